Context: an optimization exercise on an open-source flow, tuned for small area, a short achievable clock period and few clock cycles per item. The choices shown serve that exercise and are no tape-out recipe. Only simulation tests tie the RTL to the original design; equivalence was not proved. The runs stand in the order in which they began. Some may have run side by side, so a run need not build on the results above it, and the first need not be the original design. Not every run is shown, and edits may drop behaviour that the tests do not exercise. Power is estimated from default activity; no workload was simulated.

===== design/flow/config.mk =====
export PLATFORM = sky130hd
export DESIGN_NAME = tnn_conv
export DESIGN_NICKNAME = tnn_conv
export VERILOG_FILES = /design/flow/design.v
export SDC_FILE = /design/flow/constraint.sdc
export NUM_CORES = 4
export LEC_CHECK = 0
export CAP_MARGIN = 20
export CORE_MARGIN = 2
export CORE_UTILIZATION = 40
export SLEW_MARGIN = 20

===== design/flow/constraint.sdc =====
create_clock -name core_clock -period 8.5 [get_ports {clk}]
set_input_delay 1.7000 -clock core_clock [delete_from_list [all_inputs] [get_ports {clk}]]
set_output_delay 1.7000 -clock core_clock [all_outputs]
set_load 0.01 [all_outputs]

===== design/flow/design.v =====
module select_unit(clk,rst_n,select_in,kernel,select_out);
parameter FEATURE_WIDTH = 32; 
parameter KERNEL_WIDTH = 2;
input   clk;
input   rst_n;
input   signed [FEATURE_WIDTH-1:0]                          select_in;
input   signed [KERNEL_WIDTH - 1 : 0]                       kernel;
output  reg signed [FEATURE_WIDTH-1:0]                      select_out;
always @(posedge clk or negedge rst_n)
    begin
        if(!rst_n)
            select_out <= 0;
        else
            begin
            if(kernel == 1)
                select_out <= select_in;
            else if(kernel == -1)
                select_out <= -select_in;
            else 
                select_out <= 0;
            end
    end
endmodule
module add_unit(clk,rst_n,adder_a,adder_b,adder_out);    
    parameter data_in_width = 32;
input clk;
input rst_n;
input [data_in_width-1:0] adder_a;
input [data_in_width-1:0] adder_b;
output [data_in_width-1:0]adder_out;
reg [data_in_width:0]sum;
always@(posedge clk or negedge rst_n)
begin
    if(!rst_n)
        sum <= 0;
    else
        sum <= adder_a + adder_b;
end
assign adder_out = sum[data_in_width - 1:0];
endmodule
module mult_scaler(clk,rst_n,in1,in2,out);
parameter FEATURE_WIDTH = 32;
parameter SCALER_WIDTH = 32;
input                                                   clk;
input                                                   rst_n;
input  signed [ FEATURE_WIDTH - 1 : 0 ]                 in1;
input  signed [ SCALER_WIDTH - 1 : 0 ]                  in2;
output signed[ FEATURE_WIDTH - 1 : 0 ]                  out;
reg    signed [ FEATURE_WIDTH + SCALER_WIDTH  - 1 :0]   temp_out;
always@(posedge clk or negedge rst_n)
    if(!rst_n)
        temp_out<= 0;
    else
        temp_out <= in1 * in2;
assign out = temp_out>>>16;
endmodule
module CLP( 
    clk,
    rst_n,
    feature_in,
    weight_in,
    weight_scaler,
    bias_in,
    feature_out
    );
parameter Tn = 2;
parameter Tm = 1;
parameter KERNEL_SIZE = 5;
parameter KERNEL_WIDTH = 2;
parameter SCALER_WIDTH = 32;
parameter FEATURE_WIDTH = 32;
parameter FEATURE_SIZE = 28;
parameter ADDER_TREE_CELL=63;
parameter ADDER_TREE_CELL2 = 3;
parameter BIAS_WIDTH = 32;
input clk;
input rst_n;
input        [ Tn * KERNEL_SIZE * KERNEL_SIZE * FEATURE_WIDTH - 1 : 0 ]                  feature_in;
input        [ Tn * Tm * KERNEL_SIZE * KERNEL_SIZE * KERNEL_WIDTH - 1 : 0 ]              weight_in;
input        [ SCALER_WIDTH - 1 : 0 ]                                                    weight_scaler;
input        [ Tm * BIAS_WIDTH - 1 : 0 ]                                                 bias_in;
output       [ Tm * FEATURE_WIDTH - 1 : 0 ]                                              feature_out;
wire        [ FEATURE_WIDTH - 1 : 0 ]                                                   feature_in_wire[Tn * KERNEL_SIZE * KERNEL_SIZE - 1:0];
wire        [ KERNEL_WIDTH - 1 : 0 ]                                                    weight_in_wire[Tn * Tm * KERNEL_SIZE * KERNEL_SIZE - 1 : 0];
wire        [ FEATURE_WIDTH - 1 : 0 ]                                                   select_out_wire[Tn * Tm * KERNEL_SIZE * KERNEL_SIZE - 1 : 0];
wire signed [ FEATURE_WIDTH - 1 :0 ]                                                    adder_tree_wire[Tn * Tm * ADDER_TREE_CELL - 1 : 0];
wire signed [ FEATURE_WIDTH - 1 : 0 ]                                                   scaler_out[Tm - 1 : 0];
wire signed [ FEATURE_WIDTH - 1 : 0 ]                                                   adder_tree_wire2[Tm * ADDER_TREE_CELL2 - 1 : 0];
wire signed [ FEATURE_WIDTH - 1 : 0 ]                                                   bias_out[Tm - 1 : 0];
genvar i;
genvar j;
genvar k;
genvar x;
genvar y;
genvar z;
generate
    for(i = 0 ; i < Tn ; i = i + 1) begin:feature_in_wire_i
        for(j = 0 ; j < KERNEL_SIZE ; j = j + 1) begin:feature_in_wire_j
            for(k = 0 ; k < KERNEL_SIZE; k = k + 1) begin:feature_in_wire_k
                assign feature_in_wire[i * KERNEL_SIZE * KERNEL_SIZE + j * KERNEL_SIZE + k] 
                        = feature_in[i * KERNEL_SIZE * KERNEL_SIZE * FEATURE_WIDTH + j * KERNEL_SIZE * FEATURE_WIDTH + k * FEATURE_WIDTH  + FEATURE_WIDTH - 1 :
                                     i * KERNEL_SIZE * KERNEL_SIZE * FEATURE_WIDTH + j * KERNEL_SIZE * FEATURE_WIDTH + k * FEATURE_WIDTH  ];
            end
        end
    end
endgenerate
generate
    for(i = 0 ; i < Tm;i = i + 1) begin:weight_in_wire_i
        for(j = 0 ; j < Tn; j = j + 1) begin:weight_in_wire_j
            for(k = 0 ; k < KERNEL_SIZE ; k = k + 1) begin:weight_in_wire_k
                for(x = 0 ; x < KERNEL_SIZE ; x = x+ 1) begin:weight_in_wire_x
                    assign weight_in_wire[i * Tn * KERNEL_SIZE * KERNEL_SIZE + j * KERNEL_SIZE * KERNEL_SIZE + k * KERNEL_SIZE + x]
                            = weight_in[i * Tn * KERNEL_SIZE * KERNEL_SIZE * KERNEL_WIDTH + j * KERNEL_SIZE * KERNEL_SIZE * KERNEL_WIDTH + k * KERNEL_SIZE * KERNEL_WIDTH + x * KERNEL_WIDTH + KERNEL_WIDTH - 1 :
                                        i * Tn * KERNEL_SIZE * KERNEL_SIZE * KERNEL_WIDTH + j * KERNEL_SIZE * KERNEL_SIZE * KERNEL_WIDTH + k * KERNEL_SIZE * KERNEL_WIDTH + x * KERNEL_WIDTH];
                end
            end
        end
    end
endgenerate
generate 
    for(x = 0; x < Tm;x = x + 1) begin:select_m
        for(k = 0; k < Tn; k = k + 1) begin:select_n
            for(i = 0; i < KERNEL_SIZE; i = i + 1) begin:select_r
               for(j = 0; j < KERNEL_SIZE; j = j + 1) begin:select_c
                   select_unit my_select_unit(
                                        .clk(clk),
                                        .rst_n(rst_n),
                                        .select_in(feature_in_wire[k * KERNEL_SIZE * KERNEL_SIZE + i * KERNEL_SIZE + j]),
                                        .kernel(weight_in_wire[x * Tn *KERNEL_SIZE *KERNEL_SIZE + k * KERNEL_SIZE * KERNEL_SIZE + i * KERNEL_SIZE + j]),                                
                                        .select_out(select_out_wire[x * Tn * KERNEL_SIZE * KERNEL_SIZE + k * KERNEL_SIZE * KERNEL_SIZE + i * KERNEL_SIZE + j])
                                        );
                end
            end
        end
    end
endgenerate 
generate
    for(x = 0; x < Tm;x = x + 1) begin:adder_tree_wire_m
        for(k = 0; k < Tn; k = k + 1) begin:adder_tree_wire_n
            for(z = (ADDER_TREE_CELL - 1)/2 + KERNEL_SIZE * KERNEL_SIZE ; z < ADDER_TREE_CELL;z = z + 1) begin:adder_tree_wire_z
                assign adder_tree_wire[x * Tn * ADDER_TREE_CELL + k *ADDER_TREE_CELL + z] = 0;
            end
            for (i = 0; i < KERNEL_SIZE; i = i + 1) begin:adder_tree_i
                for(j = 0;j < KERNEL_SIZE;j = j + 1) begin:adder_tree_j
                   assign adder_tree_wire[x * Tn * ADDER_TREE_CELL + k * ADDER_TREE_CELL + i * KERNEL_SIZE + j + (ADDER_TREE_CELL - 1)/2 ]
                              =select_out_wire[x * Tn * KERNEL_SIZE * KERNEL_SIZE + k * KERNEL_SIZE * KERNEL_SIZE   + i * KERNEL_SIZE + j];
                end
            end
        end
    end
endgenerate
generate 
    for(x = 0; x < Tm;x = x + 1) begin:add_m
        for(k = 0; k < Tn; k = k + 1) begin:add_n
            for(i =ADDER_TREE_CELL - 1; i >= 1;i = i - 2) begin:add_i
                      add_unit my_adder_tree(
                        .clk(clk),
                        .rst_n(rst_n),
                        .adder_a(adder_tree_wire[x * Tn * ADDER_TREE_CELL  + k * ADDER_TREE_CELL  + (i - 1)]),
                        .adder_b(adder_tree_wire[x * Tn * ADDER_TREE_CELL  + k * ADDER_TREE_CELL  + i]),
                        .adder_out(adder_tree_wire[x * Tn * ADDER_TREE_CELL + k * ADDER_TREE_CELL  + (i/2) -1])
                      );
            end
        end
    end
endgenerate
generate
    for(i = 0 ; i < Tm ; i = i + 1) begin:adder_tree_wire2_i
        for(j = 0 ; j < Tn ; j = j + 1) begin:adder_tree_wire2_j
            assign adder_tree_wire2[ i * ADDER_TREE_CELL2 + j + ( ADDER_TREE_CELL2 - 1 ) / 2 ] = adder_tree_wire[i * Tn * ADDER_TREE_CELL + j * ADDER_TREE_CELL];
        end
    end
endgenerate
generate
    for(i = 0 ; i < Tm ; i = i + 1) begin:add_2_i
        for(j = ADDER_TREE_CELL2 - 1 ; j >= 1;j = j - 2) begin:add2_j
             add_unit my_adder_tree2(
                               .clk(clk),
                               .rst_n(rst_n),
                               .adder_a(adder_tree_wire2[ i * ADDER_TREE_CELL2  + (j - 1)]),
                               .adder_b(adder_tree_wire2[ i * ADDER_TREE_CELL2 + j]),
                               .adder_out(adder_tree_wire2[ i * ADDER_TREE_CELL2  + ( j / 2 ) - 1])
                             );
        end
    end
endgenerate
generate 
    for(i = 0; i < Tm;i = i + 1) begin:mult_i
            mult_scaler my_mult_scaler(
                                        .clk(clk),
                                        .rst_n(rst_n),
                                        .in1(adder_tree_wire2[i * ADDER_TREE_CELL2]),
                                        .in2(weight_scaler),
                                        .out(scaler_out[i])
                                        );
    end
endgenerate
generate
    for(i = 0; i < Tm;i = i + 1) begin:add_bias_i
            add_unit bias_add(
                                .clk(clk),
                                .rst_n(rst_n),
                                .adder_a(scaler_out[i]),
                                .adder_b(bias_in[i * BIAS_WIDTH + BIAS_WIDTH - 1 : i * BIAS_WIDTH]),
                                .adder_out(bias_out[i])
                            );
    end
endgenerate
generate
    for(i = 0 ; i < Tm ; i = i + 1) begin:feature_out_i
        assign feature_out[i * FEATURE_WIDTH + FEATURE_WIDTH - 1 : i * FEATURE_WIDTH] = bias_out[i];
    end
endgenerate
endmodule
module tnn_conv(
    input               clk,
    input               rst_n,
    input               in_valid,
    output              in_ready,
    input  [1599:0]     feature_in,      
    input  [99:0]       weight_in,       
    input  [31:0]       scaler_in,
    input  [31:0]       bias_in,         
    output              out_valid,
    output [31:0]       feature_out      
    );
localparam LATENCY = 9;
reg [LATENCY - 1 : 0] valid_pipe;
always@(posedge clk or negedge rst_n)
    if(!rst_n)
        valid_pipe <= 0;
    else
        valid_pipe <= {valid_pipe[LATENCY - 2 : 0], in_valid};
assign in_ready  = 1'b1;
assign out_valid = valid_pipe[LATENCY - 1];
CLP #(
        .Tn(2),
        .Tm(1),
        .ADDER_TREE_CELL2(3)
    ) CLP0(
        .clk(clk),
        .rst_n(rst_n),
        .feature_in(feature_in),
        .weight_in(weight_in),
        .weight_scaler(scaler_in),
        .bias_in(bias_in),
        .feature_out(feature_out)
    );
endmodule

===== design/flow/run.sh =====
#!/bin/bash
# synth_recipe.tcl (not shown) runs the flow's synth.tcl, then flattens the netlist and writes it again
# the make line also repeats each setting of config.mk as NAME=value (left out here)
make -C /OpenROAD-flow-scripts/flow DESIGN_CONFIG=/design/flow/config.mk WORK_HOME=/design/flow/orfs CLKGATE_MAP_FILE= SYNTH_SCRIPT=/design/flow/synth_recipe.tcl finish

==> results.toml, run 1 <==
[critical_path]
path_max_fanout = 10
cp_slowest_cell = "fa_1"
cp.arrival_ns = 9.13
r2r_slack_ns = 0.56
required_ns = 9.34
critical_path_class = "in2reg"
worst_setup_path_end_kind = "flop"
start_kind = "input port"
reg2reg_from = "CLP0.add_2_i[0].add2_j[2].my_adder_tree2.sum[19]"
cp_slowest_stage_delay_ns = 0.59
cp_common_cell = "fa_1"
reg2reg_to = "CLP0.mult_i[0].my_mult_scaler.temp_out[47]"
ff2ff_path_depth = 27

[drt]
firstDrtPassIters = 8
via_per_inst = 5.27
wirelength_mm = 776
post-route-drc-count = 0
wl_per_cell_um = 23.7
drt.antenna.violating_nets = 0
vias = 172116
first_iter_violations = 11772

[logic_synthesis]
postSynthCellCount = 22570
synth-compound-area-share_pct = 13.3
async_reset_ff_share_pct = 100
yosys_warnings = 5
synthMuxAreaShare_pct = 0.231
yosysTopAreaCellShare_pct = 38.0
synth_edf_count = 0
syn_nets = 26988
synth.distinct_cells = 80
synth_top_family_by_area = "adder cells"
synthSimpleGateAreaFrac_pct = 16.1
syn-cell-area_um2 = 226000
synthXorXnorAreaFrac_pct = 11.5
seq_area_frac_synth_pct = 38.0
yosysTopAreaCell = "dfrtp_1"
synth_ff_type = "dfrtp_1"
synth_seq_cells = 3433
synth_commonest_cells = "3,433 x dfrtp_1, 2,594 x xnor2_1, 2,010 x and2_1, 1,763 x ha_1, 1,614 x nand2_1"
synth_fa_ha_area_share_pct = 17.6
yosys-top-cells-area = "dfrtp_1 38%, xnor2_1 10%, ha_1 9.8%"
synth.most_common_cell = "dfrtp_1"
syn_avg_cell_area_um2 = 10.0

[hold_path]
holdPathStages = 0
hold_class = "reg2reg"

[cts]
cts_tree = "built"
h-tree-depth = 5
cts-root-buf = "clkbuf_16"
clkTransAtPathRegs_ns = 0.06
cts_sinks = 3433
clk_latency_ns = 1.02
numCtsBuffers = 388
clk_path_buf_depth = 4

[timing]
finalCritPeriodShare_pct = 97.5
hold_slack_ns = 0.315
maxClockFrequency_mhz = 121
worstMarginPinSlew_ns = 1.39
drv_slew = 0
final-setup-viol-count = 0
finClkSkew_ns = 0.0886
final_hold_viol_count = 0
period_needed_ns = 8.29
rsz0062_at_grt = "false"
max_slew_margin_pct = 6.96

[die]
pin_count = 1801
start_util_pct = 40.1
die_h_um = 755
die_w_um = 755
core_area_um2 = 564000
rows = 276
die_area_um2 = 571000

[global_route]
grt.overflow.total = 0
grt_pass1_vias = 171570
grt_pass1_wl_mm = 1120
antenna_found_initial = 322
grt_max_degree = 178
grtUsageTotal_pct = 26.5

[final_layout]
nFillCells = 52164
syn_to_final_growth_pct = 19.3
seqCellArea_um2 = 85900
layout.nets = 29049
multiInputGateArea_um2 = 133000
drive_above_1_share_pct = 4.83

[placement]
gp_congestion = 0.995
hpwl_mm = 648
portBuffers = 1799

[job]
cap_violations = 0

[status]
outcome = "finished clean"
## worst max path at each step
stage                              from  depth (start not counted)                                          to  slack, ns
after CTS                  scaler_in[8]                         27  CLP0.mult_i[0].my_mult_scaler.temp_out[47]       0.03
after floorplan           scaler_in[19]                         28  CLP0.mult_i[0].my_mult_scaler.temp_out[47]     0.0003
after detailed placement   scaler_in[8]                         27  CLP0.mult_i[0].my_mult_scaler.temp_out[47]      -1.04
after global routing      scaler_in[15]                         28  CLP0.mult_i[0].my_mult_scaler.temp_out[47]      0.005
final                     scaler_in[14]                         29  CLP0.mult_i[0].my_mult_scaler.temp_out[47]       0.21
after global placement     scaler_in[8]                         27  CLP0.mult_i[0].my_mult_scaler.temp_out[47]      -1.02
## logic make-up after synthesis
logic type               Yosys count
flip-flops                      3433
other                              1
AND/OR/NAND/NOR                 6897
adder cells (fa/ha/maj)         2651
multiplexers                      52
buffers and inverters           1881
XOR/XNOR                        2974
AO/OA/AOI/OAI                   4681
## routing by layer
metal,routed length (µm),part of all wire [%],vias up,GRT usage (%)
li1,-,-,81476,-
met1,307000,40,84102,31.7
met2,373000,48,4785,44.7
met3,42200,5.4,1637,4.40
met4,52500,6.8,116,15.8
met5,774,0.10,-,0
## worst max-delay path, delay by kind of cell
family,cells,cell delay (ns)
AOI/OAI and AO/OA,7,1.65
xor gates and xnor gates,1,0.14
adders and majority gates,9,3.96
buffers and inverters,8,1.13
and+or+nand+nor,4,0.54
## cells in the final DEF (no fill, tap or decap), types with 92 or more instances in the layout
cell and count:
or3_1 348, dfrtp_1 3422, nand2_1 1612, a21o_1 499, nand3_1 230, nor3_1 297, ha_1 1759, inv_1 1397
o21ai_0 1174, clkdlybuf4s50_1 1766, diode_2 214, or4_1 241, nor2_1 993, nand2b_1 400, o31ai_1 471, xor2_1 380
nor4_1 92, o21bai_1 110, fa_1 879, a21oi_1 1169, o21a_1 335, clkbuf_16 401, nor2b_1 324, xnor2_1 2592
or2_2 92, and2_1 2007, a211oi_1 106, buf_4 288, o41ai_1 213
## stage by stage
| step | setup WS [ns] | area [µm²] | utilization, % | setup TNS, ns | std cells |
|---|---|---|---|---|---|
| after floorplan | 0.000276 | 226000 | - | 0 | 22570 |
| after global placement | -1.02 | 255000 | 45.2 | -17.68 | 31730 |
| after detailed placement | -1.04 | 255000 | 45.2 | -18.40 | 31730 |
| after CTS | 0.0268 | 269000 | 47.6 | 0 | 32439 |
| after global routing | 0.00525 | 269000 | 47.8 | 0 | 32623 |
| final | 0.208 | 269000 | 47.8 | 0 | 32670 |
## timing repair
action / in CTS / in global routing
pin swaps: 1 / 34
setup endpoints to repair: 1 / 12
gates cloned: 0 / 7
setup buffers: 0 / 8
gates resized for setup: 0 / 62
hold buffers: 0 / 0
## layout make-up
cell class / instances / area share [%]
flip-flops and latches: 3433 / 31.9
clock buffers: 519 / 4.10
clock inverters: 190 / 1.05
diodes: 214 / 0.199
inverters: 1397 / 1.95
well taps: 7506 / 3.49
repair buffers: 2155 / 7.94
multi-input cells: 17256 / 49.4
Testbench counts, summed over its fixed seeds: cycles 6,688, items 6,400.
Power of run 1 is left out: the tool's default activity adds up to more than one toggle a clock period on the data nets, which glitch-free logic cannot reach.
--- run 2: outline of the changes from run 1 ---
design/flow/design.v: 249 -> 5606 lines; modules unchanged: 0
  select_unit: edited, 23 -> 9 lines
  CLP: edited, 158 -> 5567 lines, shown in part
  tnn_conv: edited, 35 -> 30 lines
  removed: add_unit, mult_scaler
==> module select_unit as of run 2 <==
module select_unit(
    input  [31:0] select_in,
    input  [1:0]  kernel,
    output [31:0] select_out,
    output        neg_one
    );
assign select_out = {32{kernel[0]}} & (select_in ^ {32{kernel[1]}});
assign neg_one    = kernel[0] & kernel[1];
endmodule
==> module CLP, changes in run 2, first 38 of 5723 lines <==
@@ -1,158 +1,5567 @@
-module CLP( 
-    clk,
-    rst_n,
-    feature_in,
-    weight_in,
-    weight_scaler,
-    bias_in,
-    feature_out
+module CLP(
+    input             clk,
+    input  [1599:0]   feature_in,
+    input  [99:0]     weight_in,
+    input  [31:0]     weight_scaler,
+    input  [31:0]     bias_in,
+    output [31:0]     feature_out
     );
-parameter Tn = 2;
-parameter Tm = 1;
-parameter KERNEL_SIZE = 5;
-parameter KERNEL_WIDTH = 2;
-parameter SCALER_WIDTH = 32;
-parameter FEATURE_WIDTH = 32;
-parameter FEATURE_SIZE = 28;
-parameter ADDER_TREE_CELL=63;
-parameter ADDER_TREE_CELL2 = 3;
-parameter BIAS_WIDTH = 32;
-input clk;
-input rst_n;
-input        [ Tn * KERNEL_SIZE * KERNEL_SIZE * FEATURE_WIDTH - 1 : 0 ]                  feature_in;
-input        [ Tn * Tm * KERNEL_SIZE * KERNEL_SIZE * KERNEL_WIDTH - 1 : 0 ]              weight_in;
-input        [ SCALER_WIDTH - 1 : 0 ]                                                    weight_scaler;
-input        [ Tm * BIAS_WIDTH - 1 : 0 ]                                                 bias_in;
-output       [ Tm * FEATURE_WIDTH - 1 : 0 ]                                              feature_out;
-wire        [ FEATURE_WIDTH - 1 : 0 ]                                                   feature_in_wire[Tn * KERNEL_SIZE * KERNEL_SIZE - 1:0];
-wire        [ KERNEL_WIDTH - 1 : 0 ]                                                    weight_in_wire[Tn * Tm * KERNEL_SIZE * KERNEL_SIZE - 1 : 0];
-wire        [ FEATURE_WIDTH - 1 : 0 ]                                                   select_out_wire[Tn * Tm * KERNEL_SIZE * KERNEL_SIZE - 1 : 0];
-wire signed [ FEATURE_WIDTH - 1 :0 ]                                                    adder_tree_wire[Tn * Tm * ADDER_TREE_CELL - 1 : 0];
==> module tnn_conv as of run 2 <==
module tnn_conv(
    input               clk,
    input               rst_n,
    input               in_valid,
    output              in_ready,
    input  [1599:0]     feature_in,      
    input  [99:0]       weight_in,       
    input  [31:0]       scaler_in,
    input  [31:0]       bias_in,
    output              out_valid,
    output [31:0]       feature_out
    );
localparam LATENCY = 5;
reg [LATENCY - 1 : 0] valid_pipe;
always@(posedge clk or negedge rst_n)
    if(!rst_n)
        valid_pipe <= 0;
    else
        valid_pipe <= {valid_pipe[LATENCY - 2 : 0], in_valid};
assign in_ready  = 1'b1;
assign out_valid = valid_pipe[LATENCY - 1];
CLP CLP0(
        .clk(clk),
        .feature_in(feature_in),
        .weight_in(weight_in),
        .weight_scaler(scaler_in),
        .bias_in(bias_in),
        .feature_out(feature_out)
    );
endmodule
==> results.toml, run 2 <==
[status]
outcome = "finished clean"

[critical_path]
start_kind = "input port"
worst_setup_path_end_kind = "flop"
r2r_slack_ns = 3.55
critical_path_class = "in2reg"
ff2ff_path_depth = 15
path_max_fanout = 21
required_ns = 9.14
cp.arrival_ns = 5.71
reg2reg_from = "CLP0.m4_26_2"
reg2reg_to = "CLP0.res_q[23]"

[timing]
setup-tns-final_ns = 0
rsz0062_at_grt = "false"
hold_slack_ns = 0.352
finalCritPeriodShare_pct = 59.5
period_needed_ns = 5.06
finClkSkew_ns = 0.0412
maxClockFrequency_mhz = 198
final_hold_viol_count = 0
final-setup-viol-count = 0
max_slew_margin_pct = 12.2
drv_slew = 0
worstMarginPinSlew_ns = 1.32

[drt]
wirelength_mm = 656
wl_per_cell_um = 44.5
first_iter_violations = 11276
post-route-drc-count = 0
firstDrtPassIters = 14
vias = 82281
drt.antenna.violating_nets = 0
via_per_inst = 5.58

[placement]
hpwl_mm = 562
gp_congestion = 1.14
portBuffers = 1799

[die]
rows = 182
die_area_um2 = 252000
start_util_pct = 40.3
die_h_um = 502
core_area_um2 = 246000
pin_count = 1801
die_w_um = 502

[final_layout]
layout_common_cells = "1,921 x xor2_1, 1,899 x fa_1, 1,728 x clkdlybuf4s50_1"
utilization_pct = 50.4
layout_commonest_cell = "xor2_1"
multiInputGateArea_um2 = 74800
top_regs = "CLP0.acc_q x32, CLP0.res_q x32"
seqCellArea_um2 = 16700
drive_above_1_share_pct = 4.13
syn_to_final_growth_pct = 25.0
nFillCells = 22879
layout.nets = 15015

[hold_path]
worstHoldEndpoint = "valid_pipe[4]"
holdPathStages = 0
min_from = "valid_pipe[3]"
hold_class = "reg2reg"

[cts]
clkTransAtPathRegs_ns = 0.06
hold_buffers = 0
cts_sinks = 828
numCtsBuffers = 100
clk_path_buf_depth = 3
ctsResizeCount = 0
h-tree-depth = 3
cts-root-buf = "clkbuf_16"
cts_setup_buffers = 0
cts_tree = "built"
clk_latency_ns = 0.78

[logic_synthesis]
syn_nets = 13554
seq_area_frac_synth_pct = 16.7
async_reset_ff_share_pct = 0.604
synth_commonest_cells = "1,932 x xor2_1, 1,899 x fa_1, 1,553 x inv_1, 1,414 x and2_1, 823 x dfxtp_1"
synth_ff_type = "dfxtp_1"
syn_avg_cell_area_um2 = 10.2
synth.most_common_cell = "xor2_1"
yosysTopAreaCellShare_pct = 38.3
synth.distinct_cells = 65
yosysTopAreaCell = "fa_1"
synth_edf_count = 0
syn-cell-area_um2 = 99400
yosys-top-cells-area = "fa_1 38%, xor2_1 17%, dfxtp_1 17%"
yosys_warnings = 2
synth_seq_cells = 828
postSynthCellCount = 9750

[global_route]
grt_max_degree = 35
antenna_found_initial = 216
grt.overflow.total = 0
grt_pass1_wl_mm = 834
grt_pass1_vias = 85096
grtUsageTotal_pct = 51.2

[job]
cap_violations = 0
-- run 2: cell count changes in the layout (fill, tap and decap cells not counted), moves of 1020 or more --
cell,change
a21oi_1,-1116
fa_1,+1020
xnor2_1,-2282
dfrtp_1,-3417
ha_1,-1621
xor2_1,+1541
nand2_1,-1308
o21ai_0,-1120
-- run 2: cell families after synthesis --
| group | after synthesis | synth area share [%] |
|---|---|---|
| XOR/XNOR | 2246 | 19.8 |
| flip-flops | 828 | 16.7 |
| multiplexers | 1 | 0.0113 |
| adder cells (fa/ha/maj) | 2037 | 40.0 |
| AO/OA/AOI/OAI | 640 | 4.62 |
| other | 1 | 0.00377 |
| AND/OR/NAND/NOR | 1851 | 10.8 |
| buffers and inverters | 2146 | 8.11 |
-- run 2: layer usage --
layer	vias to the layer above	share of wire, %	GRT usage [%]
li1	31687	-	-
met3	1613	13	23.1
met1	42581	35	59.2
met4	82	9.5	39.4
met5	-	0.10	0
met2	6318	42	73.7
-- run 2: worst max-delay path by stage --
stage,start,to,slack [ns],cells after the start
4_1_cts,CLP0.m4_26_2,CLP0.res_q[23],3.60,15
3_5_place_dp,weight_in[36],CLP0.a1_21_13,2.85,6
5_1_grt,CLP0.m4_26_2,CLP0.res_q[23],3.41,15
6_report,weight_in[36],CLP0.a1_21_13,3.44,6
2_1_floorplan,weight_in[25],CLP0.a1_1_9,3.95,8
3_3_place_gp,weight_in[4],CLP0.a1_23_13,2.27,5
-- run 2: per-stage QoR --
stage               area, µm²  setup slack [ns]  cells
CTS                    124000              3.60  14607
floorplan               99400              3.95   9750
detailed placement     120000              2.85  14421
global placement       120000              2.27  14419
finish                 124000              3.44  14744
global route           124000              3.41  14682
-- run 2: final cells by class --
class	count	area share (%)
Sequential cell	828	13.4
Tap cell	3312	3.34
Antenna cell	137	0.276
Inverter	1555	4.70
Timing Repair Buffer	1950	15.2
Multi-Input combinational cell	6776	60.3
Clock buffer	136	2.29
Clock inverter	50	0.565
-- run 2: critical path: stages --
cell             delay [ns]
clkdlybuf4s50_1        1.13
buf_4                  0.45
and2_1                 0.21
fa_1                   0.65
fa_1                   1.00
fa_1                   0.51
Testbench counts for the RTL of run 2, summed over its fixed seeds: cycles 6,560, items 6,400.
Power of run 2 is not shown: the default activity estimate is doubtful for this run.
==> run 3: too many edits to list; what changed since run 2 <==
design/flow/design.v: 5606 -> 6100 lines; modules unchanged: 0
  select_unit: edited, 9 -> 13 lines
  add_unit: new, 10 lines
  CLP: edited, 5567 -> 6047 lines, shown in part
  tnn_conv: edited, 30 -> 30 lines
==> module select_unit as of run 3 <==
module select_unit(
    input  [31:0] select_in,
    input         pos,
    input         neg,
    output [31:0] select_n
    );
genvar i;
generate
    for (i = 0; i < 32; i = i + 1) begin : bit_i
        assign select_n[i] = ~(select_in[i] ? pos : neg);
    end
endgenerate
endmodule
==> module add_unit as of run 3 <==
module add_unit(
    input  a,
    input  b,
    input  c,
    output s,
    output co
    );
assign s  = a ^ b ^ c;
assign co = (a & b) | (a & c) | (b & c);
endmodule
==> module CLP, changes in run 3, first 28 of 10517 lines <==
@@ -6,121 +6,175 @@
     input  [31:0]     bias_in,
     output [31:0]     feature_out
     );
-wire [49:0] q;
+wire [49:0] qn;
 wire [31:0] r0;
-select_unit su0(.select_in(feature_in[31:0]), .kernel(weight_in[1:0]), .select_out(r0), .neg_one(q[0]));
+select_unit su0(.select_in(feature_in[31:0]), .pos(weight_in[0] & ~weight_in[1]), .neg(weight_in[0] & weight_in[1]), .select_n(r0));
+assign qn[0] = ~(weight_in[0] & weight_in[1]);
 wire [31:0] r1;
-select_unit su1(.select_in(feature_in[63:32]), .kernel(weight_in[3:2]), .select_out(r1), .neg_one(q[1]));
+select_unit su1(.select_in(feature_in[63:32]), .pos(weight_in[2] & ~weight_in[3]), .neg(weight_in[2] & weight_in[3]), .select_n(r1));
+assign qn[1] = ~(weight_in[2] & weight_in[3]);
 wire [31:0] r2;
-select_unit su2(.select_in(feature_in[95:64]), .kernel(weight_in[5:4]), .select_out(r2), .neg_one(q[2]));
+select_unit su2(.select_in(feature_in[95:64]), .pos(weight_in[4] & ~weight_in[5]), .neg(weight_in[4] & weight_in[5]), .select_n(r2));
+assign qn[2] = ~(weight_in[4] & weight_in[5]);
 wire [31:0] r3;
-select_unit su3(.select_in(feature_in[127:96]), .kernel(weight_in[7:6]), .select_out(r3), .neg_one(q[3]));
+select_unit su3(.select_in(feature_in[127:96]), .pos(weight_in[6] & ~weight_in[7]), .neg(weight_in[6] & weight_in[7]), .select_n(r3));
+assign qn[3] = ~(weight_in[6] & weight_in[7]);
 wire [31:0] r4;
-select_unit su4(.select_in(feature_in[159:128]), .kernel(weight_in[9:8]), .select_out(r4), .neg_one(q[4]));
+select_unit su4(.select_in(feature_in[159:128]), .pos(weight_in[8] & ~weight_in[9]), .neg(weight_in[8] & weight_in[9]), .select_n(r4));
+assign qn[4] = ~(weight_in[8] & weight_in[9]);
 wire [31:0] r5;
-select_unit su5(.select_in(feature_in[191:160]), .kernel(weight_in[11:10]), .select_out(r5), .neg_one(q[5]));
==> module tnn_conv, changes in run 3 <==
@@ -10,7 +10,7 @@
     output              out_valid,
     output [31:0]       feature_out
     );
-localparam LATENCY = 5;
+localparam LATENCY = 6;
 reg [LATENCY - 1 : 0] valid_pipe;
 always@(posedge clk or negedge rst_n)
     if(!rst_n)
--- a/design/flow/config.mk
+++ b/design/flow/config.mk
@@ -5,7 +5,11 @@
 export SDC_FILE = /design/flow/constraint.sdc
 export NUM_CORES = 4
 export LEC_CHECK = 0
+export ABC_CLOCK_PERIOD_IN_PS = 3300
 export CAP_MARGIN = 20
 export CORE_MARGIN = 2
 export CORE_UTILIZATION = 40
+export SETUP_SLACK_MARGIN = 5
 export SLEW_MARGIN = 20
+export SYNTH_HIERARCHICAL = 1
+export SYNTH_MINIMUM_KEEP_SIZE = 0
==> results.toml, run 3 <==
[logic_synthesis]
synthXorXnorAreaFrac_pct = 6.03
syn-cell-area_um2 = 93500
syn_avg_cell_area_um2 = 13.3
synth_top_family_by_area = "adder cells"
synth_fa_ha_area_share_pct = 43.0
synth_seq_cells = 1011
synthMuxAreaShare_pct = 17.2
seq_area_frac_synth_pct = 21.7
synth_commonest_cells = "1,906 x fa_1, 1,602 x mux2i_1, 1,005 x dfxtp_1, 570 x xnor2_1, 441 x a22oi_1"
synth.distinct_cells = 67
synth.most_common_cell = "fa_1"
yosysTopAreaCellShare_pct = 40.8
async_reset_ff_share_pct = 0.593
synth-compound-area-share_pct = 5.04
yosys_warnings = 8
yosysTopAreaCell = "fa_1"
synth_ff_type = "dfxtp_1"
synth_edf_count = 0
syn_nets = 10864
synthSimpleGateAreaFrac_pct = 1.61
yosys-top-cells-area = "fa_1 41%, dfxtp_1 22%, mux2i_1 17%"
postSynthCellCount = 7029

[die]
die_w_um = 487
rows = 177
die_h_um = 487
start_util_pct = 40.2

[status]
outcome = "stopped before the end"
haltStage = "I/O pin placement"
error = "[ERROR PPL-0024] Number of IO pins (1801) exceeds maximum number of available positions (1764). Increase the die perimeter from 1949.44um to 2449.36um."
-- run 3: cell count changes after synthesis, moves of 202 or more --
cell | before | now
inv_1 | 1553 | 209
nand2_1 | 304 | 102
clkbuf_1 | 502 | 201
xnor2_1 | 314 | 570
mux2i_1 | 0 | 1602
buf_6 | 0 | 300
xor2_1 | 1932 | 73
and2_1 | 1414 | 6
-- run 3: cells by family after synthesis --
logic type                 count (synthesis)
xor gates and xnor gates                 643
AOI/OAI and AO/OA                        652
DFF                                     1011
buffers and inverters                    762
muxes                                   1602
and+or+nand+nor                          290
other                                      1
adders and majority gates               2068
-- run 3: modules after synthesis, one instance, submodules excluded --
module       flops+latches  times used  cells  area [µm²]
CLP                   1005           1   3218       35800
add_unit                 0        1903      1        20.0
select_unit              0          50     38         388
tnn_conv                 6           1      8         161
Testbench counts for the RTL of run 3, summed over its fixed seeds: cycles 6,592, items 6,400.
==> inputs of run 4 (changes only) <==
==> design/flow/flow/run.sh (new file) <==
#!/bin/bash
# The standard layout, with the port buffers made from the smallest buffer
# cell (buf_1) instead of the delay-buffer cell buffer_ports picks by default.
# Synthesis is the standard one (standard.sh synth runs as part of finish).
set -euo pipefail
export BUFFER_PORTS_ARGS="-buffer_cell sky130_fd_sc_hd__buf_1"
bash standard.sh > standard_flow.log 2>&1
==> design/flow/standard.sh (new file) <==
#!/bin/bash
# synth_recipe.tcl (not shown) runs the flow's synth.tcl, then flattens the netlist and writes it again
# the make line also repeats each setting of config.mk as NAME=value (left out here)
make -C /OpenROAD-flow-scripts/flow DESIGN_CONFIG=/design/flow/config.mk WORK_HOME=/design/flow/orfs CLKGATE_MAP_FILE= SYNTH_SCRIPT=/design/flow/synth_recipe.tcl "${@:-finish}"
removed: design/flow/run.sh
==> results.toml, run 4 <==
[logic_synthesis]
async_reset_ff_share_pct = 0.593
synth_edf_count = 0
seq_area_frac_synth_pct = 21.7
yosys-top-cells-area = "fa_1 41%, dfxtp_1 22%, mux2i_1 17%"
synth_ff_type = "dfxtp_1"
syn_nets = 10864
synth.distinct_cells = 67
yosys_warnings = 8
syn-cell-area_um2 = 93500
synth_commonest_cells = "1,906 x fa_1, 1,602 x mux2i_1, 1,005 x dfxtp_1, 570 x xnor2_1, 441 x a22oi_1"
yosysTopAreaCellShare_pct = 40.8
synth.most_common_cell = "fa_1"
postSynthCellCount = 7029
yosysTopAreaCell = "fa_1"
synth_seq_cells = 1011
syn_avg_cell_area_um2 = 13.3

[die]
start_util_pct = 40.2
die_h_um = 487
rows = 177
die_w_um = 487

[status]
haltStage = "I/O pin placement"
error = "[ERROR PPL-0024] Number of IO pins (1801) exceeds maximum number of available positions (1764). Increase the die perimeter from 1949.44um to 2449.36um."
outcome = "stopped before the end"
==> run 4: cell counts after synthesis <==
Identical to the previous run, type by type.
==> run 4: cell families after synthesis <==
family | share of synthesized area, %
AOI/OAI and AO/OA | 5.04
xor gates and xnor gates | 6.03
adders and majority gates | 43.0
buffers and inverters | 5.48
DFF | 21.7
muxes | 17.2
other | 0.00401
and+or+nand+nor | 1.61
==> run 4: per-module statistics from Yosys, one instance, submodules excluded <==
module / cells inside / area, µm²
CLP: 3218 / 35800
select_unit: 38 / 388
tnn_conv: 8 / 161
add_unit: 1 / 20.0
==> inputs of run 5 (changes only) <==
==> design/flow/run.sh (new file) <==
#!/bin/bash
# synth_recipe.tcl (not shown) runs the flow's synth.tcl, then flattens the netlist and writes it again
# the make line also repeats each setting of config.mk as NAME=value (left out here)
make -C /OpenROAD-flow-scripts/flow DESIGN_CONFIG=/design/flow/config.mk WORK_HOME=/design/flow/orfs CLKGATE_MAP_FILE= SYNTH_SCRIPT=/design/flow/synth_recipe.tcl finish
--- a/design/flow/config.mk
+++ b/design/flow/config.mk
@@ -7,8 +7,8 @@
 export LEC_CHECK = 0
 export ABC_CLOCK_PERIOD_IN_PS = 3300
 export CAP_MARGIN = 20
-export CORE_MARGIN = 2
-export CORE_UTILIZATION = 40
+export CORE_AREA = 4 4 506 506
+export DIE_AREA = 0 0 510 510
 export SETUP_SLACK_MARGIN = 5
 export SLEW_MARGIN = 20
 export SYNTH_HIERARCHICAL = 1
removed: design/flow/flow/run.sh
removed: design/flow/standard.sh
==> results.toml, run 5 <==
[logic_synthesis]
synth_commonest_cells = "1,906 x fa_1, 1,602 x mux2i_1, 1,005 x dfxtp_1, 570 x xnor2_1, 441 x a22oi_1"
synth.distinct_cells = 67
yosysTopAreaCellShare_pct = 40.8
async_reset_ff_share_pct = 0.593
syn_avg_cell_area_um2 = 13.3
synth.most_common_cell = "fa_1"
postSynthCellCount = 7029
synth_edf_count = 0
yosys_warnings = 8
synth_ff_type = "dfxtp_1"
syn-cell-area_um2 = 93500
syn_nets = 10864
yosysTopAreaCell = "fa_1"
synth_seq_cells = 1011
yosys-top-cells-area = "fa_1 41%, dfxtp_1 22%, mux2i_1 17%"
seq_area_frac_synth_pct = 21.7

[placement]
place_area_um2 = 116000
dpl.cell_count = 11783
hpwl_mm = 541
gp_congestion = 1.09
portBuffers = 1799
dpl_worst_slack_ns = 2.79

[power]
p_per_area_nw_per_um2 = 419
ir_worst_vdd_v = 0.000494
p_leak_nw = 50.4

[final_layout]
layout_common_cells = "1,615 x clkdlybuf4s50_1, 1,060 x fa_1, 944 x dfxtp_1"
final_cells = 12844
final_area_um2 = 139000
nFillCells = 20593
layout.nets = 13052
top_regs = "CLP0.acc_q x32, CLP0.res_q x32"
syn_to_final_growth_pct = 48.9
drive_above_1_share_pct = 32.0
layout_commonest_cell = "clkdlybuf4s50_1"

[die]
start_util_pct = 37.2
die_h_um = 510
rows = 184
die_area_um2 = 260000
die_w_um = 510
pin_count = 1801
core_area_um2 = 251000

[timing]
worstMarginPinSlew_ns = 1.32
fin_ws_ns = 4.73
max_slew_margin_pct = 12.2
final-setup-viol-count = 0
finalCritPeriodShare_pct = 44.3
rsz0062_at_grt = "true"
setup-tns-final_ns = 0
finClkSkew_ns = 0.0529
period_needed_ns = 3.77
maxClockFrequency_mhz = 265
drv_slew = 0
final_hold_viol_count = 0

[drt]
vias = 82897
wirelength_mm = 796
firstDrtPassIters = 9
first_iter_violations = 11919
post-route-drc-count = 0
drt.antenna.violating_nets = 0
wl_per_cell_um = 62.0
via_per_inst = 6.45

[global_route]
grt_pass1_vias = 84483
grt_max_degree = 35
grt.overflow.total = 0
antenna_found_initial = 189
grt_pass1_wl_mm = 962
grtUsageTotal_pct = 59.2

[critical_path]
path_max_fanout = 5
start_kind = "input port"
critical_path_class = "in2reg"
cp.arrival_ns = 4.47
required_ns = 9.20
startpoint = "weight_in[56]"
reg2reg_from = "CLP0.a1_2_9"
worst_setup_path_end_kind = "flop"

[cts]
cts_tree = "built"
clkTransAtPathRegs_ns = 0.06
h-tree-depth = 3
hold_buffers = 0
cts_sinks = 1011
numCtsBuffers = 118
clk_path_buf_depth = 3
clk_latency_ns = 0.83
cts-root-buf = "clkbuf_16"

[status]
outcome = "finished clean"

[hold_path]
hold_class = "reg2reg"
min_from = "CLP0.a2_0_0"

[job]
cap_violations = 0
run 5: final timing paths:
kind / endpoint / slack (ns) / depth (start not counted)
setup / recovery: CLP0.a1_28_14 / 4.73 / 8
hold reg to reg: CLP0.acc_q[0] / 0.36 / 1
hold / removal: CLP0.acc_q[0] / 0.36 / 1
max in group asynchronous: valid_pipe[2] / 7.20 / 1
setup reg to reg: CLP0.a2_4_1 / 4.96 / 5
min in group asynchronous: valid_pipe[1] / 1.10 / 1
run 5: per-module statistics from Yosys, one instance, submodules excluded:
module	cells	area, µm²	times used	flops+latches
tnn_conv	8	161	1	6
select_unit	38	388	50	0
CLP	3218	35800	1	1005
add_unit	1	20.0	1903	0
run 5: logic make-up after synthesis:
group           share of synthesized area (%)
buf+inv                                  5.48
xor+xnor                                 6.03
flops                                    21.7
other cells                           0.00401
mux                                      17.2
simple gates                             1.61
fa+ha+maj                                43.0
compound gates                           5.04
run 5: cell type report:
| cell class | count | area (µm²) | share of cell area [%] |
|---|---|---|---|
| diodes | 181 | 453 | 0.326 |
| flip-flops and latches | 1011 | 20400 | 14.6 |
| multi-input cells | 5257 | 76600 | 55.1 |
| repair buffers | 2611 | 31800 | 22.9 |
| clock inverters | 66 | 961 | 0.691 |
| clock buffers | 152 | 3300 | 2.37 |
| inverters | 209 | 1290 | 0.926 |
| repair inverters | 9 | 91.3 | 0.0657 |
| well taps | 3348 | 4190 | 3.01 |
run 5: stage by stage:
stage               util, %  hold WS [ns]  power [mW]
floorplan                 -         0.329        31.8
global route           55.3         0.360        60.6
finish                 55.4         0.357        58.2
CTS                    54.1         0.358        56.0
detailed placement     46.3         0.342        48.6
global placement       46.3         0.336        48.4
run 5: what timing repair did:
action / 4_1_cts / 5_1_grt
buffers inserted: 405 / 85
cloned: 154 / 18
pin swaps: 392 / 290
endpoints found under the setup margin: 544 / 202
gates resized for setup: 1823 / 396
run 5: metal layers:
| metal | part of all wire, % | up-vias | track usage, % |
|---|---|---|---|
| li1 | - | 28238 | - |
| met1 | 31 | 42955 | 60.2 |
| met2 | 39 | 8503 | 80.5 |
| met3 | 16 | 3111 | 37.2 |
| met4 | 13 | 90 | 59.7 |
| met5 | 0.24 | - | 2.98 |
run 5: worst max-delay path, stage by stage:
cell and delay, ns:
buf_8 0.08, nor2b_4 0.14, buf_12 0.17, buf_16 0.20, mux2i_4 0.10, fa_2 0.83, fa_2 0.68, fa_2 0.54
run 5: power by group:
part / total [mW] / leakage (nW) / internal [mW] / switching (mW)
Combinational: 41.8 / 39.8 / 17.9 / 24.0
Clock: 5.86 / 2.08 / 3.33 / 2.53
Sequential: 10.6 / 8.52 / 7.97 / 2.59
==> inputs of run 6 (changes only) <==
==> design/flow/flow/run.sh (new file) <==
#!/bin/bash
# The standard layout, with the port buffers made from the smallest buffer
# cell (buf_1) instead of the delay-buffer cell buffer_ports picks by default.
# Synthesis is the standard one (standard.sh synth runs as part of finish).
set -euo pipefail
export BUFFER_PORTS_ARGS="-buffer_cell sky130_fd_sc_hd__buf_1"
bash standard.sh > standard_flow.log 2>&1
==> design/flow/standard.sh (new file) <==
#!/bin/bash
# synth_recipe.tcl (not shown) runs the flow's synth.tcl, then flattens the netlist and writes it again
# the make line also repeats each setting of config.mk as NAME=value (left out here)
make -C /OpenROAD-flow-scripts/flow DESIGN_CONFIG=/design/flow/config.mk WORK_HOME=/design/flow/orfs CLKGATE_MAP_FILE= SYNTH_SCRIPT=/design/flow/synth_recipe.tcl "${@:-finish}"
removed: design/flow/run.sh
==> results.toml, run 6 <==
[status]
outcome = "finished clean"

[critical_path]
r2r_slack_ns = 5.03
required_ns = 9.27
path_buf_inv = 2
critical-path-top-delay-family = "adder cells"
worst_setup_path_end_kind = "flop"
critical_path_class = "in2reg"
reg2reg_to = "CLP0.res_q[18]"
crit_chain = "buf_1 -> nor2b_4 -> buf_12 -> mux2i_1 -> fa_2 -> fa_2 -> fa_2"
cp_slowest_stage_delay_ns = 0.62
start_kind = "input port"
cp_slowest_cell = "fa_2"
reg2reg_from = "CLP0.m5_0_0"
path_max_fanout = 32
ff2ff_path_depth = 9
cp.arrival_ns = 4.58
cp_common_cell = "fa_2"

[global_route]
grt_pass1_vias = 79206
grtUsageTotal_pct = 51.2
antenna_found_initial = 156
grt_max_degree = 35
grt.overflow.total = 0
grt_pass1_wl_mm = 842

[power]
report.power.total_mw = 55.9
p_per_area_nw_per_um2 = 469
internal-power_mw = 27.9
p_seq_share_pct = 19.1
p_switching_mw = 28.0
p_leak_nw = 42.7
clkPwrFrac_pct = 10.1
ir_worst_vdd_v = 0.000403
pwr-share-comb_pct = 70.8
switching_share_pct = 50.1

[logic_synthesis]
synth_commonest_cells = "1,906 x fa_1, 1,602 x mux2i_1, 1,005 x dfxtp_1, 570 x xnor2_1, 441 x a22oi_1"
syn-cell-area_um2 = 93500
yosysTopAreaCell = "fa_1"
syn_nets = 10864
yosys-top-cells-area = "fa_1 41%, dfxtp_1 22%, mux2i_1 17%"
synth_seq_cells = 1011
synth.distinct_cells = 67
yosysTopAreaCellShare_pct = 40.8
postSynthCellCount = 7029
synth.most_common_cell = "fa_1"
syn_avg_cell_area_um2 = 13.3
async_reset_ff_share_pct = 0.593
synth_ff_type = "dfxtp_1"
seq_area_frac_synth_pct = 21.7
synth_edf_count = 0
yosys_warnings = 8

[cts]
numCtsBuffers = 121
hold_buffers = 0
cts_tree = "built"
h-tree-depth = 3
clk_latency_ns = 0.85
cts_sinks = 1011
clk_path_buf_depth = 3
cts-root-buf = "clkbuf_16"
clkTransAtPathRegs_ns = 0.06

[die]
die_w_um = 510
core_area_um2 = 251000
die_h_um = 510
die_area_um2 = 260000
start_util_pct = 37.2
rows = 184
pin_count = 1801

[timing]
drv_slew = 0
final-setup-viol-count = 0
finalCritPeriodShare_pct = 44.7
finClkSkew_ns = 0.0538
worstMarginPinSlew_ns = 1.33
period_needed_ns = 3.80
setup-tns-final_ns = 0
rsz0062_at_grt = "true"
final_hold_viol_count = 0
maxClockFrequency_mhz = 263
max_slew_margin_pct = 11.1

[drt]
wirelength_mm = 719
via_per_inst = 6.33
drt.antenna.violating_nets = 0
wl_per_cell_um = 57.6
first_iter_violations = 11807
firstDrtPassIters = 7
post-route-drc-count = 0
vias = 78921

[final_layout]
drive_above_1_share_pct = 26.0
layout_common_cells = "1,731 x buf_1, 1,114 x fa_1, 1,077 x mux2i_1"
top_regs = "CLP0.acc_q x32, CLP0.res_q x32"
layout.nets = 12752
syn_to_final_growth_pct = 27.5
layout_commonest_cell = "buf_1"

[job]
cap_violations = 0

[placement]
gp_congestion = 1.08
hpwl_mm = 524
portBuffers = 1799

[hold_path]
worstHoldEndpoint = "CLP0.acc_q[1]"
holdPathStages = 1
hold_class = "reg2reg"
min_from = "CLP0.a2_1_0"
run 6: modules after synthesis, one instance, submodules excluded:
| module | times used | cells | flip-flops and latches |
|---|---|---|---|
| CLP | 1 | 3218 | 1005 |
| select_unit | 50 | 38 | 0 |
| add_unit | 1903 | 1 | 0 |
| tnn_conv | 1 | 8 | 6 |
run 6: kinds of logic (layout without fill, tap and decap cells):
kind of cell / Yosys count / after routing / share of synthesized area, %
adder cells (fa/ha/maj): 2068 / 2068 / 43.0
multiplexers: 1602 / 1602 / 17.2
flip-flops: 1011 / 1011 / 21.7
buffers and inverters: 762 / 2751 / 5.48
AO/OA/AOI/OAI: 652 / 652 / 5.04
XOR/XNOR: 643 / 643 / 6.03
AND/OR/NAND/NOR: 290 / 292 / 1.61
other: 1 / 107 / 0.00401
run 6: power by group through the flow:
| stage | registers (mW) | clock network, mW | logic, mW |
|---|---|---|---|
| 2_1_floorplan | 8.97 | 0 | 22.8 |
| 3_3_place_gp | 10.6 | 0 | 36.9 |
| 3_5_place_dp | 10.6 | 0 | 37.2 |
| 4_1_cts | 10.5 | 5.66 | 37.9 |
| 5_1_grt | 10.7 | 5.84 | 42.3 |
| 6_report | 10.7 | 5.67 | 39.5 |
run 6: timing repair:
| action | CTS | global route |
|---|---|---|
| gates cloned | 42 | 42 |
| pin swaps | 86 | 168 |
| resized for setup | 671 | 374 |
| endpoints found under the setup margin | 516 | 175 |
| buffers inserted | 140 | 150 |
run 6: worst max-delay path by stage:
stage | start | end | slack, ns | cells after the start
after floorplan | weight_in[82] | CLP0.a1_10_16 | 4.84 | 6
after global placement | weight_in[34] | CLP0.a1_31_13 | 2.89 | 8
after detailed placement | weight_in[86] | CLP0.a1_1_14 | 3.06 | 7
after CTS | weight_in[55] | CLP0.a1_27_16 | 4.91 | 8
after global routing | weight_in[7] | CLP0.a1_4_13 | 4.87 | 7
final | weight_in[7] | CLP0.a1_4_13 | 4.70 | 7
run 6: worst reg2reg max path: stages (launching register included):
cell and delay (ns):
dfxtp_1 0.32, fa_1 0.49, fa_1 0.44, a21oi_1 0.25, o22a_1 0.27, a21oi_1 0.15, o41ai_2 0.57, o21ba_2 0.24
o21ai_0 0.14, xnor2_2 0.47
run 6: through the flow:
step	hold WS (ns)	std cells	utilization [%]	area, µm²	setup WS, ns
after CTS	0.353	12176	45.7	115000	4.91
after floorplan	0.329	7029	-	97200	4.84
final	0.357	12474	47.4	119000	4.70
after global routing	0.362	12410	47.4	119000	4.87
after detailed placement	0.336	11768	41.8	105000	3.06
after global placement	0.339	11768	41.8	105000	2.89
run 6: area by class of cell:
cell class,instances,area (µm²)
Clock inverter,59,703
Timing Repair inverter,2,20.0
Sequential cell,1011,20400
Clock buffer,167,3500
Timing Repair Buffer,2314,15300
Antenna cell,106,265
Fill cell,22641,132000
Tap cell,3348,4190
Inverter,209,1200
Multi-Input combinational cell,5258,73600
run 6: metal layers:
metal	share of wire [%]	up-vias	global-route usage, %
li1	-	27484	-
met1	33	41391	57.6
met2	40	7670	72.9
met3	15	2312	26.3
met4	11	64	40.3
met5	0.089	-	0.603
==> run 7: too many edits to list; what changed since run 6 <==
design/flow/design.v: 6100 -> 6522 lines; modules unchanged: 3
  CLP: edited, 6047 -> 6469 lines, shown in part
==> module CLP, changes in run 7, first 125 of 5645 lines <==
@@ -190,6 +190,14 @@
 reg a1_1_12;
 reg a1_1_13;
 reg a1_1_14;
+reg a1_1_15;
+reg a1_1_16;
+reg a1_1_17;
+reg a1_1_18;
+reg a1_1_19;
+reg a1_1_20;
+reg a1_1_21;
+reg a1_1_22;
 reg a1_2_0;
 reg a1_2_1;
 reg a1_2_2;
@@ -210,6 +218,14 @@
 reg a1_2_17;
 reg a1_2_18;
 reg a1_2_19;
+reg a1_2_20;
+reg a1_2_21;
+reg a1_2_22;
+reg a1_2_23;
+reg a1_2_24;
+reg a1_2_25;
+reg a1_2_26;
+reg a1_2_27;
 reg a1_3_0;
 reg a1_3_1;
 reg a1_3_2;
@@ -229,6 +245,12 @@
 reg a1_3_16;
 reg a1_3_17;
 reg a1_3_18;
+reg a1_3_19;
+reg a1_3_20;
+reg a1_3_21;
+reg a1_3_22;
+reg a1_3_23;
+reg a1_3_24;
 reg a1_4_0;
 reg a1_4_1;
 reg a1_4_2;
@@ -246,6 +268,12 @@
 reg a1_4_14;
 reg a1_4_15;
 reg a1_4_16;
+reg a1_4_17;
+reg a1_4_18;
+reg a1_4_19;
+reg a1_4_20;
+reg a1_4_21;
+reg a1_4_22;
 reg a1_5_0;
 reg a1_5_1;
 reg a1_5_2;
@@ -263,6 +291,12 @@
 reg a1_5_14;
 reg a1_5_15;
 reg a1_5_16;
+reg a1_5_17;
+reg a1_5_18;
+reg a1_5_19;
+reg a1_5_20;
+reg a1_5_21;
+reg a1_5_22;
 reg a1_6_0;
 reg a1_6_1;
 reg a1_6_2;
@@ -280,6 +314,12 @@
 reg a1_6_14;
 reg a1_6_15;
 reg a1_6_16;
+reg a1_6_17;
+reg a1_6_18;
+reg a1_6_19;
+reg a1_6_20;
+reg a1_6_21;
+reg a1_6_22;
 reg a1_7_0;
 reg a1_7_1;
 reg a1_7_2;
@@ -297,6 +337,12 @@
 reg a1_7_14;
 reg a1_7_15;
 reg a1_7_16;
+reg a1_7_17;
+reg a1_7_18;
+reg a1_7_19;
+reg a1_7_20;
+reg a1_7_21;
+reg a1_7_22;
 reg a1_8_0;
 reg a1_8_1;
 reg a1_8_2;
@@ -314,6 +360,12 @@
 reg a1_8_14;
 reg a1_8_15;
 reg a1_8_16;
+reg a1_8_17;
+reg a1_8_18;
+reg a1_8_19;
+reg a1_8_20;
+reg a1_8_21;
+reg a1_8_22;
 reg a1_9_0;
 reg a1_9_1;
 reg a1_9_2;
@@ -331,6 +383,12 @@
 reg a1_9_14;
 reg a1_9_15;
 reg a1_9_16;
+reg a1_9_17;
+reg a1_9_18;
+reg a1_9_19;
+reg a1_9_20;
+reg a1_9_21;
+reg a1_9_22;
 reg a1_10_0;
 reg a1_10_1;
 reg a1_10_2;
@@ -348,6 +406,12 @@
 reg a1_10_14;
 reg a1_10_15;
 reg a1_10_16;
==> design/flow/flow/run.sh (replaced) <==
#!/bin/bash
set -euo pipefail
export BUFFER_PORTS_ARGS="-buffer_cell sky130_fd_sc_hd__buf_1"
export SETUP_SLACK_MARGIN=5.3
bash standard.sh > standard_flow.log 2>&1
==> design/flow/config.mk (replaced) <==
export PLATFORM = sky130hd
export DESIGN_NAME = tnn_conv
export DESIGN_NICKNAME = tnn_conv
export VERILOG_FILES = /design/flow/design.v
export SDC_FILE = /design/flow/constraint.sdc
export NUM_CORES = 4
export LEC_CHECK = 0
export ABC_CLOCK_PERIOD_IN_PS = 3500
export CAP_MARGIN = 20
export CORE_AREA = 4 4 506 506
export DIE_AREA = 0 0 510 510
export SLEW_MARGIN = 20
export SYNTH_HIERARCHICAL = 1
export SYNTH_MINIMUM_KEEP_SIZE = 0
==> results.toml, run 7 <==
[status]
outcome = "finished clean"

[final_layout]
utilization_pct = 46.5
layout_common_cells = "1,785 x fa_1, 1,766 x buf_1, 1,341 x mux2i_1"
final_cells = 12529
layout.nets = 12757
drive_above_1_share_pct = 14.6
syn_to_final_growth_pct = 19.8
nFillCells = 23144
layout_commonest_cell = "fa_1"
top_regs = "CLP0.acc_q x32, CLP0.res_q x32"

[global_route]
grt.overflow.total = 0
grt_pass1_vias = 78791
grt_max_degree = 35
antenna_found_initial = 192
grtUsageTotal_pct = 48.5
grt_pass1_wl_mm = 807

[logic_synthesis]
yosysTopAreaCellShare_pct = 39.1
syn_nets = 11037
syn_avg_cell_area_um2 = 13.5
async_reset_ff_share_pct = 0.490
synth_seq_cells = 1225
seq_area_frac_synth_pct = 25.2
yosys_warnings = 8
synth_ff_type = "dfxtp_1"
postSynthCellCount = 7205
yosysTopAreaCell = "fa_1"
yosys-top-cells-area = "fa_1 39%, dfxtp_1 25%, mux2i_1 16%"
synth_commonest_cells = "1,906 x fa_1, 1,600 x mux2i_1, 1,219 x dfxtp_1, 579 x xnor2_1, 440 x a22oi_1"
synth.most_common_cell = "fa_1"
syn-cell-area_um2 = 97500
synth_edf_count = 0
synth.distinct_cells = 65

[critical_path]
critical_path_class = "reg2reg"
reg2reg_from = "CLP0.a2_4_2"
cp_slowest_stage_delay_ns = 0.45
r2r_slack_ns = 4.98
start_kind = "flop"
cp_slowest_cell = "fa_2"
worst_setup_path_end_kind = "flop"
cp.arrival_ns = 4.28
required_ns = 9.26
crit_chain = "fa_2 -> ha_4 -> fa_2 -> ha_4 -> nor2b_4 -> o21ai_4 -> a21oi_4 -> o211ai_1 -> buf_4 -> buf_4 -> buf_8 -> o221ai_4 -> a21oi_2 -> o21bai_1 -> xnor2_1"
ff2ff_path_depth = 15
path_max_fanout = 3
reg2reg_to = "CLP0.acc_q[31]"

[hold_path]
min_from = "CLP0.a2_1_0"
holdPathStages = 1
hold_class = "reg2reg"
worstHoldEndpoint = "CLP0.acc_q[1]"

[timing]
final_hold_viol_count = 0
drv_slew = 0
worstMarginPinSlew_ns = 1.22
finalCritPeriodShare_pct = 41.4
rsz0062_at_grt = "true"
period_needed_ns = 3.52
max_slew_margin_pct = 18.9
setup-tns-final_ns = 0
fin_ws_ns = 4.98
final-setup-viol-count = 0
finClkSkew_ns = 0.0484
maxClockFrequency_mhz = 284

[power]
p_per_area_nw_per_um2 = 505
switching_share_pct = 48.4
ir_worst_vdd_v = 0.000541
clkPwrFrac_pct = 11.7
p_switching_mw = 28.6
pwr-share-comb_pct = 67.2
p_seq_share_pct = 21.1
p_leak_nw = 43.2
internal-power_mw = 30.5

[placement]
dpl_worst_slack_ns = 3.08
gp_congestion = 1.10
portBuffers = 1799
hpwl_mm = 528
dpl.cell_count = 11939

[cts]
clk_latency_ns = 0.86
cts-root-buf = "clkbuf_16"
clkTransAtPathRegs_ns = 0.06
h-tree-depth = 4
cts_tree = "built"
hold_buffers = 0
numCtsBuffers = 147
cts_sinks = 1225
clk_path_buf_depth = 3

[die]
die_h_um = 510
rows = 184
pin_count = 1801
die_w_um = 510
die_area_um2 = 260000
start_util_pct = 38.8
core_area_um2 = 251000

[drt]
drt.antenna.violating_nets = 0
wl_per_cell_um = 52.9
vias = 75736
first_iter_violations = 9878
wirelength_mm = 663
via_per_inst = 6.04
post-route-drc-count = 0
firstDrtPassIters = 6

[job]
cap_violations = 0
## run 7: changes by cell type after synthesis, sizes merged, moves of 6 or more
| cell | delta |
|---|---|
| o21ai | +6 |
| a21oi | +9 |
| dfxtp | +214 |
| a21o | -8 |
| xnor2 | +9 |
| inv | -6 |
| nor2 | -11 |
## run 7: final cells by class
class	instances	area [µm²]	share of cell area, %
multi-input cells	5231	70400	60.2
flip-flops and latches	1225	24800	21.2
repair buffers	2115	11000	9.38
well taps	3348	4190	3.59
clock buffers	191	4120	3.52
inverters	203	1040	0.888
clock inverters	79	1030	0.886
diodes	135	338	0.289
repair inverters	2	20.0	0.0171
## run 7: routing by layer
metal	global-route usage [%]	share of wire (%)
met1	56.9	35
met2	68.6	41
met3	23.2	14
met4	36.0	10
met5	0	0.10
## run 7: timing repair
item	CTS	global route
buffers inserted	80	77
setup endpoints to repair	766	245
pin swaps	62	45
cloned	9	19
resized for setup	457	199
## run 7: logic make-up (layout without fill, tap and decap cells)
kind of cell               after synthesis  in the layout  synth area share [%]
xor gates and xnor gates               651            651                  5.85
buffers and inverters                  753           2590                  5.24
DFF                                   1225           1225                  25.2
AOI/OAI and AO/OA                      638            638                  4.67
adders and majority gates             2065           2065                  41.2
muxes                                 1600           1600                  16.4
other                                    1            136               0.00385
and+or+nand+nor                        272            276                  1.45
## run 7: power groups by stage
stage / Combinational, mW / Clock [mW] / Sequential (mW)
3_5_place_dp: 35.8 / 0 / 12.3
6_report: 39.7 / 6.89 / 12.5
2_1_floorplan: 23.2 / 0 / 9.96
3_3_place_gp: 35.4 / 0 / 12.3
5_1_grt: 42.8 / 7.11 / 12.4
4_1_cts: 38.4 / 6.88 / 12.2
## run 7: worst max-delay path by stage
stage                  start             end  slack, ns
2_1_floorplan  weight_in[57]     CLP0.a1_0_8       5.17
3_3_place_gp   weight_in[79]   CLP0.a1_31_16       3.05
3_5_place_dp   weight_in[79]   CLP0.a1_31_16       3.08
4_1_cts          CLP0.a2_4_2  CLP0.acc_q[28]       4.93
5_1_grt          CLP0.a2_5_2  CLP0.acc_q[28]       4.86
6_report         CLP0.a2_4_2  CLP0.acc_q[31]       4.98
## run 7: per-module statistics from Yosys (local to each module, per instance)
module / copies in the design / area, µm²
select_unit: 50 / 388
CLP: 1 / 39800
add_unit: 1903 / 20.0
tnn_conv: 1 / 161
## run 7: critical path: cells and delay by family (launching register included)
kind	cells	cell delay [ns]
xor gates and xnor gates	1	0.13
buffers and inverters	3	0.44
adders and majority gates	4	1.44
and+or+nand+nor	1	0.19
DFF	1	0.32
AOI/OAI and AO/OA	6	0.89
## run 7: per-stage QoR
step           power, mW  hold slack (ns)  cell area, µm²
3_3_place_gp        47.7            0.334          107000
3_5_place_dp        48.1            0.337          107000
5_1_grt             62.4            0.351          117000
2_1_floorplan       33.2            0.329           98900
4_1_cts             57.5            0.349          115000
6_report            59.0            0.349          117000
Testbench counts for the RTL of run 7, summed over its fixed seeds: cycles 6,592, items 6,400.
## Run 8: large edit since run 7, in outline
design/flow/design.v: 6522 -> 6952 lines; modules unchanged: 2
  select_unit: edited, 13 -> 13 lines
  weight_decode: new, 8 lines
  CLP: edited, 6469 -> 6891 lines, shown in part
==> module select_unit as of run 8 <==
module select_unit #(parameter W = 8) (
    input  [W-1:0] select_in,
    input          pos,
    input          neg,
    output [W-1:0] select_n
    );
genvar i;
generate
    for (i = 0; i < W; i = i + 1) begin : bit_i
        assign select_n[i] = ~(select_in[i] ? pos : neg);
    end
endgenerate
endmodule
==> module weight_decode as of run 8 <==
module weight_decode(
    input  [1:0] kernel,
    output       pos,
    output       neg
    );
assign pos = kernel[0] & ~kernel[1];
assign neg = kernel[0] &  kernel[1];
endmodule
==> module CLP, changes in run 8, first 30 of 4961 lines <==
@@ -8,154 +8,704 @@
     );
 wire [49:0] qn;
 wire [31:0] r0;
-select_unit su0(.select_in(feature_in[31:0]), .pos(weight_in[0] & ~weight_in[1]), .neg(weight_in[0] & weight_in[1]), .select_n(r0));
+wire p0_0, n0_0;
+weight_decode wd0_0(.kernel(weight_in[1:0]), .pos(p0_0), .neg(n0_0));
+select_unit #(.W(8)) su0_0(.select_in(feature_in[7:0]), .pos(p0_0), .neg(n0_0), .select_n(r0[7:0]));
+wire p0_1, n0_1;
+weight_decode wd0_1(.kernel(weight_in[1:0]), .pos(p0_1), .neg(n0_1));
+select_unit #(.W(8)) su0_1(.select_in(feature_in[15:8]), .pos(p0_1), .neg(n0_1), .select_n(r0[15:8]));
+wire p0_2, n0_2;
+weight_decode wd0_2(.kernel(weight_in[1:0]), .pos(p0_2), .neg(n0_2));
+select_unit #(.W(8)) su0_2(.select_in(feature_in[23:16]), .pos(p0_2), .neg(n0_2), .select_n(r0[23:16]));
+wire p0_3, n0_3;
+weight_decode wd0_3(.kernel(weight_in[1:0]), .pos(p0_3), .neg(n0_3));
+select_unit #(.W(8)) su0_3(.select_in(feature_in[31:24]), .pos(p0_3), .neg(n0_3), .select_n(r0[31:24]));
 assign qn[0] = ~(weight_in[0] & weight_in[1]);
 wire [31:0] r1;
-select_unit su1(.select_in(feature_in[63:32]), .pos(weight_in[2] & ~weight_in[3]), .neg(weight_in[2] & weight_in[3]), .select_n(r1));
+wire p1_0, n1_0;
+weight_decode wd1_0(.kernel(weight_in[3:2]), .pos(p1_0), .neg(n1_0));
+select_unit #(.W(8)) su1_0(.select_in(feature_in[39:32]), .pos(p1_0), .neg(n1_0), .select_n(r1[7:0]));
+wire p1_1, n1_1;
+weight_decode wd1_1(.kernel(weight_in[3:2]), .pos(p1_1), .neg(n1_1));
+select_unit #(.W(8)) su1_1(.select_in(feature_in[47:40]), .pos(p1_1), .neg(n1_1), .select_n(r1[15:8]));
+wire p1_2, n1_2;
+weight_decode wd1_2(.kernel(weight_in[3:2]), .pos(p1_2), .neg(n1_2));
+select_unit #(.W(8)) su1_2(.select_in(feature_in[55:48]), .pos(p1_2), .neg(n1_2), .select_n(r1[23:16]));
+wire p1_3, n1_3;
==> results.toml, run 8 <==
[status]
outcome = "finished clean"

[cts]
clk_latency_ns = 0.84
clkTransAtPathRegs_ns = 0.06
cts-root-buf = "clkbuf_16"
cts_sinks = 1161
cts_tree = "built"
h-tree-depth = 4
numCtsBuffers = 141
clk_path_buf_depth = 3
hold_buffers = 0

[hold_path]
hold_class = "reg2reg"

[logic_synthesis]
synthSimpleGateAreaFrac_pct = 4.48
synth-compound-area-share_pct = 4.84
synth_commonest_cells = "1,906 x fa_1, 1,600 x mux2i_1, 1,155 x dfxtp_1, 572 x xnor2_1, 442 x a22oi_1"
synthMuxAreaShare_pct = 16.6
synth_top_family_by_area = "adder cells"
synth_edf_count = 0
synth.distinct_cells = 75
synth_ff_type = "dfxtp_1"
yosys-top-cells-area = "fa_1 39%, dfxtp_1 24%, mux2i_1 17%"
seq_area_frac_synth_pct = 24.1
synth_seq_cells = 1161
yosysTopAreaCellShare_pct = 39.5
async_reset_ff_share_pct = 0.517
yosys_warnings = 8
synth_fa_ha_area_share_pct = 41.5
syn-cell-area_um2 = 96700
synthXorXnorAreaFrac_pct = 5.90
syn_avg_cell_area_um2 = 13.1
yosysTopAreaCell = "fa_1"
syn_nets = 11189
postSynthCellCount = 7357
synth.most_common_cell = "fa_1"

[final_layout]
final_area_um2 = 121000
layout_common_cells = "1,706 x buf_1, 1,148 x fa_1, 1,079 x dfxtp_1"
drive_above_1_share_pct = 27.7
syn_to_final_growth_pct = 24.9
layout_commonest_cell = "buf_1"
top_regs = "CLP0.acc_q x32, CLP0.res_q x32"
utilization_pct = 48.1
layout.nets = 12916
nFillCells = 22687

[power]
internal-power_mw = 31.7
p_seq_share_pct = 17.8
p_per_area_nw_per_um2 = 518
ir_worst_vdd_v = 0.00104
pwr-share-comb_pct = 71.6
p_leak_nw = 42.7
p_switching_mw = 30.8
switching_share_pct = 49.3
clkPwrFrac_pct = 10.5

[global_route]
use_met1_pct = 61.1
grt.overflow.total = 0
grtUsageMet3_pct = 21.9
top_usage_layer = "met2"
grt_max_degree = 35
grtUsageTotal_pct = 48.6
grtUsageMet2_pct = 67.2
antenna_found_initial = 293
grt_pass1_vias = 78535
grt_pass1_wl_mm = 807

[timing]
max_slew_margin_pct = 23.9
worstMarginPinSlew_ns = 1.14
rsz0062_at_grt = "true"
final-setup-viol-count = 0
finalCritPeriodShare_pct = 42.6
period_needed_ns = 3.62
final_hold_viol_count = 0
drv_slew = 0
maxClockFrequency_mhz = 276
setup-tns-final_ns = 0
fin_ws_ns = 4.88
finClkSkew_ns = 0.0364

[die]
die_h_um = 510
pin_count = 1801
start_util_pct = 38.5
core_area_um2 = 251000
die_area_um2 = 260000
rows = 184
die_w_um = 510

[critical_path]
required_ns = 9.16
worst_setup_path_end_kind = "flop"
cp.arrival_ns = 4.28
critical_path_class = "reg2reg"
start_kind = "flop"
path_max_fanout = 3
crit_chain = "fa_2 -> ha_4 -> fa_1 -> ha_4 -> o211a_1 -> o31ai_4 -> a31oi_2 -> a22o_4 -> a22o_4 -> o41ai_4 -> xor2_2"
cp_slowest_cell = "xor2_2"
cp_slowest_stage_delay_ns = 0.46

[placement]
place_area_um2 = 110000
dpl_worst_slack_ns = 3.68
hpwl_mm = 545
gp_congestion = 1.10
portBuffers = 1799

[drt]
vias = 78444
post-route-drc-count = 0
first_iter_violations = 11486
drt.antenna.violating_nets = 0
via_per_inst = 6.12
firstDrtPassIters = 8
wirelength_mm = 654
wl_per_cell_um = 51.0

[job]
cap_violations = 0
==> run 8: cell count changes in the layout (fill, tap and decap cells not counted), sizes merged, moves of 13 or more <==
cell / previous run / this run
buf: 2078 / 1960
inv: 199 / 170
and2: 7 / 204
dfxtp: 1219 / 1155
clkinv: 50 / 37
diode: 135 / 271
clkbuf: 224 / 255
and2b: 0 / 200
nor2b: 63 / 6
==> run 8: metal layers <==
layer / share of wire, % / up-vias
li1: - / 28495
met1: 37 / 41155
met2: 41 / 7008
met3: 14 / 1707
met4: 8.3 / 79
met5: 0.11 / -
==> run 8: cells by family (layout without fill, tap and decap cells) <==
family | Yosys count | count (layout)
compound gates | 650 | 650
flops | 1161 | 1161
buf+inv | 608 | 2450
xor+xnor | 651 | 651
other cells | 1 | 272
fa+ha+maj | 2065 | 2065
simple gates | 621 | 621
mux | 1600 | 1600
==> run 8: repair_timing <==
item                                    in CTS  in global routing
endpoints found under the setup margin     635                149
gates cloned                                 2                 10
gates resized for setup                    526                379
pin swaps                                   79                195
buffers inserted                            50                 89
==> run 8: cell type report <==
type / count / area, µm² / share of cell area, %
timing repair buffer: 2031 / 10100 / 8.35
tap: 3348 / 4190 / 3.47
multi-input combinational: 5588 / 76900 / 63.7
inverter: 161 / 604 / 0.500
clock inverter: 73 / 948 / 0.785
antenna: 271 / 678 / 0.561
clock buffer: 185 / 3980 / 3.29
sequential: 1161 / 23400 / 19.4
==> run 8: final timing paths <==
path                                     from              to  slack, ns  cells after the start
worst min-delay path            valid_pipe[0]   valid_pipe[1]       0.36                      0
max in group asynchronous               rst_n   valid_pipe[0]       7.51                      1
worst max-delay path              CLP0.a2_5_0  CLP0.acc_q[29]       4.88                     11
worst max register to register    CLP0.a2_5_0  CLP0.acc_q[29]       4.88                     11
worst min register to register  valid_pipe[0]   valid_pipe[1]       0.36                      0
min in group asynchronous               rst_n   valid_pipe[5]       0.75                      1
==> run 8: metrics by stage <==
step           power (mW)  hold slack [ns]  cells
2_1_floorplan        32.7            0.329   7357
3_3_place_gp         48.9            0.337  12137
3_5_place_dp         49.4            0.335  12137
4_1_cts              59.8            0.356  12447
5_1_grt              65.5            0.357  12643
6_report             62.6            0.359  12818
==> run 8: critical path: cells and delay by family (launching register included) <==
family | cells | cell delay, ns
AO/OA/AOI/OAI | 6 | 1.30
XOR/XNOR | 1 | 0.46
flip-flops | 1 | 0.32
adder cells (fa/ha/maj) | 4 | 1.36
==> run 8: modules after synthesis (local to each module, per instance), a selection <==
| module | flip-flops and latches | times used | cells inside |
|---|---|---|---|
| tnn_conv | 6 | 1 | 8 |
| CLP | 1155 | 1 | 3246 |
| add_unit | 0 | 1903 | 1 |
| weight_decode | 0 | 200 | 2 |
==> run 8: power by group through the flow <==
stage / clock network (mW) / logic (mW) / registers (mW)
after global placement: 0 / 37.8 / 11.1
after detailed placement: 0 / 38.3 / 11.1
after CTS: 6.61 / 42.1 / 11.1
final: 6.60 / 44.8 / 11.2
after global routing: 6.79 / 47.5 / 11.2
after floorplan: 0 / 23.1 / 9.66
Testbench counts for the RTL of run 8, summed over its fixed seeds: cycles 6,592, items 6,400.
## Run 9: large edit since run 8, in outline
design/flow/design.v: 6952 -> 7015 lines; modules unchanged: 1
  select_unit: edited, 13 -> 13 lines
  weight_decode: edited, 8 -> 8 lines
  CLP: edited, 6891 -> 6954 lines, shown in part
  tnn_conv: edited, 30 -> 30 lines
==> module select_unit as of run 9 <==
module select_unit #(parameter W = 8) (
    input  [W-1:0] select_in,
    input          pos_n,
    input          neg_n,
    output [W-1:0] select_out
    );
genvar i;
generate
    for (i = 0; i < W; i = i + 1) begin : bit_i
        assign select_out[i] = ~(select_in[i] ? pos_n : neg_n);
    end
endgenerate
endmodule
==> module weight_decode as of run 9 <==
module weight_decode(
    input  [1:0] kernel,
    output       pos_n,
    output       neg_n
    );
assign pos_n = ~(kernel[0] & ~kernel[1]);
assign neg_n = ~(kernel[0] &  kernel[1]);
endmodule
==> module CLP, changes in run 9, first 31 of 11188 lines <==
@@ -6,707 +6,707 @@
     input  [31:0]     bias_in,
     output [31:0]     feature_out
     );
-wire [49:0] qn;
+wire [49:0] q;
 wire [31:0] r0;
 wire p0_0, n0_0;
-weight_decode wd0_0(.kernel(weight_in[1:0]), .pos(p0_0), .neg(n0_0));
-select_unit #(.W(8)) su0_0(.select_in(feature_in[7:0]), .pos(p0_0), .neg(n0_0), .select_n(r0[7:0]));
+weight_decode wd0_0(.kernel(weight_in[1:0]), .pos_n(p0_0), .neg_n(n0_0));
+select_unit #(.W(8)) su0_0(.select_in(feature_in[7:0]), .pos_n(p0_0), .neg_n(n0_0), .select_out(r0[7:0]));
 wire p0_1, n0_1;
-weight_decode wd0_1(.kernel(weight_in[1:0]), .pos(p0_1), .neg(n0_1));
-select_unit #(.W(8)) su0_1(.select_in(feature_in[15:8]), .pos(p0_1), .neg(n0_1), .select_n(r0[15:8]));
+weight_decode wd0_1(.kernel(weight_in[1:0]), .pos_n(p0_1), .neg_n(n0_1));
+select_unit #(.W(8)) su0_1(.select_in(feature_in[15:8]), .pos_n(p0_1), .neg_n(n0_1), .select_out(r0[15:8]));
 wire p0_2, n0_2;
-weight_decode wd0_2(.kernel(weight_in[1:0]), .pos(p0_2), .neg(n0_2));
-select_unit #(.W(8)) su0_2(.select_in(feature_in[23:16]), .pos(p0_2), .neg(n0_2), .select_n(r0[23:16]));
+weight_decode wd0_2(.kernel(weight_in[1:0]), .pos_n(p0_2), .neg_n(n0_2));
+select_unit #(.W(8)) su0_2(.select_in(feature_in[23:16]), .pos_n(p0_2), .neg_n(n0_2), .select_out(r0[23:16]));
 wire p0_3, n0_3;
-weight_decode wd0_3(.kernel(weight_in[1:0]), .pos(p0_3), .neg(n0_3));
-select_unit #(.W(8)) su0_3(.select_in(feature_in[31:24]), .pos(p0_3), .neg(n0_3), .select_n(r0[31:24]));
-assign qn[0] = ~(weight_in[0] & weight_in[1]);
+weight_decode wd0_3(.kernel(weight_in[1:0]), .pos_n(p0_3), .neg_n(n0_3));
+select_unit #(.W(8)) su0_3(.select_in(feature_in[31:24]), .pos_n(p0_3), .neg_n(n0_3), .select_out(r0[31:24]));
+assign q[0] = weight_in[0] & weight_in[1];
 wire [31:0] r1;
 wire p1_0, n1_0;
==> module tnn_conv, changes in run 9 <==
@@ -10,7 +10,7 @@
     output              out_valid,
     output [31:0]       feature_out
     );
-localparam LATENCY = 6;
+localparam LATENCY = 7;
 reg [LATENCY - 1 : 0] valid_pipe;
 always@(posedge clk or negedge rst_n)
     if(!rst_n)
==> design/flow/flow/run.sh (replaced) <==
#!/bin/bash
set -euo pipefail
export BUFFER_PORTS_ARGS="-buffer_cell sky130_fd_sc_hd__buf_1"
export SETUP_SLACK_MARGIN=5.25
bash standard.sh > standard_flow.log 2>&1
--- a/design/flow/config.mk
+++ b/design/flow/config.mk
@@ -5,9 +5,11 @@
 export SDC_FILE = /design/flow/constraint.sdc
 export NUM_CORES = 4
 export LEC_CHECK = 0
-export ABC_CLOCK_PERIOD_IN_PS = 3500
+export ABC_CLOCK_PERIOD_IN_PS = 3300
 export CAP_MARGIN = 20
 export CORE_AREA = 4 4 506 506
+export CTS_CLUSTER_DIAMETER = 70
+export CTS_CLUSTER_SIZE = 20
 export DIE_AREA = 0 0 510 510
 export SLEW_MARGIN = 20
 export SYNTH_HIERARCHICAL = 1
==> results.toml, run 9 <==
[timing]
max_slew_margin_pct = 20.7
finClkSkew_ns = 0.0683
final-setup-viol-count = 0
worstMarginPinSlew_ns = 1.19
period_needed_ns = 3.41
drv_slew = 0
finalCritPeriodShare_pct = 40.1
maxClockFrequency_mhz = 293
rsz0062_at_grt = "true"
fin_ws_ns = 5.09
final_hold_viol_count = 0
setup-tns-final_ns = 0

[placement]
gp_congestion = 1.15
dpl_worst_slack_ns = 3.70
portBuffers = 1799
hpwl_mm = 537

[die]
die_area_um2 = 260000
die_h_um = 510
core_area_um2 = 251000
rows = 184
start_util_pct = 38.3
die_w_um = 510
pin_count = 1801

[final_layout]
multiInputGateArea_um2 = 73500
drive_above_1_share_pct = 18.0
top_regs = "CLP0.acc_q x32, CLP0.res_q x32"
layout.nets = 12665
nFillCells = 23034
layout_common_cells = "1,698 x buf_1, 1,400 x mux2i_1, 1,314 x fa_1"
syn_to_final_growth_pct = 20.4
layout_commonest_cell = "buf_1"
seqCellArea_um2 = 24700
utilization_pct = 46.1

[cts]
hold_buffers = 0
clk_latency_ns = 0.84
cts-root-buf = "clkbuf_16"
clk_path_buf_depth = 3
numCtsBuffers = 109
clkTransAtPathRegs_ns = 0.08
h-tree-depth = 3
cts_sinks = 1225
cts_tree = "built"

[drt]
vias = 77413
firstDrtPassIters = 7
wl_per_cell_um = 51.7
first_iter_violations = 10768
wirelength_mm = 645
via_per_inst = 6.20
drt.antenna.violating_nets = 0
post-route-drc-count = 0

[global_route]
grt_max_degree = 35
grtUsageTotal_pct = 48.3
grt_pass1_vias = 78698
grt_pass1_wl_mm = 806
antenna_found_initial = 303
grt.overflow.total = 0

[power]
p_per_area_nw_per_um2 = 426
p_leak_nw = 46.8
ir_worst_vdd_v = 0.000289

[logic_synthesis]
syn_nets = 11087
yosysTopAreaCellShare_pct = 39.7
yosysTopAreaCell = "fa_1"
syn-cell-area_um2 = 96100
synth_seq_cells = 1225
synth_edf_count = 0
seq_area_frac_synth_pct = 25.6
synth.most_common_cell = "fa_1"
synth_ff_type = "dfxtp_1"
async_reset_ff_share_pct = 0.571
synth.distinct_cells = 59
yosys-top-cells-area = "fa_1 40%, dfxtp_1 25%, mux2i_1 17%"
yosys_warnings = 8
postSynthCellCount = 7285
synth_commonest_cells = "1,905 x fa_1, 1,601 x mux2i_1, 1,218 x dfxtp_1, 578 x xnor2_1, 441 x a22oi_1"
syn_avg_cell_area_um2 = 13.2

[critical_path]
critical_path_class = "in2reg"
path_max_fanout = 4
start_kind = "input port"
required_ns = 9.19
cp.arrival_ns = 4.10
worst_setup_path_end_kind = "flop"

[job]
cap_violations = 0

[hold_path]
hold_class = "reg2reg"

[status]
outcome = "finished clean"
## run 9: cell types whose count changed after synthesis, moves of 6 or more
cell      delta
ha_1        -29
o21a_1       +7
clkbuf_1     +6
and2_2     -200
o21ai_0      -6
inv_1      -136
and2_1      +49
nand3_1      +8
nand2b_1   +202
and2b_2    -200
dfxtp_1     +63
xnor2_1      +6
nand2_1    +156
o21bai_1     +8
## run 9: cell families after synthesis
| family | synth area share (%) |
|---|---|
| compound gates | 4.88 |
| xor+xnor | 5.97 |
| fa+ha+maj | 41.4 |
| buf+inv | 2.15 |
| flops | 25.6 |
| mux | 16.7 |
| other cells | 0.00390 |
| simple gates | 3.38 |
## run 9: layout make-up
type | count | share of cell area [%]
antenna | 192 | 0.415
clock buffer | 118 | 2.46
clock inverter | 79 | 1.00
inverter | 25 | 0.0811
multi-input combinational | 5579 | 63.6
sequential | 1225 | 21.4
tap | 3348 | 3.62
timing repair buffer | 1923 | 7.51
## run 9: where the power goes
part / internal [mW] / switching (mW) / total, mW
clock: 2.80 / 2.91 / 5.71
sequential: 9.02 / 2.90 / 11.9
combinational: 13.7 / 18.0 / 31.7
## run 9: stage by stage
step	power, mW	instance area (µm²)	hold WS, ns	instances
2_1_floorplan	29.1	99200	0.310	7285
3_3_place_gp	42.0	108000	0.314	12058
3_5_place_dp	42.5	108000	0.313	12059
4_1_cts	48.3	114000	0.332	12258
5_1_grt	52.0	115000	0.339	12379
6_report	49.3	116000	0.333	12489
## run 9: critical path: stages
cell and delay, ns:
buf_12 0.13, buf_16 0.15, nand2b_4 0.16, buf_4 0.16, mux2i_4 0.48, fa_2 0.49
fa_2 0.34, fa_2 0.46
## run 9: per-layer routing
layer	vias up	GRT usage, %	share of wire (%)	wire length, µm
li1	27989	-	-	-
met1	40146	54.6	34	221000
met2	7106	66.3	40	259000
met3	2016	30.4	16	105000
met4	156	33.3	9.1	58800
met5	-	1.39	0.26	1670
## run 9: what timing repair did
action	4_1_cts	5_1_grt
pin swaps	20	45
buffers inserted	1	34
gates resized for setup	486	318
gates cloned	1	5
setup endpoints to repair	602	202
## run 9: final timing paths
check,start,end,slack [ns],depth (start not counted)
max in group asynchronous,rst_n,valid_pipe[5],7.51,1
min in group asynchronous,rst_n,valid_pipe[0],0.74,1
min reg2reg,CLP0.a2_0_1,CLP0.a3_0_1,0.33,0
min,CLP0.a2_0_1,CLP0.a3_0_1,0.33,0
max reg2reg,CLP0.acc_q[8],CLP0.m5_20_2,5.20,5
max,weight_in[41],CLP0.a1_25_20,5.09,8
## run 9: modules after synthesis, one instance, submodules excluded, excerpt
| module | area [µm²] | copies in the design |
|---|---|---|
| CLP | 38800 | 1 |
| tnn_conv | 186 | 1 |
| add_unit | 20.0 | 1903 |
| weight_decode | 10.0 | 200 |
Testbench counts for the RTL of run 9, summed over its fixed seeds: cycles 6,624, items 6,400.
==> run 10: too many edits to list; what changed since run 9 <==
design/flow/design.v: 7015 -> 7289 lines; modules unchanged: 4
  CLP: edited, 6954 -> 7228 lines, shown in part
==> module CLP, changes in run 10, first 123 of 5927 lines <==
@@ -724,6 +724,10 @@
 reg a1_0_5;
 reg a1_0_6;
 reg a1_0_7;
+reg a1_0_8;
+reg a1_0_9;
+reg a1_0_10;
+reg a1_0_11;
 reg a1_1_0;
 reg a1_1_1;
 reg a1_1_2;
@@ -746,8 +750,6 @@
 reg a1_1_19;
 reg a1_1_20;
 reg a1_1_21;
-reg a1_1_22;
-reg a1_1_23;
 reg a1_2_0;
 reg a1_2_1;
 reg a1_2_2;
@@ -772,6 +774,10 @@
 reg a1_2_21;
 reg a1_2_22;
 reg a1_2_23;
+reg a1_2_24;
+reg a1_2_25;
+reg a1_2_26;
+reg a1_2_27;
 reg a1_3_0;
 reg a1_3_1;
 reg a1_3_2;
@@ -795,6 +801,8 @@
 reg a1_3_20;
 reg a1_3_21;
 reg a1_3_22;
+reg a1_3_23;
+reg a1_3_24;
 reg a1_4_0;
 reg a1_4_1;
 reg a1_4_2;
@@ -816,6 +824,8 @@
 reg a1_4_18;
 reg a1_4_19;
 reg a1_4_20;
+reg a1_4_21;
+reg a1_4_22;
 reg a1_5_0;
 reg a1_5_1;
 reg a1_5_2;
@@ -837,6 +847,8 @@
 reg a1_5_18;
 reg a1_5_19;
 reg a1_5_20;
+reg a1_5_21;
+reg a1_5_22;
 reg a1_6_0;
 reg a1_6_1;
 reg a1_6_2;
@@ -858,6 +870,8 @@
 reg a1_6_18;
 reg a1_6_19;
 reg a1_6_20;
+reg a1_6_21;
+reg a1_6_22;
 reg a1_7_0;
 reg a1_7_1;
 reg a1_7_2;
@@ -879,6 +893,8 @@
 reg a1_7_18;
 reg a1_7_19;
 reg a1_7_20;
+reg a1_7_21;
+reg a1_7_22;
 reg a1_8_0;
 reg a1_8_1;
 reg a1_8_2;
@@ -900,6 +916,8 @@
 reg a1_8_18;
 reg a1_8_19;
 reg a1_8_20;
+reg a1_8_21;
+reg a1_8_22;
 reg a1_9_0;
 reg a1_9_1;
 reg a1_9_2;
@@ -921,6 +939,8 @@
 reg a1_9_18;
 reg a1_9_19;
 reg a1_9_20;
+reg a1_9_21;
+reg a1_9_22;
 reg a1_10_0;
 reg a1_10_1;
 reg a1_10_2;
@@ -942,6 +962,8 @@
 reg a1_10_18;
 reg a1_10_19;
 reg a1_10_20;
+reg a1_10_21;
+reg a1_10_22;
 reg a1_11_0;
 reg a1_11_1;
 reg a1_11_2;
@@ -963,6 +985,8 @@
 reg a1_11_18;
 reg a1_11_19;
 reg a1_11_20;
+reg a1_11_21;
+reg a1_11_22;
 reg a1_12_0;
 reg a1_12_1;
 reg a1_12_2;
@@ -984,6 +1008,8 @@
 reg a1_12_18;
 reg a1_12_19;
 reg a1_12_20;
+reg a1_12_21;
+reg a1_12_22;
 reg a1_13_0;
 reg a1_13_1;
 reg a1_13_2;
@@ -1005,6 +1031,8 @@
 reg a1_13_18;
==> design/flow/flow/run.sh (replaced) <==
#!/bin/bash
set -euo pipefail
export BUFFER_PORTS_ARGS="-buffer_cell sky130_fd_sc_hd__buf_1"
export SETUP_SLACK_MARGIN=5.3
bash standard.sh > standard_flow.log 2>&1
==> results.toml, run 10 <==
[status]
outcome = "failed layout checks"
failed_checks = "antenna rules"

[drt]
firstDrtPassIters = 9
drt.antenna.violating_nets = 1
via_per_inst = 6.24
wirelength_mm = 669
first_iter_violations = 11898
wl_per_cell_um = 52.9
post-route-drc-count = 0
vias = 78938

[logic_synthesis]
synth_fa_ha_area_share_pct = 40.2
yosys-top-cells-area = "fa_1 39%, dfxtp_1 27%, mux2i_1 16%"
synth_commonest_cells = "1,906 x fa_1, 1,600 x mux2i_1, 1,352 x dfxtp_1, 575 x xnor2_1, 442 x a22oi_1"
synth_ff_type = "dfxtp_1"
synth_seq_cells = 1359
synthXorXnorAreaFrac_pct = 5.76
yosysTopAreaCell = "fa_1"
async_reset_ff_share_pct = 0.515
yosys_warnings = 8
synth.distinct_cells = 62
postSynthCellCount = 7455
yosysTopAreaCellShare_pct = 38.6
syn-cell-area_um2 = 99000
synthSimpleGateAreaFrac_pct = 3.38
syn_avg_cell_area_um2 = 13.3
synthMuxAreaShare_pct = 16.2
seq_area_frac_synth_pct = 27.5
syn_nets = 11259
synth.most_common_cell = "fa_1"
synth-compound-area-share_pct = 4.83
synth_edf_count = 0
synth_top_family_by_area = "adder cells"

[die]
pin_count = 1801
core_area_um2 = 251000
rows = 184
die_area_um2 = 260000
die_h_um = 510
die_w_um = 510
start_util_pct = 39.4

[global_route]
grtUsageMet2_pct = 71.5
use_met1_pct = 61.1
grt_pass1_vias = 80100
grt.overflow.total = 0
antenna_found_initial = 246
grtUsageTotal_pct = 50.5
grt_pass1_wl_mm = 837
top_usage_layer = "met2"
grt_max_degree = 35
grtUsageMet3_pct = 22.9

[critical_path]
worst_setup_path_end_kind = "flop"
critical_path_class = "in2reg"
reg2reg_from = "CLP0.acc_q[21]"
cp_slowest_cell = "fa_1"
start_kind = "input port"
cp.arrival_ns = 4.04
path_max_fanout = 9
cp_common_cell = "fa_1"
crit_chain = "clkbuf_4 -> nand2_1 -> mux2i_1 -> fa_1 -> fa_1"
r2r_slack_ns = 5.28
cp_slowest_stage_delay_ns = 0.57
required_ns = 9.19
ff2ff_path_depth = 5
reg2reg_to = "CLP0.m5_39_4"

[timing]
maxClockFrequency_mhz = 299
final-setup-viol-count = 0
worstMarginPinSlew_ns = 1.30
finClkSkew_ns = 0.0503
final_hold_viol_count = 0
rsz0062_at_grt = "true"
finalCritPeriodShare_pct = 39.4
fin_ws_ns = 5.15
drv_slew = 0
max_slew_margin_pct = 13.5
hold_slack_ns = 0.337
setup-tns-final_ns = 0
period_needed_ns = 3.35

[cts]
cts-root-buf = "clkbuf_16"
h-tree-depth = 3
clk_path_buf_depth = 3
clkTransAtPathRegs_ns = 0.09
hold_buffers = 0
cts_sinks = 1359
numCtsBuffers = 121
clk_latency_ns = 0.85
cts_tree = "built"

[final_layout]
layout.nets = 12827
nFillCells = 23140
utilization_pct = 46.2
layout_common_cells = "1,853 x fa_1, 1,702 x buf_1, 1,493 x mux2i_1"
drive_above_1_share_pct = 9.23
top_regs = "CLP0.acc_q x32, CLP0.res_q x32"
final_area_um2 = 116000
final_cells = 12644
syn_to_final_growth_pct = 17.2
layout_commonest_cell = "fa_1"

[power]
report.power.total_mw = 48.6
p_per_area_nw_per_um2 = 419
ir_worst_vdd_v = 0.000234
p_leak_nw = 48.4

[placement]
place_area_um2 = 109000
portBuffers = 1799
gp_congestion = 1.13
hpwl_mm = 568
dpl.cell_count = 12237
dpl_worst_slack_ns = 3.75

[hold_path]
worstHoldEndpoint = "CLP0.a3_1_0"
min_from = "CLP0.a2_1_0"
hold_class = "reg2reg"
holdPathStages = 0

[job]
cap_violations = 0
## run 10: how the worst max path moves through the flow
stage | to | depth (start not counted) | slack, ns | start
2_1_floorplan | CLP0.a1_1_20 | 4 | 5.17 | weight_in[82]
3_3_place_gp | CLP0.a1_28_8 | 5 | 3.76 | weight_in[28]
3_5_place_dp | CLP0.a1_25_21 | 5 | 3.75 | weight_in[56]
4_1_cts | CLP0.a1_17_20 | 6 | 5.25 | weight_in[43]
5_1_grt | CLP0.a1_29_18 | 5 | 5.25 | weight_in[2]
6_report | CLP0.a1_1_15 | 5 | 5.15 | weight_in[38]
## run 10: final cells by class
| cell class | instances | area, µm² | share of cell area, % |
|---|---|---|---|
| Timing Repair Buffer | 1898 | 8050 | 6.94 |
| Tap cell | 3348 | 4190 | 3.61 |
| Antenna cell | 170 | 425 | 0.367 |
| Sequential cell | 1359 | 27400 | 23.6 |
| Clock inverter | 96 | 1180 | 1.02 |
| Clock buffer | 130 | 3140 | 2.71 |
| Inverter | 30 | 113 | 0.0971 |
| Multi-Input combinational cell | 5613 | 71500 | 61.6 |
## run 10: what timing repair did
item | CTS | global route
pin swaps | 2 | 11
setup buffers | 0 | 10
gates cloned | 0 | 0
endpoints found under the hold margin | 0 | 0
endpoints found under the setup margin | 671 | 254
gates resized for setup | 407 | 143
## run 10: routing by layer
metal / part of all wire, % / up-vias
met1: 36 / 41738
met4: 8.6 / 74
met5: 0.086 / -
met3: 14 / 1807
li1: - / 28512
met2: 42 / 6807
## run 10: cell families (layout without fill, tap and decap cells)
logic type | Yosys count | in the layout
mux | 1600 | 1600
xor+xnor | 651 | 651
compound gates | 673 | 673
simple gates | 651 | 651
other cells | 1 | 171
buf+inv | 483 | 2154
flops | 1359 | 1359
fa+ha+maj | 2037 | 2037
## run 10: worst max-delay path: cells and delay by family
family	cells	cell delay, ns
muxes	1	0.36
adders and majority gates	2	1.07
buffers and inverters	1	0.48
and+or+nand+nor	1	0.39
## run 10: per-module statistics from Yosys, one instance, submodules excluded, a selection
module,flip-flops and latches,cell area (µm²)
CLP,1352,41600
tnn_conv,7,186
add_unit,0,20.0
weight_decode,0,10.0
## run 10: report_power, final
| part | internal, mW | switching, mW | total [mW] |
|---|---|---|---|
| registers | 9.74 | 3.24 | 13.0 |
| clock network | 2.92 | 3.29 | 6.21 |
| logic | 12.4 | 17.0 | 29.4 |
| total | 25.0 | 23.5 | 48.6 |
Testbench counts for the RTL of run 10, summed over its fixed seeds: cycles 6,624, items 6,400.
==> inputs of run 11 (changes only) <==
==> design/flow/flow/run.sh (replaced) <==
#!/bin/bash
# The standard layout (standard synthesis included), with these changes:
#  - port buffers made from the smallest buffer cell (buf_1) instead of the
#    delay-buffer cell buffer_ports picks by default;
#  - more antenna-repair iterations after global and detailed routing.
set -euo pipefail
export BUFFER_PORTS_ARGS="-buffer_cell sky130_fd_sc_hd__buf_1"
export SETUP_SLACK_MARGIN=5.3
export MAX_REPAIR_ANTENNAS_ITER_GRT=10
export MAX_REPAIR_ANTENNAS_ITER_DRT=15
bash standard.sh > standard_flow.log 2>&1
==> results.toml, run 11 <==
[status]
outcome = "finished clean"

[timing]
hold_slack_ns = 0.337
maxClockFrequency_mhz = 299
final-setup-viol-count = 0
period_needed_ns = 3.35
rsz0062_at_grt = "true"
drv_slew = 0
worstMarginPinSlew_ns = 1.30
setup-tns-final_ns = 0
finClkSkew_ns = 0.0502
finalCritPeriodShare_pct = 39.4
final_hold_viol_count = 0
fin_ws_ns = 5.15
max_slew_margin_pct = 13.5

[critical_path]
reg2reg_to = "CLP0.m5_39_4"
path_max_fanout = 9
worst_setup_path_end_kind = "flop"
required_ns = 9.19
reg2reg_from = "CLP0.acc_q[21]"
start_kind = "input port"
critical_path_class = "in2reg"
ff2ff_path_depth = 5
cp.arrival_ns = 4.04
r2r_slack_ns = 5.28

[placement]
portBuffers = 1799
gp_congestion = 1.13
dpl_worst_slack_ns = 3.75
hpwl_mm = 568

[logic_synthesis]
syn_nets = 11259
synth-compound-area-share_pct = 4.83
yosys-top-cells-area = "fa_1 39%, dfxtp_1 27%, mux2i_1 16%"
postSynthCellCount = 7455
seq_area_frac_synth_pct = 27.5
yosysTopAreaCell = "fa_1"
synth.most_common_cell = "fa_1"
synth_commonest_cells = "1,906 x fa_1, 1,600 x mux2i_1, 1,352 x dfxtp_1, 575 x xnor2_1, 442 x a22oi_1"
synth_fa_ha_area_share_pct = 40.2
yosysTopAreaCellShare_pct = 38.6
synth.distinct_cells = 62
async_reset_ff_share_pct = 0.515
synth_edf_count = 0
synthSimpleGateAreaFrac_pct = 3.38
synthMuxAreaShare_pct = 16.2
syn-cell-area_um2 = 99000
syn_avg_cell_area_um2 = 13.3
synthXorXnorAreaFrac_pct = 5.76
synth_top_family_by_area = "adder cells"
synth_seq_cells = 1359
synth_ff_type = "dfxtp_1"
yosys_warnings = 8

[drt]
wl_per_cell_um = 52.9
first_iter_violations = 11898
post-route-drc-count = 0
wirelength_mm = 669
via_per_inst = 6.24
firstDrtPassIters = 9
drt.antenna.violating_nets = 0
vias = 78948

[hold_path]
worstHoldEndpoint = "CLP0.a3_1_0"
holdPathStages = 0
min_from = "CLP0.a2_1_0"
hold_class = "reg2reg"

[global_route]
grt_pass1_wl_mm = 837
grt_pass1_vias = 80100
antenna_found_initial = 246
grt.overflow.total = 0
grtUsageTotal_pct = 50.5
grt_max_degree = 35

[final_layout]
drive_above_1_share_pct = 9.23
syn_to_final_growth_pct = 17.2
layout.nets = 12827
layout_commonest_cell = "fa_1"
top_regs = "CLP0.acc_q x32, CLP0.res_q x32"
nFillCells = 23141
layout_common_cells = "1,853 x fa_1, 1,702 x buf_1, 1,493 x mux2i_1"

[die]
die_w_um = 510
rows = 184
die_h_um = 510
start_util_pct = 39.4
die_area_um2 = 260000
core_area_um2 = 251000
pin_count = 1801

[power]
p_per_area_nw_per_um2 = 419
p_leak_nw = 48.4
ir_worst_vdd_v = 0.000234
report.power.total_mw = 48.6

[cts]
cts-root-buf = "clkbuf_16"
clk_latency_ns = 0.85
numCtsBuffers = 121
h-tree-depth = 3
hold_buffers = 0
cts_sinks = 1359
cts_tree = "built"
clkTransAtPathRegs_ns = 0.09
clk_path_buf_depth = 3

[job]
cap_violations = 0
run 11: cell count changes in the layout (fill, tap and decap cells not counted):
| cell | before | now |
|---|---|---|
| diode_2 | 170 | 171 |
run 11: where the power goes:
part	switching, mW	internal, mW
Combinational	17.0	12.4
Clock	3.29	2.92
Sequential	3.24	9.74
run 11: through the flow:
| step | area, µm² | util [%] | instances |
|---|---|---|---|
| after floorplan | 99700 | - | 7455 |
| after CTS | 115000 | 45.8 | 12463 |
| final | 116000 | 46.2 | 12645 |
| after global routing | 116000 | 46.1 | 12564 |
| after detailed placement | 109000 | 43.4 | 12237 |
| after global placement | 109000 | 43.4 | 12237 |
run 11: worst max-delay path by stage:
| stage | end | from | depth (start not counted) |
|---|---|---|---|
| finish | CLP0.a1_1_15 | weight_in[38] | 5 |
| global route | CLP0.a1_29_18 | weight_in[2] | 5 |
| CTS | CLP0.a1_17_20 | weight_in[43] | 6 |
| detailed placement | CLP0.a1_25_21 | weight_in[56] | 5 |
| global placement | CLP0.a1_28_8 | weight_in[28] | 5 |
| floorplan | CLP0.a1_1_20 | weight_in[82] | 4 |
run 11: layer usage:
| layer | global-route usage, % | wire, µm | up-vias |
|---|---|---|---|
| met1 | 61.1 | 242000 | 41743 |
| met3 | 22.9 | 90500 | 1811 |
| met5 | 0 | 805 | - |
| li1 | - | - | 28513 |
| met4 | 34.8 | 57300 | 76 |
| met2 | 71.5 | 279000 | 6805 |
run 11: per-module statistics from Yosys (local to each module, per instance), excerpt:
module	cell area (µm²)	copies in the design	flops+latches	cells inside
CLP	41600	1	1352	3342
tnn_conv	186	1	7	9
add_unit	20.0	1904	0	1
weight_decode	10.0	200	0	2
run 11: cells by family (layout without fill, tap and decap cells):
kind of cell               count (synthesis)  in the layout
adders and majority gates               2037           2037
muxes                                   1600           1600
DFF                                     1359           1359
AOI/OAI and AO/OA                        673            673
xor gates and xnor gates                 651            651
and+or+nand+nor                          651            651
buffers and inverters                    483           2154
other                                      1            172
run 11: worst max-delay path, stage by stage:
cell	delay (ns)
clkbuf_4	0.48
nand2_1	0.39
mux2i_1	0.36
fa_1	0.57
fa_1	0.50
run 11: cell type report:
| class | count | area [µm²] | share of cell area (%) |
|---|---|---|---|
| diodes | 171 | 428 | 0.369 |
| clock buffers | 130 | 3140 | 2.71 |
| clock inverters | 96 | 1180 | 1.02 |
| inverters | 30 | 113 | 0.0971 |
| multi-input cells | 5613 | 71500 | 61.6 |
| flip-flops and latches | 1359 | 27400 | 23.6 |
| well taps | 3348 | 4190 | 3.61 |
| repair buffers | 1898 | 8050 | 6.94 |
run 11: repair_timing:
action,in CTS,in global routing
setup endpoints to repair,671,254
buffers inserted,0,10
gates resized for setup,407,143
pin swaps,2,11
==> inputs of run 12 (changes only) <==
==> design/flow/flow/run.sh (replaced) <==
#!/bin/bash
# The standard layout (standard synthesis included), with these changes:
#  - port buffers made from the smallest buffer cell (buf_1) instead of the
#    delay-buffer cell buffer_ports picks by default;
#  - the feature input pins placed in groups by bit index (bit i of all 50
#    features side by side), so each column of the adder tree is local;
#  - more antenna-repair iterations after global and detailed routing.
set -euo pipefail
export BUFFER_PORTS_ARGS="-buffer_cell sky130_fd_sc_hd__buf_1"
export PRE_IO_PLACEMENT_TCL="$PWD/flow/pins.tcl"
export SETUP_SLACK_MARGIN=5.3
export MAX_REPAIR_ANTENNAS_ITER_GRT=10
export MAX_REPAIR_ANTENNAS_ITER_DRT=15
bash standard.sh > standard_flow.log 2>&1
==> design/flow/flow/pins.tcl (new file) <==
# Feature input pins grouped by bit index (bit i of all 50 features side by
# side, in feature order), the bit groups in ring order around the die, so
# each column of the carry-save tree sits next to its neighbours.
set_io_pin_constraint -group -order -region bottom:12.0-65.4 -pin_names {feature_in[0] feature_in[32] feature_in[64] feature_in[96] feature_in[128] feature_in[160] feature_in[192] feature_in[224] feature_in[256] feature_in[288] feature_in[320] feature_in[352] feature_in[384] feature_in[416] feature_in[448] feature_in[480] feature_in[512] feature_in[544] feature_in[576] feature_in[608] feature_in[640] feature_in[672] feature_in[704] feature_in[736] feature_in[768] feature_in[800] feature_in[832] feature_in[864] feature_in[896] feature_in[928] feature_in[960] feature_in[992] feature_in[1024] feature_in[1056] feature_in[1088] feature_in[1120] feature_in[1152] feature_in[1184] feature_in[1216] feature_in[1248] feature_in[1280] feature_in[1312] feature_in[1344] feature_in[1376] feature_in[1408] feature_in[1440] feature_in[1472] feature_in[1504] feature_in[1536] feature_in[1568]}
set_io_pin_constraint -group -order -region bottom:65.4-118.8 -pin_names {feature_in[1] feature_in[33] feature_in[65] feature_in[97] feature_in[129] feature_in[161] feature_in[193] feature_in[225] feature_in[257] feature_in[289] feature_in[321] feature_in[353] feature_in[385] feature_in[417] feature_in[449] feature_in[481] feature_in[513] feature_in[545] feature_in[577] feature_in[609] feature_in[641] feature_in[673] feature_in[705] feature_in[737] feature_in[769] feature_in[801] feature_in[833] feature_in[865] feature_in[897] feature_in[929] feature_in[961] feature_in[993] feature_in[1025] feature_in[1057] feature_in[1089] feature_in[1121] feature_in[1153] feature_in[1185] feature_in[1217] feature_in[1249] feature_in[1281] feature_in[1313] feature_in[1345] feature_in[1377] feature_in[1409] feature_in[1441] feature_in[1473] feature_in[1505] feature_in[1537] feature_in[1569]}
set_io_pin_constraint -group -order -region bottom:118.8-172.2 -pin_names {feature_in[2] feature_in[34] feature_in[66] feature_in[98] feature_in[130] feature_in[162] feature_in[194] feature_in[226] feature_in[258] feature_in[290] feature_in[322] feature_in[354] feature_in[386] feature_in[418] feature_in[450] feature_in[482] feature_in[514] feature_in[546] feature_in[578] feature_in[610] feature_in[642] feature_in[674] feature_in[706] feature_in[738] feature_in[770] feature_in[802] feature_in[834] feature_in[866] feature_in[898] feature_in[930] feature_in[962] feature_in[994] feature_in[1026] feature_in[1058] feature_in[1090] feature_in[1122] feature_in[1154] feature_in[1186] feature_in[1218] feature_in[1250] feature_in[1282] feature_in[1314] feature_in[1346] feature_in[1378] feature_in[1410] feature_in[1442] feature_in[1474] feature_in[1506] feature_in[1538] feature_in[1570]}
set_io_pin_constraint -group -order -region bottom:172.2-225.6 -pin_names {feature_in[3] feature_in[35] feature_in[67] feature_in[99] feature_in[131] feature_in[163] feature_in[195] feature_in[227] feature_in[259] feature_in[291] feature_in[323] feature_in[355] feature_in[387] feature_in[419] feature_in[451] feature_in[483] feature_in[515] feature_in[547] feature_in[579] feature_in[611] feature_in[643] feature_in[675] feature_in[707] feature_in[739] feature_in[771] feature_in[803] feature_in[835] feature_in[867] feature_in[899] feature_in[931] feature_in[963] feature_in[995] feature_in[1027] feature_in[1059] feature_in[1091] feature_in[1123] feature_in[1155] feature_in[1187] feature_in[1219] feature_in[1251] feature_in[1283] feature_in[1315] feature_in[1347] feature_in[1379] feature_in[1411] feature_in[1443] feature_in[1475] feature_in[1507] feature_in[1539] feature_in[1571]}
set_io_pin_constraint -group -order -region bottom:225.6-279.0 -pin_names {feature_in[4] feature_in[36] feature_in[68] feature_in[100] feature_in[132] feature_in[164] feature_in[196] feature_in[228] feature_in[260] feature_in[292] feature_in[324] feature_in[356] feature_in[388] feature_in[420] feature_in[452] feature_in[484] feature_in[516] feature_in[548] feature_in[580] feature_in[612] feature_in[644] feature_in[676] feature_in[708] feature_in[740] feature_in[772] feature_in[804] feature_in[836] feature_in[868] feature_in[900] feature_in[932] feature_in[964] feature_in[996] feature_in[1028] feature_in[1060] feature_in[1092] feature_in[1124] feature_in[1156] feature_in[1188] feature_in[1220] feature_in[1252] feature_in[1284] feature_in[1316] feature_in[1348] feature_in[1380] feature_in[1412] feature_in[1444] feature_in[1476] feature_in[1508] feature_in[1540] feature_in[1572]}
set_io_pin_constraint -group -order -region bottom:279.0-332.4 -pin_names {feature_in[5] feature_in[37] feature_in[69] feature_in[101] feature_in[133] feature_in[165] feature_in[197] feature_in[229] feature_in[261] feature_in[293] feature_in[325] feature_in[357] feature_in[389] feature_in[421] feature_in[453] feature_in[485] feature_in[517] feature_in[549] feature_in[581] feature_in[613] feature_in[645] feature_in[677] feature_in[709] feature_in[741] feature_in[773] feature_in[805] feature_in[837] feature_in[869] feature_in[901] feature_in[933] feature_in[965] feature_in[997] feature_in[1029] feature_in[1061] feature_in[1093] feature_in[1125] feature_in[1157] feature_in[1189] feature_in[1221] feature_in[1253] feature_in[1285] feature_in[1317] feature_in[1349] feature_in[1381] feature_in[1413] feature_in[1445] feature_in[1477] feature_in[1509] feature_in[1541] feature_in[1573]}
set_io_pin_constraint -group -order -region bottom:332.4-385.8 -pin_names {feature_in[6] feature_in[38] feature_in[70] feature_in[102] feature_in[134] feature_in[166] feature_in[198] feature_in[230] feature_in[262] feature_in[294] feature_in[326] feature_in[358] feature_in[390] feature_in[422] feature_in[454] feature_in[486] feature_in[518] feature_in[550] feature_in[582] feature_in[614] feature_in[646] feature_in[678] feature_in[710] feature_in[742] feature_in[774] feature_in[806] feature_in[838] feature_in[870] feature_in[902] feature_in[934] feature_in[966] feature_in[998] feature_in[1030] feature_in[1062] feature_in[1094] feature_in[1126] feature_in[1158] feature_in[1190] feature_in[1222] feature_in[1254] feature_in[1286] feature_in[1318] feature_in[1350] feature_in[1382] feature_in[1414] feature_in[1446] feature_in[1478] feature_in[1510] feature_in[1542] feature_in[1574]}
set_io_pin_constraint -group -order -region bottom:385.8-439.2 -pin_names {feature_in[7] feature_in[39] feature_in[71] feature_in[103] feature_in[135] feature_in[167] feature_in[199] feature_in[231] feature_in[263] feature_in[295] feature_in[327] feature_in[359] feature_in[391] feature_in[423] feature_in[455] feature_in[487] feature_in[519] feature_in[551] feature_in[583] feature_in[615] feature_in[647] feature_in[679] feature_in[711] feature_in[743] feature_in[775] feature_in[807] feature_in[839] feature_in[871] feature_in[903] feature_in[935] feature_in[967] feature_in[999] feature_in[1031] feature_in[1063] feature_in[1095] feature_in[1127] feature_in[1159] feature_in[1191] feature_in[1223] feature_in[1255] feature_in[1287] feature_in[1319] feature_in[1351] feature_in[1383] feature_in[1415] feature_in[1447] feature_in[1479] feature_in[1511] feature_in[1543] feature_in[1575]}
set_io_pin_constraint -group -order -region bottom:439.2-492.6 -pin_names {feature_in[8] feature_in[40] feature_in[72] feature_in[104] feature_in[136] feature_in[168] feature_in[200] feature_in[232] feature_in[264] feature_in[296] feature_in[328] feature_in[360] feature_in[392] feature_in[424] feature_in[456] feature_in[488] feature_in[520] feature_in[552] feature_in[584] feature_in[616] feature_in[648] feature_in[680] feature_in[712] feature_in[744] feature_in[776] feature_in[808] feature_in[840] feature_in[872] feature_in[904] feature_in[936] feature_in[968] feature_in[1000] feature_in[1032] feature_in[1064] feature_in[1096] feature_in[1128] feature_in[1160] feature_in[1192] feature_in[1224] feature_in[1256] feature_in[1288] feature_in[1320] feature_in[1352] feature_in[1384] feature_in[1416] feature_in[1448] feature_in[1480] feature_in[1512] feature_in[1544] feature_in[1576]}
set_io_pin_constraint -group -order -region bottom:492.6-546.0 -pin_names {feature_in[9] feature_in[41] feature_in[73] feature_in[105] feature_in[137] feature_in[169] feature_in[201] feature_in[233] feature_in[265] feature_in[297] feature_in[329] feature_in[361] feature_in[393] feature_in[425] feature_in[457] feature_in[489] feature_in[521] feature_in[553] feature_in[585] feature_in[617] feature_in[649] feature_in[681] feature_in[713] feature_in[745] feature_in[777] feature_in[809] feature_in[841] feature_in[873] feature_in[905] feature_in[937] feature_in[969] feature_in[1001] feature_in[1033] feature_in[1065] feature_in[1097] feature_in[1129] feature_in[1161] feature_in[1193] feature_in[1225] feature_in[1257] feature_in[1289] feature_in[1321] feature_in[1353] feature_in[1385] feature_in[1417] feature_in[1449] feature_in[1481] feature_in[1513] feature_in[1545] feature_in[1577]}
set_io_pin_constraint -group -order -region right:12.0-80.5 -pin_names {feature_in[10] feature_in[42] feature_in[74] feature_in[106] feature_in[138] feature_in[170] feature_in[202] feature_in[234] feature_in[266] feature_in[298] feature_in[330] feature_in[362] feature_in[394] feature_in[426] feature_in[458] feature_in[490] feature_in[522] feature_in[554] feature_in[586] feature_in[618] feature_in[650] feature_in[682] feature_in[714] feature_in[746] feature_in[778] feature_in[810] feature_in[842] feature_in[874] feature_in[906] feature_in[938] feature_in[970] feature_in[1002] feature_in[1034] feature_in[1066] feature_in[1098] feature_in[1130] feature_in[1162] feature_in[1194] feature_in[1226] feature_in[1258] feature_in[1290] feature_in[1322] feature_in[1354] feature_in[1386] feature_in[1418] feature_in[1450] feature_in[1482] feature_in[1514] feature_in[1546] feature_in[1578]}
set_io_pin_constraint -group -order -region right:80.5-149.0 -pin_names {feature_in[11] feature_in[43] feature_in[75] feature_in[107] feature_in[139] feature_in[171] feature_in[203] feature_in[235] feature_in[267] feature_in[299] feature_in[331] feature_in[363] feature_in[395] feature_in[427] feature_in[459] feature_in[491] feature_in[523] feature_in[555] feature_in[587] feature_in[619] feature_in[651] feature_in[683] feature_in[715] feature_in[747] feature_in[779] feature_in[811] feature_in[843] feature_in[875] feature_in[907] feature_in[939] feature_in[971] feature_in[1003] feature_in[1035] feature_in[1067] feature_in[1099] feature_in[1131] feature_in[1163] feature_in[1195] feature_in[1227] feature_in[1259] feature_in[1291] feature_in[1323] feature_in[1355] feature_in[1387] feature_in[1419] feature_in[1451] feature_in[1483] feature_in[1515] feature_in[1547] feature_in[1579]}
set_io_pin_constraint -group -order -region right:149.0-217.5 -pin_names {feature_in[12] feature_in[44] feature_in[76] feature_in[108] feature_in[140] feature_in[172] feature_in[204] feature_in[236] feature_in[268] feature_in[300] feature_in[332] feature_in[364] feature_in[396] feature_in[428] feature_in[460] feature_in[492] feature_in[524] feature_in[556] feature_in[588] feature_in[620] feature_in[652] feature_in[684] feature_in[716] feature_in[748] feature_in[780] feature_in[812] feature_in[844] feature_in[876] feature_in[908] feature_in[940] feature_in[972] feature_in[1004] feature_in[1036] feature_in[1068] feature_in[1100] feature_in[1132] feature_in[1164] feature_in[1196] feature_in[1228] feature_in[1260] feature_in[1292] feature_in[1324] feature_in[1356] feature_in[1388] feature_in[1420] feature_in[1452] feature_in[1484] feature_in[1516] feature_in[1548] feature_in[1580]}
set_io_pin_constraint -group -order -region right:217.5-286.0 -pin_names {feature_in[13] feature_in[45] feature_in[77] feature_in[109] feature_in[141] feature_in[173] feature_in[205] feature_in[237] feature_in[269] feature_in[301] feature_in[333] feature_in[365] feature_in[397] feature_in[429] feature_in[461] feature_in[493] feature_in[525] feature_in[557] feature_in[589] feature_in[621] feature_in[653] feature_in[685] feature_in[717] feature_in[749] feature_in[781] feature_in[813] feature_in[845] feature_in[877] feature_in[909] feature_in[941] feature_in[973] feature_in[1005] feature_in[1037] feature_in[1069] feature_in[1101] feature_in[1133] feature_in[1165] feature_in[1197] feature_in[1229] feature_in[1261] feature_in[1293] feature_in[1325] feature_in[1357] feature_in[1389] feature_in[1421] feature_in[1453] feature_in[1485] feature_in[1517] feature_in[1549] feature_in[1581]}
set_io_pin_constraint -group -order -region right:286.0-354.5 -pin_names {feature_in[14] feature_in[46] feature_in[78] feature_in[110] feature_in[142] feature_in[174] feature_in[206] feature_in[238] feature_in[270] feature_in[302] feature_in[334] feature_in[366] feature_in[398] feature_in[430] feature_in[462] feature_in[494] feature_in[526] feature_in[558] feature_in[590] feature_in[622] feature_in[654] feature_in[686] feature_in[718] feature_in[750] feature_in[782] feature_in[814] feature_in[846] feature_in[878] feature_in[910] feature_in[942] feature_in[974] feature_in[1006] feature_in[1038] feature_in[1070] feature_in[1102] feature_in[1134] feature_in[1166] feature_in[1198] feature_in[1230] feature_in[1262] feature_in[1294] feature_in[1326] feature_in[1358] feature_in[1390] feature_in[1422] feature_in[1454] feature_in[1486] feature_in[1518] feature_in[1550] feature_in[1582]}
set_io_pin_constraint -group -order -region right:354.5-423.0 -pin_names {feature_in[15] feature_in[47] feature_in[79] feature_in[111] feature_in[143] feature_in[175] feature_in[207] feature_in[239] feature_in[271] feature_in[303] feature_in[335] feature_in[367] feature_in[399] feature_in[431] feature_in[463] feature_in[495] feature_in[527] feature_in[559] feature_in[591] feature_in[623] feature_in[655] feature_in[687] feature_in[719] feature_in[751] feature_in[783] feature_in[815] feature_in[847] feature_in[879] feature_in[911] feature_in[943] feature_in[975] feature_in[1007] feature_in[1039] feature_in[1071] feature_in[1103] feature_in[1135] feature_in[1167] feature_in[1199] feature_in[1231] feature_in[1263] feature_in[1295] feature_in[1327] feature_in[1359] feature_in[1391] feature_in[1423] feature_in[1455] feature_in[1487] feature_in[1519] feature_in[1551] feature_in[1583]}
set_io_pin_constraint -group -order -region top:534.6-588.0 -pin_names {feature_in[16] feature_in[48] feature_in[80] feature_in[112] feature_in[144] feature_in[176] feature_in[208] feature_in[240] feature_in[272] feature_in[304] feature_in[336] feature_in[368] feature_in[400] feature_in[432] feature_in[464] feature_in[496] feature_in[528] feature_in[560] feature_in[592] feature_in[624] feature_in[656] feature_in[688] feature_in[720] feature_in[752] feature_in[784] feature_in[816] feature_in[848] feature_in[880] feature_in[912] feature_in[944] feature_in[976] feature_in[1008] feature_in[1040] feature_in[1072] feature_in[1104] feature_in[1136] feature_in[1168] feature_in[1200] feature_in[1232] feature_in[1264] feature_in[1296] feature_in[1328] feature_in[1360] feature_in[1392] feature_in[1424] feature_in[1456] feature_in[1488] feature_in[1520] feature_in[1552] feature_in[1584]}
set_io_pin_constraint -group -order -region top:481.2-534.6 -pin_names {feature_in[17] feature_in[49] feature_in[81] feature_in[113] feature_in[145] feature_in[177] feature_in[209] feature_in[241] feature_in[273] feature_in[305] feature_in[337] feature_in[369] feature_in[401] feature_in[433] feature_in[465] feature_in[497] feature_in[529] feature_in[561] feature_in[593] feature_in[625] feature_in[657] feature_in[689] feature_in[721] feature_in[753] feature_in[785] feature_in[817] feature_in[849] feature_in[881] feature_in[913] feature_in[945] feature_in[977] feature_in[1009] feature_in[1041] feature_in[1073] feature_in[1105] feature_in[1137] feature_in[1169] feature_in[1201] feature_in[1233] feature_in[1265] feature_in[1297] feature_in[1329] feature_in[1361] feature_in[1393] feature_in[1425] feature_in[1457] feature_in[1489] feature_in[1521] feature_in[1553] feature_in[1585]}
set_io_pin_constraint -group -order -region top:427.8-481.2 -pin_names {feature_in[18] feature_in[50] feature_in[82] feature_in[114] feature_in[146] feature_in[178] feature_in[210] feature_in[242] feature_in[274] feature_in[306] feature_in[338] feature_in[370] feature_in[402] feature_in[434] feature_in[466] feature_in[498] feature_in[530] feature_in[562] feature_in[594] feature_in[626] feature_in[658] feature_in[690] feature_in[722] feature_in[754] feature_in[786] feature_in[818] feature_in[850] feature_in[882] feature_in[914] feature_in[946] feature_in[978] feature_in[1010] feature_in[1042] feature_in[1074] feature_in[1106] feature_in[1138] feature_in[1170] feature_in[1202] feature_in[1234] feature_in[1266] feature_in[1298] feature_in[1330] feature_in[1362] feature_in[1394] feature_in[1426] feature_in[1458] feature_in[1490] feature_in[1522] feature_in[1554] feature_in[1586]}
set_io_pin_constraint -group -order -region top:374.4-427.8 -pin_names {feature_in[19] feature_in[51] feature_in[83] feature_in[115] feature_in[147] feature_in[179] feature_in[211] feature_in[243] feature_in[275] feature_in[307] feature_in[339] feature_in[371] feature_in[403] feature_in[435] feature_in[467] feature_in[499] feature_in[531] feature_in[563] feature_in[595] feature_in[627] feature_in[659] feature_in[691] feature_in[723] feature_in[755] feature_in[787] feature_in[819] feature_in[851] feature_in[883] feature_in[915] feature_in[947] feature_in[979] feature_in[1011] feature_in[1043] feature_in[1075] feature_in[1107] feature_in[1139] feature_in[1171] feature_in[1203] feature_in[1235] feature_in[1267] feature_in[1299] feature_in[1331] feature_in[1363] feature_in[1395] feature_in[1427] feature_in[1459] feature_in[1491] feature_in[1523] feature_in[1555] feature_in[1587]}
set_io_pin_constraint -group -order -region top:321.0-374.4 -pin_names {feature_in[20] feature_in[52] feature_in[84] feature_in[116] feature_in[148] feature_in[180] feature_in[212] feature_in[244] feature_in[276] feature_in[308] feature_in[340] feature_in[372] feature_in[404] feature_in[436] feature_in[468] feature_in[500] feature_in[532] feature_in[564] feature_in[596] feature_in[628] feature_in[660] feature_in[692] feature_in[724] feature_in[756] feature_in[788] feature_in[820] feature_in[852] feature_in[884] feature_in[916] feature_in[948] feature_in[980] feature_in[1012] feature_in[1044] feature_in[1076] feature_in[1108] feature_in[1140] feature_in[1172] feature_in[1204] feature_in[1236] feature_in[1268] feature_in[1300] feature_in[1332] feature_in[1364] feature_in[1396] feature_in[1428] feature_in[1460] feature_in[1492] feature_in[1524] feature_in[1556] feature_in[1588]}
set_io_pin_constraint -group -order -region top:267.6-321.0 -pin_names {feature_in[21] feature_in[53] feature_in[85] feature_in[117] feature_in[149] feature_in[181] feature_in[213] feature_in[245] feature_in[277] feature_in[309] feature_in[341] feature_in[373] feature_in[405] feature_in[437] feature_in[469] feature_in[501] feature_in[533] feature_in[565] feature_in[597] feature_in[629] feature_in[661] feature_in[693] feature_in[725] feature_in[757] feature_in[789] feature_in[821] feature_in[853] feature_in[885] feature_in[917] feature_in[949] feature_in[981] feature_in[1013] feature_in[1045] feature_in[1077] feature_in[1109] feature_in[1141] feature_in[1173] feature_in[1205] feature_in[1237] feature_in[1269] feature_in[1301] feature_in[1333] feature_in[1365] feature_in[1397] feature_in[1429] feature_in[1461] feature_in[1493] feature_in[1525] feature_in[1557] feature_in[1589]}
set_io_pin_constraint -group -order -region top:214.2-267.6 -pin_names {feature_in[22] feature_in[54] feature_in[86] feature_in[118] feature_in[150] feature_in[182] feature_in[214] feature_in[246] feature_in[278] feature_in[310] feature_in[342] feature_in[374] feature_in[406] feature_in[438] feature_in[470] feature_in[502] feature_in[534] feature_in[566] feature_in[598] feature_in[630] feature_in[662] feature_in[694] feature_in[726] feature_in[758] feature_in[790] feature_in[822] feature_in[854] feature_in[886] feature_in[918] feature_in[950] feature_in[982] feature_in[1014] feature_in[1046] feature_in[1078] feature_in[1110] feature_in[1142] feature_in[1174] feature_in[1206] feature_in[1238] feature_in[1270] feature_in[1302] feature_in[1334] feature_in[1366] feature_in[1398] feature_in[1430] feature_in[1462] feature_in[1494] feature_in[1526] feature_in[1558] feature_in[1590]}
set_io_pin_constraint -group -order -region top:160.8-214.2 -pin_names {feature_in[23] feature_in[55] feature_in[87] feature_in[119] feature_in[151] feature_in[183] feature_in[215] feature_in[247] feature_in[279] feature_in[311] feature_in[343] feature_in[375] feature_in[407] feature_in[439] feature_in[471] feature_in[503] feature_in[535] feature_in[567] feature_in[599] feature_in[631] feature_in[663] feature_in[695] feature_in[727] feature_in[759] feature_in[791] feature_in[823] feature_in[855] feature_in[887] feature_in[919] feature_in[951] feature_in[983] feature_in[1015] feature_in[1047] feature_in[1079] feature_in[1111] feature_in[1143] feature_in[1175] feature_in[1207] feature_in[1239] feature_in[1271] feature_in[1303] feature_in[1335] feature_in[1367] feature_in[1399] feature_in[1431] feature_in[1463] feature_in[1495] feature_in[1527] feature_in[1559] feature_in[1591]}
set_io_pin_constraint -group -order -region top:107.4-160.8 -pin_names {feature_in[24] feature_in[56] feature_in[88] feature_in[120] feature_in[152] feature_in[184] feature_in[216] feature_in[248] feature_in[280] feature_in[312] feature_in[344] feature_in[376] feature_in[408] feature_in[440] feature_in[472] feature_in[504] feature_in[536] feature_in[568] feature_in[600] feature_in[632] feature_in[664] feature_in[696] feature_in[728] feature_in[760] feature_in[792] feature_in[824] feature_in[856] feature_in[888] feature_in[920] feature_in[952] feature_in[984] feature_in[1016] feature_in[1048] feature_in[1080] feature_in[1112] feature_in[1144] feature_in[1176] feature_in[1208] feature_in[1240] feature_in[1272] feature_in[1304] feature_in[1336] feature_in[1368] feature_in[1400] feature_in[1432] feature_in[1464] feature_in[1496] feature_in[1528] feature_in[1560] feature_in[1592]}
set_io_pin_constraint -group -order -region top:54.0-107.4 -pin_names {feature_in[25] feature_in[57] feature_in[89] feature_in[121] feature_in[153] feature_in[185] feature_in[217] feature_in[249] feature_in[281] feature_in[313] feature_in[345] feature_in[377] feature_in[409] feature_in[441] feature_in[473] feature_in[505] feature_in[537] feature_in[569] feature_in[601] feature_in[633] feature_in[665] feature_in[697] feature_in[729] feature_in[761] feature_in[793] feature_in[825] feature_in[857] feature_in[889] feature_in[921] feature_in[953] feature_in[985] feature_in[1017] feature_in[1049] feature_in[1081] feature_in[1113] feature_in[1145] feature_in[1177] feature_in[1209] feature_in[1241] feature_in[1273] feature_in[1305] feature_in[1337] feature_in[1369] feature_in[1401] feature_in[1433] feature_in[1465] feature_in[1497] feature_in[1529] feature_in[1561] feature_in[1593]}
set_io_pin_constraint -group -order -region left:519.5-588.0 -pin_names {feature_in[26] feature_in[58] feature_in[90] feature_in[122] feature_in[154] feature_in[186] feature_in[218] feature_in[250] feature_in[282] feature_in[314] feature_in[346] feature_in[378] feature_in[410] feature_in[442] feature_in[474] feature_in[506] feature_in[538] feature_in[570] feature_in[602] feature_in[634] feature_in[666] feature_in[698] feature_in[730] feature_in[762] feature_in[794] feature_in[826] feature_in[858] feature_in[890] feature_in[922] feature_in[954] feature_in[986] feature_in[1018] feature_in[1050] feature_in[1082] feature_in[1114] feature_in[1146] feature_in[1178] feature_in[1210] feature_in[1242] feature_in[1274] feature_in[1306] feature_in[1338] feature_in[1370] feature_in[1402] feature_in[1434] feature_in[1466] feature_in[1498] feature_in[1530] feature_in[1562] feature_in[1594]}
set_io_pin_constraint -group -order -region left:451.0-519.5 -pin_names {feature_in[27] feature_in[59] feature_in[91] feature_in[123] feature_in[155] feature_in[187] feature_in[219] feature_in[251] feature_in[283] feature_in[315] feature_in[347] feature_in[379] feature_in[411] feature_in[443] feature_in[475] feature_in[507] feature_in[539] feature_in[571] feature_in[603] feature_in[635] feature_in[667] feature_in[699] feature_in[731] feature_in[763] feature_in[795] feature_in[827] feature_in[859] feature_in[891] feature_in[923] feature_in[955] feature_in[987] feature_in[1019] feature_in[1051] feature_in[1083] feature_in[1115] feature_in[1147] feature_in[1179] feature_in[1211] feature_in[1243] feature_in[1275] feature_in[1307] feature_in[1339] feature_in[1371] feature_in[1403] feature_in[1435] feature_in[1467] feature_in[1499] feature_in[1531] feature_in[1563] feature_in[1595]}
set_io_pin_constraint -group -order -region left:382.5-451.0 -pin_names {feature_in[28] feature_in[60] feature_in[92] feature_in[124] feature_in[156] feature_in[188] feature_in[220] feature_in[252] feature_in[284] feature_in[316] feature_in[348] feature_in[380] feature_in[412] feature_in[444] feature_in[476] feature_in[508] feature_in[540] feature_in[572] feature_in[604] feature_in[636] feature_in[668] feature_in[700] feature_in[732] feature_in[764] feature_in[796] feature_in[828] feature_in[860] feature_in[892] feature_in[924] feature_in[956] feature_in[988] feature_in[1020] feature_in[1052] feature_in[1084] feature_in[1116] feature_in[1148] feature_in[1180] feature_in[1212] feature_in[1244] feature_in[1276] feature_in[1308] feature_in[1340] feature_in[1372] feature_in[1404] feature_in[1436] feature_in[1468] feature_in[1500] feature_in[1532] feature_in[1564] feature_in[1596]}
set_io_pin_constraint -group -order -region left:314.0-382.5 -pin_names {feature_in[29] feature_in[61] feature_in[93] feature_in[125] feature_in[157] feature_in[189] feature_in[221] feature_in[253] feature_in[285] feature_in[317] feature_in[349] feature_in[381] feature_in[413] feature_in[445] feature_in[477] feature_in[509] feature_in[541] feature_in[573] feature_in[605] feature_in[637] feature_in[669] feature_in[701] feature_in[733] feature_in[765] feature_in[797] feature_in[829] feature_in[861] feature_in[893] feature_in[925] feature_in[957] feature_in[989] feature_in[1021] feature_in[1053] feature_in[1085] feature_in[1117] feature_in[1149] feature_in[1181] feature_in[1213] feature_in[1245] feature_in[1277] feature_in[1309] feature_in[1341] feature_in[1373] feature_in[1405] feature_in[1437] feature_in[1469] feature_in[1501] feature_in[1533] feature_in[1565] feature_in[1597]}
set_io_pin_constraint -group -order -region left:245.5-314.0 -pin_names {feature_in[30] feature_in[62] feature_in[94] feature_in[126] feature_in[158] feature_in[190] feature_in[222] feature_in[254] feature_in[286] feature_in[318] feature_in[350] feature_in[382] feature_in[414] feature_in[446] feature_in[478] feature_in[510] feature_in[542] feature_in[574] feature_in[606] feature_in[638] feature_in[670] feature_in[702] feature_in[734] feature_in[766] feature_in[798] feature_in[830] feature_in[862] feature_in[894] feature_in[926] feature_in[958] feature_in[990] feature_in[1022] feature_in[1054] feature_in[1086] feature_in[1118] feature_in[1150] feature_in[1182] feature_in[1214] feature_in[1246] feature_in[1278] feature_in[1310] feature_in[1342] feature_in[1374] feature_in[1406] feature_in[1438] feature_in[1470] feature_in[1502] feature_in[1534] feature_in[1566] feature_in[1598]}
set_io_pin_constraint -group -order -region left:177.0-245.5 -pin_names {feature_in[31] feature_in[63] feature_in[95] feature_in[127] feature_in[159] feature_in[191] feature_in[223] feature_in[255] feature_in[287] feature_in[319] feature_in[351] feature_in[383] feature_in[415] feature_in[447] feature_in[479] feature_in[511] feature_in[543] feature_in[575] feature_in[607] feature_in[639] feature_in[671] feature_in[703] feature_in[735] feature_in[767] feature_in[799] feature_in[831] feature_in[863] feature_in[895] feature_in[927] feature_in[959] feature_in[991] feature_in[1023] feature_in[1055] feature_in[1087] feature_in[1119] feature_in[1151] feature_in[1183] feature_in[1215] feature_in[1247] feature_in[1279] feature_in[1311] feature_in[1343] feature_in[1375] feature_in[1407] feature_in[1439] feature_in[1471] feature_in[1503] feature_in[1535] feature_in[1567] feature_in[1599]}
--- a/design/flow/config.mk
+++ b/design/flow/config.mk
@@ -7,10 +7,10 @@
 export LEC_CHECK = 0
 export ABC_CLOCK_PERIOD_IN_PS = 3300
 export CAP_MARGIN = 20
-export CORE_AREA = 4 4 506 506
+export CORE_AREA = 4 4 596 596
 export CTS_CLUSTER_DIAMETER = 70
 export CTS_CLUSTER_SIZE = 20
-export DIE_AREA = 0 0 510 510
+export DIE_AREA = 0 0 600 600
 export SLEW_MARGIN = 20
 export SYNTH_HIERARCHICAL = 1
 export SYNTH_MINIMUM_KEEP_SIZE = 0
==> results.toml, run 12 <==
[drt]
wl_per_cell_um = 44.7
vias = 76026
firstDrtPassIters = 8
first_iter_violations = 9969
post-route-drc-count = 0
via_per_inst = 5.51
wirelength_mm = 617
drt.antenna.violating_nets = 0

[power]
p_switching_mw = 22.8
pwr-share-comb_pct = 62.3
clkPwrFrac_pct = 12.7
p_per_area_nw_per_um2 = 409
switching_share_pct = 47.3
p_seq_share_pct = 25.0
internal-power_mw = 25.4
p_leak_nw = 49.6
report.power.total_mw = 48.1
ir_worst_vdd_v = 0.000295

[hold_path]
worstHoldEndpoint = "CLP0.a3_0_1"
holdPathStages = 0
min_from = "CLP0.a2_0_1"
hold_class = "reg2reg"

[logic_synthesis]
synth.distinct_cells = 62
synth_commonest_cells = "1,906 x fa_1, 1,600 x mux2i_1, 1,352 x dfxtp_1, 575 x xnor2_1, 442 x a22oi_1"
postSynthCellCount = 7455
syn-cell-area_um2 = 99000
synth-compound-area-share_pct = 4.83
synthXorXnorAreaFrac_pct = 5.76
synth_edf_count = 0
synth_ff_type = "dfxtp_1"
synth_fa_ha_area_share_pct = 40.2
syn_nets = 11259
synth_top_family_by_area = "adder cells"
yosys-top-cells-area = "fa_1 39%, dfxtp_1 27%, mux2i_1 16%"
yosysTopAreaCellShare_pct = 38.6
yosys_warnings = 8
synth_seq_cells = 1359
synthSimpleGateAreaFrac_pct = 3.38
synth.most_common_cell = "fa_1"
syn_avg_cell_area_um2 = 13.3
async_reset_ff_share_pct = 0.515
synthMuxAreaShare_pct = 16.2
yosysTopAreaCell = "fa_1"
seq_area_frac_synth_pct = 27.5

[cts]
cts-root-buf = "clkbuf_16"
clk_latency_ns = 0.95
clkTransAtPathRegs_ns = 0.08
cts_sinks = 1359
h-tree-depth = 3
clk_path_buf_depth = 4
cts_tree = "built"
numCtsBuffers = 117

[die]
die_area_um2 = 360000
start_util_pct = 28.3
die_h_um = 600
rows = 217
core_area_um2 = 349000
pin_count = 1801
die_w_um = 600

[global_route]
grt_pass1_wl_mm = 785
grt.overflow.total = 0
grtUsageMet2_pct = 49.0
grt_pass1_vias = 79402
grt_max_degree = 35
grtUsageTotal_pct = 33.6
grtUsageMet3_pct = 14.7
antenna_found_initial = 113
use_met1_pct = 40.2
top_usage_layer = "met2"

[critical_path]
cp.arrival_ns = 4.07
path_buf_inv = 2
ff2ff_path_depth = 5
critical_path_class = "in2reg"
crit_chain = "clkbuf_2 -> buf_4 -> nand2_2 -> mux2i_1 -> fa_1 -> fa_1"
cp_slowest_cell = "fa_1"
r2r_slack_ns = 5.30
critical-path-top-delay-family = "adder cells"
path_max_fanout = 9
worst_setup_path_end_kind = "flop"
reg2reg_to = "CLP0.m5_35_6"
cp_common_cell = "fa_1"
cp_slowest_stage_delay_ns = 0.50
required_ns = 9.18
start_kind = "input port"
crit_cells = 6
reg2reg_from = "CLP0.bo[6]"

[final_layout]
layout_common_cells = "1,892 x fa_1, 1,684 x buf_1, 1,599 x mux2i_1"
syn_to_final_growth_pct = 18.9
layout.nets = 12852
top_regs = "CLP0.acc_q x32, CLP0.res_q x32"
drive_above_1_share_pct = 9.98
utilization_pct = 33.7
layout_commonest_cell = "fa_1"

[timing]
setup-tns-final_ns = 0
drv_slew = 0
final_hold_viol_count = 0
rsz0062_at_grt = "true"
max_slew_margin_pct = 26.5
final-setup-viol-count = 0
period_needed_ns = 3.40
finClkSkew_ns = 0.162
finalCritPeriodShare_pct = 40.0
maxClockFrequency_mhz = 294
worstMarginPinSlew_ns = 1.09

[placement]
portBuffers = 1799
gp_congestion = 1.03
hpwl_mm = 497

[job]
cap_violations = 0

[status]
outcome = "finished clean"
-- run 12: cell counts after synthesis --
No cell type changed its count.
-- run 12: what timing repair did --
action                                  in CTS  in global routing
setup buffers                                0                 16
cloned                                       0                  0
pin swaps                                    0                  0
hold buffers                                 0                  0
endpoints found under the setup margin     741                390
gates resized for setup                    459                227
-- run 12: layout make-up --
| cell class | instances | area [µm²] |
|---|---|---|
| clock buffers | 130 | 3100 |
| repair buffers | 1927 | 8270 |
| multi-input cells | 5613 | 71900 |
| inverters | 30 | 113 |
| clock inverters | 73 | 1060 |
| diodes | 77 | 193 |
| fillers | 34992 | 231000 |
| flip-flops and latches | 1359 | 27400 |
| well taps | 4599 | 5750 |
-- run 12: kinds of logic (layout without fill, tap and decap cells) --
| family | Yosys count | in the layout |
|---|---|---|
| and+or+nand+nor | 651 | 651 |
| AOI/OAI and AO/OA | 673 | 673 |
| adders and majority gates | 2037 | 2037 |
| buffers and inverters | 483 | 2160 |
| DFF | 1359 | 1359 |
| xor gates and xnor gates | 651 | 651 |
| other | 1 | 78 |
| muxes | 1600 | 1600 |
-- run 12: worst max-delay path by stage --
stage                   from            end
2_1_floorplan  weight_in[82]   CLP0.a1_1_20
3_3_place_gp   weight_in[70]   CLP0.a1_9_21
3_5_place_dp   weight_in[61]  CLP0.a1_13_21
4_1_cts        weight_in[68]   CLP0.a1_1_17
5_1_grt        weight_in[56]  CLP0.a1_24_21
6_report       weight_in[56]   CLP0.a1_2_21
-- run 12: metal layers --
layer | vias up | wire (µm) | share of wire, %
met5 | - | 763 | 0.12
met4 | 56 | 48400 | 7.8
met3 | 1735 | 78600 | 13
met2 | 6455 | 262000 | 43
met1 | 39314 | 227000 | 37
li1 | 28466 | - | -
-- run 12: metrics by stage --
step	worst slack, ns	cell area [µm²]	cells	hold WS (ns)
final	5.10	118000	13808	0.336
after floorplan	5.17	99700	7455	0.310
after global routing	5.18	118000	13764	0.337
after detailed placement	3.53	111000	13512	0.317
after global placement	3.59	111000	13511	0.313
after CTS	5.16	116000	13715	0.336
-- run 12: power by group through the flow --
stage / clock network, mW / logic (mW) / registers (mW)
after floorplan: 0 / 17.3 / 10.9
after global placement: 0 / 28.9 / 12.1
after detailed placement: 0 / 29.2 / 12.1
after CTS: 6.14 / 29.5 / 12.0
after global routing: 6.34 / 33.0 / 12.3
final: 6.09 / 30.0 / 12.0
-- run 12: Yosys stat by module, one instance, submodules excluded, a selection --
module         times used  cell area (µm²)  cells  flip-flops and latches
CLP                     1            41600   3342                    1352
add_unit             1904             20.0      1                       0
tnn_conv                1              186      9                       7
weight_decode         200             10.0      2                       0
--- run 13: outline of the changes from run 12 ---
design/flow/design.v: 7289 -> 7889 lines; modules unchanged: 4
  CLP: edited, 7228 -> 7828 lines, shown in part
==> module CLP, changes in run 13, first 26 of 1503 lines <==
@@ -10,702 +10,1302 @@
 wire [31:0] r0;
 wire p0_0, n0_0;
 weight_decode wd0_0(.kernel(weight_in[1:0]), .pos_n(p0_0), .neg_n(n0_0));
-select_unit #(.W(8)) su0_0(.select_in(feature_in[7:0]), .pos_n(p0_0), .neg_n(n0_0), .select_out(r0[7:0]));
+select_unit #(.W(4)) su0_0(.select_in(feature_in[3:0]), .pos_n(p0_0), .neg_n(n0_0), .select_out(r0[3:0]));
 wire p0_1, n0_1;
 weight_decode wd0_1(.kernel(weight_in[1:0]), .pos_n(p0_1), .neg_n(n0_1));
-select_unit #(.W(8)) su0_1(.select_in(feature_in[15:8]), .pos_n(p0_1), .neg_n(n0_1), .select_out(r0[15:8]));
+select_unit #(.W(4)) su0_1(.select_in(feature_in[7:4]), .pos_n(p0_1), .neg_n(n0_1), .select_out(r0[7:4]));
 wire p0_2, n0_2;
 weight_decode wd0_2(.kernel(weight_in[1:0]), .pos_n(p0_2), .neg_n(n0_2));
-select_unit #(.W(8)) su0_2(.select_in(feature_in[23:16]), .pos_n(p0_2), .neg_n(n0_2), .select_out(r0[23:16]));
+select_unit #(.W(4)) su0_2(.select_in(feature_in[11:8]), .pos_n(p0_2), .neg_n(n0_2), .select_out(r0[11:8]));
 wire p0_3, n0_3;
 weight_decode wd0_3(.kernel(weight_in[1:0]), .pos_n(p0_3), .neg_n(n0_3));
-select_unit #(.W(8)) su0_3(.select_in(feature_in[31:24]), .pos_n(p0_3), .neg_n(n0_3), .select_out(r0[31:24]));
+select_unit #(.W(4)) su0_3(.select_in(feature_in[15:12]), .pos_n(p0_3), .neg_n(n0_3), .select_out(r0[15:12]));
+wire p0_4, n0_4;
+weight_decode wd0_4(.kernel(weight_in[1:0]), .pos_n(p0_4), .neg_n(n0_4));
+select_unit #(.W(4)) su0_4(.select_in(feature_in[19:16]), .pos_n(p0_4), .neg_n(n0_4), .select_out(r0[19:16]));
+wire p0_5, n0_5;
+weight_decode wd0_5(.kernel(weight_in[1:0]), .pos_n(p0_5), .neg_n(n0_5));
+select_unit #(.W(4)) su0_5(.select_in(feature_in[23:20]), .pos_n(p0_5), .neg_n(n0_5), .select_out(r0[23:20]));
+wire p0_6, n0_6;
+weight_decode wd0_6(.kernel(weight_in[1:0]), .pos_n(p0_6), .neg_n(n0_6));
removed: design/flow/flow/pins.tcl
==> design/flow/flow/run.sh (replaced) <==
#!/bin/bash
# The standard layout (standard synthesis included), with these changes:
#  - port buffers made from the smallest buffer cell (buf_1) instead of the
#    delay-buffer cell buffer_ports picks by default;
#  - more antenna-repair iterations after global and detailed routing.
set -euo pipefail
export BUFFER_PORTS_ARGS="-buffer_cell sky130_fd_sc_hd__buf_1"
export SETUP_SLACK_MARGIN=5.3
export MAX_REPAIR_ANTENNAS_ITER_GRT=10
export MAX_REPAIR_ANTENNAS_ITER_DRT=15
bash standard.sh > standard_flow.log 2>&1
--- a/design/flow/config.mk
+++ b/design/flow/config.mk
@@ -7,10 +7,10 @@
 export LEC_CHECK = 0
 export ABC_CLOCK_PERIOD_IN_PS = 3300
 export CAP_MARGIN = 20
-export CORE_AREA = 4 4 596 596
+export CORE_AREA = 4 4 506 506
 export CTS_CLUSTER_DIAMETER = 70
 export CTS_CLUSTER_SIZE = 20
-export DIE_AREA = 0 0 600 600
+export DIE_AREA = 0 0 510 510
 export SLEW_MARGIN = 20
 export SYNTH_HIERARCHICAL = 1
 export SYNTH_MINIMUM_KEEP_SIZE = 0
==> results.toml, run 13 <==
[placement]
dpl.cell_count = 12681
hpwl_mm = 529
gp_congestion = 1.11
portBuffers = 1799
place_area_um2 = 111000

[cts]
cts_tree = "built"
h-tree-depth = 3
cts-root-buf = "clkbuf_16"
numCtsBuffers = 112
clk_path_buf_depth = 3
hold_buffers = 0
cts_sinks = 1359
clkTransAtPathRegs_ns = 0.08
clk_latency_ns = 0.83

[logic_synthesis]
yosys-top-cells-area = "fa_1 38%, dfxtp_1 27%, mux2i_1 16%"
synth_seq_cells = 1359
synth_ff_type = "dfxtp_1"
syn_nets = 11460
synth_edf_count = 0
yosysTopAreaCell = "fa_1"
async_reset_ff_share_pct = 0.515
syn-cell-area_um2 = 100000
syn_avg_cell_area_um2 = 13.1
synth.most_common_cell = "fa_1"
synth.distinct_cells = 61
yosys_warnings = 8
postSynthCellCount = 7656
synth_commonest_cells = "1,906 x fa_1, 1,600 x mux2i_1, 1,352 x dfxtp_1, 576 x xnor2_1, 470 x nand2_1"
yosysTopAreaCellShare_pct = 38.2
seq_area_frac_synth_pct = 27.2

[timing]
final-setup-viol-count = 0
finalCritPeriodShare_pct = 39.7
drv_slew = 0
worstMarginPinSlew_ns = 1.15
setup-tns-final_ns = 0
finClkSkew_ns = 0.0465
max_slew_margin_pct = 23.7
maxClockFrequency_mhz = 296
period_needed_ns = 3.38
rsz0062_at_grt = "true"
hold_slack_ns = 0.342
final_hold_viol_count = 0

[final_layout]
top_regs = "CLP0.acc_q x32, CLP0.res_q x32"
layout_common_cells = "1,868 x fa_1, 1,706 x buf_1, 1,563 x mux2i_1"
layout_commonest_cell = "fa_1"
nFillCells = 23365
final_area_um2 = 116000
multiInputGateArea_um2 = 72000
drive_above_1_share_pct = 6.22
layout.nets = 13252
seqCellArea_um2 = 27300
final_cells = 13091
syn_to_final_growth_pct = 16.5

[critical_path]
cp.arrival_ns = 4.07
critical_path_class = "in2reg"
ff2ff_path_depth = 5
path_max_fanout = 17
reg2reg_to = "CLP0.m5_25_4"
required_ns = 9.19
start_kind = "input port"
r2r_slack_ns = 5.26
worst_setup_path_end_kind = "flop"
reg2reg_from = "CLP0.acc_q[17]"

[drt]
wirelength_mm = 637
drt.antenna.violating_nets = 0
vias = 79242
first_iter_violations = 11228
post-route-drc-count = 0
wl_per_cell_um = 48.7
via_per_inst = 6.05
firstDrtPassIters = 9

[job]
cap_violations = 0

[global_route]
grtUsageMet3_pct = 23.1
grt_pass1_wl_mm = 803
grtUsageMet2_pct = 69.1
use_met1_pct = 56.3
antenna_found_initial = 322
grt.overflow.total = 0
top_usage_layer = "met2"
grt_pass1_vias = 81363
grt_max_degree = 35
grtUsageTotal_pct = 48.1

[hold_path]
min_from = "CLP0.a2_1_0"
holdPathStages = 0
hold_class = "reg2reg"
worstHoldEndpoint = "CLP0.a3_1_0"

[status]
outcome = "finished clean"

[power]
ir_worst_vdd_v = 0.000378
p_leak_nw = 49.0
report.power.total_mw = 48.7
p_per_area_nw_per_um2 = 419

[die]
pin_count = 1801
die_area_um2 = 260000
die_h_um = 510
start_util_pct = 39.8
rows = 184
core_area_um2 = 251000
die_w_um = 510
run 13: kinds of logic after synthesis:
kind of cell / synth area share (%)
buffers and inverters: 1.07
XOR/XNOR: 5.70
adder cells (fa/ha/maj): 39.8
flip-flops: 27.2
other: 0.00375
AO/OA/AOI/OAI: 4.78
AND/OR/NAND/NOR: 5.36
multiplexers: 16.0
run 13: worst max path at each step:
stage	from	end	slack, ns	depth (start not counted)
final	weight_in[70]	CLP0.a1_22_21	5.12	6
after global routing	weight_in[61]	CLP0.a1_30_21	5.22	6
after CTS	weight_in[5]	CLP0.a1_25_18	5.27	5
after detailed placement	weight_in[36]	CLP0.a1_29_14	4.09	5
after global placement	weight_in[57]	CLP0.a1_27_21	3.78	5
after floorplan	weight_in[82]	CLP0.a1_1_20	5.17	4
run 13: repair_timing:
item	4_1_cts	5_1_grt
endpoints found under the setup margin	366	210
pin swaps	1	3
resized for setup	111	116
buffers inserted	1	0
endpoints found under the hold margin	0	0
run 13: layer usage:
metal	share of wire, %	vias to the layer above
li1	-	29833
met1	35	41024
met2	42	6462
met3	14	1793
met4	8.5	130
met5	0.17	-
run 13: power breakdown:
group | switching, mW | internal (mW)
Sequential | 2.86 | 9.72
Combinational | 17.6 | 12.7
Clock | 3.06 | 2.84
Total | 23.5 | 25.3
run 13: layout make-up:
type,instances,share of cell area (%)
Multi-Input combinational cell,6015,61.8
Sequential cell,1359,23.5
Timing Repair Buffer,1933,7.12
Tap cell,3348,3.60
Clock buffer,120,2.49
Clock inverter,84,0.972
Antenna cell,205,0.440
Inverter,27,0.0870
run 13: per-module statistics from Yosys (local to each module, per instance), a selection:
module | flops+latches | copies in the design
weight_decode | 0 | 400
CLP | 1352 | 1
tnn_conv | 7 | 1
add_unit | 0 | 1904
run 13: worst max-delay path, cell delays in order:
cell and delay [ns]:
clkbuf_2 0.11, buf_8 0.36, nand2b_1 0.24, mux2i_1 0.44, fa_1 0.64, fa_1 0.47
run 13: stage by stage:
stage / util (%) / setup WS, ns
detailed placement: 44.3 / 4.09
CTS: 46.0 / 5.27
global route: 46.3 / 5.22
global placement: 44.3 / 3.78
floorplan: - / 5.17
finish: 46.4 / 5.12
Testbench counts for the RTL of run 13, summed over its fixed seeds: cycles 6,624, items 6,400.
==> inputs of run 14 (changes only) <==
==> design/flow/design.v: back to that of run 10 <==
--- a/design/flow/config.mk
+++ b/design/flow/config.mk
@@ -8,8 +8,8 @@
 export ABC_CLOCK_PERIOD_IN_PS = 3300
 export CAP_MARGIN = 20
 export CORE_AREA = 4 4 506 506
-export CTS_CLUSTER_DIAMETER = 70
-export CTS_CLUSTER_SIZE = 20
+export CTS_CLUSTER_DIAMETER = 80
+export CTS_CLUSTER_SIZE = 25
 export DIE_AREA = 0 0 510 510
 export SLEW_MARGIN = 20
 export SYNTH_HIERARCHICAL = 1
==> results.toml, run 14 <==
[status]
outcome = "finished clean"

[logic_synthesis]
seq_area_frac_synth_pct = 27.5
synth_ff_type = "dfxtp_1"
syn-cell-area_um2 = 99000
async_reset_ff_share_pct = 0.515
yosysTopAreaCellShare_pct = 38.6
synth_commonest_cells = "1,906 x fa_1, 1,600 x mux2i_1, 1,352 x dfxtp_1, 575 x xnor2_1, 442 x a22oi_1"
syn_nets = 11259
synth_edf_count = 0
postSynthCellCount = 7455
synth.most_common_cell = "fa_1"
yosys-top-cells-area = "fa_1 39%, dfxtp_1 27%, mux2i_1 16%"
syn_avg_cell_area_um2 = 13.3
yosysTopAreaCell = "fa_1"
synth_seq_cells = 1359
synth.distinct_cells = 62
yosys_warnings = 8

[hold_path]
worstHoldEndpoint = "CLP0.a3_1_0"
min_from = "CLP0.a2_1_0"
holdPathStages = 0
hold_class = "reg2reg"

[power]
ir_worst_vdd_v = 0.000232
p_leak_nw = 48.2
report.power.total_mw = 48.1
p_per_area_nw_per_um2 = 416

[critical_path]
r2r_slack_ns = 5.26
reg2reg_from = "CLP0.bt[4]"
worst_setup_path_end_kind = "flop"
start_kind = "input port"
reg2reg_to = "CLP0.m5_25_4"
path_max_fanout = 9
crit_chain = "buf_2 -> nand2b_2 -> mux2i_1 -> fa_1 -> fa_1"
cp_slowest_cell = "fa_1"
cp.arrival_ns = 4.08
startpoint = "weight_in[79]"
cp_slowest_stage_delay_ns = 0.83
path_buf_inv = 1
ff2ff_path_depth = 5
cp_common_cell = "fa_1"
critical_path_class = "in2reg"
critical-path-top-delay-family = "adder cells"
required_ns = 9.20

[timing]
setup-tns-final_ns = 0
finalCritPeriodShare_pct = 39.8
final_hold_viol_count = 0
max_slew_margin_pct = 16.5
final-setup-viol-count = 0
rsz0062_at_grt = "true"
hold_slack_ns = 0.339
drv_slew = 0
finClkSkew_ns = 0.0364
maxClockFrequency_mhz = 296
worstMarginPinSlew_ns = 1.25
period_needed_ns = 3.38

[cts]
clk_path_buf_depth = 3
clkTransAtPathRegs_ns = 0.09
cts_sinks = 1359
cts-root-buf = "clkbuf_16"
clk_latency_ns = 0.84
cts_tree = "built"
numCtsBuffers = 101
h-tree-depth = 3

[drt]
wl_per_cell_um = 53.1
drt.antenna.violating_nets = 0
firstDrtPassIters = 8
wirelength_mm = 668
first_iter_violations = 11313
post-route-drc-count = 0
vias = 77474
via_per_inst = 6.16

[global_route]
antenna_found_initial = 239
grt_pass1_vias = 79905
grt.overflow.total = 0
grtUsageTotal_pct = 50.4
grt_max_degree = 35
grt_pass1_wl_mm = 836

[final_layout]
layout_commonest_cell = "fa_1"
layout_common_cells = "1,853 x fa_1, 1,703 x buf_1, 1,486 x mux2i_1"
nFillCells = 23154
syn_to_final_growth_pct = 16.8
top_regs = "CLP0.acc_q x32, CLP0.res_q x32"
drive_above_1_share_pct = 9.11
final_area_um2 = 116000
layout.nets = 12809
utilization_pct = 46.0

[placement]
hpwl_mm = 568
portBuffers = 1799
gp_congestion = 1.13
place_area_um2 = 109000

[die]
rows = 184
start_util_pct = 39.4
pin_count = 1801
core_area_um2 = 251000
die_w_um = 510
die_h_um = 510
die_area_um2 = 260000

[job]
cap_violations = 0
## run 14: changes by cell type after synthesis, sizes merged, moves of 2 or more
cell,before,now
nand2,471,272
buf,58,56
clkbuf,197,397
inv,27,30
nand2b,419,219
nand3,17,15
## run 14: report_power, final
| group | switching [mW] | total, mW | internal (mW) |
|---|---|---|---|
| clock network | 3.23 | 5.85 | 2.62 |
| logic | 16.9 | 29.3 | 12.4 |
| registers | 3.22 | 13.0 | 9.74 |
| total | 23.4 | 48.1 | 24.7 |
## run 14: what timing repair did
item                       in CTS  in global routing
setup buffers                   0                 11
setup endpoints to repair     681                246
hold buffers                    0                  0
gates resized for setup       419                158
gates cloned                    0                  1
pin swaps                       3                 11
## run 14: area by class of cell
class,count,area [µm²],area share [%]
multi-input cells,5613,71500,61.9
flip-flops and latches,1359,27400,23.7
repair buffers,1900,8120,7.02
well taps,3348,4190,3.62
clock buffers,108,2620,2.26
clock inverters,80,1260,1.09
diodes,146,365,0.316
inverters,30,113,0.0974
## run 14: how the worst max path moves through the flow
stage	endpoint	slack (ns)	depth (start not counted)
final	CLP0.a1_10_22	5.12	5
after global routing	CLP0.a1_10_22	5.22	5
after CTS	CLP0.a1_10_22	5.19	5
after detailed placement	CLP0.a1_25_21	3.75	5
after global placement	CLP0.a1_28_8	3.76	5
after floorplan	CLP0.a1_1_20	5.17	4
## run 14: metrics by stage
step,setup WS (ns),instances
after floorplan,5.17,7455
after global placement,3.76,12237
after detailed placement,3.75,12237
after CTS,5.19,12425
after global routing,5.22,12526
final,5.12,12584
## run 14: cell families (layout without fill, tap and decap cells)
kind of cell / count (synthesis) / after routing / share of synthesized area (%)
DFF: 1359 / 1359 / 27.5
buffers and inverters: 483 / 2118 / 2.10
AOI/OAI and AO/OA: 673 / 673 / 4.83
other: 1 / 147 / 0.00379
muxes: 1600 / 1600 / 16.2
adders and majority gates: 2037 / 2037 / 40.2
and+or+nand+nor: 651 / 651 / 3.38
xor gates and xnor gates: 651 / 651 / 5.76
## run 14: worst register-to-register path: stages, from the launching register on
cell and delay [ns]:
dfxtp_2 1.02, a22oi_1 0.28, xnor2_1 0.28, fa_1 0.50, fa_1 0.61, fa_1 0.43
## run 14: modules after synthesis, one instance, submodules excluded, a selection
module / copies in the design / flops+latches / cell area [µm²]
CLP: 1 / 1352 / 41600
weight_decode: 200 / 0 / 10.0
add_unit: 1904 / 0 / 20.0
tnn_conv: 1 / 7 / 186
## run 14: layer usage
layer	global-route usage [%]	wire (µm)
met5	0	664
met4	35.1	57500
met3	23.3	89900
met2	71.2	278000
met1	60.9	242000
Testbench counts for the RTL of run 14, summed over its fixed seeds: cycles 6,624, items 6,400.
==> inputs of run 15 (changes only) <==
--- a/design/flow/flow/run.sh
+++ b/design/flow/flow/run.sh
@@ -5,7 +5,7 @@
 #  - more antenna-repair iterations after global and detailed routing.
 set -euo pipefail
 export BUFFER_PORTS_ARGS="-buffer_cell sky130_fd_sc_hd__buf_1"
-export SETUP_SLACK_MARGIN=5.3
+export SETUP_SLACK_MARGIN=5.2
 export MAX_REPAIR_ANTENNAS_ITER_GRT=10
 export MAX_REPAIR_ANTENNAS_ITER_DRT=15
 bash standard.sh > standard_flow.log 2>&1
--- a/design/flow/config.mk
+++ b/design/flow/config.mk
@@ -8,8 +8,8 @@
 export ABC_CLOCK_PERIOD_IN_PS = 3300
 export CAP_MARGIN = 20
 export CORE_AREA = 4 4 506 506
-export CTS_CLUSTER_DIAMETER = 80
-export CTS_CLUSTER_SIZE = 25
+export CTS_CLUSTER_DIAMETER = 70
+export CTS_CLUSTER_SIZE = 20
 export DIE_AREA = 0 0 510 510
 export SLEW_MARGIN = 20
 export SYNTH_HIERARCHICAL = 1
==> results.toml, run 15 <==
[status]
outcome = "finished clean"

[job]
cap_violations = 0

[global_route]
grtUsageTotal_pct = 49.1
antenna_found_initial = 247
top_usage_layer = "met2"
grt.overflow.total = 0
grtUsageMet2_pct = 68.2
grt_pass1_wl_mm = 814
grt_pass1_vias = 78991
grt_max_degree = 35
grtUsageMet3_pct = 28.6
use_met1_pct = 56.6

[timing]
drv_slew = 0
finalCritPeriodShare_pct = 40.8
final_hold_viol_count = 0
maxClockFrequency_mhz = 289
worstMarginPinSlew_ns = 1.29
final-setup-viol-count = 0
rsz0062_at_grt = "true"
setup-tns-final_ns = 0
hold_slack_ns = 0.342
period_needed_ns = 3.47
finClkSkew_ns = 0.0585
fin_ws_ns = 5.03
max_slew_margin_pct = 14.1

[placement]
dpl.cell_count = 12227
dpl_worst_slack_ns = 3.61
gp_congestion = 1.14
place_area_um2 = 109000
portBuffers = 1799
hpwl_mm = 550

[logic_synthesis]
yosys_warnings = 8
yosys-top-cells-area = "fa_1 39%, dfxtp_1 27%, mux2i_1 16%"
synth_ff_type = "dfxtp_1"
synth_edf_count = 0
yosysTopAreaCellShare_pct = 38.6
syn-cell-area_um2 = 99000
synth_commonest_cells = "1,906 x fa_1, 1,600 x mux2i_1, 1,352 x dfxtp_1, 575 x xnor2_1, 442 x a22oi_1"
seq_area_frac_synth_pct = 27.5
synth.most_common_cell = "fa_1"
synth.distinct_cells = 62
yosysTopAreaCell = "fa_1"
syn_nets = 11259
syn_avg_cell_area_um2 = 13.3
async_reset_ff_share_pct = 0.515
postSynthCellCount = 7455
synth_seq_cells = 1359

[final_layout]
nFillCells = 23437
final_area_um2 = 114000
top_regs = "CLP0.acc_q x32, CLP0.res_q x32"
syn_to_final_growth_pct = 15.7
final_cells = 12663
utilization_pct = 45.6
layout.nets = 12799
drive_above_1_share_pct = 7.66
layout_commonest_cell = "fa_1"
layout_common_cells = "1,821 x fa_1, 1,715 x buf_1, 1,544 x mux2i_1"

[power]
p_per_area_nw_per_um2 = 417
report.power.total_mw = 47.8
ir_worst_vdd_v = 0.000257
p_leak_nw = 47.8

[die]
die_h_um = 510
rows = 184
pin_count = 1801
start_util_pct = 39.4
die_area_um2 = 260000
die_w_um = 510
core_area_um2 = 251000

[cts]
h-tree-depth = 3
clkTransAtPathRegs_ns = 0.08
cts_tree = "built"
clk_path_buf_depth = 3
clk_latency_ns = 0.84
numCtsBuffers = 114
cts-root-buf = "clkbuf_16"
cts_sinks = 1359

[critical_path]
required_ns = 9.19
worst_setup_path_end_kind = "flop"
cp_slowest_cell = "mux2i_2"
crit_chain = "clkbuf_4 -> nand2b_1 -> mux2i_2 -> fa_1 -> fa_1"
path_max_fanout = 9
cp_slowest_stage_delay_ns = 0.63
reg2reg_to = "CLP0.m5_25_4"
crit_cells = 5
startpoint = "weight_in[60]"
critical_path_class = "in2reg"
critical-path-top-delay-family = "adder cells"
start_kind = "input port"
r2r_slack_ns = 5.03
cp.arrival_ns = 4.15
cp_common_cell = "fa_1"
cp-endpoint = "CLP0.a1_15_21"
ff2ff_path_depth = 5
reg2reg_from = "CLP0.acc_q[9]"
path_buf_inv = 1

[drt]
vias = 76927
post-route-drc-count = 0
wirelength_mm = 653
firstDrtPassIters = 12
wl_per_cell_um = 51.5
drt.antenna.violating_nets = 0
first_iter_violations = 10377
via_per_inst = 6.07

[hold_path]
hold_class = "reg2reg"
## run 15: power by group
part | switching (mW) | internal, mW | total (mW)
Sequential | 3.04 | 9.73 | 12.8
Combinational | 16.8 | 12.3 | 29.0
Clock | 3.11 | 2.83 | 5.94
## run 15: how the worst min path moves through the flow
stage	startpoint	to	slack [ns]	depth (start not counted)
global placement	CLP0.a2_0_1	CLP0.a3_0_1	0.31	0
CTS	CLP0.a2_0_1	CLP0.a3_0_1	0.34	0
detailed placement	CLP0.a2_0_0	CLP0.a3_0_0	0.32	0
floorplan	CLP0.a2_0_0	CLP0.a3_0_0	0.31	0
global route	CLP0.a2_0_1	CLP0.a3_0_1	0.34	0
finish	CLP0.a2_0_0	CLP0.a3_0_0	0.34	0
## run 15: per-module statistics from Yosys (local to each module, per instance), a selection
module,times used,cell area (µm²),cells
tnn_conv,1,186,9
CLP,1,41600,3342
add_unit,1904,20.0,1
weight_decode,200,10.0,2
## run 15: cell families after synthesis
family	count (synthesis)	share of synthesized area, %
adders and majority gates	2037	40.2
muxes	1600	16.2
DFF	1359	27.5
AOI/OAI and AO/OA	673	4.83
xor gates and xnor gates	651	5.76
and+or+nand+nor	651	3.38
buffers and inverters	483	2.10
other	1	0.00379
## run 15: per-layer routing
| layer | routed length, µm | vias to the layer above | part of all wire, % |
|---|---|---|---|
| li1 | - | 28504 | - |
| met1 | 229000 | 40404 | 35 |
| met2 | 266000 | 6248 | 41 |
| met3 | 102000 | 1637 | 16 |
| met4 | 54400 | 134 | 8.3 |
| met5 | 1810 | - | 0.28 |
## run 15: what timing repair did
action / in CTS / in global routing
hold buffers: 0 / 0
setup buffers: 0 / 0
gates cloned: 0 / 0
resized for setup: 233 / 142
pin swaps: 1 / 15
setup endpoints to repair: 581 / 206
## run 15: cell type report
type                       count  area (µm²)  area share, %
antenna                      229         573          0.501
clock buffer                 125        2980           2.60
clock inverter                82        1070          0.931
inverter                      30         113         0.0984
multi-input combinational   5613       70500           61.6
sequential                  1359       27300           23.9
tap                         3348        4190           3.66
timing repair buffer        1877        7710           6.73

## port drivers added, routing unchanged
No port has a modelled driver above. Below, the same layouts with a new extraction and two added sets of constraints. Step 1: set_driving_cell puts a clkbuf_16 on clk and a buf_2 on each other input, an assumption about the parent block. Step 2, shift: input delay + t, output delay - t, t = (earliest + latest rising clock arrival at the registers) / 2. This alone moves slack from input paths to output paths. Slacks: ideal / step 1 / step 2; pairs: ideal / step 1.
run	t (ns)	setup WS [ns]	worst hold slack (ns)	worst slew at a driven data input, ns	pins driven straight from the clock port
run 1	1.117	0.208 / 0.321 / -0.796	0.315 / 0.315 / 0.315	0.46	1
run 2	0.877	3.438 / 3.376 / 2.499	0.352 / 0.352 / 0.352	0.49	1
run 5	0.926	4.731 / 4.562 / 3.636	0.357 / 0.357 / 0.357	0.62	1
run 6	0.945	4.698 / 4.788 / 3.843	0.357 / 0.357 / 0.357	0.51	1
run 7	0.907	4.980 / 4.980 / 4.186	0.349 / 0.349 / 0.349	0.53	1
run 8	0.939	4.882 / 4.882 / 4.203	0.359 / 0.359 / 0.359	0.47	1
run 9	0.908	5.090 / 4.843 / 3.935	0.333 / 0.333 / 0.333	0.65	1
run 10	0.940	5.152 / 5.090 / 4.150	0.337 / 0.337 / 0.337	0.57	1
run 11	0.940	5.152 / 5.090 / 4.150	0.337 / 0.337 / 0.337	0.57	1
run 12	0.979	5.104 / 5.176 / 4.198	0.336 / 0.336 / 0.336	0.31	1
run 13	0.927	5.122 / 5.208 / 4.281	0.342 / 0.342 / 0.342	0.56	1
run 14	0.929	5.120 / 5.062 / 4.133	0.339 / 0.339 / 0.339	0.59	1
run 15	0.921	5.035 / 4.998 / 4.076	0.342 / 0.342 / 0.342	0.45	1
Met with ideal ports but missed after step 2: setup timing in run 1. The setup slack of run 9, which loses most, moves by -0.247 ns with the drivers and by -1.155 ns with both steps.
